What follows belongs to an exercise in optimizing a design on an open flow for small area; a production flow would make more cautious choices.
The RTL was checked by simulation tests, not by an equivalence proof against the original design.
Order is by start time. A run may have started before the one above it ended, and the first run may already hold edits.
Not every run is shown, and edits may drop behaviour that the tests do not exercise.
No activity file was given, so power comes from the tool's default toggle rates. No driver is modelled on the clock port, so clocking that relies on it looks cheaper here than on a real chip.

**flow/run.sh**
```bash
#!/bin/bash
# synth_recipe.tcl (not shown) runs the flow's synth.tcl, then flattens the netlist and writes it again
# the make line also repeats each setting of config.mk as NAME=value (left out here)
make -C /OpenROAD-flow-scripts/flow DESIGN_CONFIG=/design/flow/config.mk WORK_HOME=/design/flow/orfs CLKGATE_MAP_FILE= SYNTH_SCRIPT=/design/flow/synth_recipe.tcl finish
```
**flow/config.mk**
```make
export PLATFORM = sky130hd
export DESIGN_NAME = trapezoidal_filter
export DESIGN_NICKNAME = trapezoidal_filter
export VERILOG_FILES = /design/flow/design.v
export SDC_FILE = /design/flow/constraint.sdc
export NUM_CORES = 4
export LEC_CHECK = 0
export CAP_MARGIN = 20
export CORE_MARGIN = 2
export CORE_UTILIZATION = 50
export SLEW_MARGIN = 20
```
**flow/constraint.sdc**
```tcl
create_clock -name core_clock -period 10.0 [get_ports {SYS_CLK}]
set_input_delay 2.0000 -clock core_clock [delete_from_list [all_inputs] [get_ports {SYS_CLK}]]
set_output_delay 2.0000 -clock core_clock [all_outputs]
set_load 0.01 [all_outputs]
```
**flow/design.v**
```verilog
module trapezoidal_filter
(
	input SYS_CLK ,
	input RESET_N ,
	input signed [13:0] DATA_IN ,
	output signed [13:0] DATA_OUT ,
	output OVERFLOW
) ;
	localparam HD = 377;	 
	localparam SD = 27;	 
	reg [8:0] n;
	always @(negedge RESET_N or posedge SYS_CLK)
		if (!RESET_N) n <= 9'd0;
		else if (n != HD) n <= n + 9'd1;
	reg [13:0] H [0:HD-1];
	integer i;
	always @(posedge SYS_CLK) begin
		H[0] <= DATA_IN;
		for (i = 1; i < HD; i = i + 1) H[i] <= H[i-1];
	end
	wire signed [13:0] xa = (n >= 9'd5)   ? H[4]    : 14'sd0;
	wire signed [13:0] xb = (n == HD)     ? H[HD-1] : 14'sd0;
	wire signed [24:0] pa = (xa <<< 10) - (xa <<< 5) - (xa <<< 3) - xa + (xa[13] ? 25'sd0 : 25'sd63);
	wire signed [24:0] pb = (xb <<< 10) - (xb <<< 5) - (xb <<< 3) - xb + (xb[13] ? 25'sd0 : 25'sd63);
	wire signed [17:0] ka = pa[23:6];
	wire signed [17:0] kb = pb[23:6];
	wire signed [14:0] e = xa - xb;
	reg signed [26:0] W;
	always @(negedge RESET_N or posedge SYS_CLK)
		if (!RESET_N) W <= 27'sd0;
		else W <= W + ka - kb;
	wire signed [16:0] Wh = W[26:10];
	wire signed [16:0] s = Wh + e;
	reg [16:0] S [0:SD-1];
	always @(posedge SYS_CLK) begin
		S[0] <= s;
		for (i = 1; i < SD; i = i + 1) S[i] <= S[i-1];
	end
	wire signed [16:0] so = (n >= SD) ? S[SD-1] : 17'sd0;
	reg signed [21:0] M;
	always @(negedge RESET_N or posedge SYS_CLK)
		if (!RESET_N) M <= 22'sd0;
		else M <= M + s - so;
	wire [25:0] prod = {M[20:0], 8'd0} + {M[20:0], 4'd0} + M[20:0];
	assign DATA_OUT = M[21] ? 14'd0 : {1'b0, prod[25:13]};
	assign OVERFLOW = 1'b0;
endmodule
```
==> results of run 1 <==
## area by class of cell
class | instances | area (um2) | share of cell area (%)
diodes | 1 | 2.502 | 0.001694
clock buffers | 758 | 15480 | 10.48
clock inverters | 167 | 2106 | 1.426
inverters | 212 | 795.8 | 0.5388
multi-input cells | 944 | 8509 | 5.761
flip-flops and latches | 5795 | 116300 | 78.74
well taps | 3348 | 4189 | 2.836
repair buffers | 34 | 320.3 | 0.2169
## worst register-to-register path, delay by kind of cell, from the launching register on
| kind | cells | cell delay [ps] |
|---|---|---|
| simple gates | 4 | 1240 |
| xor+xnor | 2 | 270 |
| buf+inv | 3 | 380 |
| flops | 1 | 470 |
| fa+ha+maj | 6 | 2350 |
| compound gates | 13 | 3460 |
## power breakdown
part	internal [mW]	total, mW	switching, mW
sequential	24.5	24.9	0.410
clock	11.7	19.7	8.03
combinational	3.00	6.69	3.69
## placed cells by master, fill, tap and decap left out, drive strengths merged, types with 5 or more instances in the layout
master	Yosys	final
clkinvlp	0	16
nand4	9	9
bufinv	0	33
a21oi	69	69
xnor2	81	81
clkbuf	12	758
nand3	15	15
o31ai	9	9
xor2	32	32
or2	6	6
clkdlybuf4s50	0	27
and3	14	14
inv	212	239
a211oi	13	13
ha	160	160
nand2b	8	8
buf	4	7
clkinv	0	91
nand2	93	93
nor2	80	80
o21a	18	18
fa	114	114
o31a	5	5
nor2b	14	14
o21bai	12	12
nor3	19	19
a31oi	14	14
o21ai	40	40
and2	12	12
o211ai	11	11
a21o	48	48
dfrtp	58	58
dfxtp	5737	5737
## cells by family (layout without fill, tap and decap cells)
logic type	count (synthesis)	count (layout)
compound gates	271	271
buf+inv	228	1171
fa+ha+maj	274	274
simple gates	281	281
other cells	1	3
flops	5795	5795
xor+xnor	113	113
mux	3	3
## through the flow
step	instance area [um2]	util (%)	hold slack [ps]	instances
after floorplan	125700	-	309.6	6967
after CTS	147700	58.91	271.6	11260
final	147700	58.91	276.4	11260
after detailed placement	130100	51.90	312.1	10330
after global routing	147700	58.91	283.5	11260
after global placement	130100	51.90	309.5	10330
## sequential cells by signal (all words and copies together) (netlist names)
register and count:
H 5278, M 22, S 459, W 27
n 9
## synth_stat cells (18+ instances only)
library cell / n
sky130_fd_sc_hd__a21o_1: 48
sky130_fd_sc_hd__a21oi_1: 69
sky130_fd_sc_hd__dfrtp_1: 58
sky130_fd_sc_hd__dfxtp_1: 5737
sky130_fd_sc_hd__fa_1: 114
sky130_fd_sc_hd__ha_1: 160
sky130_fd_sc_hd__inv_1: 212
sky130_fd_sc_hd__nand2_1: 93
sky130_fd_sc_hd__nor2_1: 80
sky130_fd_sc_hd__nor3_1: 19
sky130_fd_sc_hd__o21a_1: 18
sky130_fd_sc_hd__o21ai_0: 33
sky130_fd_sc_hd__xnor2_1: 81
sky130_fd_sc_hd__xor2_1: 32
## metal layers
metal,vias to the layer above,share of wire [%],routed length [um],track usage (%)
met5,-,0,0,0
met4,0,3.3,4882,5.443
met1,21500,52,75860,17.04
met2,664,41,59320,16.66
li1,22950,-,-,-
met3,380,4.2,6161,2.951
## final timing paths
path,from,to,slack (ps),cells past startpoint
max,n[0],W[26],1770,28
min reg2reg,H[121][10],H[122][10],280,0
min,H[121][10],H[122][10],280,0
max in group asynchronous,RESET_N,n[2],8030,2
max reg2reg,n[0],W[26],1770,28
min in group asynchronous,RESET_N,M[8],1240,2
==> Implementation_results.wiki, run 1 <==
{| class="wikitable"
! Metric !! Value
|-
| Outcome || timing/DRC/antenna clean
|-
| Post-synthesis cell type with the largest combined area || sky130_fd_sc_hd__dfxtp_1
|-
| Yosys top cell area share || about nine tenths
|-
| Number of global-route vias before repair || about 48000
|-
| Mux cell area share after synthesis || less than 1%
|-
| Largest voltage drop on the vdd net || between 200 and 300 uV
|-
| Number of rows in the core area || 184
|-
| Leakage power total || ~61 nW
|-
| MaxCap Viol Count || 0
|-
| Number of buffers and inverters on the critical path || 3
|-
| Syn_area_per_cell || around 18 um2
|-
| Buffer levels on the longest clock path || 4
|-
| Kind of end point of the critical path || flip-flop
|-
| Core ar. || approximately 250000 um2
|-
| Peak per-stage delay on the critical path || 610 ps
|-
| Clock tree from TritonCTS || yes
|-
| DRT Wirelength || roughly 150000 um
|-
| Number of design-rule violations left by the first detailed-router iteration || 1525
|-
| Yosys synthesis warning count || 3
|-
| Clock transition at the register clock pins on the worst setup and hold paths after CTS || about 60 ps
|-
| Worst hold-check path type || flip-flop to flip-flop
|-
| IO Pins || 31
|-
| Filler Cell Count || 18540
|-
| Detailed-route vias per instance || between 4 and 5
|-
| Maximum net fanout on the critical path || 15
|-
| GPL Wtd Cong || about 0.74
|-
| Min Tclk post-route || ~8200 ps
|-
| Top delay family on crit path || compound AO/OA/AOI/OAI gates
|-
| Total of cells resized after clock tree synthesis || 0
|-
| Buffers inserted by post-CTS timing repair || 0
|-
| Overall die height || approximately 500 um
|-
| CP Class || flip-flop to flip-flop
|-
| Ys async rst share || 1.001%
|-
| Remaining global-route overflow || 0
|-
| Wire length of the first global-routing pass || 246400 um
|-
| Via count || roughly 45000
|-
| Number of buffers created by CTS || about 530
|-
| Clock insertion delay at the later pin of the skew report || about 940 ps
|-
| Cell at the root of the clock tree || sky130_fd_sc_hd__clkbuf_16
|-
| Compound-Gate Fraction of Synth Area || 1.495%
|-
| Number of unique standard cell types used by synthesis || 66
|-
| Netlist area before placement || 125700 um2
|-
| Initial core utilization || roughly half
|-
| Final routed DRC violation total || 0
|-
| Basic-gate share of the synthesized area counting and, or, nand and nor cells || slightly above 1%
|-
| Relative area change from synthesis to final layout || 17.55%
|-
| TritonRoute pass-1 iters || 5
|-
| Power Dens Cells || ~350 nW/um2
|-
| Synthesized flop and latch total || approximately 5800
|-
| Unrepaired setup endpoints after global routing || no
|-
| CP max-delay cell || sky130_fd_sc_hd__and2_1
|-
| Synth top area cells || sky130_fd_sc_hd__dfxtp_1 91%, sky130_fd_sc_hd__fa_1 1.8%, sky130_fd_sc_hd__ha_1 1.6%, sky130_fd_sc_hd__dfrtp_1 1.2%, sky130_fd_sc_hd__inv_1 0.63%
|-
| Pin count of the biggest net entering global routing || 59
|-
| Finish-stage setup viols || 0
|-
| Post-route ant nets || 0
|-
| H-tree depth || 6
|-
| Worst endpoint data arrival time || around 9100 ps
|-
| Worst slack at placement || ~1600 ps
|-
| HPWL Detailed || between 70000 and 80000 um
|-
| Combinational family with the most area after synthesis || adder cells
|-
| Tightest Pin Transition || approximately 990 ps
|-
| Net total in the final layout || 7810
|-
| Final Power || approximately 51 mW
|-
| Final setup slack of the worst path || approximately 1800 ps
|-
| Crit path launch type || flip-flop
|-
| Highest attainable clock frequency || ~120 MHz
|-
| Post-synthesis cell count || about 7000
|-
| Hold-fix buffers, CTS || 0
|-
| Number of synthesized flops with an enable pin || 0
|-
| Overall Global Routing Usage || 11.79%
|-
| Detailed-route wire length per cell || about 13 um
|-
| Clock Sinks || between 5000 and 6000
|-
| Final cycle utilization of the critical path || 82.35%
|-
| Sequential element share of the synthesized area || a little over 90%
|-
| Post-synthesis share of cell area spent on full adders, half adders and majority gates || under 10%
|-
| Post-route clock skew || roughly 80 ps
|-
| Number of buffers added on ports || 28
|-
| Tightest slew margin relative to the limit || 33.88%
|-
| Dominant register cell in the synthesized netlist || sky130_fd_sc_hd__dfxtp_1
|-
| Setup TNS after final layout || 0 ps
|-
| Antenna violations before repair || 4
|-
| Final max-slew violation count || 0
|-
| Xor/xnor cell area share of the yosys netlist || less than 1%
|-
| Die boundary width || 505.3 um
|-
| Data required time at the worst endpoint || roughly 11000 ps
|-
| Fraction of layout cells with a size suffix above 1 || between 10% and 20%
|-
| Area enclosed by the die boundary || 255300 um2
|-
| Cell mode on critical path || sky130_fd_sc_hd__a21oi_1
|-
| Number of hold violations in the final report || 0
|}
==> inputs of run 2 (changes only) <==
==> flow/flow/run.sh (new file) <==
#!/bin/bash
set -euo pipefail
export CTS_ARGS="-sink_clustering_enable -repair_clock_nets -buf_list sky130_fd_sc_hd__clkbuf_16 -root_buf sky130_fd_sc_hd__clkbuf_16 -sink_clustering_buffer sky130_fd_sc_hd__clkbuf_16 -dont_use_dummy_load -sink_clustering_size 30 -sink_clustering_max_diameter 60"
bash standard.sh > flow_make.log 2>&1
==> flow/standard.sh (new file) <==
#!/bin/bash
# synth_recipe.tcl (not shown) runs the flow's synth.tcl, then flattens the netlist and writes it again
# the make line also repeats each setting of config.mk as NAME=value (left out here)
make -C /OpenROAD-flow-scripts/flow DESIGN_CONFIG=/design/flow/config.mk WORK_HOME=/design/flow/orfs CLKGATE_MAP_FILE= SYNTH_SCRIPT=/design/flow/synth_recipe.tcl "${@:-finish}"
--- a/flow/config.mk
+++ b/flow/config.mk
@@ -7,5 +7,6 @@
 export LEC_CHECK = 0
+export ABC_AREA = 1
 export CAP_MARGIN = 20
 export CORE_MARGIN = 2
-export CORE_UTILIZATION = 50
+export CORE_UTILIZATION = 60
 export SLEW_MARGIN = 20
removed: flow/run.sh
==> run 2 against run 1 <==
Against the previous run: sequential share of layout area is 6.5 points higher; first-iteration DRC count is 21% higher; worst setup slack better by 1400 ps; flip-flop and latch count is the same; non-clock buffer count fell by 4; synthesized cell count is 6.8% higher; fmax up 21%; total power fell by 17%; die area decreased by 16%; clock skew grew 46 ps; combinational power grew 15%; count of clock-buffer cells in the layout decreased by 531; largest cell class unchanged.
==> Implementation_results.wiki, run 2 <==
{| class="wikitable"
! Metric !! Value
|-
| Outcome || timing/DRC/antenna clean
|-
| Tightest Pin Transition || 998.3 ps
|-
| Ys async rst share || under 10%
|-
| Net total in the final layout || between 7000 and 8000
|-
| Number of design-rule violations left by the first detailed-router iteration || approximately 1800
|-
| Post-route worst hold slack || approximately 240 ps
|-
| Post-synthesis cell type with the largest combined area || sky130_fd_sc_hd__dfxtp_1
|-
| Via count || about 45000
|-
| Number of buffers added on ports || 28
|-
| Yosys top cell area share || approximately nine tenths
|-
| Hold-fix buffers, CTS || 0
|-
| Final cycle utilization of the critical path || approximately two thirds
|-
| Registers with the highest flip-flop counts || H (5278), S (459), W (27)
|-
| Die boundary width || around 460 um
|-
| Antenna violations before repair || 7
|-
| Post-layout instance area || between 100000 and 150000 um2
|-
| Final setup slack of the worst path || between 3000 and 4000 ps
|-
| Finish-stage setup viols || 0
|-
| Netlist area before placement || between 100000 and 150000 um2
|-
| Most frequently used cell type in the post-synthesis netlist || sky130_fd_sc_hd__dfxtp_1
|-
| Number of buffers created by CTS || 227
|-
| Dominant register cell in the synthesized netlist || sky130_fd_sc_hd__dfxtp_1
|-
| Setup TNS after final layout || 0 ps
|-
| Post-route clock skew || ~130 ps
|-
| Number of global-route vias before repair || 45450
|-
| Clock transition at the register clock pins on the worst setup and hold paths after CTS || 100 ps
|-
| Crit path launch type || flip-flop
|-
| Post-route ant nets || 0
|-
| Relative area change from synthesis to final layout || 7.458%
|-
| Min Tclk post-route || roughly 6800 ps
|-
| Sequential element share of the synthesized area || around nine tenths
|-
| Remaining global-route overflow || 0
|-
| Core ar. || roughly 210000 um2
|-
| IO Pins || 31
|-
| Kind of end point of the critical path || flip-flop
|-
| Power Dens Cells || about 310 nW/um2
|-
| Peak per-stage delay on the critical path || 530 ps
|-
| Post-synthesis cell count || roughly 7400
|-
| Buffers inserted by post-CTS timing repair || 0
|-
| Clock tree from TritonCTS || yes
|-
| Number of unique standard cell types used by synthesis || 45
|-
| Post-place instance area || about 130000 um2
|-
| CP max-delay cell || sky130_fd_sc_hd__fa_1
|-
| Data required time at the worst endpoint || around 11000 ps
|-
| HPWL Detailed || 88790 um
|-
| Flip-flop count of the largest register, all copies and words added || 5278
|-
| Number of rows in the core area || around 170
|-
| MaxCap Viol Count || 0
|-
| Pin count of the biggest net entering global routing || 59
|-
| Highest-count cells in the layout ignoring fill and taps || 5737 x sky130_fd_sc_hd__dfxtp_1, 350 x sky130_fd_sc_hd__nand2_1, 339 x sky130_fd_sc_hd__inv_1
|-
| Overall Global Routing Usage || around 14%
|-
| Post-Place Cells || around 10000
|-
| Yosys synthesis warning count || 3
|-
| Leakage power total || about 56 nW
|-
| Post-Layout Cell Count || approximately 11000
|-
| CP Class || flip-flop to flip-flop
|-
| Clock insertion delay at the later pin of the skew report || just under 900 ps
|-
| Clock Sinks || around 5800
|-
| Worst hold-check path type || flip-flop to flip-flop
|-
| Cell mode on critical path || sky130_fd_sc_hd__inv_1
|-
| Sequential cell area || approximately 120000 um2
|-
| Overall die height || approximately 460 um
|-
| Worst endpoint data arrival time || 7490 ps
|-
| Highest attainable clock frequency || between 100 and 150 MHz
|-
| Buffer levels on the longest clock path || 3
|-
| Number of synthesized flops with an enable pin || 0
|-
| Worst slack at placement || 3113 ps
|-
| Unrepaired setup endpoints after global routing || no
|-
| Final max-slew violation count || 0
|-
| Maximum net fanout on the critical path || 14
|-
| Initial core utilization || 60.49%
|-
| Syn_area_per_cell || 17.08 um2
|-
| Wire length of the first global-routing pass || 241300 um
|-
| Cell at the root of the clock tree || sky130_fd_sc_hd__clkbuf_16
|-
| Fraction of layout cells with a size suffix above 1 || 3.432%
|-
| Detailed-route vias per instance || ~4.3
|-
| TritonRoute pass-1 iters || 5
|-
| Synth top area cells || sky130_fd_sc_hd__dfxtp_1 90%, sky130_fd_sc_hd__fa_1 1.8%, sky130_fd_sc_hd__ha_1 1.6%, sky130_fd_sc_hd__dfrtp_1 1.1%, sky130_fd_sc_hd__nand2_1 1.0%
|-
| GPL Wtd Cong || about 0.83
|-
| Commonest cells in the synthesized netlist || 5737 x sky130_fd_sc_hd__dfxtp_1, 350 x sky130_fd_sc_hd__nand2_1, 339 x sky130_fd_sc_hd__inv_1, 160 x sky130_fd_sc_hd__ha_1, 147 x sky130_fd_sc_hd__a21oi_1
|-
| Largest voltage drop on the vdd net || 337.2 uV
|-
| H-tree depth || 4
|-
| Area enclosed by the die boundary || ~220000 um2
|-
| Final routed DRC violation total || 0
|-
| Synthesized flop and latch total || slightly below 6000
|-
| Number of hold violations in the final report || 0
|-
| Total of cells resized after clock tree synthesis || 0
|-
| Detailed-route wire length per cell || approximately 14 um
|-
| DRT Wirelength || 147600 um
|-
| Filler Cell Count || roughly 15000
|-
| Most common cell after layout, fill and taps aside || sky130_fd_sc_hd__dfxtp_1
|-
| Biggest register || H
|-
| Total area of multi-input combinational cells || roughly 9400 um2
|-
| Tightest slew margin relative to the limit || 33.44%
|}
-- run 2: per-stage QoR --
step | util, % | power, mW
final | 65.00 | 42.65
after global routing | 65.00 | 45.04
after CTS | 65.00 | 43.16
after detailed placement | 62.29 | 33.15
after global placement | 62.29 | 33.16
after floorplan | - | 30.69
-- run 2: logic make-up after synthesis --
kind of cell             count (synthesis)  synth area share [%]
flip-flops                            5795                 91.55
AO/OA/AOI/OAI                          293                 1.291
other                                    1              0.002952
adder cells (fa/ha/maj)                274                 3.373
buffers and inverters                  346                 1.031
XOR/XNOR                                91                0.6274
AND/OR/NAND/NOR                        639                 2.120
-- run 2: worst paths after layout --
| check | startpoint | endpoint | slack (ps) | depth (start not counted) |
|---|---|---|---|---|
| worst max-delay path | n[1] | W[18] | 3210 | 30 |
| worst min-delay path | H[373][13] | H[374][13] | 240 | 0 |
| worst max register to register | n[1] | W[18] | 3210 | 30 |
| worst min register to register | H[373][13] | H[374][13] | 240 | 0 |
| max in group asynchronous | RESET_N | W[20] | 7830 | 2 |
| min in group asynchronous | RESET_N | M[2] | 1390 | 2 |
-- run 2: routing by layer --
| metal | vias up | GRT usage (%) | share of wire [%] | wire length [um] |
|---|---|---|---|---|
| li1 | 23270 | - | - | - |
| met1 | 21330 | 21.60 | 54 | 79100 |
| met2 | 403 | 20.01 | 40 | 59520 |
| met3 | 267 | 2.676 | 3.5 | 5096 |
| met4 | 2 | 4.072 | 2.6 | 3819 |
| met5 | - | 0 | 0.0088 | 13 |
-- run 2: where the power goes --
group	internal, mW	total, mW	switching [mW]
clock network	4.05	10.1	6.04
logic	2.83	7.71	4.88
registers	24.4	24.9	0.427
total	31.3	42.6	11.3
-- run 2: final cells by class --
cell class | count | area share, %
clock buffer | 227 | 4.161
antenna | 6 | 0.01100
multi-input combinational | 1299 | 6.902
tap | 2805 | 2.571
sequential | 5795 | 85.20
inverter | 342 | 0.9414
timing repair buffer | 30 | 0.2127
-- run 2: worst max-delay path: cells and delay by family (launching register included) --
family / cells / cell delay [ps]
AND/OR/NAND/NOR: 9 / 1200
XOR/XNOR: 1 / 180
adder cells (fa/ha/maj): 7 / 2490
buffers and inverters: 8 / 1100
flip-flops: 1 / 430
AO/OA/AOI/OAI: 5 / 1330
==> inputs of run 3 (changes only) <==
--- a/flow/design.v
+++ b/flow/design.v
@@ -22,11 +22,14 @@
 	wire signed [13:0] xb = (n == HD)     ? H[HD-1] : 14'sd0;
-	wire signed [24:0] pa = (xa <<< 10) - (xa <<< 5) - (xa <<< 3) - xa + (xa[13] ? 25'sd0 : 25'sd63);
-	wire signed [24:0] pb = (xb <<< 10) - (xb <<< 5) - (xb <<< 3) - xb + (xb[13] ? 25'sd0 : 25'sd63);
-	wire signed [17:0] ka = pa[23:6];
-	wire signed [17:0] kb = pb[23:6];
 	wire signed [14:0] e = xa - xb;
+	wire pa = ~xa[13];
+	wire pb = ~xb[13];
+	wire [5:0] rb = xb[5:0]*6'd23 - pb;
+	wire signed [6:0] rbs = {1'b0, rb};
 	reg signed [26:0] W;
+	wire signed [32:0] W6 = {W, 6'd0};
+	wire signed [32:0] Wsum = W6 + (e <<< 10) - (e <<< 5) - (e <<< 3) - e
+				+ (pa ? 33'sd63 : 33'sd0) - (pb ? 33'sd63 : 33'sd0) + rbs;
 	always @(negedge RESET_N or posedge SYS_CLK)
 		if (!RESET_N) W <= 27'sd0;
-		else W <= W + ka - kb;
+		else W <= Wsum[32:6];
 	wire signed [16:0] Wh = W[26:10];
==> flow/flow/run.sh (replaced) <==
#!/bin/bash
set -euo pipefail
export CTS_ARGS="-sink_clustering_enable -repair_clock_nets -buf_list sky130_fd_sc_hd__clkbuf_16 -root_buf sky130_fd_sc_hd__clkbuf_16 -sink_clustering_buffer sky130_fd_sc_hd__clkbuf_16 -dont_use_dummy_load -sink_clustering_size 35 -sink_clustering_max_diameter 70"
bash standard.sh > flow_make.log 2>&1
--- a/flow/config.mk
+++ b/flow/config.mk
@@ -7,3 +7,2 @@
 export LEC_CHECK = 0
-export ABC_AREA = 1
 export CAP_MARGIN = 20
==> run 3 against run 2 <==
Against the previous run: flip-flop and latch count unchanged; routed wire length decreased by 13%; clock power decreased by 7%; core utilization decreased by 0.64 points; critical path type unchanged.
==> Implementation_results.wiki, run 3 <==
{| class="wikitable"
! Metric !! Value
|-
| Start point of the critical path || n[6]
|-
| Unrepaired setup endpoints after global routing || no
|-
| Largest voltage drop on the vdd net || 338.6 uV
|-
| Crit path launch type || flip-flop
|-
| Number of synthesized flops with an enable pin || 0
|-
| Total area of multi-input combinational cells || between 7000 and 8000 um2
|-
| Syn_area_per_cell || between 15 and 20 um2
|-
| Overall Global Routing Usage || 12.40%
|-
| Post-route worst hold slack || approximately 260 ps
|-
| Number of hold violations in the final report || 0
|-
| Post-Layout Cell Count || between 9000 and 10000
|-
| Clock insertion delay at the later pin of the skew report || just over 800 ps
|-
| Worst hold-check path type || flip-flop to flip-flop
|-
| Antenna violations before repair || 8
|-
| Biggest register || H
|-
| HPWL Detailed || 70550 um
|-
| Global-route met3 utilization || 2.462%
|-
| Highest attainable clock frequency || between 100 and 150 MHz
|-
| Flip-flop count of the largest register, all copies and words added || 5278
|-
| Final routed DRC violation total || 0
|-
| Number of unique standard cell types used by synthesis || 66
|-
| Ys async rst share || roughly 1.0%
|-
| Synth top area cells || sky130_fd_sc_hd__dfxtp_1 92%, sky130_fd_sc_hd__ha_1 1.5%, sky130_fd_sc_hd__fa_1 1.4%, sky130_fd_sc_hd__dfrtp_1 1.2%, sky130_fd_sc_hd__xnor2_1 0.63%
|-
| CP max-delay cell || sky130_fd_sc_hd__nand3_1
|-
| Total of cells resized after clock tree synthesis || 0
|-
| Relative area change from synthesis to final layout || 6.776%
|-
| Reg-to-reg startpoint || n[6]
|-
| Synthesized flop and latch total || 5795
|-
| Setup TNS after final layout || 0 ps
|-
| Number of global-route vias before repair || about 40000
|-
| Final setup slack of the worst path || between 1500 and 2000 ps
|-
| Most common cell after layout, fill and taps aside || sky130_fd_sc_hd__dfxtp_1
|-
| Detailed-route vias per instance || between 4 and 5
|-
| Peak per-stage delay on the critical path || 680 ps
|-
| Die boundary width || 459.7 um
|-
| Highest-count cells in the layout ignoring fill and taps || 5737 x sky130_fd_sc_hd__dfxtp_1, 199 x sky130_fd_sc_hd__inv_1, 191 x sky130_fd_sc_hd__clkbuf_16
|-
| Most frequently used cell type in the post-synthesis netlist || sky130_fd_sc_hd__dfxtp_1
|-
| Sequential element share of the synthesized area || between 90% and 100%
|-
| Overall die height || 459.7 um
|-
| Met1 Track Usage GR || approximately 20%
|-
| Fraction of layout cells with a size suffix above 1 || between 3 and 4%
|-
| Outcome || timing/DRC/antenna clean
|-
| Yosys synthesis warning count || 3
|-
| Number of buffers added on ports || 28
|-
| Post-place instance area || 128200 um2
|-
| Tightest slew margin relative to the limit || ~42%
|-
| Worst endpoint data arrival time || 8970 ps
|-
| Source of the worst hold timing path || H[340][7]
|-
| Tightest Pin Transition || ~870 ps
|-
| Post-layout instance area || roughly 130000 um2
|-
| Buffers inserted by post-CTS timing repair || 0
|-
| Post-Place Cells || approximately 9600
|-
| Number of rows in the core area || approximately 170
|-
| Final Power || 40.81 mW
|-
| Utilization of the core after routing || around 64%
|-
| Number of buffers created by CTS || between 150 and 200
|-
| Remaining global-route overflow || 0
|-
| Final cycle utilization of the critical path || between 80% and 90%
|-
| Net total in the final layout || approximately 7300
|-
| Met2 track demand over resource in global routing || between 10% and 20%
|-
| Registers with the highest flip-flop counts || H (5278), S (459), W (27)
|-
| Number of design-rule violations left by the first detailed-router iteration || roughly 1900
|-
| Core ar. || 206700 um2
|-
| Filler Cell Count || roughly 15000
|-
| Detailed-route wire length per cell || between 10 and 15 um
|-
| Wire length of the first global-routing pass || between 200000 and 250000 um
|-
| IO Pins || 31
|-
| Final max-slew violation count || 0
|-
| Clock tree from TritonCTS || yes
|-
| Worst slack at placement || about 1700 ps
|-
| CP Class || flip-flop to flip-flop
|-
| H-tree depth || 4
|-
| Dominant register cell in the synthesized netlist || sky130_fd_sc_hd__dfxtp_1
|-
| Post-route ant nets || 0
|-
| Pin count of the biggest net entering global routing || between 50 and 60
|-
| Finish-stage setup viols || 0
|-
| Sequential cell area || 116300 um2
|-
| Data required time at the worst endpoint || around 11000 ps
|-
| Clock transition at the register clock pins on the worst setup and hold paths after CTS || between 100 and 150 ps
|-
| TritonRoute pass-1 iters || 5
|-
| Initial core utilization || 60.28%
|-
| Hold-fix buffers, CTS || 0
|-
| Maximum net fanout on the critical path || 17
|-
| Kind of end point of the critical path || flip-flop
|-
| Leakage power total || 54.13 nW
|-
| Post-route clock skew || 96.20 ps
|-
| Netlist area before placement || between 100000 and 150000 um2
|-
| Yosys top cell area share || between 90 and 100%
|-
| MaxCap Viol Count || 0
|-
| Post-synthesis cell count || 6833
|-
| Cell at the root of the clock tree || sky130_fd_sc_hd__clkbuf_16
|-
| Buffer levels on the longest clock path || 3
|-
| Commonest cells in the synthesized netlist || 5737 x sky130_fd_sc_hd__dfxtp_1, 199 x sky130_fd_sc_hd__inv_1, 152 x sky130_fd_sc_hd__ha_1, 89 x sky130_fd_sc_hd__xnor2_1, 87 x sky130_fd_sc_hd__fa_1
|-
| Layer with the highest usage || met1
|-
| Power Dens Cells || approximately 310 nW/um2
|-
| Clock Sinks || 5795
|-
| Post-synthesis cell type with the largest combined area || sky130_fd_sc_hd__dfxtp_1
|-
| Min Tclk post-route || ~8300 ps
|-
| GPL Wtd Cong || between 0.7 and 0.8
|-
| Area enclosed by the die boundary || about 210000 um2
|-
| Via count || between 40000 and 50000
|-
| DRT Wirelength || around 130000 um
|}
-- run 3: cell types whose count changed after synthesis, sizes merged, moves of 12 or more --
cell and change:
inv -141, o21ai -50, nor2b +12, xnor2 +59, fa -27, nor2 -79, a21oi -83, a21o +18
xor2 -20, nand2 -316, nor3 -13, and2 +29, nand3 -50
-- run 3: final timing paths --
check,to,slack (ps),cells past startpoint
max in group asynchronous,n[3],7950,2
worst max register to register,M[21],1730,30
worst max-delay path,M[21],1730,30
worst min register to register,H[341][7],260,0
worst min-delay path,H[341][7],260,0
min in group asynchronous,M[21],1380,2
-- run 3: report_power, final --
group / switching, mW / total (mW) / internal, mW
Combinational: 3.56 / 6.58 / 3.01
Sequential: 0.435 / 24.9 / 24.4
Clock: 5.91 / 9.37 / 3.46
Total: 9.91 / 40.8 / 30.9
-- run 3: cell families (layout without fill, tap and decap cells) --
kind of cell | count (synthesis) | in the layout | share of synthesized area (%)
AO/OA/AOI/OAI | 204 | 204 | 1.094
other | 1 | 9 | 0.003010
buffers and inverters | 215 | 425 | 0.6558
AND/OR/NAND/NOR | 239 | 239 | 0.9602
multiplexers | 9 | 9 | 0.07332
adder cells (fa/ha/maj) | 239 | 239 | 2.925
XOR/XNOR | 131 | 131 | 0.9330
flip-flops | 5795 | 5795 | 93.36
-- run 3: metal layers --
layer	vias up	wire (um)	part of all wire (%)
met5	-	11	0.0086
li1	21360	-	-
met2	340	48250	38
met3	219	4259	3.3
met4	2	3173	2.5
met1	19530	72110	56
-- run 3: area by class of cell --
| cell class | instances | share of cell area [%] |
|---|---|---|
| Timing Repair Buffer | 35 | 0.2464 |
| Multi-Input combinational cell | 824 | 5.611 |
| Tap cell | 2704 | 2.543 |
| Inverter | 199 | 0.5615 |
| Sequential cell | 5795 | 87.43 |
| Antenna cell | 7 | 0.01317 |
| Clock buffer | 191 | 3.593 |
-- run 3: worst max-delay path: cells and delay by family, from the launching register on --
family | cells | cell delay, ps
AND/OR/NAND/NOR | 9 | 2570
buffers and inverters | 1 | 50
XOR/XNOR | 3 | 900
adder cells (fa/ha/maj) | 4 | 1540
AO/OA/AOI/OAI | 13 | 2630
flip-flops | 1 | 430
==> inputs of run 4 (changes only) <==
==> flow/design.v (replaced) <==
module sub_e
(
	input [13:0] A,
	input [13:0] B,
	output [14:0] D
);
	wire se_1 = A[0] ^ ~B[0] ^ 1'b1;
	wire se_2 = (A[0] & ~B[0]) | (A[0] & 1'b1) | (~B[0] & 1'b1);
	wire se_3 = A[1] ^ ~B[1] ^ se_2;
	wire se_4 = (A[1] & ~B[1]) | (A[1] & se_2) | (~B[1] & se_2);
	wire se_5 = A[2] ^ ~B[2] ^ se_4;
	wire se_6 = (A[2] & ~B[2]) | (A[2] & se_4) | (~B[2] & se_4);
	wire se_7 = A[3] ^ ~B[3] ^ se_6;
	wire se_8 = (A[3] & ~B[3]) | (A[3] & se_6) | (~B[3] & se_6);
	wire se_9 = A[4] ^ ~B[4] ^ se_8;
	wire se_10 = (A[4] & ~B[4]) | (A[4] & se_8) | (~B[4] & se_8);
	wire se_11 = A[5] ^ ~B[5] ^ se_10;
	wire se_12 = (A[5] & ~B[5]) | (A[5] & se_10) | (~B[5] & se_10);
	wire se_13 = A[6] ^ ~B[6] ^ se_12;
	wire se_14 = (A[6] & ~B[6]) | (A[6] & se_12) | (~B[6] & se_12);
	wire se_15 = A[7] ^ ~B[7] ^ se_14;
	wire se_16 = (A[7] & ~B[7]) | (A[7] & se_14) | (~B[7] & se_14);
	wire se_17 = A[8] ^ ~B[8] ^ se_16;
	wire se_18 = (A[8] & ~B[8]) | (A[8] & se_16) | (~B[8] & se_16);
	wire se_19 = A[9] ^ ~B[9] ^ se_18;
	wire se_20 = (A[9] & ~B[9]) | (A[9] & se_18) | (~B[9] & se_18);
	wire se_21 = A[10] ^ ~B[10] ^ se_20;
	wire se_22 = (A[10] & ~B[10]) | (A[10] & se_20) | (~B[10] & se_20);
	wire se_23 = A[11] ^ ~B[11] ^ se_22;
	wire se_24 = (A[11] & ~B[11]) | (A[11] & se_22) | (~B[11] & se_22);
	wire se_25 = A[12] ^ ~B[12] ^ se_24;
	wire se_26 = (A[12] & ~B[12]) | (A[12] & se_24) | (~B[12] & se_24);
	wire se_27 = ~A[13] ^ B[13] ^ se_26;
	wire se_28 = (~A[13] & B[13]) | (~A[13] & se_26) | (B[13] & se_26);
	wire se_29 = 1'b1 ^ 1'b0 ^ se_28;
	wire se_30 = (1'b1 & 1'b0) | (1'b1 & se_28) | (1'b0 & se_28);
	assign D = {se_29, se_27, se_25, se_23, se_21, se_19, se_17, se_15, se_13, se_11, se_9, se_7, se_5, se_3, se_1};
endmodule
module upd_w
(
	input [9:0] WL,
	input [16:0] WH,
	input [14:0] E,
	input [5:0] R,
	input PA,
	input PB,
	input CI,
	output [9:0] WLN,
	output [16:0] WHN,
	output CO
);
	wire sz_1 = ~E[0] ^ R[0] ^ ~PA;
	wire sz_2 = (~E[0] & R[0]) | (~E[0] & ~PA) | (R[0] & ~PA);
	wire sz_3 = ~E[0] ^ ~E[3] ^ R[3];
	wire sz_4 = (~E[0] & ~E[3]) | (~E[0] & R[3]) | (~E[3] & R[3]);
	wire sz_5 = ~E[1] ^ ~E[4] ^ R[4];
	wire sz_6 = (~E[1] & ~E[4]) | (~E[1] & R[4]) | (~E[4] & R[4]);
	wire sz_7 = ~E[0] ^ ~E[2] ^ ~E[5];
	wire sz_8 = (~E[0] & ~E[2]) | (~E[0] & ~E[5]) | (~E[2] & ~E[5]);
	wire sz_9 = WL[0] ^ ~E[1] ^ ~E[3];
	wire sz_10 = (WL[0] & ~E[1]) | (WL[0] & ~E[3]) | (~E[1] & ~E[3]);
	wire sz_11 = ~E[6] ^ PA ^ ~PB;
	wire sz_12 = (~E[6] & PA) | (~E[6] & ~PB) | (PA & ~PB);
	wire sz_13 = WL[1] ^ ~E[2] ^ ~E[4];
	wire sz_14 = (WL[1] & ~E[2]) | (WL[1] & ~E[4]) | (~E[2] & ~E[4]);
	wire sz_15 = WL[2] ^ ~E[3] ^ ~E[5];
	wire sz_16 = (WL[2] & ~E[3]) | (WL[2] & ~E[5]) | (~E[3] & ~E[5]);
	wire sz_17 = WL[3] ^ ~E[4] ^ ~E[6];
	wire sz_18 = (WL[3] & ~E[4]) | (WL[3] & ~E[6]) | (~E[4] & ~E[6]);
	wire sz_19 = WL[4] ^ E[0] ^ ~E[5];
	wire sz_20 = (WL[4] & E[0]) | (WL[4] & ~E[5]) | (E[0] & ~E[5]);
	wire sz_21 = ~E[7] ^ ~E[10] ^ 1'b1;
	wire sz_22 = (~E[7] & ~E[10]) | (~E[7] & 1'b1) | (~E[10] & 1'b1);
	wire sz_23 = WL[5] ^ E[1] ^ ~E[6];
	wire sz_24 = (WL[5] & E[1]) | (WL[5] & ~E[6]) | (E[1] & ~E[6]);
	wire sz_25 = ~E[8] ^ ~E[11] ^ 1'b1;
	wire sz_26 = (~E[8] & ~E[11]) | (~E[8] & 1'b1) | (~E[11] & 1'b1);
	wire sz_27 = WL[6] ^ E[2] ^ ~E[7];
	wire sz_28 = (WL[6] & E[2]) | (WL[6] & ~E[7]) | (E[2] & ~E[7]);
	wire sz_29 = ~E[9] ^ ~E[12] ^ 1'b1;
	wire sz_30 = (~E[9] & ~E[12]) | (~E[9] & 1'b1) | (~E[12] & 1'b1);
	wire sz_31 = WL[7] ^ E[3] ^ ~E[8];
	wire sz_32 = (WL[7] & E[3]) | (WL[7] & ~E[8]) | (E[3] & ~E[8]);
	wire sz_33 = ~E[10] ^ ~E[13] ^ 1'b1;
	wire sz_34 = (~E[10] & ~E[13]) | (~E[10] & 1'b1) | (~E[13] & 1'b1);
	wire sz_35 = WL[8] ^ E[4] ^ ~E[9];
	wire sz_36 = (WL[8] & E[4]) | (WL[8] & ~E[9]) | (E[4] & ~E[9]);
	wire sz_37 = WL[9] ^ E[5] ^ ~E[10];
	wire sz_38 = (WL[9] & E[5]) | (WL[9] & ~E[10]) | (E[5] & ~E[10]);
	wire sz_39 = WH[0] ^ E[6] ^ ~E[11];
	wire sz_40 = (WH[0] & E[6]) | (WH[0] & ~E[11]) | (E[6] & ~E[11]);
	wire sz_41 = WH[1] ^ E[7] ^ ~E[12];
	wire sz_42 = (WH[1] & E[7]) | (WH[1] & ~E[12]) | (E[7] & ~E[12]);
	wire sz_43 = WH[2] ^ E[8] ^ ~E[13];
	wire sz_44 = (WH[2] & E[8]) | (WH[2] & ~E[13]) | (E[8] & ~E[13]);
	wire sz_45 = WH[3] ^ E[9] ^ E[14];
	wire sz_46 = (WH[3] & E[9]) | (WH[3] & E[14]) | (E[9] & E[14]);
	wire sz_47 = WH[4] ^ E[10] ^ 1'b1;
	wire sz_48 = (WH[4] & E[10]) | (WH[4] & 1'b1) | (E[10] & 1'b1);
	wire sz_49 = WH[5] ^ E[11] ^ 1'b1;
	wire sz_50 = (WH[5] & E[11]) | (WH[5] & 1'b1) | (E[11] & 1'b1);
	wire sz_51 = WH[6] ^ E[12] ^ 1'b1;
	wire sz_52 = (WH[6] & E[12]) | (WH[6] & 1'b1) | (E[12] & 1'b1);
	wire sz_53 = WH[7] ^ E[13] ^ 1'b1;
	wire sz_54 = (WH[7] & E[13]) | (WH[7] & 1'b1) | (E[13] & 1'b1);
	wire sz_55 = sz_2 ^ ~E[1] ^ R[1];
	wire sz_56 = (sz_2 & ~E[1]) | (sz_2 & R[1]) | (~E[1] & R[1]);
	wire sz_57 = sz_6 ^ sz_7 ^ R[5];
	wire sz_58 = (sz_6 & sz_7) | (sz_6 & R[5]) | (sz_7 & R[5]);
	wire sz_59 = sz_8 ^ sz_9 ^ sz_11;
	wire sz_60 = (sz_8 & sz_9) | (sz_8 & sz_11) | (sz_9 & sz_11);
	wire sz_61 = sz_10 ^ sz_12 ^ sz_13;
	wire sz_62 = (sz_10 & sz_12) | (sz_10 & sz_13) | (sz_12 & sz_13);
	wire sz_63 = sz_14 ^ sz_15 ^ ~E[8];
	wire sz_64 = (sz_14 & sz_15) | (sz_14 & ~E[8]) | (sz_15 & ~E[8]);
	wire sz_65 = sz_16 ^ sz_17 ^ ~E[9];
	wire sz_66 = (sz_16 & sz_17) | (sz_16 & ~E[9]) | (sz_17 & ~E[9]);
	wire sz_67 = sz_18 ^ sz_19 ^ sz_21;
	wire sz_68 = (sz_18 & sz_19) | (sz_18 & sz_21) | (sz_19 & sz_21);
	wire sz_69 = sz_20 ^ sz_22 ^ sz_23;
	wire sz_70 = (sz_20 & sz_22) | (sz_20 & sz_23) | (sz_22 & sz_23);
	wire sz_71 = sz_24 ^ sz_26 ^ sz_27;
	wire sz_72 = (sz_24 & sz_26) | (sz_24 & sz_27) | (sz_26 & sz_27);
	wire sz_73 = sz_28 ^ sz_30 ^ sz_31;
	wire sz_74 = (sz_28 & sz_30) | (sz_28 & sz_31) | (sz_30 & sz_31);
	wire sz_75 = sz_32 ^ sz_34 ^ sz_35;
	wire sz_76 = (sz_32 & sz_34) | (sz_32 & sz_35) | (sz_34 & sz_35);
	wire sz_77 = sz_36 ^ sz_37 ^ ~E[12];
	wire sz_78 = (sz_36 & sz_37) | (sz_36 & ~E[12]) | (sz_37 & ~E[12]);
	wire sz_79 = sz_38 ^ sz_39 ^ ~E[13];
	wire sz_80 = (sz_38 & sz_39) | (sz_38 & ~E[13]) | (sz_39 & ~E[13]);
	wire sz_81 = sz_40 ^ sz_41 ^ E[14];
	wire sz_82 = (sz_40 & sz_41) | (sz_40 & E[14]) | (sz_41 & E[14]);
	wire sz_83 = sz_42 ^ sz_43 ^ 1'b1;
	wire sz_84 = (sz_42 & sz_43) | (sz_42 & 1'b1) | (sz_43 & 1'b1);
	wire sz_85 = sz_54 ^ WH[8] ^ ~E[14];
	wire sz_86 = (sz_54 & WH[8]) | (sz_54 & ~E[14]) | (WH[8] & ~E[14]);
	wire sz_87 = sz_56 ^ ~E[2] ^ R[2];
	wire sz_88 = (sz_56 & ~E[2]) | (sz_56 & R[2]) | (~E[2] & R[2]);
	wire sz_89 = sz_58 ^ sz_59 ^ 1'b1;
	wire sz_90 = (sz_58 & sz_59) | (sz_58 & 1'b1) | (sz_59 & 1'b1);
	wire sz_91 = sz_60 ^ sz_61 ^ ~E[7];
	wire sz_92 = (sz_60 & sz_61) | (sz_60 & ~E[7]) | (sz_61 & ~E[7]);
	wire sz_93 = sz_62 ^ sz_63 ^ 1'b1;
	wire sz_94 = (sz_62 & sz_63) | (sz_62 & 1'b1) | (sz_63 & 1'b1);
	wire sz_95 = sz_64 ^ sz_65 ^ 1'b1;
	wire sz_96 = (sz_64 & sz_65) | (sz_64 & 1'b1) | (sz_65 & 1'b1);
	wire sz_97 = sz_68 ^ sz_69 ^ sz_25;
	wire sz_98 = (sz_68 & sz_69) | (sz_68 & sz_25) | (sz_69 & sz_25);
	wire sz_99 = sz_70 ^ sz_71 ^ sz_29;
	wire sz_100 = (sz_70 & sz_71) | (sz_70 & sz_29) | (sz_71 & sz_29);
	wire sz_101 = sz_72 ^ sz_73 ^ sz_33;
	wire sz_102 = (sz_72 & sz_73) | (sz_72 & sz_33) | (sz_73 & sz_33);
	wire sz_103 = sz_74 ^ sz_75 ^ ~E[11];
	wire sz_104 = (sz_74 & sz_75) | (sz_74 & ~E[11]) | (sz_75 & ~E[11]);
	wire sz_105 = sz_76 ^ sz_77 ^ 1'b1;
	wire sz_106 = (sz_76 & sz_77) | (sz_76 & 1'b1) | (sz_77 & 1'b1);
	wire sz_107 = sz_78 ^ sz_79 ^ 1'b1;
	wire sz_108 = (sz_78 & sz_79) | (sz_78 & 1'b1) | (sz_79 & 1'b1);
	wire sz_109 = sz_84 ^ sz_44 ^ sz_45;
	wire sz_110 = (sz_84 & sz_44) | (sz_84 & sz_45) | (sz_44 & sz_45);
	wire sz_111 = sz_86 ^ WH[9] ^ 1'b1;
	wire sz_112 = (sz_86 & WH[9]) | (sz_86 & 1'b1) | (WH[9] & 1'b1);
	wire sz_113 = sz_88 ^ sz_3 ^ 1'b1;
	wire sz_114 = (sz_88 & sz_3) | (sz_88 & 1'b1) | (sz_3 & 1'b1);
	wire sz_115 = sz_90 ^ sz_91 ^ 1'b1;
	wire sz_116 = (sz_90 & sz_91) | (sz_90 & 1'b1) | (sz_91 & 1'b1);
	wire sz_117 = sz_96 ^ sz_66 ^ sz_67;
	wire sz_118 = (sz_96 & sz_66) | (sz_96 & sz_67) | (sz_66 & sz_67);
	wire sz_119 = sz_102 ^ sz_103 ^ E[14];
	wire sz_120 = (sz_102 & sz_103) | (sz_102 & E[14]) | (sz_103 & E[14]);
	wire sz_121 = sz_108 ^ sz_80 ^ sz_81;
	wire sz_122 = (sz_108 & sz_80) | (sz_108 & sz_81) | (sz_80 & sz_81);
	wire sz_123 = sz_110 ^ sz_46 ^ sz_47;
	wire sz_124 = (sz_110 & sz_46) | (sz_110 & sz_47) | (sz_46 & sz_47);
	wire sz_125 = sz_112 ^ WH[10] ^ 1'b1;
	wire sz_126 = (sz_112 & WH[10]) | (sz_112 & 1'b1) | (WH[10] & 1'b1);
	wire sz_127 = sz_114 ^ sz_4 ^ sz_5;
	wire sz_128 = (sz_114 & sz_4) | (sz_114 & sz_5) | (sz_4 & sz_5);
	wire sz_129 = sz_116 ^ sz_92 ^ sz_93;
	wire sz_130 = (sz_116 & sz_92) | (sz_116 & sz_93) | (sz_92 & sz_93);
	wire sz_131 = sz_120 ^ sz_104 ^ sz_105;
	wire sz_132 = (sz_120 & sz_104) | (sz_120 & sz_105) | (sz_104 & sz_105);
	wire sz_133 = sz_122 ^ sz_82 ^ sz_83;
	wire sz_134 = (sz_122 & sz_82) | (sz_122 & sz_83) | (sz_82 & sz_83);
	wire sz_135 = sz_124 ^ sz_48 ^ sz_49;
	wire sz_136 = (sz_124 & sz_48) | (sz_124 & sz_49) | (sz_48 & sz_49);
	wire sz_137 = sz_126 ^ WH[11] ^ 1'b1;
	wire sz_138 = (sz_126 & WH[11]) | (sz_126 & 1'b1) | (WH[11] & 1'b1);
	wire sz_139 = sz_128 ^ sz_57 ^ 1'b1;
	wire sz_140 = (sz_128 & sz_57) | (sz_128 & 1'b1) | (sz_57 & 1'b1);
	wire sz_141 = sz_130 ^ sz_94 ^ sz_95;
	wire sz_142 = (sz_130 & sz_94) | (sz_130 & sz_95) | (sz_94 & sz_95);
	wire sz_143 = sz_132 ^ sz_106 ^ sz_107;
	wire sz_144 = (sz_132 & sz_106) | (sz_132 & sz_107) | (sz_106 & sz_107);
	wire sz_145 = sz_136 ^ sz_50 ^ sz_51;
	wire sz_146 = (sz_136 & sz_50) | (sz_136 & sz_51) | (sz_50 & sz_51);
	wire sz_147 = sz_138 ^ WH[12] ^ 1'b1;
	wire sz_148 = (sz_138 & WH[12]) | (sz_138 & 1'b1) | (WH[12] & 1'b1);
	wire sz_149 = sz_146 ^ sz_52 ^ sz_53;
	wire sz_150 = (sz_146 & sz_52) | (sz_146 & sz_53) | (sz_52 & sz_53);
	wire sz_151 = sz_148 ^ WH[13] ^ 1'b1;
	wire sz_152 = (sz_148 & WH[13]) | (sz_148 & 1'b1) | (WH[13] & 1'b1);
	wire sz_153 = sz_152 ^ WH[14] ^ 1'b1;
	wire sz_154 = (sz_152 & WH[14]) | (sz_152 & 1'b1) | (WH[14] & 1'b1);
	wire sz_155 = sz_154 ^ WH[15] ^ 1'b1;
	wire sz_156 = (sz_154 & WH[15]) | (sz_154 & 1'b1) | (WH[15] & 1'b1);
	wire sz_158 = (sz_1 & PB) | (sz_1 & 1'b0) | (PB & 1'b0);
	wire sz_160 = (sz_55 & 1'b0) | (sz_55 & sz_158) | (1'b0 & sz_158);
	wire sz_162 = (sz_87 & 1'b0) | (sz_87 & sz_160) | (1'b0 & sz_160);
	wire sz_164 = (sz_113 & 1'b0) | (sz_113 & sz_162) | (1'b0 & sz_162);
	wire sz_166 = (sz_127 & 1'b0) | (sz_127 & sz_164) | (1'b0 & sz_164);
	wire sz_168 = (sz_139 & 1'b0) | (sz_139 & sz_166) | (1'b0 & sz_166);
	wire sz_169 = sz_140 ^ sz_89 ^ sz_168;
	wire sz_170 = (sz_140 & sz_89) | (sz_140 & sz_168) | (sz_89 & sz_168);
	wire sz_171 = sz_115 ^ 1'b0 ^ sz_170;
	wire sz_172 = (sz_115 & 1'b0) | (sz_115 & sz_170) | (1'b0 & sz_170);
	wire sz_173 = sz_129 ^ 1'b0 ^ sz_172;
	wire sz_174 = (sz_129 & 1'b0) | (sz_129 & sz_172) | (1'b0 & sz_172);
	wire sz_175 = sz_141 ^ 1'b0 ^ sz_174;
	wire sz_176 = (sz_141 & 1'b0) | (sz_141 & sz_174) | (1'b0 & sz_174);
	wire sz_177 = sz_142 ^ sz_117 ^ sz_176;
	wire sz_178 = (sz_142 & sz_117) | (sz_142 & sz_176) | (sz_117 & sz_176);
	wire sz_179 = sz_118 ^ sz_97 ^ sz_178;
	wire sz_180 = (sz_118 & sz_97) | (sz_118 & sz_178) | (sz_97 & sz_178);
	wire sz_181 = sz_98 ^ sz_99 ^ sz_180;
	wire sz_182 = (sz_98 & sz_99) | (sz_98 & sz_180) | (sz_99 & sz_180);
	wire sz_183 = sz_100 ^ sz_101 ^ sz_182;
	wire sz_184 = (sz_100 & sz_101) | (sz_100 & sz_182) | (sz_101 & sz_182);
	wire sz_185 = sz_119 ^ 1'b0 ^ sz_184;
	wire sz_186 = (sz_119 & 1'b0) | (sz_119 & sz_184) | (1'b0 & sz_184);
	wire sz_187 = sz_131 ^ 1'b0 ^ sz_186;
	wire sz_188 = (sz_131 & 1'b0) | (sz_131 & sz_186) | (1'b0 & sz_186);
	wire sz_189 = sz_143 ^ 1'b0 ^ CI;
	wire sz_190 = (sz_143 & 1'b0) | (sz_143 & CI) | (1'b0 & CI);
	wire sz_191 = sz_144 ^ sz_121 ^ sz_190;
	wire sz_192 = (sz_144 & sz_121) | (sz_144 & sz_190) | (sz_121 & sz_190);
	wire sz_193 = sz_133 ^ 1'b0 ^ sz_192;
	wire sz_194 = (sz_133 & 1'b0) | (sz_133 & sz_192) | (1'b0 & sz_192);
	wire sz_195 = sz_134 ^ sz_109 ^ sz_194;
	wire sz_196 = (sz_134 & sz_109) | (sz_134 & sz_194) | (sz_109 & sz_194);
	wire sz_197 = sz_123 ^ 1'b0 ^ sz_196;
	wire sz_198 = (sz_123 & 1'b0) | (sz_123 & sz_196) | (1'b0 & sz_196);
	wire sz_199 = sz_135 ^ 1'b0 ^ sz_198;
	wire sz_200 = (sz_135 & 1'b0) | (sz_135 & sz_198) | (1'b0 & sz_198);
	wire sz_201 = sz_145 ^ 1'b0 ^ sz_200;
	wire sz_202 = (sz_145 & 1'b0) | (sz_145 & sz_200) | (1'b0 & sz_200);
	wire sz_203 = sz_149 ^ 1'b0 ^ sz_202;
	wire sz_204 = (sz_149 & 1'b0) | (sz_149 & sz_202) | (1'b0 & sz_202);
	wire sz_205 = sz_150 ^ sz_85 ^ sz_204;
	wire sz_206 = (sz_150 & sz_85) | (sz_150 & sz_204) | (sz_85 & sz_204);
	wire sz_207 = sz_111 ^ 1'b0 ^ sz_206;
	wire sz_208 = (sz_111 & 1'b0) | (sz_111 & sz_206) | (1'b0 & sz_206);
	wire sz_209 = sz_125 ^ 1'b0 ^ sz_208;
	wire sz_210 = (sz_125 & 1'b0) | (sz_125 & sz_208) | (1'b0 & sz_208);
	wire sz_211 = sz_137 ^ 1'b0 ^ sz_210;
	wire sz_212 = (sz_137 & 1'b0) | (sz_137 & sz_210) | (1'b0 & sz_210);
	wire sz_213 = sz_147 ^ 1'b0 ^ sz_212;
	wire sz_214 = (sz_147 & 1'b0) | (sz_147 & sz_212) | (1'b0 & sz_212);
	wire sz_215 = sz_151 ^ 1'b0 ^ sz_214;
	wire sz_216 = (sz_151 & 1'b0) | (sz_151 & sz_214) | (1'b0 & sz_214);
	wire sz_217 = sz_153 ^ 1'b0 ^ sz_216;
	wire sz_218 = (sz_153 & 1'b0) | (sz_153 & sz_216) | (1'b0 & sz_216);
	wire sz_219 = sz_155 ^ 1'b0 ^ sz_218;
	wire sz_220 = (sz_155 & 1'b0) | (sz_155 & sz_218) | (1'b0 & sz_218);
	wire sz_221 = sz_156 ^ ~WH[16] ^ sz_220;
	wire sz_222 = (sz_156 & ~WH[16]) | (sz_156 & sz_220) | (~WH[16] & sz_220);
	assign WLN = {sz_187, sz_185, sz_183, sz_181, sz_179, sz_177, sz_175, sz_173, sz_171, sz_169};
	assign WHN = {sz_221, sz_219, sz_217, sz_215, sz_213, sz_211, sz_209, sz_207, sz_205, sz_203, sz_201, sz_199, sz_197, sz_195, sz_193, sz_191, sz_189};
	assign CO = sz_188;
endmodule
module rem_b
(
	input [5:0] B,
	input P,
	output [5:0] R
);
	wire sr_1 = B[0] ^ ~P ^ 1'b1;
	wire sr_2 = (B[0] & ~P) | (B[0] & 1'b1) | (~P & 1'b1);
	wire sr_3 = B[1] ^ B[0] ^ 1'b1;
	wire sr_4 = (B[1] & B[0]) | (B[1] & 1'b1) | (B[0] & 1'b1);
	wire sr_5 = B[2] ^ B[1] ^ B[0];
	wire sr_6 = (B[2] & B[1]) | (B[2] & B[0]) | (B[1] & B[0]);
	wire sr_7 = B[3] ^ B[2] ^ B[1];
	wire sr_8 = (B[3] & B[2]) | (B[3] & B[1]) | (B[2] & B[1]);
	wire sr_9 = B[4] ^ B[3] ^ B[2];
	wire sr_10 = (B[4] & B[3]) | (B[4] & B[2]) | (B[3] & B[2]);
	wire sr_11 = B[5] ^ B[4] ^ B[3];
	wire sr_12 = (B[5] & B[4]) | (B[5] & B[3]) | (B[4] & B[3]);
	wire sr_13 = sr_4 ^ sr_5 ^ 1'b1;
	wire sr_14 = (sr_4 & sr_5) | (sr_4 & 1'b1) | (sr_5 & 1'b1);
	wire sr_15 = sr_6 ^ sr_7 ^ 1'b1;
	wire sr_16 = (sr_6 & sr_7) | (sr_6 & 1'b1) | (sr_7 & 1'b1);
	wire sr_17 = sr_8 ^ sr_9 ^ B[0];
	wire sr_18 = (sr_8 & sr_9) | (sr_8 & B[0]) | (sr_9 & B[0]);
	wire sr_19 = sr_10 ^ sr_11 ^ B[1];
	wire sr_20 = (sr_10 & sr_11) | (sr_10 & B[1]) | (sr_11 & B[1]);
	wire sr_21 = sr_16 ^ sr_17 ^ 1'b1;
	wire sr_22 = (sr_16 & sr_17) | (sr_16 & 1'b1) | (sr_17 & 1'b1);
	wire sr_23 = sr_18 ^ sr_19 ^ 1'b1;
	wire sr_24 = (sr_18 & sr_19) | (sr_18 & 1'b1) | (sr_19 & 1'b1);
	wire sr_25 = sr_1 ^ 1'b0 ^ 1'b0;
	wire sr_26 = (sr_1 & 1'b0) | (sr_1 & 1'b0) | (1'b0 & 1'b0);
	wire sr_27 = sr_2 ^ sr_3 ^ sr_26;
	wire sr_28 = (sr_2 & sr_3) | (sr_2 & sr_26) | (sr_3 & sr_26);
	wire sr_29 = sr_13 ^ 1'b0 ^ sr_28;
	wire sr_30 = (sr_13 & 1'b0) | (sr_13 & sr_28) | (1'b0 & sr_28);
	wire sr_31 = sr_14 ^ sr_15 ^ sr_30;
	wire sr_32 = (sr_14 & sr_15) | (sr_14 & sr_30) | (sr_15 & sr_30);
	wire sr_33 = sr_21 ^ 1'b0 ^ sr_32;
	wire sr_34 = (sr_21 & 1'b0) | (sr_21 & sr_32) | (1'b0 & sr_32);
	wire sr_35 = sr_22 ^ sr_23 ^ sr_34;
	wire sr_36 = (sr_22 & sr_23) | (sr_22 & sr_34) | (sr_23 & sr_34);
	assign R = {sr_35, sr_33, sr_31, sr_29, sr_27, sr_25};
endmodule
module get_s
(
	input [16:0] WH,
	input [14:0] E,
	input CI,
	output [16:0] S
);
	wire ss_1 = WH[14] ^ ~E[14] ^ 1'b1;
	wire ss_2 = (WH[14] & ~E[14]) | (WH[14] & 1'b1) | (~E[14] & 1'b1);
	wire ss_3 = ss_2 ^ WH[15] ^ 1'b1;
	wire ss_4 = (ss_2 & WH[15]) | (ss_2 & 1'b1) | (WH[15] & 1'b1);
	wire ss_5 = WH[0] ^ E[0] ^ CI;
	wire ss_6 = (WH[0] & E[0]) | (WH[0] & CI) | (E[0] & CI);
	wire ss_7 = WH[1] ^ E[1] ^ ss_6;
	wire ss_8 = (WH[1] & E[1]) | (WH[1] & ss_6) | (E[1] & ss_6);
	wire ss_9 = WH[2] ^ E[2] ^ ss_8;
	wire ss_10 = (WH[2] & E[2]) | (WH[2] & ss_8) | (E[2] & ss_8);
	wire ss_11 = WH[3] ^ E[3] ^ ss_10;
	wire ss_12 = (WH[3] & E[3]) | (WH[3] & ss_10) | (E[3] & ss_10);
	wire ss_13 = WH[4] ^ E[4] ^ ss_12;
	wire ss_14 = (WH[4] & E[4]) | (WH[4] & ss_12) | (E[4] & ss_12);
	wire ss_15 = WH[5] ^ E[5] ^ ss_14;
	wire ss_16 = (WH[5] & E[5]) | (WH[5] & ss_14) | (E[5] & ss_14);
	wire ss_17 = WH[6] ^ E[6] ^ ss_16;
	wire ss_18 = (WH[6] & E[6]) | (WH[6] & ss_16) | (E[6] & ss_16);
	wire ss_19 = WH[7] ^ E[7] ^ ss_18;
	wire ss_20 = (WH[7] & E[7]) | (WH[7] & ss_18) | (E[7] & ss_18);
	wire ss_21 = WH[8] ^ E[8] ^ ss_20;
	wire ss_22 = (WH[8] & E[8]) | (WH[8] & ss_20) | (E[8] & ss_20);
	wire ss_23 = WH[9] ^ E[9] ^ ss_22;
	wire ss_24 = (WH[9] & E[9]) | (WH[9] & ss_22) | (E[9] & ss_22);
	wire ss_25 = WH[10] ^ E[10] ^ ss_24;
	wire ss_26 = (WH[10] & E[10]) | (WH[10] & ss_24) | (E[10] & ss_24);
	wire ss_27 = WH[11] ^ E[11] ^ ss_26;
	wire ss_28 = (WH[11] & E[11]) | (WH[11] & ss_26) | (E[11] & ss_26);
	wire ss_29 = WH[12] ^ E[12] ^ ss_28;
	wire ss_30 = (WH[12] & E[12]) | (WH[12] & ss_28) | (E[12] & ss_28);
	wire ss_31 = WH[13] ^ E[13] ^ ss_30;
	wire ss_32 = (WH[13] & E[13]) | (WH[13] & ss_30) | (E[13] & ss_30);
	wire ss_33 = ss_1 ^ 1'b0 ^ ss_32;
	wire ss_34 = (ss_1 & 1'b0) | (ss_1 & ss_32) | (1'b0 & ss_32);
	wire ss_35 = ss_3 ^ 1'b0 ^ ss_34;
	wire ss_36 = (ss_3 & 1'b0) | (ss_3 & ss_34) | (1'b0 & ss_34);
	wire ss_37 = ss_4 ^ ~WH[16] ^ ss_36;
	wire ss_38 = (ss_4 & ~WH[16]) | (ss_4 & ss_36) | (~WH[16] & ss_36);
	assign S = {ss_37, ss_35, ss_33, ss_31, ss_29, ss_27, ss_25, ss_23, ss_21, ss_19, ss_17, ss_15, ss_13, ss_11, ss_9, ss_7, ss_5};
endmodule
module upd_m
(
	input [21:0] M,
	input [16:0] WH,
	input [14:0] E,
	input [16:0] SO,
	input CW,
	input CI,
	output [21:0] MN,
	output CO
);
	wire sm_1 = M[0] ^ WH[0] ^ E[0];
	wire sm_2 = (M[0] & WH[0]) | (M[0] & E[0]) | (WH[0] & E[0]);
	wire sm_3 = ~SO[0] ^ CW ^ 1'b1;
	wire sm_4 = (~SO[0] & CW) | (~SO[0] & 1'b1) | (CW & 1'b1);
	wire sm_5 = M[1] ^ WH[1] ^ E[1];
	wire sm_6 = (M[1] & WH[1]) | (M[1] & E[1]) | (WH[1] & E[1]);
	wire sm_7 = M[2] ^ WH[2] ^ E[2];
	wire sm_8 = (M[2] & WH[2]) | (M[2] & E[2]) | (WH[2] & E[2]);
	wire sm_9 = M[3] ^ WH[3] ^ E[3];
	wire sm_10 = (M[3] & WH[3]) | (M[3] & E[3]) | (WH[3] & E[3]);
	wire sm_11 = M[4] ^ WH[4] ^ E[4];
	wire sm_12 = (M[4] & WH[4]) | (M[4] & E[4]) | (WH[4] & E[4]);
	wire sm_13 = M[5] ^ WH[5] ^ E[5];
	wire sm_14 = (M[5] & WH[5]) | (M[5] & E[5]) | (WH[5] & E[5]);
	wire sm_15 = M[6] ^ WH[6] ^ E[6];
	wire sm_16 = (M[6] & WH[6]) | (M[6] & E[6]) | (WH[6] & E[6]);
	wire sm_17 = M[7] ^ WH[7] ^ E[7];
	wire sm_18 = (M[7] & WH[7]) | (M[7] & E[7]) | (WH[7] & E[7]);
	wire sm_19 = M[8] ^ WH[8] ^ E[8];
	wire sm_20 = (M[8] & WH[8]) | (M[8] & E[8]) | (WH[8] & E[8]);
	wire sm_21 = M[9] ^ WH[9] ^ E[9];
	wire sm_22 = (M[9] & WH[9]) | (M[9] & E[9]) | (WH[9] & E[9]);
	wire sm_23 = M[10] ^ WH[10] ^ E[10];
	wire sm_24 = (M[10] & WH[10]) | (M[10] & E[10]) | (WH[10] & E[10]);
	wire sm_25 = M[11] ^ WH[11] ^ E[11];
	wire sm_26 = (M[11] & WH[11]) | (M[11] & E[11]) | (WH[11] & E[11]);
	wire sm_27 = M[12] ^ WH[12] ^ E[12];
	wire sm_28 = (M[12] & WH[12]) | (M[12] & E[12]) | (WH[12] & E[12]);
	wire sm_29 = M[13] ^ WH[13] ^ E[13];
	wire sm_30 = (M[13] & WH[13]) | (M[13] & E[13]) | (WH[13] & E[13]);
	wire sm_31 = M[14] ^ WH[14] ^ ~E[14];
	wire sm_32 = (M[14] & WH[14]) | (M[14] & ~E[14]) | (WH[14] & ~E[14]);
	wire sm_33 = M[15] ^ WH[15] ^ ~SO[15];
	wire sm_34 = (M[15] & WH[15]) | (M[15] & ~SO[15]) | (WH[15] & ~SO[15]);
	wire sm_35 = M[16] ^ ~WH[16] ^ SO[16];
	wire sm_36 = (M[16] & ~WH[16]) | (M[16] & SO[16]) | (~WH[16] & SO[16]);
	wire sm_37 = sm_2 ^ sm_4 ^ sm_5;
	wire sm_38 = (sm_2 & sm_4) | (sm_2 & sm_5) | (sm_4 & sm_5);
	wire sm_39 = sm_6 ^ sm_7 ^ ~SO[2];
	wire sm_40 = (sm_6 & sm_7) | (sm_6 & ~SO[2]) | (sm_7 & ~SO[2]);
	wire sm_41 = sm_8 ^ sm_9 ^ ~SO[3];
	wire sm_42 = (sm_8 & sm_9) | (sm_8 & ~SO[3]) | (sm_9 & ~SO[3]);
	wire sm_43 = sm_10 ^ sm_11 ^ ~SO[4];
	wire sm_44 = (sm_10 & sm_11) | (sm_10 & ~SO[4]) | (sm_11 & ~SO[4]);
	wire sm_45 = sm_12 ^ sm_13 ^ ~SO[5];
	wire sm_46 = (sm_12 & sm_13) | (sm_12 & ~SO[5]) | (sm_13 & ~SO[5]);
	wire sm_47 = sm_14 ^ sm_15 ^ ~SO[6];
	wire sm_48 = (sm_14 & sm_15) | (sm_14 & ~SO[6]) | (sm_15 & ~SO[6]);
	wire sm_49 = sm_16 ^ sm_17 ^ ~SO[7];
	wire sm_50 = (sm_16 & sm_17) | (sm_16 & ~SO[7]) | (sm_17 & ~SO[7]);
	wire sm_51 = sm_18 ^ sm_19 ^ ~SO[8];
	wire sm_52 = (sm_18 & sm_19) | (sm_18 & ~SO[8]) | (sm_19 & ~SO[8]);
	wire sm_53 = sm_20 ^ sm_21 ^ ~SO[9];
	wire sm_54 = (sm_20 & sm_21) | (sm_20 & ~SO[9]) | (sm_21 & ~SO[9]);
	wire sm_55 = sm_22 ^ sm_23 ^ ~SO[10];
	wire sm_56 = (sm_22 & sm_23) | (sm_22 & ~SO[10]) | (sm_23 & ~SO[10]);
	wire sm_57 = sm_24 ^ sm_25 ^ ~SO[11];
	wire sm_58 = (sm_24 & sm_25) | (sm_24 & ~SO[11]) | (sm_25 & ~SO[11]);
	wire sm_59 = sm_26 ^ sm_27 ^ ~SO[12];
	wire sm_60 = (sm_26 & sm_27) | (sm_26 & ~SO[12]) | (sm_27 & ~SO[12]);
	wire sm_61 = sm_28 ^ sm_29 ^ ~SO[13];
	wire sm_62 = (sm_28 & sm_29) | (sm_28 & ~SO[13]) | (sm_29 & ~SO[13]);
	wire sm_63 = sm_30 ^ sm_31 ^ ~SO[14];
	wire sm_64 = (sm_30 & sm_31) | (sm_30 & ~SO[14]) | (sm_31 & ~SO[14]);
	wire sm_65 = sm_32 ^ sm_33 ^ 1'b1;
	wire sm_66 = (sm_32 & sm_33) | (sm_32 & 1'b1) | (sm_33 & 1'b1);
	wire sm_67 = sm_34 ^ sm_35 ^ 1'b1;
	wire sm_68 = (sm_34 & sm_35) | (sm_34 & 1'b1) | (sm_35 & 1'b1);
	wire sm_69 = sm_62 ^ sm_63 ^ 1'b1;
	wire sm_70 = (sm_62 & sm_63) | (sm_62 & 1'b1) | (sm_63 & 1'b1);
	wire sm_71 = sm_68 ^ sm_36 ^ M[17];
	wire sm_72 = (sm_68 & sm_36) | (sm_68 & M[17]) | (sm_36 & M[17]);
	wire sm_73 = sm_70 ^ sm_64 ^ sm_65;
	wire sm_74 = (sm_70 & sm_64) | (sm_70 & sm_65) | (sm_64 & sm_65);
	wire sm_75 = sm_72 ^ M[18] ^ 1'b1;
	wire sm_76 = (sm_72 & M[18]) | (sm_72 & 1'b1) | (M[18] & 1'b1);
	wire sm_77 = sm_74 ^ sm_66 ^ sm_67;
	wire sm_78 = (sm_74 & sm_66) | (sm_74 & sm_67) | (sm_66 & sm_67);
	wire sm_79 = sm_76 ^ M[19] ^ 1'b1;
	wire sm_80 = (sm_76 & M[19]) | (sm_76 & 1'b1) | (M[19] & 1'b1);
	wire sm_81 = sm_80 ^ M[20] ^ 1'b1;
	wire sm_82 = (sm_80 & M[20]) | (sm_80 & 1'b1) | (M[20] & 1'b1);
	wire sm_83 = sm_1 ^ sm_3 ^ 1'b0;
	wire sm_84 = (sm_1 & sm_3) | (sm_1 & 1'b0) | (sm_3 & 1'b0);
	wire sm_85 = sm_37 ^ ~SO[1] ^ sm_84;
	wire sm_86 = (sm_37 & ~SO[1]) | (sm_37 & sm_84) | (~SO[1] & sm_84);
	wire sm_87 = sm_38 ^ sm_39 ^ sm_86;
	wire sm_88 = (sm_38 & sm_39) | (sm_38 & sm_86) | (sm_39 & sm_86);
	wire sm_89 = sm_40 ^ sm_41 ^ sm_88;
	wire sm_90 = (sm_40 & sm_41) | (sm_40 & sm_88) | (sm_41 & sm_88);
	wire sm_91 = sm_42 ^ sm_43 ^ sm_90;
	wire sm_92 = (sm_42 & sm_43) | (sm_42 & sm_90) | (sm_43 & sm_90);
	wire sm_93 = sm_44 ^ sm_45 ^ sm_92;
	wire sm_94 = (sm_44 & sm_45) | (sm_44 & sm_92) | (sm_45 & sm_92);
	wire sm_95 = sm_46 ^ sm_47 ^ sm_94;
	wire sm_96 = (sm_46 & sm_47) | (sm_46 & sm_94) | (sm_47 & sm_94);
	wire sm_97 = sm_48 ^ sm_49 ^ sm_96;
	wire sm_98 = (sm_48 & sm_49) | (sm_48 & sm_96) | (sm_49 & sm_96);
	wire sm_99 = sm_50 ^ sm_51 ^ sm_98;
	wire sm_100 = (sm_50 & sm_51) | (sm_50 & sm_98) | (sm_51 & sm_98);
	wire sm_101 = sm_52 ^ sm_53 ^ sm_100;
	wire sm_102 = (sm_52 & sm_53) | (sm_52 & sm_100) | (sm_53 & sm_100);
	wire sm_103 = sm_54 ^ sm_55 ^ sm_102;
	wire sm_104 = (sm_54 & sm_55) | (sm_54 & sm_102) | (sm_55 & sm_102);
	wire sm_105 = sm_56 ^ sm_57 ^ CI;
	wire sm_106 = (sm_56 & sm_57) | (sm_56 & CI) | (sm_57 & CI);
	wire sm_107 = sm_58 ^ sm_59 ^ sm_106;
	wire sm_108 = (sm_58 & sm_59) | (sm_58 & sm_106) | (sm_59 & sm_106);
	wire sm_109 = sm_60 ^ sm_61 ^ sm_108;
	wire sm_110 = (sm_60 & sm_61) | (sm_60 & sm_108) | (sm_61 & sm_108);
	wire sm_111 = sm_69 ^ 1'b0 ^ sm_110;
	wire sm_112 = (sm_69 & 1'b0) | (sm_69 & sm_110) | (1'b0 & sm_110);
	wire sm_113 = sm_73 ^ 1'b0 ^ sm_112;
	wire sm_114 = (sm_73 & 1'b0) | (sm_73 & sm_112) | (1'b0 & sm_112);
	wire sm_115 = sm_77 ^ 1'b0 ^ sm_114;
	wire sm_116 = (sm_77 & 1'b0) | (sm_77 & sm_114) | (1'b0 & sm_114);
	wire sm_117 = sm_78 ^ sm_71 ^ sm_116;
	wire sm_118 = (sm_78 & sm_71) | (sm_78 & sm_116) | (sm_71 & sm_116);
	wire sm_119 = sm_75 ^ 1'b0 ^ sm_118;
	wire sm_120 = (sm_75 & 1'b0) | (sm_75 & sm_118) | (1'b0 & sm_118);
	wire sm_121 = sm_79 ^ 1'b0 ^ sm_120;
	wire sm_122 = (sm_79 & 1'b0) | (sm_79 & sm_120) | (1'b0 & sm_120);
	wire sm_123 = sm_81 ^ 1'b0 ^ sm_122;
	wire sm_124 = (sm_81 & 1'b0) | (sm_81 & sm_122) | (1'b0 & sm_122);
	wire sm_125 = sm_82 ^ ~M[21] ^ sm_124;
	wire sm_126 = (sm_82 & ~M[21]) | (sm_82 & sm_124) | (~M[21] & sm_124);
	assign MN = {sm_125, sm_123, sm_121, sm_119, sm_117, sm_115, sm_113, sm_111, sm_109, sm_107, sm_105, sm_103, sm_101, sm_99, sm_97, sm_95, sm_93, sm_91, sm_89, sm_87, sm_85, sm_83};
	assign CO = sm_104;
endmodule
module mul273
(
	input [21:0] M,
	input CI,
	output [12:0] HI,
	output C13
);
	wire sf_1 = M[0] ^ M[4] ^ M[8];
	wire sf_2 = (M[0] & M[4]) | (M[0] & M[8]) | (M[4] & M[8]);
	wire sf_3 = M[1] ^ M[5] ^ M[9];
	wire sf_4 = (M[1] & M[5]) | (M[1] & M[9]) | (M[5] & M[9]);
	wire sf_5 = M[2] ^ M[6] ^ M[10];
	wire sf_6 = (M[2] & M[6]) | (M[2] & M[10]) | (M[6] & M[10]);
	wire sf_7 = M[3] ^ M[7] ^ M[11];
	wire sf_8 = (M[3] & M[7]) | (M[3] & M[11]) | (M[7] & M[11]);
	wire sf_9 = M[4] ^ M[8] ^ M[12];
	wire sf_10 = (M[4] & M[8]) | (M[4] & M[12]) | (M[8] & M[12]);
	wire sf_11 = M[5] ^ M[9] ^ M[13];
	wire sf_12 = (M[5] & M[9]) | (M[5] & M[13]) | (M[9] & M[13]);
	wire sf_13 = M[6] ^ M[10] ^ M[14];
	wire sf_14 = (M[6] & M[10]) | (M[6] & M[14]) | (M[10] & M[14]);
	wire sf_15 = M[7] ^ M[11] ^ M[15];
	wire sf_16 = (M[7] & M[11]) | (M[7] & M[15]) | (M[11] & M[15]);
	wire sf_17 = M[8] ^ M[12] ^ M[16];
	wire sf_18 = (M[8] & M[12]) | (M[8] & M[16]) | (M[12] & M[16]);
	wire sf_19 = M[9] ^ M[13] ^ M[17];
	wire sf_20 = (M[9] & M[13]) | (M[9] & M[17]) | (M[13] & M[17]);
	wire sf_21 = M[10] ^ M[14] ^ M[18];
	wire sf_22 = (M[10] & M[14]) | (M[10] & M[18]) | (M[14] & M[18]);
	wire sf_23 = M[11] ^ M[15] ^ M[19];
	wire sf_24 = (M[11] & M[15]) | (M[11] & M[19]) | (M[15] & M[19]);
	wire sf_25 = M[12] ^ M[16] ^ M[20];
	wire sf_26 = (M[12] & M[16]) | (M[12] & M[20]) | (M[16] & M[20]);
	wire sf_27 = M[13] ^ M[17] ^ ~M[21];
	wire sf_28 = (M[13] & M[17]) | (M[13] & ~M[21]) | (M[17] & ~M[21]);
	wire sf_29 = M[14] ^ M[18] ^ 1'b1;
	wire sf_30 = (M[14] & M[18]) | (M[14] & 1'b1) | (M[18] & 1'b1);
	wire sf_31 = M[15] ^ M[19] ^ 1'b1;
	wire sf_32 = (M[15] & M[19]) | (M[15] & 1'b1) | (M[19] & 1'b1);
	wire sf_33 = M[16] ^ M[20] ^ 1'b1;
	wire sf_34 = (M[16] & M[20]) | (M[16] & 1'b1) | (M[20] & 1'b1);
	wire sf_35 = sf_6 ^ sf_7 ^ CI;
	wire sf_36 = (sf_6 & sf_7) | (sf_6 & CI) | (sf_7 & CI);
	wire sf_37 = sf_14 ^ sf_15 ^ CI;
	wire sf_38 = (sf_14 & sf_15) | (sf_14 & CI) | (sf_15 & CI);
	wire sf_39 = sf_22 ^ sf_23 ^ CI;
	wire sf_40 = (sf_22 & sf_23) | (sf_22 & CI) | (sf_23 & CI);
	wire sf_41 = sf_26 ^ sf_27 ^ 1'b1;
	wire sf_42 = (sf_26 & sf_27) | (sf_26 & 1'b1) | (sf_27 & 1'b1);
	wire sf_43 = sf_34 ^ M[17] ^ ~M[21];
	wire sf_44 = (sf_34 & M[17]) | (sf_34 & ~M[21]) | (M[17] & ~M[21]);
	wire sf_45 = sf_36 ^ sf_8 ^ sf_9;
	wire sf_46 = (sf_36 & sf_8) | (sf_36 & sf_9) | (sf_8 & sf_9);
	wire sf_47 = sf_38 ^ sf_16 ^ sf_17;
	wire sf_48 = (sf_38 & sf_16) | (sf_38 & sf_17) | (sf_16 & sf_17);
	wire sf_49 = sf_40 ^ sf_24 ^ sf_25;
	wire sf_50 = (sf_40 & sf_24) | (sf_40 & sf_25) | (sf_24 & sf_25);
	wire sf_51 = sf_42 ^ sf_28 ^ sf_29;
	wire sf_52 = (sf_42 & sf_28) | (sf_42 & sf_29) | (sf_28 & sf_29);
	wire sf_53 = sf_46 ^ sf_10 ^ sf_11;
	wire sf_54 = (sf_46 & sf_10) | (sf_46 & sf_11) | (sf_10 & sf_11);
	wire sf_55 = sf_48 ^ sf_18 ^ sf_19;
	wire sf_56 = (sf_48 & sf_18) | (sf_48 & sf_19) | (sf_18 & sf_19);
	wire sf_57 = sf_52 ^ sf_30 ^ sf_31;
	wire sf_58 = (sf_52 & sf_30) | (sf_52 & sf_31) | (sf_30 & sf_31);
	wire sf_59 = sf_54 ^ sf_12 ^ sf_13;
	wire sf_60 = (sf_54 & sf_12) | (sf_54 & sf_13) | (sf_12 & sf_13);
	wire sf_61 = sf_56 ^ sf_20 ^ sf_21;
	wire sf_62 = (sf_56 & sf_20) | (sf_56 & sf_21) | (sf_20 & sf_21);
	wire sf_63 = sf_58 ^ sf_32 ^ sf_33;
	wire sf_64 = (sf_58 & sf_32) | (sf_58 & sf_33) | (sf_32 & sf_33);
	wire sf_66 = (M[0] & 1'b0) | (M[0] & 1'b0) | (1'b0 & 1'b0);
	wire sf_68 = (M[1] & 1'b0) | (M[1] & sf_66) | (1'b0 & sf_66);
	wire sf_70 = (M[2] & 1'b0) | (M[2] & sf_68) | (1'b0 & sf_68);
	wire sf_72 = (M[3] & 1'b0) | (M[3] & sf_70) | (1'b0 & sf_70);
	wire sf_74 = (M[0] & M[4]) | (M[0] & sf_72) | (M[4] & sf_72);
	wire sf_76 = (M[1] & M[5]) | (M[1] & sf_74) | (M[5] & sf_74);
	wire sf_78 = (M[2] & M[6]) | (M[2] & sf_76) | (M[6] & sf_76);
	wire sf_80 = (M[3] & M[7]) | (M[3] & sf_78) | (M[7] & sf_78);
	wire sf_82 = (sf_1 & 1'b0) | (sf_1 & sf_80) | (1'b0 & sf_80);
	wire sf_84 = (sf_2 & sf_3) | (sf_2 & sf_82) | (sf_3 & sf_82);
	wire sf_86 = (sf_4 & sf_5) | (sf_4 & sf_84) | (sf_5 & sf_84);
	wire sf_88 = (sf_35 & 1'b0) | (sf_35 & sf_86) | (1'b0 & sf_86);
	wire sf_90 = (sf_45 & 1'b0) | (sf_45 & sf_88) | (1'b0 & sf_88);
	wire sf_91 = sf_53 ^ 1'b0 ^ 1'b0;
	wire sf_92 = (sf_53 & 1'b0) | (sf_53 & 1'b0) | (1'b0 & 1'b0);
	wire sf_93 = sf_59 ^ 1'b0 ^ sf_92;
	wire sf_94 = (sf_59 & 1'b0) | (sf_59 & sf_92) | (1'b0 & sf_92);
	wire sf_95 = sf_60 ^ sf_37 ^ sf_94;
	wire sf_96 = (sf_60 & sf_37) | (sf_60 & sf_94) | (sf_37 & sf_94);
	wire sf_97 = sf_47 ^ 1'b0 ^ sf_96;
	wire sf_98 = (sf_47 & 1'b0) | (sf_47 & sf_96) | (1'b0 & sf_96);
	wire sf_99 = sf_55 ^ 1'b0 ^ sf_98;
	wire sf_100 = (sf_55 & 1'b0) | (sf_55 & sf_98) | (1'b0 & sf_98);
	wire sf_101 = sf_61 ^ 1'b0 ^ sf_100;
	wire sf_102 = (sf_61 & 1'b0) | (sf_61 & sf_100) | (1'b0 & sf_100);
	wire sf_103 = sf_62 ^ sf_39 ^ sf_102;
	wire sf_104 = (sf_62 & sf_39) | (sf_62 & sf_102) | (sf_39 & sf_102);
	wire sf_105 = sf_49 ^ 1'b0 ^ sf_104;
	wire sf_106 = (sf_49 & 1'b0) | (sf_49 & sf_104) | (1'b0 & sf_104);
	wire sf_107 = sf_50 ^ sf_41 ^ sf_106;
	wire sf_108 = (sf_50 & sf_41) | (sf_50 & sf_106) | (sf_41 & sf_106);
	wire sf_109 = sf_51 ^ 1'b0 ^ sf_108;
	wire sf_110 = (sf_51 & 1'b0) | (sf_51 & sf_108) | (1'b0 & sf_108);
	wire sf_111 = sf_57 ^ 1'b0 ^ sf_110;
	wire sf_112 = (sf_57 & 1'b0) | (sf_57 & sf_110) | (1'b0 & sf_110);
	wire sf_113 = sf_63 ^ 1'b0 ^ sf_112;
	wire sf_114 = (sf_63 & 1'b0) | (sf_63 & sf_112) | (1'b0 & sf_112);
	wire sf_115 = sf_64 ^ sf_43 ^ sf_114;
	wire sf_116 = (sf_64 & sf_43) | (sf_64 & sf_114) | (sf_43 & sf_114);
	assign HI = {sf_115, sf_113, sf_111, sf_109, sf_107, sf_105, sf_103, sf_101, sf_99, sf_97, sf_95, sf_93, sf_91};
	assign C13 = sf_90;
endmodule
module inc13
(
	input [12:0] HI,
	input CI,
	output [12:0] O
);
	wire so_1 = HI[0] ^ 1'b0 ^ CI;
	wire so_2 = (HI[0] & 1'b0) | (HI[0] & CI) | (1'b0 & CI);
	wire so_3 = HI[1] ^ 1'b0 ^ so_2;
	wire so_4 = (HI[1] & 1'b0) | (HI[1] & so_2) | (1'b0 & so_2);
	wire so_5 = HI[2] ^ 1'b0 ^ so_4;
	wire so_6 = (HI[2] & 1'b0) | (HI[2] & so_4) | (1'b0 & so_4);
	wire so_7 = HI[3] ^ 1'b0 ^ so_6;
	wire so_8 = (HI[3] & 1'b0) | (HI[3] & so_6) | (1'b0 & so_6);
	wire so_9 = HI[4] ^ 1'b0 ^ so_8;
	wire so_10 = (HI[4] & 1'b0) | (HI[4] & so_8) | (1'b0 & so_8);
	wire so_11 = HI[5] ^ 1'b0 ^ so_10;
	wire so_12 = (HI[5] & 1'b0) | (HI[5] & so_10) | (1'b0 & so_10);
	wire so_13 = HI[6] ^ 1'b0 ^ so_12;
	wire so_14 = (HI[6] & 1'b0) | (HI[6] & so_12) | (1'b0 & so_12);
	wire so_15 = HI[7] ^ 1'b0 ^ so_14;
	wire so_16 = (HI[7] & 1'b0) | (HI[7] & so_14) | (1'b0 & so_14);
	wire so_17 = HI[8] ^ 1'b0 ^ so_16;
	wire so_18 = (HI[8] & 1'b0) | (HI[8] & so_16) | (1'b0 & so_16);
	wire so_19 = HI[9] ^ 1'b0 ^ so_18;
	wire so_20 = (HI[9] & 1'b0) | (HI[9] & so_18) | (1'b0 & so_18);
	wire so_21 = HI[10] ^ 1'b0 ^ so_20;
	wire so_22 = (HI[10] & 1'b0) | (HI[10] & so_20) | (1'b0 & so_20);
	wire so_23 = HI[11] ^ 1'b0 ^ so_22;
	wire so_24 = (HI[11] & 1'b0) | (HI[11] & so_22) | (1'b0 & so_22);
	wire so_25 = HI[12] ^ 1'b0 ^ so_24;
	wire so_26 = (HI[12] & 1'b0) | (HI[12] & so_24) | (1'b0 & so_24);
	assign O = {so_25, so_23, so_21, so_19, so_17, so_15, so_13, so_11, so_9, so_7, so_5, so_3, so_1};
endmodule
module trapezoidal_filter
(
	input SYS_CLK ,
	input RESET_N ,
	input signed [13:0] DATA_IN ,
	output signed [13:0] DATA_OUT ,
	output OVERFLOW
) ;
	localparam HD = 376;	 
	localparam SD = 27;	 
	reg [8:0] n;
	always @(negedge RESET_N or posedge SYS_CLK)
		if (!RESET_N) n <= 9'd0;
		else if (n != HD) n <= n + 9'd1;
	reg [13:0] H [0:HD-1];
	integer i;
	always @(posedge SYS_CLK) begin
		H[0] <= DATA_IN;
		for (i = 1; i < HD; i = i + 1) H[i] <= H[i-1];
	end
	wire [13:0] xa = (n >= 9'd4)    ? H[3]    : 14'd0;
	wire [13:0] xb = (n == HD)      ? H[HD-1] : 14'd0;
	wire [13:0] ya = (n >= 9'd3)    ? H[2]    : 14'd0;
	wire [13:0] yb = (n >= HD - 1)  ? H[HD-2] : 14'd0;
	wire [14:0] En;
	reg  [14:0] E;
	sub_e u_e (.A(ya), .B(yb), .D(En));
	always @(negedge RESET_N or posedge SYS_CLK)
		if (!RESET_N) E <= 15'd0;
		else E <= En;
	wire [5:0] rb;
	rem_b u_r (.B(xb[5:0]), .P(~xb[13]), .R(rb));
	reg  [9:0]  WL;
	reg  [16:0] WH;
	reg         cW;
	wire [9:0]  WLn;
	wire [16:0] WHn;
	wire        cWn;
	upd_w u_w (.WL(WL), .WH(WH), .E(E), .R(rb), .PA(~xa[13]), .PB(~xb[13]), .CI(cW),
		.WLN(WLn), .WHN(WHn), .CO(cWn));
	always @(negedge RESET_N or posedge SYS_CLK)
		if (!RESET_N) begin
			WL <= 10'd0;
			WH <= 17'd0;
			cW <= 1'b0;
		end else begin
			WL <= WLn;
			WH <= WHn;
			cW <= cWn;
		end
	wire [16:0] s;
	get_s u_s (.WH(WH), .E(E), .CI(cW), .S(s));
	reg [16:0] S [0:SD-1];
	always @(posedge SYS_CLK) begin
		S[0] <= s;
		for (i = 1; i < SD; i = i + 1) S[i] <= S[i-1];
	end
	wire [16:0] so = (n >= SD) ? S[SD-1] : 17'd0;
	reg  [21:0] M;
	reg         cM;
	wire [21:0] Mn;
	wire        cMn;
	upd_m u_m (.M(M), .WH(WH), .E(E), .SO(so), .CW(cW), .CI(cM), .MN(Mn), .CO(cMn));
	always @(negedge RESET_N or posedge SYS_CLK)
		if (!RESET_N) begin
			M  <= 22'd0;
			cM <= 1'b0;
		end else begin
			M  <= Mn;
			cM <= cMn;
		end
	wire [12:0] hi;
	wire        c13;
	mul273 u_f (.M(M), .CI(cM), .HI(hi), .C13(c13));
	wire neg = M[21] ^ (cM & (&M[20:11]));
	reg [12:0] OH;
	reg        OC;
	always @(negedge RESET_N or posedge SYS_CLK)
		if (!RESET_N) begin
			OH <= 13'd0;
			OC <= 1'b0;
		end else begin
			OH <= neg ? 13'd0 : hi;
			OC <= neg ? 1'b0 : c13;
		end
	wire [12:0] o;
	inc13 u_i (.HI(OH), .CI(OC), .O(o));
	assign DATA_OUT = {1'b0, o};
	assign OVERFLOW = 1'b0;
endmodule
==> run 4 against run 3 <==
Against the previous run: critical path type unchanged; non-clock buffer count down 5; core utilization up 0.10 points; register-to-register slack better by 600 ps; final cell count down 3.5%; sequential power about the same; via count down 6.3%.
==> Implementation_results.wiki, run 4 <==
{| class="wikitable"
! Metric !! Value
|-
| Outcome || timing/DRC/antenna clean
|-
| Post-route worst hold slack || approximately 260 ps
|-
| Post-route clock skew || approximately 93 ps
|-
| Fraction of layout cells with a size suffix above 1 || ~3.3%
|-
| Dominant register cell in the synthesized netlist || sky130_fd_sc_hd__dfxtp_1
|-
| Registers with the highest flip-flop counts || H (5257), S (459), M (22)
|-
| Utilization of the core after routing || 64.47%
|-
| Largest voltage drop on the vdd net || 220.1 uV
|-
| Number of global-route vias before repair || around 39000
|-
| Post-route ant nets || 0
|-
| Area enclosed by the die boundary || 209400 um2
|-
| Commonest cells in the synthesized netlist || 5716 x sky130_fd_sc_hd__dfxtp_1, 273 x sky130_fd_sc_hd__inv_1, 171 x sky130_fd_sc_hd__fa_1, 100 x sky130_fd_sc_hd__ha_1, 89 x sky130_fd_sc_hd__dfrtp_1
|-
| Synth top area cells || sky130_fd_sc_hd__dfxtp_1 93%, sky130_fd_sc_hd__fa_1 2.8%, sky130_fd_sc_hd__dfrtp_1 1.8%, sky130_fd_sc_hd__ha_1 1.0%, sky130_fd_sc_hd__inv_1 0.83%
|-
| Number of rows in the core area || roughly 170
|-
| Sequential cell area || 116700 um2
|-
| Number of synthesized flops with an enable pin || 0
|-
| Total area of multi-input combinational cells || 5640 um2
|-
| Final routed DRC violation total || 0
|-
| Post-layout instance area || 131900 um2
|-
| CP Class || flip-flop to flip-flop
|-
| Relative area change from synthesis to final layout || 6.830%
|-
| Syn_area_per_cell || ~19 um2
|-
| Number of design-rule violations left by the first detailed-router iteration || around 1700
|-
| Final Power || roughly 37 mW
|-
| Most common cell after layout, fill and taps aside || sky130_fd_sc_hd__dfxtp_1
|-
| Hold-fix buffers, CTS || 0
|-
| Post-synthesis cell count || ~6500
|-
| Core ar. || 204600 um2
|-
| Part of the power in the clock network || 25.4%
|-
| Number of buffers created by CTS || approximately 200
|-
| Highest routed layer || met4
|-
| Most frequently used cell type in the post-synthesis netlist || sky130_fd_sc_hd__dfxtp_1
|-
| Met1 layer wirelength in the final routing || 67000 um
|-
| Yosys synthesis warning count || 3
|-
| Overall die height || about 460 um
|-
| Number of unique standard cell types used by synthesis || 42
|-
| Cell mode on critical path || sky130_fd_sc_hd__fa_1
|-
| Clock tree from TritonCTS || yes
|-
| DRT Wirelength || 117500 um
|-
| Basic-gate share of the synthesized area counting and, or, nand and nor cells || less than 1%
|-
| Overall Global Routing Usage || between 10% and 20%
|-
| Clock insertion delay at the later pin of the skew report || between 800 and 900 ps
|-
| Flip-flop count of the largest register, all copies and words added || approximately 5300
|-
| Final max-slew violation count || 0
|-
| MaxCap Viol Count || 0
|-
| Ys async rst share || roughly 1.5%
|-
| Remaining global-route overflow || 0
|-
| Pin count of the biggest net entering global routing || 70
|-
| Min Tclk post-route || about 7700 ps
|-
| Internal power consumption || approximately 29 mW
|-
| Post-synthesis share of cell area spent on full adders, half adders and majority gates || approximately 3.8%
|-
| Xor/xnor cell area share of the yosys netlist || less than 1%
|-
| GPL Wtd Cong || about 0.73
|-
| Filler Cell Count || about 14000
|-
| Sum of met2 wire segment lengths after detailed routing || about 43000 um
|-
| Worst endpoint data arrival time || 8310 ps
|-
| Sequential element share of the synthesized area || about 94%
|-
| Detailed-route wire length per cell || 12.48 um
|-
| Setup TNS after final layout || 0 ps
|-
| Post-synthesis cell type with the largest combined area || sky130_fd_sc_hd__dfxtp_1
|-
| Clock transition at the register clock pins on the worst setup and hold paths after CTS || about 110 ps
|-
| Finish-stage setup viols || 0
|-
| H-tree depth || 4
|-
| Leakage power total || around 54 nW
|-
| Highest attainable clock frequency || roughly 130 MHz
|-
| Biggest register || H
|-
| Maximum net fanout on the critical path || 18
|-
| Unrepaired setup endpoints after global routing || no
|-
| Buffer levels on the longest clock path || 3
|-
| Mux cell area share after synthesis || less than 1%
|-
| Data required time at the worst endpoint || around 11000 ps
|-
| Cell at the root of the clock tree || sky130_fd_sc_hd__clkbuf_16
|-
| Kind of end point of the critical path || flip-flop
|-
| Compound-Gate Fraction of Synth Area || less than 1%
|-
| Net total in the final layout || 7013
|-
| Netlist area before placement || between 100000 and 150000 um2
|-
| HPWL Detailed || between 60000 and 70000 um
|-
| Antenna violations before repair || 9
|-
| Initial core utilization || 60.35%
|-
| Post-place instance area || 127000 um2
|-
| Detailed-route vias per instance || 4.126
|-
| Wire length on met3 || around 3900 um
|-
| Share of total power consumed by net switching || 21.30%
|-
| Worst hold-check path type || flip-flop to flip-flop
|-
| Tightest slew margin relative to the limit || between 50% and 60%
|-
| Die boundary width || 457.6 um
|-
| IO Pins || 31
|-
| Peak per-stage delay on the critical path || 690 ps
|-
| Tightest Pin Transition || between 600 and 700 ps
|-
| Final cycle utilization of the critical path || between 70% and 80%
|-
| CP max-delay cell || sky130_fd_sc_hd__dfrtp_1
|-
| Fraction of power consumed by sequential logic || between 60% and 70%
|-
| Synthesized flop and latch total || 5805
|-
| Yosys top cell area share || ~93%
|-
| Highest-count cells in the layout ignoring fill and taps || 5716 x sky130_fd_sc_hd__dfxtp_1, 273 x sky130_fd_sc_hd__inv_1, 196 x sky130_fd_sc_hd__clkbuf_16
|-
| Crit path launch type || flip-flop
|-
| Total of cells resized after clock tree synthesis || 0
|-
| Number of buffers added on ports || 28
|-
| Number of hold violations in the final report || 0
|-
| Combinational family with the most area after synthesis || adder cells
|-
| Via count || between 30000 and 40000
|-
| Wire length of the first global-routing pass || about 200000 um
|-
| Power Dens Cells || 282.9 nW/um2
|-
| Combinational fraction of design power || under 10%
|-
| TritonRoute pass-1 iters || 4
|-
| Clock Sinks || 5805
|-
| Buffers inserted by post-CTS timing repair || 0
|-
| Switching component of the power || 7.948 mW
|}
-- run 4: final timing paths --
kind                           start         to  slack, ps  cells past startpoint
max in group asynchronous    RESET_N      WH[4]       7850                      3
max                             n[8]      WL[9]       2330                     27
max reg2reg                     n[8]      WL[9]       2330                     27
min in group asynchronous    RESET_N      M[20]       1020                      1
min                        H[97][11]  H[98][11]        260                      0
min reg2reg                H[97][11]  H[98][11]        260                      0
-- run 4: final cells by class --
cell class,instances,area share (%)
well taps,2688,2.550
inverters,273,0.7769
repair buffers,30,0.2315
clock buffers,196,3.718
multi-input cells,420,4.276
diodes,3,0.005691
flip-flops and latches,5805,88.44
-- run 4: power groups by stage --
stage                     clock network [mW]  logic, mW  registers, mW
after global routing                    10.6       3.53           25.1
after CTS                               9.87       3.01           25.0
after detailed placement                   0       2.98           25.5
after floorplan                            0       2.21           25.3
after global placement                     0       2.91           25.5
final                                   9.49       2.88           24.9
-- run 4: stage by stage --
stage / setup WS [ps] / std cells
floorplan: 2977 / 6519
global placement: 2395 / 9215
detailed placement: 2289 / 9215
CTS: 2214 / 9411
global route: 1846 / 9414
finish: 2328 / 9415
-- run 4: metal layers --
metal / track usage [%] / up-vias
li1: - / 19940
met1: 19.10 / 18390
met2: 15.37 / 277
met3: 2.355 / 244
met4: 3.872 / 0
met5: 0 / -
-- run 4: kinds of logic (layout without fill, tap and decap cells) --
logic type,after synthesis,after routing
other,1,5
multiplexers,2,2
flip-flops,5805,5805
adder cells (fa/ha/maj),271,271
AND/OR/NAND/NOR,107,107
XOR/XNOR,26,26
AO/OA/AOI/OAI,12,12
buffers and inverters,294,499
-- run 4: critical path: cells and delay by family (launching register included) --
family / cells / cell delay (ps)
DFF: 1 / 690
and+or+nand+nor: 3 / 880
adders and majority gates: 17 / 5550
buffers and inverters: 7 / 380
==> inputs of run 5 (changes only) <==
==> flow/design.v (replaced) <==
module sub_e
(
	input [13:0] A,
	input [13:0] B,
	output [14:0] D
);
	wire se_1 = A[0] ^ B[0];
	wire se_2 = ~A[0] & B[0];
	wire se_3 = ~A[1] ^ B[1] ^ se_2;
	wire se_4 = (~A[1] & B[1]) | (~A[1] & se_2) | (B[1] & se_2);
	wire se_5 = ~A[2] ^ B[2] ^ se_4;
	wire se_6 = (~A[2] & B[2]) | (~A[2] & se_4) | (B[2] & se_4);
	wire se_7 = ~A[3] ^ B[3] ^ se_6;
	wire se_8 = (~A[3] & B[3]) | (~A[3] & se_6) | (B[3] & se_6);
	wire se_9 = ~A[4] ^ B[4] ^ se_8;
	wire se_10 = (~A[4] & B[4]) | (~A[4] & se_8) | (B[4] & se_8);
	wire se_11 = ~A[5] ^ B[5] ^ se_10;
	wire se_12 = (~A[5] & B[5]) | (~A[5] & se_10) | (B[5] & se_10);
	wire se_13 = ~A[6] ^ B[6] ^ se_12;
	wire se_14 = (~A[6] & B[6]) | (~A[6] & se_12) | (B[6] & se_12);
	wire se_15 = ~A[7] ^ B[7] ^ se_14;
	wire se_16 = (~A[7] & B[7]) | (~A[7] & se_14) | (B[7] & se_14);
	wire se_17 = ~A[8] ^ B[8] ^ se_16;
	wire se_18 = (~A[8] & B[8]) | (~A[8] & se_16) | (B[8] & se_16);
	wire se_19 = ~A[9] ^ B[9] ^ se_18;
	wire se_20 = (~A[9] & B[9]) | (~A[9] & se_18) | (B[9] & se_18);
	wire se_21 = ~A[10] ^ B[10] ^ se_20;
	wire se_22 = (~A[10] & B[10]) | (~A[10] & se_20) | (B[10] & se_20);
	wire se_23 = ~A[11] ^ B[11] ^ se_22;
	wire se_24 = (~A[11] & B[11]) | (~A[11] & se_22) | (B[11] & se_22);
	wire se_25 = ~A[12] ^ B[12] ^ se_24;
	wire se_26 = (~A[12] & B[12]) | (~A[12] & se_24) | (B[12] & se_24);
	wire se_27 = A[13] ^ ~B[13] ^ se_26;
	wire se_28 = (A[13] & ~B[13]) | (A[13] & se_26) | (~B[13] & se_26);
	assign D = {se_28, ~se_27, ~se_25, ~se_23, ~se_21, ~se_19, ~se_17, ~se_15, ~se_13, ~se_11, ~se_9, ~se_7, ~se_5, ~se_3, se_1};
endmodule
module upd_w
(
	input [9:0] WL,
	input [16:0] WH,
	input [14:0] E,
	input [5:0] R,
	input PA,
	input PB,
	input CI,
	output [9:0] WLN,
	output [16:0] WHN,
	output CO
);
	wire sz_1 = R[0] ^ PB ^ ~E[0];
	wire sz_2 = (R[0] & PB) | (R[0] & ~E[0]) | (PB & ~E[0]);
	wire sz_3 = E[0] ^ E[3];
	wire sz_4 = E[0] & E[3];
	wire sz_5 = ~R[4] ^ E[1] ^ E[4];
	wire sz_6 = (~R[4] & E[1]) | (~R[4] & E[4]) | (E[1] & E[4]);
	wire sz_7 = E[0] ^ E[2];
	wire sz_8 = E[0] & E[2];
	wire sz_9 = WL[0] ^ PA;
	wire sz_10 = WL[0] | PA;
	wire sz_11 = E[1] ^ E[3] ^ E[6];
	wire sz_12 = (E[1] & E[3]) | (E[1] & E[6]) | (E[3] & E[6]);
	wire sz_13 = E[2] ^ E[4];
	wire sz_14 = E[2] & E[4];
	wire sz_15 = E[3] ^ E[5];
	wire sz_16 = E[3] & E[5];
	wire sz_17 = E[4] ^ E[6];
	wire sz_18 = E[4] & E[6];
	wire sz_19 = WL[4] ^ E[0];
	wire sz_20 = WL[4] | E[0];
	wire sz_21 = E[5] ^ E[7] ^ E[10];
	wire sz_22 = (E[5] & E[7]) | (E[5] & E[10]) | (E[7] & E[10]);
	wire sz_23 = WL[5] ^ E[1];
	wire sz_24 = WL[5] | E[1];
	wire sz_25 = E[6] ^ E[8] ^ E[11];
	wire sz_26 = (E[6] & E[8]) | (E[6] & E[11]) | (E[8] & E[11]);
	wire sz_27 = WL[6] ^ E[2];
	wire sz_28 = WL[6] | E[2];
	wire sz_29 = E[7] ^ E[9] ^ E[12];
	wire sz_30 = (E[7] & E[9]) | (E[7] & E[12]) | (E[9] & E[12]);
	wire sz_31 = WL[7] ^ E[3];
	wire sz_32 = WL[7] | E[3];
	wire sz_33 = E[8] ^ E[10] ^ E[13];
	wire sz_34 = (E[8] & E[10]) | (E[8] & E[13]) | (E[10] & E[13]);
	wire sz_35 = WL[8] ^ E[4] ^ E[14];
	wire sz_36 = (WL[8] & E[4]) | (WL[8] & E[14]) | (E[4] & E[14]);
	wire sz_37 = WL[9] ^ E[5];
	wire sz_38 = WL[9] | E[5];
	wire sz_39 = WH[0] ^ E[6];
	wire sz_40 = WH[0] | E[6];
	wire sz_41 = WH[1] ^ E[7] ^ E[14];
	wire sz_42 = (WH[1] & E[7]) | (WH[1] & E[14]) | (E[7] & E[14]);
	wire sz_43 = WH[2] ^ E[8];
	wire sz_44 = WH[2] | E[8];
	wire sz_45 = WH[3] ^ E[9] ^ E[14];
	wire sz_46 = (WH[3] & E[9]) | (WH[3] & E[14]) | (E[9] & E[14]);
	wire sz_47 = WH[4] ^ E[10];
	wire sz_48 = WH[4] | E[10];
	wire sz_49 = WH[5] ^ E[11];
	wire sz_50 = WH[5] | E[11];
	wire sz_51 = WH[6] ^ E[12];
	wire sz_52 = WH[6] | E[12];
	wire sz_53 = WH[7] ^ E[13];
	wire sz_54 = WH[7] | E[13];
	wire sz_55 = sz_2 ^ R[1] ^ ~E[1];
	wire sz_56 = (sz_2 & R[1]) | (sz_2 & ~E[1]) | (R[1] & ~E[1]);
	wire sz_57 = sz_6 ^ sz_7 ^ E[5];
	wire sz_58 = (sz_6 & sz_7) | (sz_6 & E[5]) | (sz_7 & E[5]);
	wire sz_59 = sz_8 ^ sz_9 ^ sz_11;
	wire sz_60 = (sz_8 & sz_9) | (sz_8 & sz_11) | (sz_9 & sz_11);
	wire sz_61 = sz_12 ^ sz_13 ^ E[7];
	wire sz_62 = (sz_12 & sz_13) | (sz_12 & E[7]) | (sz_13 & E[7]);
	wire sz_63 = sz_14 ^ sz_15 ^ E[8];
	wire sz_64 = (sz_14 & sz_15) | (sz_14 & E[8]) | (sz_15 & E[8]);
	wire sz_65 = sz_16 ^ sz_17 ^ E[9];
	wire sz_66 = (sz_16 & sz_17) | (sz_16 & E[9]) | (sz_17 & E[9]);
	wire sz_67 = sz_18 ^ sz_19 ^ sz_21;
	wire sz_68 = (sz_18 & sz_19) | (sz_18 & sz_21) | (sz_19 & sz_21);
	wire sz_69 = sz_22 ^ sz_23 ^ sz_25;
	wire sz_70 = (sz_22 & sz_23) | (sz_22 & sz_25) | (sz_23 & sz_25);
	wire sz_71 = sz_26 ^ sz_27 ^ sz_29;
	wire sz_72 = (sz_26 & sz_27) | (sz_26 & sz_29) | (sz_27 & sz_29);
	wire sz_73 = sz_30 ^ sz_31 ^ sz_33;
	wire sz_74 = (sz_30 & sz_31) | (sz_30 & sz_33) | (sz_31 & sz_33);
	wire sz_75 = sz_34 ^ E[9] ^ E[11];
	wire sz_76 = (sz_34 & E[9]) | (sz_34 & E[11]) | (E[9] & E[11]);
	wire sz_77 = sz_37 ^ E[10] ^ E[12];
	wire sz_78 = (sz_37 & E[10]) | (sz_37 & E[12]) | (E[10] & E[12]);
	wire sz_79 = sz_39 ^ E[11] ^ E[13];
	wire sz_80 = (sz_39 & E[11]) | (sz_39 & E[13]) | (E[11] & E[13]);
	wire sz_81 = sz_40 ^ sz_41 ^ ~E[12];
	wire sz_82 = (sz_40 & sz_41) | (sz_40 & ~E[12]) | (sz_41 & ~E[12]);
	wire sz_83 = ~sz_42 ^ sz_43 ^ E[13];
	wire sz_84 = (~sz_42 & sz_43) | (~sz_42 & E[13]) | (sz_43 & E[13]);
	wire sz_85 = sz_54 ^ WH[8] ^ ~E[14];
	wire sz_86 = (sz_54 & WH[8]) | (sz_54 & ~E[14]) | (WH[8] & ~E[14]);
	wire sz_87 = sz_56 ^ R[2] ^ ~E[2];
	wire sz_88 = (sz_56 & R[2]) | (sz_56 & ~E[2]) | (R[2] & ~E[2]);
	wire sz_89 = sz_58 ^ sz_59 ^ PB;
	wire sz_90 = (sz_58 & sz_59) | (sz_58 & PB) | (sz_59 & PB);
	wire sz_91 = sz_10 ^ WL[1] ^ ~sz_60;
	wire sz_92 = (sz_10 & WL[1]) | (sz_10 & ~sz_60) | (WL[1] & ~sz_60);
	wire sz_93 = ~WL[2] ^ sz_62 ^ sz_63;
	wire sz_94 = (~WL[2] & sz_62) | (~WL[2] & sz_63) | (sz_62 & sz_63);
	wire sz_95 = ~WL[3] ^ sz_64 ^ sz_65;
	wire sz_96 = (~WL[3] & sz_64) | (~WL[3] & sz_65) | (sz_64 & sz_65);
	wire sz_97 = ~sz_20 ^ sz_68 ^ sz_69;
	wire sz_98 = (~sz_20 & sz_68) | (~sz_20 & sz_69) | (sz_68 & sz_69);
	wire sz_99 = ~sz_24 ^ sz_70 ^ sz_71;
	wire sz_100 = (~sz_24 & sz_70) | (~sz_24 & sz_71) | (sz_70 & sz_71);
	wire sz_101 = ~sz_28 ^ sz_72 ^ sz_73;
	wire sz_102 = (~sz_28 & sz_72) | (~sz_28 & sz_73) | (sz_72 & sz_73);
	wire sz_103 = sz_32 ^ sz_35 ^ ~sz_74;
	wire sz_104 = (sz_32 & sz_35) | (sz_32 & ~sz_74) | (sz_35 & ~sz_74);
	wire sz_105 = ~sz_36 ^ sz_76 ^ sz_77;
	wire sz_106 = (~sz_36 & sz_76) | (~sz_36 & sz_77) | (sz_76 & sz_77);
	wire sz_107 = ~sz_38 ^ sz_78 ^ sz_79;
	wire sz_108 = (~sz_38 & sz_78) | (~sz_38 & sz_79) | (sz_78 & sz_79);
	wire sz_109 = sz_44 ^ sz_45 ^ ~sz_84;
	wire sz_110 = (sz_44 & sz_45) | (sz_44 & ~sz_84) | (sz_45 & ~sz_84);
	wire sz_111 = sz_86 ^ WH[9];
	wire sz_112 = sz_86 | WH[9];
	wire sz_113 = sz_88 ^ R[3] ^ ~sz_3;
	wire sz_114 = (sz_88 & R[3]) | (sz_88 & ~sz_3) | (R[3] & ~sz_3);
	wire sz_115 = ~sz_91 ^ sz_90 ^ sz_61;
	wire sz_116 = (~sz_91 & sz_90) | (~sz_91 & sz_61) | (sz_90 & sz_61);
	wire sz_117 = sz_96 ^ sz_66 ^ sz_67;
	wire sz_118 = (sz_96 & sz_66) | (sz_96 & sz_67) | (sz_66 & sz_67);
	wire sz_119 = ~sz_103 ^ sz_102 ^ sz_75;
	wire sz_120 = (~sz_103 & sz_102) | (~sz_103 & sz_75) | (sz_102 & sz_75);
	wire sz_121 = ~sz_81 ^ sz_108 ^ sz_80;
	wire sz_122 = (~sz_81 & sz_108) | (~sz_81 & sz_80) | (sz_108 & sz_80);
	wire sz_123 = sz_110 ^ sz_46 ^ ~sz_47;
	wire sz_124 = (sz_110 & sz_46) | (sz_110 & ~sz_47) | (sz_46 & ~sz_47);
	wire sz_125 = sz_112 ^ WH[10];
	wire sz_126 = sz_112 | WH[10];
	wire sz_127 = ~sz_114 ^ sz_4 ^ sz_5;
	wire sz_128 = (~sz_114 & sz_4) | (~sz_114 & sz_5) | (sz_4 & sz_5);
	wire sz_129 = ~sz_92 ^ sz_116 ^ sz_93;
	wire sz_130 = (~sz_92 & sz_116) | (~sz_92 & sz_93) | (sz_116 & sz_93);
	wire sz_131 = ~sz_104 ^ sz_120 ^ sz_105;
	wire sz_132 = (~sz_104 & sz_120) | (~sz_104 & sz_105) | (sz_120 & sz_105);
	wire sz_133 = ~sz_82 ^ sz_122 ^ sz_83;
	wire sz_134 = (~sz_82 & sz_122) | (~sz_82 & sz_83) | (sz_122 & sz_83);
	wire sz_135 = sz_124 ^ sz_48 ^ ~sz_49;
	wire sz_136 = (sz_124 & sz_48) | (sz_124 & ~sz_49) | (sz_48 & ~sz_49);
	wire sz_137 = sz_126 ^ WH[11];
	wire sz_138 = sz_126 | WH[11];
	wire sz_139 = ~R[5] ^ sz_128 ^ sz_57;
	wire sz_140 = (~R[5] & sz_128) | (~R[5] & sz_57) | (sz_128 & sz_57);
	wire sz_141 = sz_130 ^ sz_94 ^ sz_95;
	wire sz_142 = (sz_130 & sz_94) | (sz_130 & sz_95) | (sz_94 & sz_95);
	wire sz_143 = sz_132 ^ sz_106 ^ sz_107;
	wire sz_144 = (sz_132 & sz_106) | (sz_132 & sz_107) | (sz_106 & sz_107);
	wire sz_145 = sz_136 ^ sz_50 ^ ~sz_51;
	wire sz_146 = (sz_136 & sz_50) | (sz_136 & ~sz_51) | (sz_50 & ~sz_51);
	wire sz_147 = sz_138 ^ WH[12];
	wire sz_148 = sz_138 | WH[12];
	wire sz_149 = sz_146 ^ sz_52 ^ ~sz_53;
	wire sz_150 = (sz_146 & sz_52) | (sz_146 & ~sz_53) | (sz_52 & ~sz_53);
	wire sz_151 = sz_148 ^ WH[13];
	wire sz_152 = sz_148 | WH[13];
	wire sz_153 = sz_152 ^ WH[14];
	wire sz_154 = sz_152 | WH[14];
	wire sz_155 = sz_154 ^ WH[15];
	wire sz_156 = sz_154 | WH[15];
	wire sz_157 = sz_1 ^ PA;
	wire sz_158 = sz_1 & ~PA;
	wire sz_159 = sz_55 ^ sz_158;
	wire sz_160 = sz_55 & sz_158;
	wire sz_161 = sz_87 ^ sz_160;
	wire sz_162 = sz_87 & sz_160;
	wire sz_163 = sz_113 ^ sz_162;
	wire sz_164 = sz_113 & sz_162;
	wire sz_165 = sz_127 ^ sz_164;
	wire sz_166 = ~sz_127 & sz_164;
	wire sz_167 = sz_139 ^ sz_166;
	wire sz_168 = ~sz_139 & sz_166;
	wire sz_169 = sz_140 ^ sz_89 ^ ~sz_168;
	wire sz_170 = (sz_140 & sz_89) | (sz_140 & ~sz_168) | (sz_89 & ~sz_168);
	wire sz_171 = sz_115 ^ sz_170;
	wire sz_172 = sz_115 | sz_170;
	wire sz_173 = sz_129 ^ sz_172;
	wire sz_174 = sz_129 | sz_172;
	wire sz_175 = sz_141 ^ sz_174;
	wire sz_176 = sz_141 | sz_174;
	wire sz_177 = sz_142 ^ sz_117 ^ sz_176;
	wire sz_178 = (sz_142 & sz_117) | (sz_142 & sz_176) | (sz_117 & sz_176);
	wire sz_179 = sz_118 ^ sz_97 ^ sz_178;
	wire sz_180 = (sz_118 & sz_97) | (sz_118 & sz_178) | (sz_97 & sz_178);
	wire sz_181 = sz_98 ^ sz_99 ^ sz_180;
	wire sz_182 = (sz_98 & sz_99) | (sz_98 & sz_180) | (sz_99 & sz_180);
	wire sz_183 = sz_100 ^ sz_101 ^ sz_182;
	wire sz_184 = (sz_100 & sz_101) | (sz_100 & sz_182) | (sz_101 & sz_182);
	wire sz_185 = sz_119 ^ sz_184;
	wire sz_186 = sz_119 | sz_184;
	wire sz_187 = sz_131 ^ sz_186;
	wire sz_188 = sz_131 | sz_186;
	wire sz_189 = sz_143 ^ CI;
	wire sz_190 = ~sz_143 & CI;
	wire sz_191 = sz_144 ^ sz_121 ^ ~sz_190;
	wire sz_192 = (sz_144 & sz_121) | (sz_144 & ~sz_190) | (sz_121 & ~sz_190);
	wire sz_193 = sz_133 ^ sz_192;
	wire sz_194 = sz_133 | sz_192;
	wire sz_195 = ~sz_109 ^ sz_134 ^ sz_194;
	wire sz_196 = (~sz_109 & sz_134) | (~sz_109 & sz_194) | (sz_134 & sz_194);
	wire sz_197 = sz_123 ^ sz_196;
	wire sz_198 = sz_123 & ~sz_196;
	wire sz_199 = sz_135 ^ sz_198;
	wire sz_200 = sz_135 & sz_198;
	wire sz_201 = sz_145 ^ sz_200;
	wire sz_202 = sz_145 & sz_200;
	wire sz_203 = sz_149 ^ sz_202;
	wire sz_204 = sz_149 & sz_202;
	wire sz_205 = sz_150 ^ sz_85 ^ sz_204;
	wire sz_206 = (sz_150 & sz_85) | (sz_150 & sz_204) | (sz_85 & sz_204);
	wire sz_207 = sz_111 ^ sz_206;
	wire sz_208 = ~sz_111 & sz_206;
	wire sz_209 = sz_125 ^ sz_208;
	wire sz_210 = ~sz_125 & sz_208;
	wire sz_211 = sz_137 ^ sz_210;
	wire sz_212 = ~sz_137 & sz_210;
	wire sz_213 = sz_147 ^ sz_212;
	wire sz_214 = ~sz_147 & sz_212;
	wire sz_215 = sz_151 ^ sz_214;
	wire sz_216 = ~sz_151 & sz_214;
	wire sz_217 = sz_153 ^ sz_216;
	wire sz_218 = ~sz_153 & sz_216;
	wire sz_219 = sz_155 ^ sz_218;
	wire sz_220 = ~sz_155 & sz_218;
	wire sz_221 = sz_156 ^ ~WH[16] ^ sz_220;
	wire sz_222 = (sz_156 & ~WH[16]) | (sz_156 & sz_220) | (~WH[16] & sz_220);
	assign WLN = {sz_187, sz_185, ~sz_183, ~sz_181, ~sz_179, ~sz_177, sz_175, sz_173, sz_171, ~sz_169};
	assign WHN = {sz_221, ~sz_219, ~sz_217, ~sz_215, ~sz_213, ~sz_211, ~sz_209, ~sz_207, sz_205, sz_203, sz_201, sz_199, ~sz_197, ~sz_195, sz_193, ~sz_191, ~sz_189};
	assign CO = ~sz_188;
endmodule
module rem_b
(
	input [5:0] B,
	input P,
	output [5:0] R
);
	wire sr_1 = B[0] ^ P;
	wire sr_2 = ~B[0] & P;
	wire sr_3 = B[1] ^ B[0];
	wire sr_4 = B[1] | B[0];
	wire sr_5 = B[2] ^ B[1];
	wire sr_6 = B[2] | B[1];
	wire sr_7 = B[3] ^ B[2];
	wire sr_8 = B[3] | B[2];
	wire sr_9 = B[4] ^ B[3];
	wire sr_10 = B[4] | B[3];
	wire sr_11 = B[5] ^ B[4];
	wire sr_12 = B[5] | B[4];
	wire sr_13 = sr_4 ^ B[0] ^ ~sr_5;
	wire sr_14 = (sr_4 & B[0]) | (sr_4 & ~sr_5) | (B[0] & ~sr_5);
	wire sr_15 = sr_6 ^ B[1] ^ ~sr_7;
	wire sr_16 = (sr_6 & B[1]) | (sr_6 & ~sr_7) | (B[1] & ~sr_7);
	wire sr_17 = sr_8 ^ B[2] ^ B[0];
	wire sr_18 = (sr_8 & B[2]) | (sr_8 & B[0]) | (B[2] & B[0]);
	wire sr_19 = sr_10 ^ B[3] ^ B[1];
	wire sr_20 = (sr_10 & B[3]) | (sr_10 & B[1]) | (B[3] & B[1]);
	wire sr_21 = sr_16 ^ sr_17 ^ ~sr_9;
	wire sr_22 = (sr_16 & sr_17) | (sr_16 & ~sr_9) | (sr_17 & ~sr_9);
	wire sr_23 = sr_18 ^ sr_19 ^ ~sr_11;
	wire sr_24 = (sr_18 & sr_19) | (sr_18 & ~sr_11) | (sr_19 & ~sr_11);
	wire sr_25 = sr_2 ^ sr_3;
	wire sr_26 = sr_2 | sr_3;
	wire sr_27 = sr_13 ^ sr_26;
	wire sr_28 = sr_13 & ~sr_26;
	wire sr_29 = sr_14 ^ sr_15 ^ sr_28;
	wire sr_30 = (sr_14 & sr_15) | (sr_14 & sr_28) | (sr_15 & sr_28);
	wire sr_31 = sr_21 ^ sr_30;
	wire sr_32 = sr_21 & sr_30;
	wire sr_33 = sr_22 ^ sr_23 ^ sr_32;
	wire sr_34 = (sr_22 & sr_23) | (sr_22 & sr_32) | (sr_23 & sr_32);
	assign R = {sr_33, sr_31, sr_29, ~sr_27, sr_25, sr_1};
endmodule
module get_s
(
	input [16:0] WH,
	input [14:0] E,
	input CI,
	output [16:0] S
);
	wire ss_1 = WH[14] ^ E[14];
	wire ss_2 = ~WH[14] & E[14];
	wire ss_3 = WH[15] ^ ss_2;
	wire ss_4 = ~WH[15] & ss_2;
	wire ss_5 = WH[0] ^ E[0] ^ CI;
	wire ss_6 = (WH[0] & E[0]) | (WH[0] & CI) | (E[0] & CI);
	wire ss_7 = WH[1] ^ E[1] ^ ss_6;
	wire ss_8 = (WH[1] & E[1]) | (WH[1] & ss_6) | (E[1] & ss_6);
	wire ss_9 = WH[2] ^ E[2] ^ ss_8;
	wire ss_10 = (WH[2] & E[2]) | (WH[2] & ss_8) | (E[2] & ss_8);
	wire ss_11 = WH[3] ^ E[3] ^ ss_10;
	wire ss_12 = (WH[3] & E[3]) | (WH[3] & ss_10) | (E[3] & ss_10);
	wire ss_13 = WH[4] ^ E[4] ^ ss_12;
	wire ss_14 = (WH[4] & E[4]) | (WH[4] & ss_12) | (E[4] & ss_12);
	wire ss_15 = WH[5] ^ E[5] ^ ss_14;
	wire ss_16 = (WH[5] & E[5]) | (WH[5] & ss_14) | (E[5] & ss_14);
	wire ss_17 = WH[6] ^ E[6] ^ ss_16;
	wire ss_18 = (WH[6] & E[6]) | (WH[6] & ss_16) | (E[6] & ss_16);
	wire ss_19 = WH[7] ^ E[7] ^ ss_18;
	wire ss_20 = (WH[7] & E[7]) | (WH[7] & ss_18) | (E[7] & ss_18);
	wire ss_21 = WH[8] ^ E[8] ^ ss_20;
	wire ss_22 = (WH[8] & E[8]) | (WH[8] & ss_20) | (E[8] & ss_20);
	wire ss_23 = WH[9] ^ E[9] ^ ss_22;
	wire ss_24 = (WH[9] & E[9]) | (WH[9] & ss_22) | (E[9] & ss_22);
	wire ss_25 = WH[10] ^ E[10] ^ ss_24;
	wire ss_26 = (WH[10] & E[10]) | (WH[10] & ss_24) | (E[10] & ss_24);
	wire ss_27 = WH[11] ^ E[11] ^ ss_26;
	wire ss_28 = (WH[11] & E[11]) | (WH[11] & ss_26) | (E[11] & ss_26);
	wire ss_29 = WH[12] ^ E[12] ^ ss_28;
	wire ss_30 = (WH[12] & E[12]) | (WH[12] & ss_28) | (E[12] & ss_28);
	wire ss_31 = WH[13] ^ E[13] ^ ss_30;
	wire ss_32 = (WH[13] & E[13]) | (WH[13] & ss_30) | (E[13] & ss_30);
	wire ss_33 = ss_1 ^ ss_32;
	wire ss_34 = ss_1 & ss_32;
	wire ss_35 = ss_3 ^ ss_34;
	wire ss_36 = ss_3 & ss_34;
	wire ss_37 = ss_4 ^ WH[16] ^ ~ss_36;
	wire ss_38 = (ss_4 & WH[16]) | (ss_4 & ~ss_36) | (WH[16] & ~ss_36);
	assign S = {~ss_37, ss_35, ss_33, ss_31, ss_29, ss_27, ss_25, ss_23, ss_21, ss_19, ss_17, ss_15, ss_13, ss_11, ss_9, ss_7, ss_5};
endmodule
module upd_m
(
	input [21:0] M,
	input [16:0] SN,
	input [16:0] SO,
	input CI,
	output [21:0] MN,
	output CO
);
	wire sm_1 = M[0] ^ SN[0];
	wire sm_2 = M[0] | SN[0];
	wire sm_3 = M[1] ^ SN[1] ^ ~SO[1];
	wire sm_4 = (M[1] & SN[1]) | (M[1] & ~SO[1]) | (SN[1] & ~SO[1]);
	wire sm_5 = M[2] ^ SN[2] ^ ~SO[2];
	wire sm_6 = (M[2] & SN[2]) | (M[2] & ~SO[2]) | (SN[2] & ~SO[2]);
	wire sm_7 = M[3] ^ SN[3] ^ ~SO[3];
	wire sm_8 = (M[3] & SN[3]) | (M[3] & ~SO[3]) | (SN[3] & ~SO[3]);
	wire sm_9 = M[4] ^ SN[4] ^ ~SO[4];
	wire sm_10 = (M[4] & SN[4]) | (M[4] & ~SO[4]) | (SN[4] & ~SO[4]);
	wire sm_11 = M[5] ^ SN[5] ^ ~SO[5];
	wire sm_12 = (M[5] & SN[5]) | (M[5] & ~SO[5]) | (SN[5] & ~SO[5]);
	wire sm_13 = M[6] ^ SN[6] ^ ~SO[6];
	wire sm_14 = (M[6] & SN[6]) | (M[6] & ~SO[6]) | (SN[6] & ~SO[6]);
	wire sm_15 = M[7] ^ SN[7] ^ ~SO[7];
	wire sm_16 = (M[7] & SN[7]) | (M[7] & ~SO[7]) | (SN[7] & ~SO[7]);
	wire sm_17 = M[8] ^ SN[8] ^ ~SO[8];
	wire sm_18 = (M[8] & SN[8]) | (M[8] & ~SO[8]) | (SN[8] & ~SO[8]);
	wire sm_19 = M[9] ^ SN[9] ^ ~SO[9];
	wire sm_20 = (M[9] & SN[9]) | (M[9] & ~SO[9]) | (SN[9] & ~SO[9]);
	wire sm_21 = M[10] ^ SN[10] ^ ~SO[10];
	wire sm_22 = (M[10] & SN[10]) | (M[10] & ~SO[10]) | (SN[10] & ~SO[10]);
	wire sm_23 = M[11] ^ SN[11] ^ ~SO[11];
	wire sm_24 = (M[11] & SN[11]) | (M[11] & ~SO[11]) | (SN[11] & ~SO[11]);
	wire sm_25 = M[12] ^ SN[12] ^ ~SO[12];
	wire sm_26 = (M[12] & SN[12]) | (M[12] & ~SO[12]) | (SN[12] & ~SO[12]);
	wire sm_27 = M[13] ^ SN[13] ^ ~SO[13];
	wire sm_28 = (M[13] & SN[13]) | (M[13] & ~SO[13]) | (SN[13] & ~SO[13]);
	wire sm_29 = M[14] ^ SN[14] ^ ~SO[14];
	wire sm_30 = (M[14] & SN[14]) | (M[14] & ~SO[14]) | (SN[14] & ~SO[14]);
	wire sm_31 = M[15] ^ SN[15] ^ ~SO[15];
	wire sm_32 = (M[15] & SN[15]) | (M[15] & ~SO[15]) | (SN[15] & ~SO[15]);
	wire sm_33 = M[16] ^ SO[16] ^ ~SN[16];
	wire sm_34 = (M[16] & SO[16]) | (M[16] & ~SN[16]) | (SO[16] & ~SN[16]);
	wire sm_35 = sm_34 ^ M[17];
	wire sm_36 = sm_34 | M[17];
	wire sm_37 = sm_36 ^ M[18];
	wire sm_38 = sm_36 | M[18];
	wire sm_39 = sm_38 ^ M[19];
	wire sm_40 = sm_38 | M[19];
	wire sm_41 = sm_40 ^ M[20];
	wire sm_42 = sm_40 | M[20];
	wire sm_43 = sm_1 ^ SO[0];
	wire sm_44 = sm_1 | SO[0];
	wire sm_45 = sm_2 ^ sm_3 ^ ~sm_44;
	wire sm_46 = (sm_2 & sm_3) | (sm_2 & ~sm_44) | (sm_3 & ~sm_44);
	wire sm_47 = sm_4 ^ sm_5 ^ sm_46;
	wire sm_48 = (sm_4 & sm_5) | (sm_4 & sm_46) | (sm_5 & sm_46);
	wire sm_49 = sm_6 ^ sm_7 ^ sm_48;
	wire sm_50 = (sm_6 & sm_7) | (sm_6 & sm_48) | (sm_7 & sm_48);
	wire sm_51 = sm_8 ^ sm_9 ^ sm_50;
	wire sm_52 = (sm_8 & sm_9) | (sm_8 & sm_50) | (sm_9 & sm_50);
	wire sm_53 = sm_10 ^ sm_11 ^ sm_52;
	wire sm_54 = (sm_10 & sm_11) | (sm_10 & sm_52) | (sm_11 & sm_52);
	wire sm_55 = sm_12 ^ sm_13 ^ sm_54;
	wire sm_56 = (sm_12 & sm_13) | (sm_12 & sm_54) | (sm_13 & sm_54);
	wire sm_57 = sm_14 ^ sm_15 ^ sm_56;
	wire sm_58 = (sm_14 & sm_15) | (sm_14 & sm_56) | (sm_15 & sm_56);
	wire sm_59 = sm_16 ^ sm_17 ^ sm_58;
	wire sm_60 = (sm_16 & sm_17) | (sm_16 & sm_58) | (sm_17 & sm_58);
	wire sm_61 = sm_18 ^ sm_19 ^ sm_60;
	wire sm_62 = (sm_18 & sm_19) | (sm_18 & sm_60) | (sm_19 & sm_60);
	wire sm_63 = sm_20 ^ sm_21 ^ sm_62;
	wire sm_64 = (sm_20 & sm_21) | (sm_20 & sm_62) | (sm_21 & sm_62);
	wire sm_65 = sm_22 ^ sm_23 ^ CI;
	wire sm_66 = (sm_22 & sm_23) | (sm_22 & CI) | (sm_23 & CI);
	wire sm_67 = sm_24 ^ sm_25 ^ sm_66;
	wire sm_68 = (sm_24 & sm_25) | (sm_24 & sm_66) | (sm_25 & sm_66);
	wire sm_69 = sm_26 ^ sm_27 ^ sm_68;
	wire sm_70 = (sm_26 & sm_27) | (sm_26 & sm_68) | (sm_27 & sm_68);
	wire sm_71 = sm_28 ^ sm_29 ^ sm_70;
	wire sm_72 = (sm_28 & sm_29) | (sm_28 & sm_70) | (sm_29 & sm_70);
	wire sm_73 = sm_30 ^ sm_31 ^ sm_72;
	wire sm_74 = (sm_30 & sm_31) | (sm_30 & sm_72) | (sm_31 & sm_72);
	wire sm_75 = sm_32 ^ sm_33 ^ sm_74;
	wire sm_76 = (sm_32 & sm_33) | (sm_32 & sm_74) | (sm_33 & sm_74);
	wire sm_77 = sm_35 ^ sm_76;
	wire sm_78 = ~sm_35 & sm_76;
	wire sm_79 = sm_37 ^ sm_78;
	wire sm_80 = ~sm_37 & sm_78;
	wire sm_81 = sm_39 ^ sm_80;
	wire sm_82 = ~sm_39 & sm_80;
	wire sm_83 = sm_41 ^ sm_82;
	wire sm_84 = ~sm_41 & sm_82;
	wire sm_85 = sm_42 ^ ~M[21] ^ sm_84;
	wire sm_86 = (sm_42 & ~M[21]) | (sm_42 & sm_84) | (~M[21] & sm_84);
	assign MN = {sm_85, ~sm_83, ~sm_81, ~sm_79, ~sm_77, sm_75, sm_73, sm_71, sm_69, sm_67, sm_65, sm_63, sm_61, sm_59, sm_57, sm_55, sm_53, sm_51, sm_49, sm_47, sm_45, sm_43};
	assign CO = sm_64;
endmodule
module mul273
(
	input [21:0] M,
	input CI,
	output [12:0] HI,
	output C13
);
	wire sf_1 = M[0] ^ M[4] ^ M[8];
	wire sf_2 = (M[0] & M[4]) | (M[0] & M[8]) | (M[4] & M[8]);
	wire sf_3 = M[1] ^ M[5] ^ M[9];
	wire sf_4 = (M[1] & M[5]) | (M[1] & M[9]) | (M[5] & M[9]);
	wire sf_5 = M[2] ^ M[6] ^ M[10];
	wire sf_6 = (M[2] & M[6]) | (M[2] & M[10]) | (M[6] & M[10]);
	wire sf_7 = M[3] ^ M[7] ^ M[11];
	wire sf_8 = (M[3] & M[7]) | (M[3] & M[11]) | (M[7] & M[11]);
	wire sf_9 = M[4] ^ M[8] ^ M[12];
	wire sf_10 = (M[4] & M[8]) | (M[4] & M[12]) | (M[8] & M[12]);
	wire sf_11 = M[5] ^ M[9] ^ M[13];
	wire sf_12 = (M[5] & M[9]) | (M[5] & M[13]) | (M[9] & M[13]);
	wire sf_13 = M[6] ^ M[10] ^ M[14];
	wire sf_14 = (M[6] & M[10]) | (M[6] & M[14]) | (M[10] & M[14]);
	wire sf_15 = M[7] ^ M[11] ^ M[15];
	wire sf_16 = (M[7] & M[11]) | (M[7] & M[15]) | (M[11] & M[15]);
	wire sf_17 = M[8] ^ M[12] ^ M[16];
	wire sf_18 = (M[8] & M[12]) | (M[8] & M[16]) | (M[12] & M[16]);
	wire sf_19 = M[9] ^ M[13] ^ M[17];
	wire sf_20 = (M[9] & M[13]) | (M[9] & M[17]) | (M[13] & M[17]);
	wire sf_21 = M[10] ^ M[14] ^ M[18];
	wire sf_22 = (M[10] & M[14]) | (M[10] & M[18]) | (M[14] & M[18]);
	wire sf_23 = M[11] ^ M[15] ^ M[19];
	wire sf_24 = (M[11] & M[15]) | (M[11] & M[19]) | (M[15] & M[19]);
	wire sf_25 = M[12] ^ M[16] ^ M[20];
	wire sf_26 = (M[12] & M[16]) | (M[12] & M[20]) | (M[16] & M[20]);
	wire sf_27 = M[13] ^ M[17];
	wire sf_28 = M[13] | M[17];
	wire sf_29 = M[14] ^ M[18];
	wire sf_30 = M[14] | M[18];
	wire sf_31 = M[15] ^ M[19];
	wire sf_32 = M[15] | M[19];
	wire sf_33 = M[16] ^ M[20];
	wire sf_34 = M[16] | M[20];
	wire sf_35 = sf_6 ^ sf_7 ^ CI;
	wire sf_36 = (sf_6 & sf_7) | (sf_6 & CI) | (sf_7 & CI);
	wire sf_37 = sf_14 ^ sf_15 ^ CI;
	wire sf_38 = (sf_14 & sf_15) | (sf_14 & CI) | (sf_15 & CI);
	wire sf_39 = sf_22 ^ sf_23 ^ CI;
	wire sf_40 = (sf_22 & sf_23) | (sf_22 & CI) | (sf_23 & CI);
	wire sf_41 = ~sf_26 ^ sf_27 ^ M[21];
	wire sf_42 = (~sf_26 & sf_27) | (~sf_26 & M[21]) | (sf_27 & M[21]);
	wire sf_43 = sf_34 ^ M[17] ^ ~M[21];
	wire sf_44 = (sf_34 & M[17]) | (sf_34 & ~M[21]) | (M[17] & ~M[21]);
	wire sf_45 = sf_36 ^ sf_8 ^ sf_9;
	wire sf_46 = (sf_36 & sf_8) | (sf_36 & sf_9) | (sf_8 & sf_9);
	wire sf_47 = sf_38 ^ sf_16 ^ sf_17;
	wire sf_48 = (sf_38 & sf_16) | (sf_38 & sf_17) | (sf_16 & sf_17);
	wire sf_49 = sf_40 ^ sf_24 ^ sf_25;
	wire sf_50 = (sf_40 & sf_24) | (sf_40 & sf_25) | (sf_24 & sf_25);
	wire sf_51 = ~sf_28 ^ sf_42 ^ sf_29;
	wire sf_52 = (~sf_28 & sf_42) | (~sf_28 & sf_29) | (sf_42 & sf_29);
	wire sf_53 = sf_46 ^ sf_10 ^ sf_11;
	wire sf_54 = (sf_46 & sf_10) | (sf_46 & sf_11) | (sf_10 & sf_11);
	wire sf_55 = sf_48 ^ sf_18 ^ sf_19;
	wire sf_56 = (sf_48 & sf_18) | (sf_48 & sf_19) | (sf_18 & sf_19);
	wire sf_57 = ~sf_30 ^ sf_52 ^ sf_31;
	wire sf_58 = (~sf_30 & sf_52) | (~sf_30 & sf_31) | (sf_52 & sf_31);
	wire sf_59 = sf_54 ^ sf_12 ^ sf_13;
	wire sf_60 = (sf_54 & sf_12) | (sf_54 & sf_13) | (sf_12 & sf_13);
	wire sf_61 = sf_56 ^ sf_20 ^ sf_21;
	wire sf_62 = (sf_56 & sf_20) | (sf_56 & sf_21) | (sf_20 & sf_21);
	wire sf_63 = ~sf_32 ^ sf_58 ^ sf_33;
	wire sf_64 = (~sf_32 & sf_58) | (~sf_32 & sf_33) | (sf_58 & sf_33);
	wire sf_65 = M[0] ^ M[4];
	wire sf_66 = M[0] & M[4];
	wire sf_67 = M[1] ^ M[5] ^ sf_66;
	wire sf_68 = (M[1] & M[5]) | (M[1] & sf_66) | (M[5] & sf_66);
	wire sf_69 = M[2] ^ M[6] ^ sf_68;
	wire sf_70 = (M[2] & M[6]) | (M[2] & sf_68) | (M[6] & sf_68);
	wire sf_71 = M[3] ^ M[7] ^ sf_70;
	wire sf_72 = (M[3] & M[7]) | (M[3] & sf_70) | (M[7] & sf_70);
	wire sf_73 = sf_1 ^ sf_72;
	wire sf_74 = sf_1 & sf_72;
	wire sf_75 = sf_2 ^ sf_3 ^ sf_74;
	wire sf_76 = (sf_2 & sf_3) | (sf_2 & sf_74) | (sf_3 & sf_74);
	wire sf_77 = sf_4 ^ sf_5 ^ sf_76;
	wire sf_78 = (sf_4 & sf_5) | (sf_4 & sf_76) | (sf_5 & sf_76);
	wire sf_79 = sf_35 ^ sf_78;
	wire sf_80 = sf_35 & sf_78;
	wire sf_81 = sf_45 ^ sf_80;
	wire sf_82 = sf_45 & sf_80;
	wire sf_83 = sf_60 ^ sf_37;
	wire sf_84 = sf_60 & sf_37;
	wire sf_85 = sf_47 ^ sf_84;
	wire sf_86 = sf_47 & sf_84;
	wire sf_87 = sf_55 ^ sf_86;
	wire sf_88 = sf_55 & sf_86;
	wire sf_89 = sf_61 ^ sf_88;
	wire sf_90 = sf_61 & sf_88;
	wire sf_91 = sf_62 ^ sf_39 ^ sf_90;
	wire sf_92 = (sf_62 & sf_39) | (sf_62 & sf_90) | (sf_39 & sf_90);
	wire sf_93 = sf_49 ^ sf_92;
	wire sf_94 = sf_49 & sf_92;
	wire sf_95 = sf_50 ^ ~sf_41 ^ sf_94;
	wire sf_96 = (sf_50 & ~sf_41) | (sf_50 & sf_94) | (~sf_41 & sf_94);
	wire sf_97 = sf_51 ^ sf_96;
	wire sf_98 = ~sf_51 & sf_96;
	wire sf_99 = sf_57 ^ sf_98;
	wire sf_100 = ~sf_57 & sf_98;
	wire sf_101 = sf_63 ^ sf_100;
	wire sf_102 = ~sf_63 & sf_100;
	wire sf_103 = ~sf_64 ^ sf_43 ^ sf_102;
	wire sf_104 = (~sf_64 & sf_43) | (~sf_64 & sf_102) | (sf_43 & sf_102);
	assign HI = {sf_103, ~sf_101, ~sf_99, ~sf_97, sf_95, sf_93, sf_91, sf_89, sf_87, sf_85, sf_83, sf_59, sf_53};
	assign C13 = sf_82;
endmodule
module inc13
(
	input [12:0] HI,
	input CI,
	output [12:0] O
);
	wire so_1 = HI[0] ^ CI;
	wire so_2 = HI[0] & CI;
	wire so_3 = HI[1] ^ so_2;
	wire so_4 = HI[1] & so_2;
	wire so_5 = HI[2] ^ so_4;
	wire so_6 = HI[2] & so_4;
	wire so_7 = HI[3] ^ so_6;
	wire so_8 = HI[3] & so_6;
	wire so_9 = HI[4] ^ so_8;
	wire so_10 = HI[4] & so_8;
	wire so_11 = HI[5] ^ so_10;
	wire so_12 = HI[5] & so_10;
	wire so_13 = HI[6] ^ so_12;
	wire so_14 = HI[6] & so_12;
	wire so_15 = HI[7] ^ so_14;
	wire so_16 = HI[7] & so_14;
	wire so_17 = HI[8] ^ so_16;
	wire so_18 = HI[8] & so_16;
	wire so_19 = HI[9] ^ so_18;
	wire so_20 = HI[9] & so_18;
	wire so_21 = HI[10] ^ so_20;
	wire so_22 = HI[10] & so_20;
	wire so_23 = HI[11] ^ so_22;
	wire so_24 = HI[11] & so_22;
	wire so_25 = HI[12] ^ so_24;
	wire so_26 = HI[12] & so_24;
	assign O = {so_25, so_23, so_21, so_19, so_17, so_15, so_13, so_11, so_9, so_7, so_5, so_3, so_1};
endmodule
module trapezoidal_filter
(
	input SYS_CLK ,
	input RESET_N ,
	input signed [13:0] DATA_IN ,
	output signed [13:0] DATA_OUT ,
	output OVERFLOW
) ;
	localparam HD = 375;	 
	localparam SD = 28;	 
	reg [8:0] n;
	always @(negedge RESET_N or posedge SYS_CLK)
		if (!RESET_N) n <= 9'd0;
		else if (n != HD) n <= n + 9'd1;
	reg [13:0] H [0:HD-1];
	integer i;
	always @(posedge SYS_CLK) begin
		H[0] <= DATA_IN;
		for (i = 1; i < HD; i = i + 1) H[i] <= H[i-1];
	end
	wire [13:0] xa = (n >= 9'd3)    ? H[2]    : 14'd0;
	wire [13:0] xb = (n == HD)      ? H[HD-1] : 14'd0;
	wire [13:0] ya = (n >= 9'd2)    ? H[1]    : 14'd0;
	wire [13:0] yb = (n >= HD - 1)  ? H[HD-2] : 14'd0;
	wire [14:0] En;
	reg  [14:0] E;
	sub_e u_e (.A(ya), .B(yb), .D(En));
	always @(negedge RESET_N or posedge SYS_CLK)
		if (!RESET_N) E <= 15'd0;
		else E <= En;
	wire [5:0] rb;
	rem_b u_r (.B(xb[5:0]), .P(~xb[13]), .R(rb));
	reg  [9:0]  WL;
	reg  [16:0] WH;
	reg         cW;
	wire [9:0]  WLn;
	wire [16:0] WHn;
	wire        cWn;
	upd_w u_w (.WL(WL), .WH(WH), .E(E), .R(rb), .PA(~xa[13]), .PB(~xb[13]), .CI(cW),
		.WLN(WLn), .WHN(WHn), .CO(cWn));
	always @(negedge RESET_N or posedge SYS_CLK)
		if (!RESET_N) begin
			WL <= 10'd0;
			WH <= 17'd0;
			cW <= 1'b0;
		end else begin
			WL <= WLn;
			WH <= WHn;
			cW <= cWn;
		end
	wire [16:0] s;
	get_s u_s (.WH(WH), .E(E), .CI(cW), .S(s));
	reg [16:0] S [0:SD-1];
	always @(negedge RESET_N or posedge SYS_CLK)
		if (!RESET_N) S[0] <= 17'd0;
		else S[0] <= s;
	always @(posedge SYS_CLK)
		for (i = 1; i < SD; i = i + 1) S[i] <= S[i-1];
	wire [16:0] so = (n >= SD - 1) ? S[SD-1] : 17'd0;
	reg  [21:0] M;
	reg         cM;
	wire [21:0] Mn;
	wire        cMn;
	upd_m u_m (.M(M), .SN(S[0]), .SO(so), .CI(cM), .MN(Mn), .CO(cMn));
	always @(negedge RESET_N or posedge SYS_CLK)
		if (!RESET_N) begin
			M  <= 22'd0;
			cM <= 1'b0;
		end else begin
			M  <= Mn;
			cM <= cMn;
		end
	wire [12:0] hi;
	wire        c13;
	mul273 u_f (.M(M), .CI(cM), .HI(hi), .C13(c13));
	wire neg = M[21] ^ (cM & (&M[20:11]));
	reg [12:0] OH;
	reg        OC;
	always @(negedge RESET_N or posedge SYS_CLK)
		if (!RESET_N) begin
			OH <= 13'd0;
			OC <= 1'b0;
		end else begin
			OH <= neg ? 13'd0 : hi;
			OC <= neg ? 1'b0 : c13;
		end
	wire [12:0] o;
	inc13 u_i (.HI(OH), .CI(OC), .O(o));
	assign DATA_OUT = {1'b0, o};
	assign OVERFLOW = 1'b0;
endmodule
==> run 5 against run 4 <==
Against the previous run: sequential share of layout area increased by 0.32 points; global-route usage decreased by 0.22 points; hold slack got worse by 16 ps; count of clock-buffer cells in the layout increased by 2; highest routed layer is now met5; area after synthesis decreased by 0.29%; largest power group unchanged; total power decreased by 1.2%.
==> Implementation_results.wiki, run 5 <==
{| class="wikitable"
! Metric !! Value
|-
| Outcome || timing/DRC/antenna clean
|-
| MaxCap Viol Count || 0
|-
| Clock tree from TritonCTS || yes
|-
| Cell at the root of the clock tree || sky130_fd_sc_hd__clkbuf_16
|-
| Dominant register cell in the synthesized netlist || sky130_fd_sc_hd__dfxtp_1
|-
| Reg-to-reg startpoint || n[1]
|-
| Power Dens Cells || ~280 nW/um2
|-
| Overall Global Routing Usage || about 11%
|-
| Endpoint of the worst hold-timing path || H[339][8]
|-
| Number of unique standard cell types used by synthesis || 38
|-
| Total of cells resized after clock tree synthesis || 0
|-
| Fraction of layout cells with a size suffix above 1 || 3.090%
|-
| Commonest cells in the synthesized netlist || 5702 x sky130_fd_sc_hd__dfxtp_1, 264 x sky130_fd_sc_hd__inv_1, 151 x sky130_fd_sc_hd__fa_1, 106 x sky130_fd_sc_hd__dfrtp_1, 97 x sky130_fd_sc_hd__ha_1
|-
| Unrepaired setup endpoints after global routing || no
|-
| Sequential element share of the synthesized area || roughly 95%
|-
| Post-synthesis cell count || 6490
|-
| Core ar. || ~200000 um2
|-
| Net total in the final layout || between 6000 and 7000
|-
| Flip-flop count of the largest register, all copies and words added || 5243
|-
| Wire length of the first global-routing pass || approximately 200000 um
|-
| Area enclosed by the die boundary || approximately 210000 um2
|-
| Registers with the highest flip-flop counts || H (5243), S (476), M (22)
|-
| Worst hold path depth || 0
|-
| Tightest slew margin relative to the limit || between 30% and 40%
|-
| Cell mode on critical path || sky130_fd_sc_hd__fa_1
|-
| Clock insertion delay at the later pin of the skew report || just over 800 ps
|-
| Number of hold violations in the final report || 0
|-
| Post-Layout Cell Count || approximately 9400
|-
| Buffers inserted by post-CTS timing repair || 0
|-
| TritonRoute pass-1 iters || 4
|-
| Data required time at the worst endpoint || 10700 ps
|-
| Crit path launch type || flip-flop
|-
| CP Class || flip-flop to flip-flop
|-
| Yosys synthesis warning count || 5
|-
| Kind of end point of the critical path || flip-flop
|-
| Final max-slew violation count || 0
|-
| Via count || a little under 40000
|-
| Tightest Pin Transition || ~900 ps
|-
| Buffer levels on the longest clock path || 3
|-
| Clock transition at the register clock pins on the worst setup and hold paths after CTS || 110 ps
|-
| R2R depth || 29
|-
| Post-place instance area || 126600 um2
|-
| H-tree depth || 4
|-
| Peak per-stage delay on the critical path || roughly 540 ps
|-
| Setup TNS after final layout || 0 ps
|-
| Die boundary width || between 400 and 500 um
|-
| CP max-delay cell || sky130_fd_sc_hd__fa_1
|-
| Most frequently used cell type in the post-synthesis netlist || sky130_fd_sc_hd__dfxtp_1
|-
| Post-layout instance area || about 130000 um2
|-
| Pin count of the biggest net entering global routing || a little under 70
|-
| Min Tclk post-route || roughly 7600 ps
|-
| Detailed-route wire length per cell || 12.36 um
|-
| Final routed DRC violation total || 0
|-
| Ys async rst share || around 1.8%
|-
| Worst hold-check path type || flip-flop to flip-flop
|-
| Finish-stage setup viols || 0
|-
| Overall die height || ~460 um
|-
| IO Pins || 31
|-
| Relative area change from synthesis to final layout || 6.892%
|-
| Leakage power total || ~54 nW
|-
| Yosys top cell area share || about 93%
|-
| Syn_area_per_cell || about 19 um2
|-
| Maximum net fanout on the critical path || 13
|-
| Post-Place Cells || slightly above 9000
|-
| Number of rows in the core area || approximately 170
|-
| Number of synthesized flops with an enable pin || 0
|-
| Synthesized flop and latch total || around 5800
|-
| Post-route clock skew || roughly 83 ps
|-
| Most common cell after layout, fill and taps aside || sky130_fd_sc_hd__dfxtp_1
|-
| Post-route ant nets || 0
|-
| Largest voltage drop on the vdd net || roughly 200 uV
|-
| Worst endpoint data arrival time || around 8300 ps
|-
| DRT Wirelength || 116000 um
|-
| Minimum setup slack among reg-to-reg paths || roughly 2400 ps
|-
| Number of buffers created by CTS || ~200
|-
| Initial core utilization || between 60% and 70%
|-
| Highest-count cells in the layout ignoring fill and taps || 5702 x sky130_fd_sc_hd__dfxtp_1, 264 x sky130_fd_sc_hd__inv_1, 198 x sky130_fd_sc_hd__clkbuf_16
|-
| Number of buffers added on ports || 28
|-
| GPL Wtd Cong || ~0.73
|-
| Highest attainable clock frequency || 131.4 MHz
|-
| HPWL Detailed || between 60000 and 70000 um
|-
| Hold-fix buffers, CTS || 0
|-
| Final cycle utilization of the critical path || between 70% and 80%
|-
| Synth top area cells || sky130_fd_sc_hd__dfxtp_1 93%, sky130_fd_sc_hd__fa_1 2.5%, sky130_fd_sc_hd__dfrtp_1 2.2%, sky130_fd_sc_hd__ha_1 0.99%, sky130_fd_sc_hd__inv_1 0.80%
|-
| Clock Sinks || 5808
|-
| Number of global-route vias before repair || 38360
|-
| Reg2Reg Capture Point || WL[9]
|-
| Source of the worst hold timing path || H[338][8]
|-
| Biggest register || H
|-
| Detailed-route vias per instance || ~4.1
|-
| Antenna violations before repair || 11
|-
| Post-synthesis cell type with the largest combined area || sky130_fd_sc_hd__dfxtp_1
|-
| Number of design-rule violations left by the first detailed-router iteration || around 1600
|-
| Remaining global-route overflow || 0
|-
| Netlist area before placement || between 100000 and 150000 um2
|}
[run 5: cell types whose count changed after synthesis, sizes merged, moves of 5 or more]
| cell | delta |
|---|---|
| dfrtp | +17 |
| inv | -8 |
| nor2 | -8 |
| o21ai | +5 |
| nand2 | -11 |
| and2 | +15 |
| fa | -20 |
| dfxtp | -14 |
[run 5: per-stage QoR]
step                      hold slack [ps]  util, %  setup WS [ps]  power (mW)
after floorplan                     309.6        -           3091       27.11
after global placement              309.6    61.96           2304       27.98
after detailed placement            312.1    61.96           2367       27.99
after CTS                           248.0    64.38           2317       37.41
after global routing                236.1    64.38           1924       38.79
final                               243.5    64.39           2388       36.87
[run 5: cell type report]
cell class | instances | area, um2
antenna | 4 | 10.01
clock buffer | 198 | 4955
fill | 14360 | 72790
inverter | 265 | 994.7
multi-input combinational | 398 | 5172
sequential | 5808 | 116800
tap | 2688 | 3363
timing repair buffer | 30 | 292.8
[run 5: power by group]
| part | total [mW] | switching (mW) | internal (mW) |
|---|---|---|---|
| combinational | 2.41 | 1.31 | 1.10 |
| sequential | 25.0 | 0.447 | 24.5 |
| clock | 9.51 | 5.93 | 3.58 |
[run 5: critical path, delay by kind of cell, from the launching register on]
| kind | cells | cell delay (ps) |
|---|---|---|
| fa+ha+maj | 19 | 5700 |
| buf+inv | 7 | 390 |
| flops | 1 | 470 |
| simple gates | 3 | 950 |
[run 5: how the worst max path moves through the flow]
stage          start  depth (start not counted)  slack (ps)  endpoint
2_1_floorplan   n[1]                         30        3090     WL[9]
3_3_place_gp    n[1]                         29        2300     WL[9]
3_5_place_dp    n[1]                         29        2370     WL[9]
4_1_cts         n[1]                         29        2320     WL[9]
5_1_grt         n[1]                         29        1920     WL[9]
6_report        n[1]                         29        2390     WL[9]
[run 5: layer usage]
| metal | up-vias | track usage (%) | wire length, um |
|---|---|---|---|
| met5 | - | 0 | 59 |
| met4 | 10 | 3.617 | 3222 |
| met3 | 238 | 2.620 | 4599 |
| met2 | 286 | 14.54 | 40660 |
| met1 | 18470 | 19.09 | 67490 |
| li1 | 19860 | - | - |
[run 5: cells by family after synthesis]
logic type	count (synthesis)	synth area share [%]
compound gates	17	0.08538
xor+xnor	28	0.2114
fa+ha+maj	248	3.441
buf+inv	285	0.9249
flops	5808	94.88
mux	1	0.009147
other cells	1	0.003046
simple gates	102	0.4452
==> inputs of run 6 (changes only) <==
==> flow/flow/run.sh (replaced) <==
#!/bin/bash
set -euo pipefail
export CTS_ARGS="-sink_clustering_enable -repair_clock_nets -buf_list sky130_fd_sc_hd__clkbuf_16 -root_buf sky130_fd_sc_hd__clkbuf_16 -sink_clustering_buffer sky130_fd_sc_hd__clkbuf_16 -dont_use_dummy_load -sink_clustering_size 35 -sink_clustering_max_diameter 70"
export BUFFER_PORTS_ARGS="-buffer_cell sky130_fd_sc_hd__buf_1"
bash standard.sh > flow_make.log 2>&1
==> run 6 against run 5 <==
Against the previous run: flip-flop and latch count did not move; die area did not move; hold slack improved by 23 ps; synthesized cell count did not move; highest routed layer unchanged; still clean on timing, DRC and antenna; clock skew rose by 9.1 ps; critical path type unchanged; count of clock-buffer cells in the layout fell by 1; global-route usage rose by 0.13 points; first-iteration DRC count fell by 1.5%.
==> Implementation_results.wiki, run 6 <==
{| class="wikitable"
! Metric !! Value
|-
| Tightest slew margin relative to the limit || a little under two fifths
|-
| TritonRoute pass-1 iters || 4
|-
| Number of synthesized flops with an enable pin || 0
|-
| Leakage power total || around 54 nW
|-
| Part of the power in the clock network || about a quarter
|-
| Peak per-stage delay on the critical path || about 540 ps
|-
| Post-route worst hold slack || approximately 270 ps
|-
| Utilization of the core after routing || between 60% and 70%
|-
| Number of buffers and inverters on the critical path || 6
|-
| Highest attainable clock frequency || approximately 130 MHz
|-
| Initial core utilization || between 60% and 70%
|-
| Post-layout instance area || ~130000 um2
|-
| HPWL Detailed || between 60000 and 70000 um
|-
| Yosys top cell area share || between 90% and 100%
|-
| Post-synthesis cell type with the largest combined area || sky130_fd_sc_hd__dfxtp_1
|-
| Sequential element share of the synthesized area || 94.88%
|-
| Clock Sinks || around 5800
|-
| Number of unique standard cell types used by synthesis || 38
|-
| Number of design-rule violations left by the first detailed-router iteration || 1620
|-
| Core ar. || 204400 um2
|-
| Number of hold violations in the final report || 0
|-
| Clock insertion delay at the later pin of the skew report || between 800 and 900 ps
|-
| Highest-count cells in the layout ignoring fill and taps || 5702 x sky130_fd_sc_hd__dfxtp_1, 264 x sky130_fd_sc_hd__inv_1, 197 x sky130_fd_sc_hd__clkbuf_16
|-
| Number of rows in the core area || around 170
|-
| Fraction of layout cells with a size suffix above 1 || 3.061%
|-
| Tightest Pin Transition || 931.1 ps
|-
| Net total in the final layout || 6963
|-
| Final Power || approximately 37 mW
|-
| Number of buffers added on ports || 28
|-
| Post-route ant nets || 0
|-
| Worst slack at placement || approximately 2300 ps
|-
| Combinational fraction of design power || ~6.4%
|-
| Maximum net fanout on the critical path || 13
|-
| Most frequently used cell type in the post-synthesis netlist || sky130_fd_sc_hd__dfxtp_1
|-
| Cell mode on critical path || sky130_fd_sc_hd__fa_1
|-
| Commonest cells in the synthesized netlist || 5702 x sky130_fd_sc_hd__dfxtp_1, 264 x sky130_fd_sc_hd__inv_1, 151 x sky130_fd_sc_hd__fa_1, 106 x sky130_fd_sc_hd__dfrtp_1, 97 x sky130_fd_sc_hd__ha_1
|-
| Die boundary width || between 400 and 500 um
|-
| CP max-delay cell || sky130_fd_sc_hd__fa_1
|-
| Share of total power consumed by net switching || between 20% and 30%
|-
| Total of cells resized after clock tree synthesis || 0
|-
| Top delay family on crit path || adder cells
|-
| Outcome || timing/DRC/antenna clean
|-
| MaxCap Viol Count || 0
|-
| IO Pins || 31
|-
| Final setup slack of the worst path || approximately 2300 ps
|-
| Hold-fix buffers, CTS || 0
|-
| Min Tclk post-route || 7660 ps
|-
| Final cycle utilization of the critical path || between 70% and 80%
|-
| Detailed-route wire length per cell || approximately 12 um
|-
| Number of global-route vias before repair || ~39000
|-
| Largest voltage drop on the vdd net || 223.8 uV
|-
| Pin count of the biggest net entering global routing || 56
|-
| Registers with the highest flip-flop counts || H (5243), S (476), M (22)
|-
| Detailed-route vias per instance || 4.116
|-
| Crit path depth || 27
|-
| Post-route clock skew || around 90 ps
|-
| Unrepaired setup endpoints after global routing || no
|-
| Finish-stage setup viols || 0
|-
| Worst endpoint data arrival time || about 8400 ps
|-
| Power Dens Cells || 280.4 nW/um2
|-
| Setup TNS after final layout || 0 ps
|-
| Post-Layout Cell Count || about 9400
|-
| CP Class || flip-flop to flip-flop
|-
| Biggest register || H
|-
| Ys async rst share || 1.825%
|-
| Post-place instance area || 126400 um2
|-
| Final max-slew violation count || 0
|-
| Overall die height || ~460 um
|-
| Synthesized flop and latch total || between 5000 and 6000
|-
| Area enclosed by the die boundary || roughly 210000 um2
|-
| Most common cell after layout, fill and taps aside || sky130_fd_sc_hd__dfxtp_1
|-
| Final routed DRC violation total || 0
|-
| Buffer levels on the longest clock path || 3
|-
| Synth top area cells || sky130_fd_sc_hd__dfxtp_1 93%, sky130_fd_sc_hd__fa_1 2.5%, sky130_fd_sc_hd__dfrtp_1 2.2%, sky130_fd_sc_hd__ha_1 0.99%, sky130_fd_sc_hd__inv_1 0.80%
|-
| Overall Global Routing Usage || between 10% and 20%
|-
| Data required time at the worst endpoint || around 11000 ps
|-
| Kind of end point of the critical path || flip-flop
|-
| R2R depth || 27
|-
| GPL Wtd Cong || between 0.7 and 0.8
|-
| Yosys synthesis warning count || 5
|-
| Cell at the root of the clock tree || sky130_fd_sc_hd__clkbuf_16
|-
| Post-synthesis cell count || 6490
|-
| Remaining global-route overflow || 0
|-
| Relative area change from synthesis to final layout || 6.730%
|-
| Worst hold-check path type || flip-flop to flip-flop
|-
| Worst hold path depth || 0
|-
| Antenna violations before repair || 8
|-
| Syn_area_per_cell || approximately 19 um2
|-
| Post-Place Cells || between 9000 and 10000
|-
| H-tree depth || 4
|-
| Switching component of the power || approximately 7.7 mW
|-
| Number of buffers created by CTS || 197
|-
| Netlist area before placement || ~120000 um2
|-
| Wire length of the first global-routing pass || between 150000 and 200000 um
|-
| DRT Wirelength || 117200 um
|-
| Crit path launch type || flip-flop
|-
| Clock transition at the register clock pins on the worst setup and hold paths after CTS || 100 ps
|-
| Clock tree from TritonCTS || yes
|-
| Dominant register cell in the synthesized netlist || sky130_fd_sc_hd__dfxtp_1
|-
| Via count || between 30000 and 40000
|-
| Internal power consumption || between 20 and 30 mW
|-
| Flip-flop count of the largest register, all copies and words added || between 5000 and 6000
|-
| Fraction of power consumed by sequential logic || roughly two thirds
|-
| Buffers inserted by post-CTS timing repair || 0
|}
-- run 6: final timing paths --
path                       startpoint   endpoint  slack, ps
hold / removal              H[340][8]  H[341][8]        270
setup reg to reg                 n[1]      WL[9]       2340
hold reg to reg             H[340][8]  H[341][8]        270
setup / recovery                 n[1]      WL[9]       2340
min in group asynchronous     RESET_N     OH[11]       1250
max in group asynchronous     RESET_N      WH[0]       7370
-- run 6: per-layer routing --
metal  GRT usage, %  up-vias  share of wire [%]
li1               -    19850                  -
met1          19.43    18270                 58
met4          3.551        6                2.6
met2          14.61      292                 35
met5              0        -              0.031
met3          2.666      233                4.3
-- run 6: kinds of logic (layout without fill, tap and decap cells) --
family	Yosys count	count (layout)	share of synthesized area (%)
multiplexers	1	1	0.009147
AO/OA/AOI/OAI	17	17	0.08538
adder cells (fa/ha/maj)	248	248	3.441
buffers and inverters	285	491	0.9249
flip-flops	5808	5808	94.88
AND/OR/NAND/NOR	102	102	0.4452
other	1	7	0.003046
XOR/XNOR	28	28	0.2114
-- run 6: layout make-up --
| cell class | instances | area (um2) |
|---|---|---|
| sequential | 5808 | 116800 |
| fill | 14440 | 72990 |
| multi-input combinational | 398 | 5172 |
| clock buffer | 197 | 4930 |
| tap | 2688 | 3363 |
| inverter | 265 | 994.7 |
| timing repair buffer | 29 | 116.4 |
| antenna | 5 | 12.51 |
-- run 6: power groups by stage --
stage | logic, mW | clock network (mW) | registers [mW]
5_1_grt | 2.95 | 10.7 | 25.1
6_report | 2.37 | 9.50 | 25.0
3_3_place_gp | 2.43 | 0 | 25.5
4_1_cts | 2.47 | 9.89 | 25.0
2_1_floorplan | 1.82 | 0 | 25.3
3_5_place_dp | 2.44 | 0 | 25.5
-- run 6: worst register-to-register path, stage by stage, from the launching register on --
cell and delay (ps):
sky130_fd_sc_hd__dfrtp_1 470, sky130_fd_sc_hd__ha_1 220, sky130_fd_sc_hd__and2_1 210, sky130_fd_sc_hd__and3_1 500
sky130_fd_sc_hd__nand2_1 240, sky130_fd_sc_hd__ha_1 380, sky130_fd_sc_hd__o21ai_0 280, sky130_fd_sc_hd__fa_1 450
sky130_fd_sc_hd__ha_1 310, sky130_fd_sc_hd__fa_1 160, sky130_fd_sc_hd__inv_1 50, sky130_fd_sc_hd__fa_1 380
sky130_fd_sc_hd__inv_1 90, sky130_fd_sc_hd__fa_1 160, sky130_fd_sc_hd__inv_1 50, sky130_fd_sc_hd__fa_1 420
sky130_fd_sc_hd__fa_1 440, sky130_fd_sc_hd__fa_1 540, sky130_fd_sc_hd__inv_1 50, sky130_fd_sc_hd__ha_1 200
sky130_fd_sc_hd__fa_1 400, sky130_fd_sc_hd__fa_1 430, sky130_fd_sc_hd__fa_1 380, sky130_fd_sc_hd__inv_1 70
sky130_fd_sc_hd__fa_1 180, sky130_fd_sc_hd__inv_1 50, sky130_fd_sc_hd__ha_1 170, sky130_fd_sc_hd__ha_1 260
==> inputs of run 7 (changes only) <==
--- a/flow/flow/run.sh
+++ b/flow/flow/run.sh
@@ -4,2 +4,3 @@
 export BUFFER_PORTS_ARGS="-buffer_cell sky130_fd_sc_hd__buf_1"
+export SYNTH_ARGS="-noabc"
 bash standard.sh > flow_make.log 2>&1
==> run 7 against run 6 <==
Against the previous run: still clean; synthesized cell count shrank 1.8%; non-clock buffer count up 1; final cell count fell by 1.5%; global-route usage is 0.10 points lower; clock skew fell by 12 ps; via count decreased by 0.66%; count of clock-buffer cells in the layout shrank 3; fmax down 9.1%; sequential share of layout area grew 0.37 points; worst setup slack lost 770 ps; combinational power fell by 5%; core utilization is 0.25 points higher; critical endpoint is now E[13]; largest power group unchanged.
==> Implementation_results.wiki, run 7 <==
{| class="wikitable"
! Metric !! Value
|-
| Net total in the final layout || between 6000 and 7000
|-
| Internal power consumption || between 20 and 30 mW
|-
| Setup TNS after final layout || 0 ps
|-
| Source of the worst hold timing path || H[367][12]
|-
| Tightest Pin Transition || approximately 900 ps
|-
| Highest attainable clock frequency || 118.7 MHz
|-
| Power Dens Cells || between 200 and 300 nW/um2
|-
| Maximum net fanout on the critical path || 14
|-
| Synth top area cells || sky130_fd_sc_hd__dfxtp_1 93%, sky130_fd_sc_hd__fa_1 2.5%, sky130_fd_sc_hd__dfrtp_1 2.2%, sky130_fd_sc_hd__ha_1 0.99%, sky130_fd_sc_hd__inv_1 0.48%
|-
| Antenna violations before repair || 4
|-
| Post-synthesis cell count || ~6400
|-
| Clock insertion delay at the later pin of the skew report || 830 ps
|-
| Post-route clock skew || 79.90 ps
|-
| Fraction of power consumed by sequential logic || 68.1%
|-
| Highest-count cells in the layout ignoring fill and taps || 5702 x sky130_fd_sc_hd__dfxtp_1, 194 x sky130_fd_sc_hd__clkbuf_16, 157 x sky130_fd_sc_hd__inv_1
|-
| Reg2Reg Capture Point || E[13]
|-
| Buffers inserted by post-CTS timing repair || 0
|-
| Detailed-route wire length per cell || about 12 um
|-
| Via count || 38390
|-
| Number of unique standard cell types used by synthesis || 36
|-
| CP Class || flip-flop to flip-flop
|-
| Clock tree from TritonCTS || yes
|-
| CP max-delay cell || sky130_fd_sc_hd__or4_1
|-
| Biggest register || H
|-
| Worst hold-check path type || flip-flop to flip-flop
|-
| Sequential element share of the synthesized area || 95.22%
|-
| Yosys top cell area share || between 90% and 100%
|-
| Unrepaired setup endpoints after global routing || no
|-
| Number of buffers added on ports || 28
|-
| Total area of multi-input combinational cells || between 5000 and 6000 um2
|-
| R2R depth || 19
|-
| MaxCap Viol Count || 0
|-
| Initial core utilization || around three fifths
|-
| Core ar. || 202700 um2
|-
| TritonRoute pass-1 iters || 4
|-
| Finish-stage setup viols || 0
|-
| Combinational fraction of design power || between 6 and 7%
|-
| Post-route worst hold slack || roughly 270 ps
|-
| Fraction of layout cells with a size suffix above 1 || between 3 and 4%
|-
| IO Pins || 31
|-
| Min Tclk post-route || between 8000 and 9000 ps
|-
| DRT Wirelength || 115000 um
|-
| Total of cells resized after clock tree synthesis || 0
|-
| Worst endpoint data arrival time || roughly 9200 ps
|-
| Synthesized flop and latch total || a little under 6000
|-
| Detailed-route vias per instance || just over 4
|-
| Number of design-rule violations left by the first detailed-router iteration || around 1700
|-
| Clock Sinks || 5808
|-
| Registers with the highest flip-flop counts || H (5243), S (476), M (22)
|-
| Die boundary width || between 400 and 500 um
|-
| Minimum setup slack among reg-to-reg paths || roughly 1600 ps
|-
| Syn_area_per_cell || 19.25 um2
|-
| Overall Global Routing Usage || a little under an eighth
|-
| Crit path launch type || flip-flop
|-
| Relative area change from synthesis to final layout || 6.673%
|-
| Cell mode on critical path || sky130_fd_sc_hd__fa_1
|-
| Post-route ant nets || 0
|-
| Switching component of the power || about 7.6 mW
|-
| Data required time at the worst endpoint || 10720 ps
|-
| Netlist area before placement || 122700 um2
|-
| Tightest slew margin relative to the limit || 38.26%
|-
| Start point of the critical path || n[7]
|-
| Part of the power in the clock network || between 20% and 30%
|-
| Number of buffers created by CTS || 194
|-
| Most frequently used cell type in the post-synthesis netlist || sky130_fd_sc_hd__dfxtp_1
|-
| Yosys synthesis warning count || 5
|-
| Number of rows in the core area || roughly 170
|-
| Final routed DRC violation total || 0
|-
| Kind of end point of the critical path || flip-flop
|-
| Buffer levels on the longest clock path || 3
|-
| Flip-flop count of the largest register, all copies and words added || 5243
|-
| Peak per-stage delay on the critical path || roughly 560 ps
|-
| Remaining global-route overflow || 0
|-
| Sequential cell area || approximately 120000 um2
|-
| Reg-to-reg startpoint || n[7]
|-
| Critical Path End || E[13]
|-
| Most common cell after layout, fill and taps aside || sky130_fd_sc_hd__dfxtp_1
|-
| Post-synthesis cell type with the largest combined area || sky130_fd_sc_hd__dfxtp_1
|-
| Share of total power consumed by net switching || between 20% and 30%
|-
| Wire length of the first global-routing pass || 198000 um
|-
| Ys async rst share || under 10%
|-
| Filler Cell Count || around 14000
|-
| Final cycle utilization of the critical path || between 80% and 90%
|-
| Area enclosed by the die boundary || 208100 um2
|-
| Commonest cells in the synthesized netlist || 5702 x sky130_fd_sc_hd__dfxtp_1, 157 x sky130_fd_sc_hd__inv_1, 155 x sky130_fd_sc_hd__fa_1, 106 x sky130_fd_sc_hd__dfrtp_1, 97 x sky130_fd_sc_hd__ha_1
|-
| Ordered cell list for the critical path || or4_1 -> or3_1 -> or4_4 -> nand2_1 -> ha_1 -> inv_1 -> fa_1 -> fa_1 -> fa_1 -> fa_1 -> fa_1 -> fa_1 -> fa_1 -> fa_1 -> fa_1 -> fa_1 -> fa_1 -> fa_1 -> fa_1
|-
| H-tree depth || 4
|-
| GPL Wtd Cong || between 0.7 and 0.8
|-
| Number of synthesized flops with an enable pin || 0
|-
| Hold-fix buffers, CTS || 0
|-
| Number of hold violations in the final report || 0
|-
| Clock transition at the register clock pins on the worst setup and hold paths after CTS || around 100 ps
|-
| Leakage power total || between 50 and 60 nW
|-
| Dominant register cell in the synthesized netlist || sky130_fd_sc_hd__dfxtp_1
|-
| HPWL Detailed || ~59000 um
|-
| Pin count of the biggest net entering global routing || 68
|-
| Final max-slew violation count || 0
|-
| Overall die height || 456.2 um
|-
| Largest voltage drop on the vdd net || 194.0 uV
|-
| Cell at the root of the clock tree || sky130_fd_sc_hd__clkbuf_16
|-
| Number of global-route vias before repair || a little under 40000
|-
| Outcome || timing/DRC/antenna clean
|}
==> run 7: kinds of logic (layout without fill, tap and decap cells) <==
kind of cell | count (synthesis) | count (layout) | synth area share [%]
flops | 5808 | 5808 | 95.22
fa+ha+maj | 252 | 252 | 3.519
buf+inv | 178 | 381 | 0.5967
simple gates | 96 | 96 | 0.4152
xor+xnor | 24 | 24 | 0.1714
compound gates | 12 | 12 | 0.06528
other cells | 1 | 3 | 0.003057
mux | 1 | 1 | 0.008161
==> run 7: through the flow <==
step	total power, mW	setup WS [ps]	util [%]	instance area [um2]	std cells
floorplan	27.06	1906	-	122700	6373
global placement	27.84	1669	62.15	126000	9054
detailed placement	27.89	1577	62.15	126000	9054
CTS	37.24	1519	64.54	130800	9248
global route	38.55	1278	64.54	130800	9249
finish	36.68	1572	64.54	130800	9249
==> run 7: final cells by class <==
type                    instances  area share, %
diodes                          1       0.001912
clock buffers                 194          3.710
inverters                     157         0.4504
multi-input cells             387          3.923
flip-flops and latches       5808          89.26
well taps                    2672          2.555
repair buffers                 30        0.09467
==> run 7: power groups by stage <==
stage | combinational (mW) | sequential [mW] | clock (mW)
after global placement | 2.29 | 25.5 | 0
after CTS | 2.37 | 25.0 | 9.82
after detailed placement | 2.35 | 25.5 | 0
after global routing | 2.78 | 25.2 | 10.6
final | 2.26 | 25.0 | 9.43
after floorplan | 1.74 | 25.3 | 0
==> run 7: routing by layer <==
metal	vias to the layer above	wire length [um]	global-route usage (%)
li1	19590	-	-
met1	18280	66160	18.99
met2	279	41470	14.86
met3	245	3914	2.350
met4	0	3412	3.849
met5	-	0	0
==> run 7: how the worst min path moves through the flow <==
stage,to,slack (ps),cells after the start
2_1_floorplan,H[100][0],310,0
3_3_place_gp,H[21][13],310,0
3_5_place_dp,H[103][3],310,0
4_1_cts,H[301][11],280,0
5_1_grt,S[3][9],280,0
6_report,H[368][12],270,0
==> run 7: worst max-delay path, delay by kind of cell, from the launching register on <==
family / cells / cell delay, ps
AND/OR/NAND/NOR: 4 / 1540
buffers and inverters: 1 / 60
adder cells (fa/ha/maj): 14 / 6290
flip-flops: 1 / 450
==> inputs of run 8 (changes only) <==
==> flow/flow/run.sh (replaced) <==
#!/bin/bash
set -euo pipefail
export CTS_ARGS="-sink_clustering_enable -repair_clock_nets -buf_list sky130_fd_sc_hd__clkbuf_4 -root_buf sky130_fd_sc_hd__clkbuf_16 -sink_clustering_buffer sky130_fd_sc_hd__clkbuf_16 -dont_use_dummy_load -sink_clustering_size 35 -sink_clustering_max_diameter 70"
export BUFFER_PORTS_ARGS="-buffer_cell sky130_fd_sc_hd__buf_1"
export SYNTH_ARGS="-noabc"
bash standard.sh > flow_make.log 2>&1
==> run 8 against run 7 <==
Against the previous run: critical endpoint unchanged; first-iteration DRC count grew 0.59%; flip-flop and latch count is the same; core utilization shrank 0.13 points; non-clock buffer count is the same; combinational power is essentially flat; final cell count grew 0.11%; final area shrank 0.19%; total power shrank 0.89%; clock power shrank 3.5%; die area is the same; fmax shrank 0.14%.
==> Implementation_results.wiki, run 8 <==
{| class="wikitable"
! Metric !! Value
|-
| Outcome || timing/DRC/antenna clean
|-
| Post-route clock skew || about 130 ps
|-
| Finish-stage setup viols || 0
|-
| Largest voltage drop on the vdd net || 192.8 uV
|-
| Crit path launch type || flip-flop
|-
| Ys async rst share || under 10%
|-
| H-tree depth || 4
|-
| Utilization of the core after routing || between 60% and 70%
|-
| Detailed-route vias per instance || ~4.1
|-
| Relative area change from synthesis to final layout || 6.465%
|-
| Hold-fix buffers, CTS || 0
|-
| Reg-to-reg startpoint || n[7]
|-
| Endpoint of the worst hold-timing path || H[301][11]
|-
| Net total in the final layout || between 6000 and 7000
|-
| Number of global-route vias before repair || 38500
|-
| GPL Wtd Cong || 0.7188
|-
| Final max-slew violation count || 0
|-
| Post-place instance area || roughly 130000 um2
|-
| MaxCap Viol Count || 0
|-
| Clock transition at the register clock pins on the worst setup and hold paths after CTS || approximately 120 ps
|-
| Number of buffers created by CTS || 194
|-
| Number of hold violations in the final report || 0
|-
| Synthesized flop and latch total || a little under 6000
|-
| TritonRoute pass-1 iters || 4
|-
| Power Dens Cells || approximately 280 nW/um2
|-
| Post-synthesis cell type with the largest combined area || sky130_fd_sc_hd__dfxtp_1
|-
| Flip-flop count of the largest register, all copies and words added || 5243
|-
| Post-synthesis cell count || 6372
|-
| Fraction of layout cells with a size suffix above 1 || approximately 3.2%
|-
| Buffer levels on the longest clock path || 3
|-
| Biggest register || H
|-
| Number of unique standard cell types used by synthesis || 36
|-
| Tightest Pin Transition || ~920 ps
|-
| Setup TNS after final layout || 0 ps
|-
| Tightest slew margin relative to the limit || between 30% and 40%
|-
| Pin count of the biggest net entering global routing || around 70
|-
| Highest attainable clock frequency || approximately 120 MHz
|-
| Final cycle utilization of the critical path || between 80% and 90%
|-
| Clock Sinks || just under 6000
|-
| Worst slack at placement || ~1600 ps
|-
| Minimum setup slack among reg-to-reg paths || 1560 ps
|-
| Detailed-route wire length per cell || 12.39 um
|-
| Synth top area cells || sky130_fd_sc_hd__dfxtp_1 93%, sky130_fd_sc_hd__fa_1 2.5%, sky130_fd_sc_hd__dfrtp_1 2.2%, sky130_fd_sc_hd__ha_1 0.99%, sky130_fd_sc_hd__inv_1 0.48%
|-
| Wire length of the first global-routing pass || just under 200000 um
|-
| Leakage power total || 52.95 nW
|-
| Registers with the highest flip-flop counts || H (5243), S (476), M (22)
|-
| Yosys synthesis warning count || 5
|-
| R2R depth || 19
|-
| Most common cell after layout, fill and taps aside || sky130_fd_sc_hd__dfxtp_1
|-
| Worst hold-check path type || flip-flop to flip-flop
|-
| IO Pins || 31
|-
| Dominant register cell in the synthesized netlist || sky130_fd_sc_hd__dfxtp_1
|-
| Most frequently used cell type in the post-synthesis netlist || sky130_fd_sc_hd__dfxtp_1
|-
| Highest-count cells in the layout ignoring fill and taps || 5702 x sky130_fd_sc_hd__dfxtp_1, 178 x sky130_fd_sc_hd__clkbuf_16, 157 x sky130_fd_sc_hd__inv_1
|-
| Data required time at the worst endpoint || about 11000 ps
|-
| Reg2Reg Capture Point || E[13]
|-
| Post-route ant nets || 0
|-
| Antenna violations before repair || 5
|-
| Buffers inserted by post-CTS timing repair || 0
|-
| Kind of end point of the critical path || flip-flop
|-
| Post-layout instance area || between 100000 and 150000 um2
|-
| Clock insertion delay at the later pin of the skew report || 1020 ps
|-
| Final Power || roughly 36 mW
|-
| HPWL Detailed || 58650 um
|-
| Source of the worst hold timing path || H[300][11]
|-
| Post-Place Cells || 9054
|-
| Initial core utilization || roughly 60%
|-
| Number of design-rule violations left by the first detailed-router iteration || approximately 1700
|-
| Area enclosed by the die boundary || 208100 um2
|-
| Maximum net fanout on the critical path || 14
|-
| Netlist area before placement || approximately 120000 um2
|-
| Syn_area_per_cell || ~19 um2
|-
| Via count || 38390
|-
| Core ar. || 202700 um2
|-
| Total of cells resized after clock tree synthesis || 0
|-
| Remaining global-route overflow || 0
|-
| CP Class || flip-flop to flip-flop
|-
| Final setup slack of the worst path || around 1600 ps
|-
| Number of synthesized flops with an enable pin || 0
|-
| Worst endpoint data arrival time || around 9300 ps
|-
| Worst hold path depth || 0
|-
| Final routed DRC violation total || 0
|-
| Number of buffers added on ports || 28
|-
| Cell at the root of the clock tree || sky130_fd_sc_hd__clkbuf_16
|-
| Commonest cells in the synthesized netlist || 5702 x sky130_fd_sc_hd__dfxtp_1, 157 x sky130_fd_sc_hd__inv_1, 155 x sky130_fd_sc_hd__fa_1, 106 x sky130_fd_sc_hd__dfrtp_1, 97 x sky130_fd_sc_hd__ha_1
|-
| Post-route worst hold slack || 217.4 ps
|-
| Post-Layout Cell Count || 9259
|-
| Unrepaired setup endpoints after global routing || no
|-
| DRT Wirelength || roughly 110000 um
|-
| Clock tree from TritonCTS || yes
|-
| Min Tclk post-route || 8439 ps
|-
| Number of rows in the core area || around 170
|-
| Overall die height || ~460 um
|-
| Yosys top cell area share || between 90% and 100%
|-
| Overall Global Routing Usage || between 10% and 20%
|-
| Sequential element share of the synthesized area || 95.22%
|-
| Die boundary width || 456.2 um
|}
## run 8: changes by cell type in the layout (fill, tap and decap cells not counted), sizes merged
cell	previous run	this run
diode	1	11
## run 8: logic make-up after synthesis
| group | share of synthesized area (%) |
|---|---|
| adder cells (fa/ha/maj) | 3.519 |
| multiplexers | 0.008161 |
| other | 0.003057 |
| flip-flops | 95.22 |
| AND/OR/NAND/NOR | 0.4152 |
| XOR/XNOR | 0.1714 |
| buffers and inverters | 0.5967 |
| AO/OA/AOI/OAI | 0.06528 |
## run 8: how the worst max path moves through the flow
stage	start	end	slack, ps	cells past startpoint
finish	n[7]	E[13]	1560	19
global route	n[7]	E[13]	1250	19
CTS	n[7]	E[13]	1470	19
detailed placement	n[7]	E[13]	1580	19
global placement	n[7]	E[13]	1670	19
floorplan	n[7]	E[13]	1910	20
## run 8: power breakdown
part           internal (mW)  switching (mW)
registers               24.5           0.481
logic                   1.08            1.18
clock network           3.22            5.88
total                   28.8            7.54
## run 8: cell type report
type,count,area [um2]
Sequential cell,5808,116800
Antenna cell,11,27.53
Inverter,157,589.3
Fill cell,14220,72140
Tap cell,2672,3343
Multi-Input combinational cell,387,5134
Clock buffer,194,4574
Timing Repair Buffer,30,123.9
## run 8: worst max-delay path: stages (launching register included)
cell	delay [ps]
sky130_fd_sc_hd__dfrtp_1	450
sky130_fd_sc_hd__or4_1	560
sky130_fd_sc_hd__or3_1	350
sky130_fd_sc_hd__or4_4	520
sky130_fd_sc_hd__nand2_1	110
sky130_fd_sc_hd__ha_1	140
sky130_fd_sc_hd__inv_1	60
sky130_fd_sc_hd__fa_1	450
sky130_fd_sc_hd__fa_1	460
sky130_fd_sc_hd__fa_1	460
sky130_fd_sc_hd__fa_1	490
sky130_fd_sc_hd__fa_1	470
sky130_fd_sc_hd__fa_1	460
sky130_fd_sc_hd__fa_1	460
sky130_fd_sc_hd__fa_1	470
sky130_fd_sc_hd__fa_1	470
sky130_fd_sc_hd__fa_1	480
sky130_fd_sc_hd__fa_1	470
sky130_fd_sc_hd__fa_1	460
sky130_fd_sc_hd__fa_1	540
## run 8: layer usage
metal	track usage, %	part of all wire (%)	up-vias	wire [um]
met5	0	0	-	0
met4	3.746	2.8	0	3235
met3	2.343	3.5	235	3976
met2	14.86	36	272	41630
met1	18.99	57	18280	65890
li1	-	-	19600	-
==> inputs of run 9 (changes only) <==
==> flow/flow/run.sh (replaced) <==
#!/bin/bash
set -euo pipefail
export CTS_ARGS="-sink_clustering_enable -repair_clock_nets -buf_list sky130_fd_sc_hd__clkbuf_4 -root_buf sky130_fd_sc_hd__clkbuf_16 -sink_clustering_buffer sky130_fd_sc_hd__buf_12 -dont_use_dummy_load -sink_clustering_size 32 -sink_clustering_max_diameter 70"
export BUFFER_PORTS_ARGS="-buffer_cell sky130_fd_sc_hd__buf_1"
export SYNTH_ARGS="-noabc"
bash standard.sh > flow_make.log 2>&1
==> run 9 against run 8 <==
Against the previous run: still clean on timing, DRC and antenna; synthesized cell count stayed put; register-to-register slack hardly changed; via count is 0.19% higher; non-clock buffer count stayed put; clock skew is 19 ps lower; critical endpoint unchanged; highest routed layer unchanged.
==> Implementation_results.wiki, run 9 <==
{| class="wikitable"
! Metric !! Value
|-
| Clock transition at the register clock pins on the worst setup and hold paths after CTS || 110 ps
|-
| Final setup slack of the worst path || roughly 1600 ps
|-
| Outcome || timing/DRC/antenna clean
|-
| Wire length of the first global-routing pass || about 200000 um
|-
| Finish-stage setup viols || 0
|-
| Overall Global Routing Usage || between 10 and 15%
|-
| Commonest cells in the synthesized netlist || 5702 x sky130_fd_sc_hd__dfxtp_1, 157 x sky130_fd_sc_hd__inv_1, 155 x sky130_fd_sc_hd__fa_1, 106 x sky130_fd_sc_hd__dfrtp_1, 97 x sky130_fd_sc_hd__ha_1
|-
| Setup TNS after final layout || 0 ps
|-
| Unrepaired setup endpoints after global routing || no
|-
| Die boundary width || about 460 um
|-
| Fraction of layout cells with a size suffix above 1 || 3.385%
|-
| Biggest register || H
|-
| Ys async rst share || under 10%
|-
| Number of unique standard cell types used by synthesis || 36
|-
| DRT Wirelength || between 100000 and 150000 um
|-
| Core ar. || roughly 200000 um2
|-
| Pin count of the biggest net entering global routing || between 60 and 70
|-
| Final routed DRC violation total || 0
|-
| GPL Wtd Cong || approximately 0.72
|-
| Final Power || between 30 and 40 mW
|-
| Buffers inserted by post-CTS timing repair || 0
|-
| Worst slack at placement || 1577 ps
|-
| Number of global-route vias before repair || approximately 38000
|-
| Number of hold violations in the final report || 0
|-
| Leakage power total || between 50 and 60 nW
|-
| Initial core utilization || between 60% and 70%
|-
| Post-Layout Cell Count || between 9000 and 10000
|-
| Data required time at the worst endpoint || around 11000 ps
|-
| Hold-fix buffers, CTS || 0
|-
| Cell mode on critical path || sky130_fd_sc_hd__fa_1
|-
| Number of buffers added on ports || 28
|-
| Area enclosed by the die boundary || about 210000 um2
|-
| CP Class || flip-flop to flip-flop
|-
| Final max-slew violation count || 0
|-
| Worst endpoint data arrival time || 9310 ps
|-
| Relative area change from synthesis to final layout || 5.926%
|-
| Flip-flop count of the largest register, all copies and words added || about 5200
|-
| Synth top area cells || sky130_fd_sc_hd__dfxtp_1 93%, sky130_fd_sc_hd__fa_1 2.5%, sky130_fd_sc_hd__dfrtp_1 2.2%, sky130_fd_sc_hd__ha_1 0.99%, sky130_fd_sc_hd__inv_1 0.48%
|-
| Total area of multi-input combinational cells || between 5000 and 6000 um2
|-
| Tightest Pin Transition || between 900 and 1000 ps
|-
| Detailed-route wire length per cell || 12.42 um
|-
| Highest attainable clock frequency || 118.7 MHz
|-
| Largest voltage drop on the vdd net || 198.5 uV
|-
| Peak per-stage delay on the critical path || roughly 550 ps
|-
| Most common cell after layout, fill and taps aside || sky130_fd_sc_hd__dfxtp_1
|-
| Via count || a little under 40000
|-
| Post-synthesis cell type with the largest combined area || sky130_fd_sc_hd__dfxtp_1
|-
| Synthesized flop and latch total || 5808
|-
| H-tree depth || 4
|-
| Buffer levels on the longest clock path || 3
|-
| Registers with the highest flip-flop counts || H (5243), S (476), M (22)
|-
| Filler Cell Count || between 10000 and 15000
|-
| Worst hold-check path type || flip-flop to flip-flop
|-
| TritonRoute pass-1 iters || 4
|-
| Power Dens Cells || 279.0 nW/um2
|-
| CP max-delay cell || sky130_fd_sc_hd__or4_1
|-
| Number of synthesized flops with an enable pin || 0
|-
| MaxCap Viol Count || 0
|-
| Number of buffers created by CTS || 205
|-
| IO Pins || 31
|-
| Min Tclk post-route || around 8400 ps
|-
| Sequential cell area || roughly 120000 um2
|-
| Kind of end point of the critical path || flip-flop
|-
| Cell at the root of the clock tree || sky130_fd_sc_hd__clkbuf_16
|-
| Clock tree from TritonCTS || yes
|-
| HPWL Detailed || between 50000 and 60000 um
|-
| Net total in the final layout || 6857
|-
| Final cycle utilization of the critical path || a little over four fifths
|-
| Overall die height || approximately 460 um
|-
| Yosys synthesis warning count || 5
|-
| Highest-count cells in the layout ignoring fill and taps || 5702 x sky130_fd_sc_hd__dfxtp_1, 188 x sky130_fd_sc_hd__buf_12, 157 x sky130_fd_sc_hd__inv_1
|-
| Detailed-route vias per instance || about 4.1
|-
| Post-synthesis cell count || between 6000 and 7000
|-
| Yosys top cell area share || between 90% and 100%
|-
| Ordered cell list for the critical path || or4_1 -> or3_1 -> or4_4 -> nand2_1 -> ha_1 -> inv_1 -> fa_1 -> fa_1 -> fa_1 -> fa_1 -> fa_1 -> fa_1 -> fa_1 -> fa_1 -> fa_1 -> fa_1 -> fa_1 -> fa_1 -> fa_1
|-
| Netlist area before placement || roughly 120000 um2
|-
| Dominant register cell in the synthesized netlist || sky130_fd_sc_hd__dfxtp_1
|-
| Tightest slew margin relative to the limit || 39.36%
|-
| Antenna violations before repair || 5
|-
| Sequential element share of the synthesized area || between 90% and 100%
|-
| Post-route ant nets || 0
|-
| Most frequently used cell type in the post-synthesis netlist || sky130_fd_sc_hd__dfxtp_1
|-
| Post-Place Cells || roughly 9000
|-
| Clock Sinks || between 5000 and 6000
|-
| Crit path launch type || flip-flop
|-
| Clock insertion delay at the later pin of the skew report || 1040 ps
|-
| Maximum net fanout on the critical path || 14
|-
| Number of design-rule violations left by the first detailed-router iteration || approximately 1700
|-
| Total of cells resized after clock tree synthesis || 0
|-
| Syn_area_per_cell || ~19 um2
|-
| Remaining global-route overflow || 0
|-
| Post-route clock skew || approximately 110 ps
|-
| Number of rows in the core area || 165
|}
-- run 9: cell counts after synthesis --
No cell type changed its count.
-- run 9: metal layers --
metal  vias up  routed length [um]  track usage (%)
met3       246                4155            2.445
met4         0                3382            3.828
met5         -                   0                0
met2       294               41810            14.86
li1      19640                   -                -
met1     18280               65780            19.00
-- run 9: worst paths after layout --
| path | from | end | slack [ps] | depth (start not counted) |
|---|---|---|---|---|
| setup reg to reg | n[7] | E[13] | 1570 | 19 |
| hold / removal | H[367][12] | H[368][12] | 230 | 0 |
| setup / recovery | n[7] | E[13] | 1570 | 19 |
| max in group asynchronous | RESET_N | WL[5] | 7570 | 2 |
| min in group asynchronous | RESET_N | OH[1] | 960 | 1 |
| hold reg to reg | H[367][12] | H[368][12] | 230 | 0 |
-- run 9: power breakdown --
| part | total (mW) | switching [mW] | internal [mW] |
|---|---|---|---|
| clock network | 9.01 | 6.03 | 2.98 |
| registers | 25.0 | 0.478 | 24.5 |
| logic | 2.26 | 1.18 | 1.08 |
-- run 9: cell families (layout without fill, tap and decap cells) --
group,after synthesis,after routing,share of synthesized area [%]
and+or+nand+nor,96,96,0.4152
muxes,1,1,0.008161
other,1,15,0.003057
xor gates and xnor gates,24,24,0.1714
buffers and inverters,178,392,0.5967
AOI/OAI and AO/OA,12,12,0.06528
adders and majority gates,252,252,3.519
DFF,5808,5808,95.22
-- run 9: cell type report --
| class | count | share of cell area, % |
|---|---|---|
| sequential | 5808 | 89.89 |
| multi-input combinational | 387 | 3.951 |
| clock buffer | 205 | 3.008 |
| tap | 2672 | 2.573 |
| inverter | 157 | 0.4536 |
| timing repair buffer | 30 | 0.09533 |
| antenna | 13 | 0.02504 |
-- run 9: through the flow --
stage               utilization (%)  hold WS (ps)  instance area (um2)
floorplan                         -         309.6               122700
global placement              62.15         309.6               126000
detailed placement            62.15         312.1               126000
CTS                           64.08         224.9               129900
global route                  64.09         228.2               129900
finish                        64.09         231.1               129900
-- run 9: worst max-delay path: cells and delay by family (launching register included) --
kind	cells	cell delay (ps)
AND/OR/NAND/NOR	4	1530
flip-flops	1	460
buffers and inverters	1	60
adder cells (fa/ha/maj)	14	6280
==> inputs of run 10 (changes only) <==
--- a/flow/flow/run.sh
+++ b/flow/flow/run.sh
@@ -5,2 +5,3 @@
 export SYNTH_ARGS="-noabc"
+echo "export DONT_USE_CELLS = sky130_fd_sc_hd__ha_1" >> config.mk
 bash standard.sh > flow_make.log 2>&1
--- a/flow/config.mk
+++ b/flow/config.mk
@@ -11 +11,2 @@
 export SLEW_MARGIN = 20
+export DONT_USE_CELLS = sky130_fd_sc_hd__ha_1
==> run 10 against run 9 <==
Against the previous run: worst setup slack improved by 180 ps; register-to-register slack improved by 180 ps; sequential power barely moved; clock power rose by 0.9%; global-route usage rose by 0.11 points; hold slack got worse by 29 ps; area after synthesis fell by 0.24%; final area fell by 0.22%; die area fell by 0.24%; critical endpoint is now WL[9]; still clean; core utilization fell by 0.077 points.
==> Implementation_results.wiki, run 10 <==
{| class="wikitable"
! Metric !! Value
|-
| Synth top area cells || sky130_fd_sc_hd__dfxtp_1 93%, sky130_fd_sc_hd__fa_1 2.5%, sky130_fd_sc_hd__dfrtp_1 2.2%, sky130_fd_sc_hd__xnor2_1 0.42%, sky130_fd_sc_hd__xor2_1 0.26%
|-
| Net total in the final layout || 6757
|-
| Number of synthesized flops with an enable pin || 0
|-
| Clock insertion delay at the later pin of the skew report || 1000 ps
|-
| Overall Global Routing Usage || a little under an eighth
|-
| Power Dens Cells || approximately 280 nW/um2
|-
| Number of rows in the core area || about 170
|-
| IO Pins || 31
|-
| TritonRoute pass-1 iters || 4
|-
| Kind of end point of the critical path || flip-flop
|-
| HPWL Detailed || 59920 um
|-
| Highest-count cells in the layout ignoring fill and taps || 5702 x sky130_fd_sc_hd__dfxtp_1, 191 x sky130_fd_sc_hd__buf_12, 155 x sky130_fd_sc_hd__fa_1
|-
| R2R depth || 24
|-
| Sequential element share of the synthesized area || a little over nine tenths
|-
| Registers with the highest flip-flop counts || H (5243), S (476), M (22)
|-
| Number of buffers added on ports || 28
|-
| Min Tclk post-route || 8249 ps
|-
| Detailed-route wire length per cell || about 13 um
|-
| Clock Sinks || between 5000 and 6000
|-
| Netlist area before placement || 122400 um2
|-
| Most frequently used cell type in the post-synthesis netlist || sky130_fd_sc_hd__dfxtp_1
|-
| CP max-delay cell || sky130_fd_sc_hd__fa_1
|-
| CP Class || flip-flop to flip-flop
|-
| Number of design-rule violations left by the first detailed-router iteration || between 1500 and 2000
|-
| Ordered cell list for the critical path || and3_1 -> nand3_1 -> nor2_1 -> and2_1 -> fa_1 -> and2_1 -> fa_1 -> xor2_1 -> fa_1 -> fa_1 -> fa_1 -> nand4_1 -> nor3_1 -> nand2_1 -> fa_1 -> nor2b_1 -> nand2_1 -> or2_2 -> fa_1 -> fa_1 -> fa_1 -> fa_1 -> nand2b_1 -> xnor2_1
|-
| Final Power || ~37 mW
|-
| Biggest register || H
|-
| Cell at the root of the clock tree || sky130_fd_sc_hd__clkbuf_16
|-
| Ys async rst share || between 1.5 and 2%
|-
| Internal power consumption || ~29 mW
|-
| Clock tree from TritonCTS || yes
|-
| Number of hold violations in the final report || 0
|-
| Worst hold-check path type || flip-flop to flip-flop
|-
| Worst endpoint data arrival time || approximately 9000 ps
|-
| Data required time at the worst endpoint || ~11000 ps
|-
| Clock transition at the register clock pins on the worst setup and hold paths after CTS || approximately 110 ps
|-
| Peak per-stage delay on the critical path || between 500 and 600 ps
|-
| Outcome || timing/DRC/antenna clean
|-
| Switching component of the power || just under 8 mW
|-
| Setup TNS after final layout || 0 ps
|-
| Reg2Reg Capture Point || WL[9]
|-
| Flip-flop count of the largest register, all copies and words added || around 5200
|-
| Leakage power total || a little over 50 nW
|-
| Critical Path End || WL[9]
|-
| Filler Cell Count || between 10000 and 15000
|-
| Crit path launch type || flip-flop
|-
| MaxCap Viol Count || 0
|-
| Fraction of layout cells with a size suffix above 1 || under 10%
|-
| Tightest slew margin relative to the limit || 33.51%
|-
| Finish-stage setup viols || 0
|-
| Total of cells resized after clock tree synthesis || 0
|-
| Share of total power consumed by net switching || 21.62%
|-
| Number of unique standard cell types used by synthesis || 46
|-
| Fraction of power consumed by sequential logic || 68.3%
|-
| Area enclosed by the die boundary || approximately 210000 um2
|-
| Yosys synthesis warning count || 5
|-
| Largest voltage drop on the vdd net || approximately 200 uV
|-
| Maximum net fanout on the critical path || 7
|-
| Overall die height || around 460 um
|-
| Post-route clock skew || approximately 170 ps
|-
| Final cycle utilization of the critical path || ~82%
|-
| Tightest Pin Transition || 990.2 ps
|-
| Highest attainable clock frequency || ~120 MHz
|-
| Relative area change from synthesis to final layout || 5.945%
|-
| Number of buffers created by CTS || 208
|-
| Combinational fraction of design power || under 10%
|-
| GPL Wtd Cong || slightly above 0.7
|-
| Yosys top cell area share || 93.28%
|-
| Cell mode on critical path || sky130_fd_sc_hd__fa_1
|-
| Remaining global-route overflow || 0
|-
| Antenna violations before repair || 11
|-
| Initial core utilization || 60.42%
|-
| Dominant register cell in the synthesized netlist || sky130_fd_sc_hd__dfxtp_1
|-
| Final routed DRC violation total || 0
|-
| Core ar. || around 200000 um2
|-
| Number of global-route vias before repair || approximately 38000
|-
| Part of the power in the clock network || 24.8%
|-
| Buffer levels on the longest clock path || 3
|-
| Buffers inserted by post-CTS timing repair || 0
|-
| Commonest cells in the synthesized netlist || 5702 x sky130_fd_sc_hd__dfxtp_1, 155 x sky130_fd_sc_hd__fa_1, 106 x sky130_fd_sc_hd__dfrtp_1, 63 x sky130_fd_sc_hd__inv_1, 58 x sky130_fd_sc_hd__xnor2_1
|-
| Reg-to-reg startpoint || n[1]
|-
| Die boundary width || 455.6 um
|-
| Unrepaired setup endpoints after global routing || no
|-
| Via count || between 30000 and 40000
|-
| Final max-slew violation count || 0
|-
| Synthesized flop and latch total || about 5800
|-
| Post-route ant nets || 0
|-
| Post-synthesis cell type with the largest combined area || sky130_fd_sc_hd__dfxtp_1
|-
| H-tree depth || 4
|-
| Post-synthesis cell count || approximately 6400
|-
| Most common cell after layout, fill and taps aside || sky130_fd_sc_hd__dfxtp_1
|-
| Minimum setup slack among reg-to-reg paths || approximately 1800 ps
|-
| Pin count of the biggest net entering global routing || 61
|-
| Hold-fix buffers, CTS || 0
|-
| Syn_area_per_cell || around 19 um2
|-
| DRT Wirelength || around 120000 um
|-
| Start point of the critical path || n[1]
|-
| Detailed-route vias per instance || between 4 and 5
|-
| Wire length of the first global-routing pass || between 150000 and 200000 um
|}
-- run 10: power groups by stage --
stage / Combinational (mW) / Sequential [mW] / Clock, mW
after CTS: 2.64 / 25.1 / 9.49
final: 2.56 / 25.1 / 9.09
after global placement: 2.59 / 25.6 / 0
after global routing: 3.04 / 25.2 / 10.3
after detailed placement: 2.62 / 25.6 / 0
after floorplan: 2.12 / 25.3 / 0
-- run 10: how the worst min path moves through the flow --
stage	from	to	slack, ps	cells past startpoint
floorplan	H[99][0]	H[100][0]	310	0
global placement	S[20][3]	S[21][3]	310	0
detailed placement	H[111][12]	H[112][12]	310	0
CTS	H[116][13]	H[117][13]	180	0
global route	H[116][13]	H[117][13]	200	0
finish	H[116][13]	H[117][13]	200	0
-- run 10: metrics by stage --
step / util, % / area [um2] / hold slack, ps / worst slack, ps / std cells
2_1_floorplan: - / 122400 / 309.6 / 2525 / 6378
3_3_place_gp: 62.04 / 125600 / 309.6 / 1815 / 9048
3_5_place_dp: 62.04 / 125600 / 312.1 / 1787 / 9048
4_1_cts: 64.00 / 129600 / 175.7 / 1620 / 9256
5_1_grt: 64.01 / 129600 / 197.3 / 1244 / 9265
6_report: 64.01 / 129600 / 202.6 / 1751 / 9269
-- run 10: logic make-up (layout without fill, tap and decap cells) --
logic type	Yosys count	in the layout	synth area share, %
flip-flops	5808	5808	95.45
AND/OR/NAND/NOR	197	197	0.8303
other	1	15	0.003065
buffers and inverters	95	301	0.3538
XOR/XNOR	95	95	0.6912
adder cells (fa/ha/maj)	155	155	2.536
multiplexers	1	1	0.008180
AO/OA/AOI/OAI	25	25	0.1268
-- run 10: critical path: cells and delay by family (launching register included) --
family	cells	cell delay [ps]
xor+xnor	2	320
flops	1	510
simple gates	12	2470
fa+ha+maj	10	4720
-- run 10: per-layer routing --
layer | track usage, % | up-vias | routed length, um
met5 | 0 | - | 21
met1 | 19.48 | 18160 | 67850
met4 | 3.867 | 4 | 3402
met3 | 2.576 | 254 | 4481
li1 | - | 19710 | -
met2 | 14.59 | 330 | 41010
-- run 10: final cells by class --
class	instances	area, um2	share of cell area, %
Multi-Input combinational cell	475	5137	3.963
Timing Repair Buffer	30	123.9	0.09555
Sequential cell	5808	116800	90.09
Antenna cell	13	32.53	0.02509
Inverter	63	236.5	0.1824
Tap cell	2672	3343	2.579
Clock buffer	208	3969	3.061
==> inputs of run 11 (changes only) <==
==> flow/flow/run.sh (replaced) <==
#!/bin/bash
set -euo pipefail
export CTS_ARGS="-sink_clustering_enable -repair_clock_nets -buf_list sky130_fd_sc_hd__clkbuf_4 -root_buf sky130_fd_sc_hd__clkbuf_16 -sink_clustering_buffer sky130_fd_sc_hd__buf_12 -dont_use_dummy_load -sink_clustering_size 34 -sink_clustering_max_diameter 70"
export BUFFER_PORTS_ARGS="-buffer_cell sky130_fd_sc_hd__buf_1"
export SYNTH_ARGS="-noabc"
echo "export DONT_USE_CELLS = sky130_fd_sc_hd__ha_1" >> config.mk
bash standard.sh > flow_make.log 2>&1
==> run 11 against run 10 <==
Against the previous run: area after synthesis unchanged; critical path depth unchanged; core utilization fell by 0.10 points; routed wire length decreased by 0.20%; final area is 0.16% lower; synthesized cell count did not move; flip-flop and latch count unchanged; sequential share of layout area rose by 0.14 points; combinational power about the same; largest power group unchanged.
==> Implementation_results.wiki, run 11 <==
{| class="wikitable"
! Metric !! Value
|-
| Outcome || timing/DRC/antenna clean
|-
| Initial core utilization || between 60% and 70%
|-
| Remaining global-route overflow || 0
|-
| Syn_area_per_cell || 19.19 um2
|-
| Overall die height || about 460 um
|-
| DRT Wirelength || roughly 120000 um
|-
| Commonest cells in the synthesized netlist || 5702 x sky130_fd_sc_hd__dfxtp_1, 155 x sky130_fd_sc_hd__fa_1, 106 x sky130_fd_sc_hd__dfrtp_1, 63 x sky130_fd_sc_hd__inv_1, 58 x sky130_fd_sc_hd__xnor2_1
|-
| Power Dens Cells || roughly 280 nW/um2
|-
| Highest-count cells in the layout ignoring fill and taps || 5702 x sky130_fd_sc_hd__dfxtp_1, 181 x sky130_fd_sc_hd__buf_12, 155 x sky130_fd_sc_hd__fa_1
|-
| Clock insertion delay at the later pin of the skew report || 1030 ps
|-
| Sequential element share of the synthesized area || between 90% and 100%
|-
| Wire length of the first global-routing pass || just under 200000 um
|-
| Hold-fix buffers, CTS || 0
|-
| GPL Wtd Cong || about 0.72
|-
| Overall Global Routing Usage || a little under an eighth
|-
| Net total in the final layout || 6747
|-
| HPWL Detailed || roughly 60000 um
|-
| Buffer levels on the longest clock path || 3
|-
| Final routed DRC violation total || 0
|-
| Netlist area before placement || between 100000 and 150000 um2
|-
| Synth top area cells || sky130_fd_sc_hd__dfxtp_1 93%, sky130_fd_sc_hd__fa_1 2.5%, sky130_fd_sc_hd__dfrtp_1 2.2%, sky130_fd_sc_hd__xnor2_1 0.42%, sky130_fd_sc_hd__xor2_1 0.26%
|-
| Number of hold violations in the final report || 0
|-
| Die boundary width || 455.6 um
|-
| Leakage power total || roughly 52 nW
|-
| Ys async rst share || under 10%
|-
| Detailed-route wire length per cell || roughly 13 um
|-
| Setup TNS after final layout || 0 ps
|-
| Largest voltage drop on the vdd net || 176.0 uV
|-
| MaxCap Viol Count || 0
|-
| R2R depth || 24
|-
| Detailed-route vias per instance || 4.148
|-
| Clock tree from TritonCTS || yes
|-
| Number of design-rule violations left by the first detailed-router iteration || a little under 2000
|-
| Area enclosed by the die boundary || 207600 um2
|-
| Clock transition at the register clock pins on the worst setup and hold paths after CTS || around 120 ps
|-
| Number of unique standard cell types used by synthesis || 46
|-
| Synthesized flop and latch total || slightly below 6000
|-
| Antenna violations before repair || 9
|-
| Number of rows in the core area || between 150 and 200
|-
| Post-Layout Cell Count || 9256
|-
| Worst hold-check path type || flip-flop to flip-flop
|-
| Number of global-route vias before repair || ~38000
|-
| Unrepaired setup endpoints after global routing || no
|-
| Worst hold path depth || 0
|-
| Pin count of the biggest net entering global routing || 61
|-
| Post-synthesis cell count || roughly 6400
|-
| Highest attainable clock frequency || 122.1 MHz
|-
| Data required time at the worst endpoint || about 11000 ps
|-
| Worst endpoint data arrival time || between 8000 and 9000 ps
|-
| Tightest slew margin relative to the limit || between 30% and 40%
|-
| Post-Place Cells || a little over 9000
|-
| Post-route ant nets || 0
|-
| Post-route clock skew || a little under 200 ps
|-
| Cell at the root of the clock tree || sky130_fd_sc_hd__clkbuf_16
|-
| Registers with the highest flip-flop counts || H (5243), S (476), M (22)
|-
| Relative area change from synthesis to final layout || 5.776%
|-
| TritonRoute pass-1 iters || 5
|-
| Fraction of layout cells with a size suffix above 1 || 3.362%
|-
| Biggest register || H
|-
| Start point of the critical path || n[1]
|-
| Finish-stage setup viols || 0
|-
| H-tree depth || 4
|-
| Number of synthesized flops with an enable pin || 0
|-
| Reg-to-reg startpoint || n[1]
|-
| Final max-slew violation count || 0
|-
| Most common cell after layout, fill and taps aside || sky130_fd_sc_hd__dfxtp_1
|-
| Minimum setup slack among reg-to-reg paths || 1810 ps
|-
| Dominant register cell in the synthesized netlist || sky130_fd_sc_hd__dfxtp_1
|-
| Final cycle utilization of the critical path || between 80 and 90%
|-
| Maximum net fanout on the critical path || 7
|-
| Reg2Reg Capture Point || WL[9]
|-
| Number of buffers added on ports || 28
|-
| Crit path launch type || flip-flop
|-
| Buffers inserted by post-CTS timing repair || 0
|-
| Clock Sinks || ~5800
|-
| CP Class || flip-flop to flip-flop
|-
| Min Tclk post-route || between 8000 and 9000 ps
|-
| Yosys top cell area share || 93.28%
|-
| Kind of end point of the critical path || flip-flop
|-
| Number of buffers created by CTS || ~200
|-
| Critical Path End || WL[9]
|-
| Total of cells resized after clock tree synthesis || 0
|-
| Post-synthesis cell type with the largest combined area || sky130_fd_sc_hd__dfxtp_1
|-
| Most frequently used cell type in the post-synthesis netlist || sky130_fd_sc_hd__dfxtp_1
|-
| Tightest Pin Transition || slightly below 1000 ps
|-
| IO Pins || 31
|-
| Flip-flop count of the largest register, all copies and words added || around 5200
|-
| Via count || between 30000 and 40000
|-
| Yosys synthesis warning count || 5
|-
| Core ar. || between 200000 and 250000 um2
|-
| Source of the worst hold timing path || H[116][13]
|}
[run 11: cell types whose count changed in the layout (fill, tap and decap cells not counted)]
cell | previous run | this run
sky130_fd_sc_hd__diode_2 | 13 | 10
sky130_fd_sc_hd__buf_12 | 191 | 181
[run 11: cells by family (layout without fill, tap and decap cells)]
kind of cell | count (synthesis) | count (layout) | share of synthesized area [%]
other | 1 | 12 | 0.003065
multiplexers | 1 | 1 | 0.008180
AND/OR/NAND/NOR | 197 | 197 | 0.8303
flip-flops | 5808 | 5808 | 95.45
XOR/XNOR | 95 | 95 | 0.6912
AO/OA/AOI/OAI | 25 | 25 | 0.1268
adder cells (fa/ha/maj) | 155 | 155 | 2.536
buffers and inverters | 95 | 291 | 0.3538
[run 11: per-stage QoR]
step	worst slack (ps)	util, %	area [um2]	hold slack, ps	total power, mW
finish	1809	63.91	129400	211.9	36.50
detailed placement	1787	62.04	125600	312.1	28.23
CTS	1674	63.90	129400	203.2	37.04
floorplan	2525	-	122400	309.6	27.46
global route	1296	63.91	129400	205.1	38.33
global placement	1815	62.04	125600	309.6	28.19
[run 11: how the worst min path moves through the flow]
stage	endpoint	slack, ps
6_report	H[117][13]	210
5_1_grt	H[117][13]	210
3_3_place_gp	S[21][3]	310
2_1_floorplan	H[100][0]	310
4_1_cts	H[117][13]	200
3_5_place_dp	H[112][12]	310
[run 11: where the power goes]
| part | total [mW] | switching, mW | internal, mW | leakage [nW] |
|---|---|---|---|---|
| Clock | 8.89 | 6.01 | 2.88 | 1.79 |
| Combinational | 2.56 | 1.32 | 1.24 | 2.24 |
| Sequential | 25.1 | 0.552 | 24.5 | 47.6 |
[run 11: critical path: stages (launching register included)]
cell                       delay, ps
sky130_fd_sc_hd__dfrtp_1         510
sky130_fd_sc_hd__and3_1          370
sky130_fd_sc_hd__nand3_1         110
sky130_fd_sc_hd__nor2_1          340
sky130_fd_sc_hd__and2_1          260
sky130_fd_sc_hd__fa_1            460
sky130_fd_sc_hd__and2_1          180
sky130_fd_sc_hd__fa_1            450
sky130_fd_sc_hd__xor2_1          190
sky130_fd_sc_hd__fa_1            460
sky130_fd_sc_hd__fa_1            420
sky130_fd_sc_hd__fa_1            530
sky130_fd_sc_hd__nand4_1         100
sky130_fd_sc_hd__nor3_1          200
sky130_fd_sc_hd__nand2_1         110
sky130_fd_sc_hd__fa_1            500
sky130_fd_sc_hd__nor2b_1         200
sky130_fd_sc_hd__nand2_1         100
sky130_fd_sc_hd__or2_2           290
sky130_fd_sc_hd__fa_1            470
sky130_fd_sc_hd__fa_1            500
sky130_fd_sc_hd__fa_1            460
sky130_fd_sc_hd__fa_1            460
sky130_fd_sc_hd__nand2b_1        190
sky130_fd_sc_hd__xnor2_1         130
[run 11: layer usage]
metal  share of wire, %  vias to the layer above  GRT usage, %
met5              0.018                        -             0
li1                   -                    19680             -
met1                 58                    18160         19.40
met3                3.6                      242         2.506
met2                 35                      307         14.61
met4                3.0                        4         3.949
[run 11: layout make-up]
class	count	area, um2
Clock buffer	198	3769
Inverter	63	236.5
Antenna cell	10	25.02
Fill cell	14160	73090
Tap cell	2672	3343
Sequential cell	5808	116800
Timing Repair Buffer	30	123.9
Multi-Input combinational cell	475	5137

==> what the ideal ports hide <==
How much do the figures lean on ideal ports? The routed layouts below were timed once more, with nothing changed but the port constraints. Step 1 (the two cells are an assumption about what drives the block):
set clk [get_ports {SYS_CLK}]
set_driving_cell -lib_cell sky130_fd_sc_hd__clkbuf_16 $clk
set_driving_cell -lib_cell sky130_fd_sc_hd__buf_2 [delete_from_list [all_inputs] $clk]
Step 2 also shifts input and output timing later by t, the mid clock arrival at the registers, as if the neighbouring blocks saw the same clock. Three values: ideal ports, drivers, drivers and shift; two values: the first two.
| run | t (ns) | slack for setup (ns) | worst data-port slew with drivers (ns) | pins driven straight from the clock port |
|---|---|---|---|---|
| run 1 | 0.991 | 1.765 / 1.765 / 1.765 | 0.04 | 1 |
| run 2 | 0.894 | 3.206 / 3.206 / 3.206 | 0.11 | 1 |
| run 3 | 0.869 | 1.730 / 1.730 / 1.730 | 0.11 | 1 |
| run 4 | 0.886 | 2.328 / 2.328 / 2.328 | 0.16 | 1 |
| run 5 | 0.865 | 2.388 / 2.388 / 2.388 | 0.11 | 1 |
| run 6 | 0.873 | 2.340 / 2.340 / 2.340 | 0.11 | 1 |
| run 7 | 0.875 | 1.572 / 1.572 / 1.572 | 0.08 | 1 |
| run 8 | 1.041 | 1.561 / 1.561 / 1.561 | 0.08 | 1 |
| run 9 | 1.058 | 1.575 / 1.575 / 1.575 | 0.08 | 1 |
| run 10 | 1.013 | 1.751 / 1.751 / 1.751 | 0.11 | 1 |
| run 11 | 1.013 | 1.809 / 1.809 / 1.809 | 0.11 | 1 |
After both steps every run listed still meets setup and hold.
